Context: an optimization exercise on an open-source flow, tuned for small area. The choices shown serve that exercise and are no tape-out recipe. Function was checked by simulation only, so behaviour that the tests miss may differ from the original. The runs stand in the order in which they began. Some may have run side by side, so a run need not build on the results above it, and the first need not be the original design. Some runs may be left out. An edit can pass the tests and still lose a function that they never use.

<file path="flow/design.v">
`timescale 1ns / 1ps
module Metastable_Remover(
    input signal_in,
    output signal_out,
    input clk
    );
    parameter BARLEN=4;  
    reg [BARLEN-1:0] barieer; 
    always @(posedge clk) begin
        barieer<={signal_in,barieer[BARLEN-1:1]};
    end
    assign signal_out=barieer[0];
endmodule
`timescale 1ns / 1ps
module Bounce_Remover(
    si,
    so,
    clk,
    rst
    );
    input  wire si;
    output reg so;
    input  wire clk;
    input  wire rst;
    parameter WAITBW=4;  
    reg si0;
    always @(posedge clk) si0<=rst ? 1'b0 : si;
    wire si_rise, si_fall;
    assign si_rise = (~si0)&si;
    assign si_fall  = si0&(~si);
    reg [WAITBW-1:0] waitcount;
    wire [WAITBW-1:0] all0;
    assign all0=0;
    always @(posedge clk) 
    if (rst) begin
        so<=0;
        waitcount<=0;
    end else if (waitcount>0) begin
        waitcount<=waitcount-1;
    end else if (si_rise) begin
        so<=1;
        waitcount<=~all0;
    end else if (si_fall) begin
        so<=0;
        waitcount<=~all0;
    end 
endmodule
`timescale 1ns / 1ps
module mixer(
        input wire ref_pulse,
        input wire pdm_pulse,
        output wire mixer_out
    );
    assign mixer_out = ref_pulse ^ pdm_pulse;
endmodule
`timescale 1ns / 1ps
module counter_new(
        input pulse,
        input CLK,
        input wire rst,
        input wire rst_count,
        output wire[15:0] result
    );
    reg[4:0] clk_count;
    reg[15:0] pulseCount;
    reg[15:0] countResult;
    reg[1:0] pulseRead;
    reg[4:0] rst_num;
    parameter TIMING = 5'd10;
    always@(posedge CLK) begin
        clk_count <= clk_count + 1'b1;
        if (rst) begin
            clk_count <= 0;
            pulseCount <= 0;
            countResult <= 0;
            pulseRead <= 0;
            rst_num <= 0;
        end
        else if (clk_count == TIMING) begin
            pulseRead[1] <= pulseRead[0];
            pulseRead[0] <= pulse;
            if (pulseRead == 2'b1) begin
                countResult <= pulseCount;
                pulseCount <= 0;
                rst_num <= 0;
            end
            else begin
                pulseCount <= pulseCount + 1'b1;
            end
            clk_count <= 0;
        end
        else begin
            if (rst_count == 1) begin
                if (rst_num == 0) begin
                end
                rst_num <= rst_num + 1'b1;
            end
        end
    end
    assign result = countResult;
endmodule
`timescale 1ns / 1ps
module Period_Measurer
  (si,Diff_fre_h,Diff_fre_l,init,locked,clk,rst);
   parameter COUNTBW  = 20;
   parameter BASEBW   = 12;
   input  wire si;
   output reg [COUNTBW-1:0] Diff_fre_h;
   output reg [COUNTBW-1:0] Diff_fre_l;
   input  wire init;
   output reg locked;
   input  wire clk;
   input  wire rst;
   reg [COUNTBW-1:0]  count_h,count_l;
   reg si0;
   always @(posedge clk) si0<=rst ? 1'b0 : si;
   wire si_rise, si_fall;
   assign si_rise = (~si0)&si;
   assign si_fall  = si0&(~si);
   always @(posedge clk)
     if (rst) begin
	count_h<=0;
	count_l<=0;
     end else
     begin
	if (si==1) begin
	   count_h<=count_h+1;
	end else if (si_fall) begin
	   period_h<=count_h;
	   count_h<=0;
	end
	if (si==0) begin
	   count_l<=count_l+1;
	end else if (si_rise) begin
	   period_l<=count_l;
	   count_l<=0;
	end
     end
   reg [BASEBW+COUNTBW-1:0]  base_h,base_l;
   reg [BASEBW-1:0] 	     basecount;  
	reg [COUNTBW-1:0] freq_count_stage1_h;
	reg [COUNTBW-1:0] freq_count_stage1_l;
	reg [COUNTBW-1:0] target_freq_stage1_h;
	reg [COUNTBW-1:0] target_freq_stage1_l;
	reg [COUNTBW-1:0] target_count_stage2_h;
	reg [COUNTBW-1:0] target_count_stage2_l;
	reg [COUNTBW-1:0] period_base_h,period_base_l;
	reg [COUNTBW-1:0] period_h,period_l;
   wire [BASEBW-1:0] 	     all0;
   assign all0=0;
   parameter DIFFFREQUENCY = 500;
   parameter STATE_BASE_INIT  = 0;
   parameter STATE_BASE_ACC   = 1;
   parameter STATE_BASE_AVG   = 2;
   parameter STATE_FREQ  = 3;
   parameter STATE_ADD_DIFF = 4;
   parameter STATE_COUNT = 5;
   parameter STATE_DONE = 6;
   reg [2:0] stt_base;
   reg count;
   always @(posedge clk)
     if (init | rst) begin
	count<=0;
	locked<=0;
	base_h<=0;
	base_l<=0;
	basecount<=~all0;
	stt_base<=STATE_BASE_INIT;
     end else begin
       case (stt_base)
	 STATE_BASE_INIT: begin  
	    if (si_rise)
	      stt_base<=STATE_BASE_ACC;
	 end
	 STATE_BASE_ACC: begin  
	    if (si_fall) begin
	       base_h<=base_h+count_h;
	    end
	    if (si_rise) begin
	       base_l<=base_l+count_l;
	       if (basecount>0) begin
		  basecount<=basecount-1;
	       end else begin
		  stt_base<=STATE_BASE_AVG;
	       end
	    end
	 end
	 STATE_BASE_AVG: begin  
	    period_base_h<=base_h[BASEBW+COUNTBW-1:BASEBW];
	    period_base_l<=base_l[BASEBW+COUNTBW-1:BASEBW];
	    stt_base<=STATE_FREQ;
	 end
	 STATE_FREQ: begin
		if (count == 0) begin
			freq_count_stage1_h <= 50000000 / period_base_h;
			freq_count_stage1_l <= 50000000 / period_base_l;
			count <= 1;
		end 
		else begin
			stt_base <= STATE_ADD_DIFF;
			count <= 0;
		end
	 end
	 STATE_ADD_DIFF: begin
		if (count == 0) begin
			target_freq_stage1_h <= freq_count_stage1_h + DIFFFREQUENCY*2;
			target_freq_stage1_l <= freq_count_stage1_l + DIFFFREQUENCY*2;
			count <= 1;
		end
		else begin
			stt_base <= STATE_COUNT;
			count <= 0;
		end
	 end
	 STATE_COUNT: begin
		if (count == 0) begin
			target_count_stage2_h <= 50000000 / target_freq_stage1_h;
			target_count_stage2_l <= 50000000 / target_freq_stage1_l;
			count <= 1;
		end
		else begin
			stt_base <= STATE_DONE;
			count <= 0;
		end
	 end
	 STATE_DONE: begin
		Diff_fre_h <= target_count_stage2_h;
		Diff_fre_l <= target_count_stage2_l;
		locked <= 1;
	 end
       endcase
    end
endmodule
`timescale 1ns / 1ps
module output_pulse(Diff_fre_h,Diff_fre_l,so,CLK,rst,locked);
    parameter COUNTBW = 20;
    input wire [COUNTBW-1:0] Diff_fre_h;
    input wire [COUNTBW-1:0] Diff_fre_l;
    input wire CLK;
    input wire rst;
    input wire locked;
    output wire so;
    reg so_reg;
    reg [1:0] sig_stt;
    reg [COUNTBW-1:0] counter;
    parameter HIGH_SIGNAL = 1;
    parameter LOW_SIGNAL = 2;
    parameter START = 3;
    always @(posedge CLK) begin
        if (locked & ~rst) begin
            if (sig_stt == 0) begin
                sig_stt <= START;
            end
            case (sig_stt)
            HIGH_SIGNAL: begin
                counter <= counter + 1;
                so_reg <= 1;
                if (counter == Diff_fre_h-1) begin
                    sig_stt <= LOW_SIGNAL;
                    counter <= 0;
                end
            end
            LOW_SIGNAL: begin
                counter <= counter +1;
                so_reg <= 0;
                if(counter==Diff_fre_l-1)begin
                    sig_stt <= HIGH_SIGNAL;
                    counter <= 0;
                end
            end
            START: begin
                sig_stt <= HIGH_SIGNAL;
            end
            endcase
        end
        else begin
            counter <= 0;
            sig_stt <= 0;
            so_reg <= 0;
        end
    end
    assign so = so_reg;
endmodule
`timescale 1ns / 1ps
module dfil_new(
    input wire indata,
    input CLK,
    input rst,
    output wire out
);
    reg [4999:0] filter;
    reg fil;
    reg [29:0] reg_sum;
    parameter STACK = 0;
    parameter WATING = 1;
    parameter GENERATE_PULSE = 2;
    parameter WATING_TIME = 16'd0;
    parameter WATING_SUM = 5'b11111;
    always@(posedge CLK)begin
        filter <= {filter[4998:0], indata & ~rst};
        if (rst) begin
            reg_sum <= 30'b0;
        end
        else if (filter[0] == 1 & filter[4999] == 0) begin
            reg_sum <= reg_sum + 1;    
        end
        else if (filter[0] == 0 & filter[4999] == 1) begin
            reg_sum <= reg_sum - 1;
        end
        else begin
            reg_sum <= reg_sum;
        end
    end
    always @(negedge CLK) begin
        if (rst) begin
            fil <= 1'b0;
        end
        else begin
        if(reg_sum > 30'd4500)begin
            fil <= 1'b1;
        end
        if(reg_sum < 30'd500)begin
            fil <= 1'b0;
        end
        end
    end
    assign out = fil;
endmodule
`timescale 1ns / 1ps
module UART(input[7:0] UARTDATA, input CLK, input rst, input START, output reg UARTTX);
    reg[7:0] uartTxBuff;
    reg[8:0] clkCount;
    reg[3:0] dataCount;
    reg sendStBit;
    parameter UARTTIMING = 9'd100;  
    always@(posedge CLK) begin
        if (rst) begin
            uartTxBuff <= 8'b0;
            clkCount <= 9'b0;
            dataCount <= 4'b0;
            sendStBit <= 0;
            UARTTX <= 1'b1;
        end
        else if (sendStBit) begin
            if (clkCount != UARTTIMING) begin
                clkCount <= clkCount + 9'b1;
            end
            else begin
                clkCount <= 9'b0;  
                dataCount <= dataCount + 4'b1;  
                UARTTX <= uartTxBuff[0];  
                uartTxBuff[7:0] <= {1'b1, uartTxBuff[7:1]};  
                if (dataCount == 4'b1001) begin
                    sendStBit <= 0;
                    clkCount <= 9'b0;
                    dataCount <= 4'b0;
                end
            end
        end
        else if (START) begin
            sendStBit <= 1;
            uartTxBuff[7:0] <= UARTDATA[7:0];
            UARTTX <= 0;
        end
    end
endmodule
`timescale 1ns / 1ps
module top(
        input CLK,
        input rst,
        input c1,
        input c2,
        input c3,
        input init,
        output Bounce_Remover_outc1,
        output Bounce_Remover_outc2,
        output Bounce_Remover_outc3,
        output mixer_out1,
        output mixer_out2,
        output mixer_out3,
        output so1,
        output so2,
        output so3,
        output dfil_new_out1,
        output dfil_new_out2,
        output dfil_new_out3,
        output UARTTX
    );
    wire binarization_out1;
    wire binarization_out2;
    wire binarization_out3;
    wire Metastable_Remover_outc1;
    wire Metastable_Remover_outc2;
    wire Metastable_Remover_outc3;
    wire Metastable_Remover_outrefc1;
    wire Metastable_Remover_outrefc2;
    wire Metastable_Remover_outrefc3;
    wire Bounce_Remover_outrefc1;
    wire Bounce_Remover_outrefc2;
    wire Bounce_Remover_outrefc3;
    wire[15:0] result1;
    wire[15:0] result2;
    wire[15:0] result3;
    wire rst_count1;
    wire rst_count2;
    wire rst_count3;
    wire division_CLK1;
    wire division_CLK2;
    wire division_CLK3;
    reg[7:0] UARTDATA;
    reg[16:0] sendtiming;
    reg[16:0] addtiming;
    reg[15:0] SENDDATA;
    reg[15:0] sensordata1;
    reg[15:0] sensordata2;
    reg[15:0] sensordata3;
    reg START;
    reg[1:0] shift;
    reg rst_countResult1;
    reg rst_countResult2;
    reg rst_countResult3;
    wire locked1;
    wire locked2;
    wire locked3;
    wire [19:0] Diff_fre_h1;
    wire [19:0] Diff_fre_l1;
    wire [19:0] Diff_fre_h2;
    wire [19:0] Diff_fre_l2;
    wire [19:0] Diff_fre_h3;
    wire [19:0] Diff_fre_l3;
    parameter PULSETIMING1 = 13'd1500;
    parameter PULSETIMING2 = 13'd2000;
    UART UART(
        .UARTDATA(UARTDATA),
        .CLK(CLK),
        .rst(rst),
        .START(START),
        .UARTTX(UARTTX)
    );
    Metastable_Remover Metastable_Remover_Sensor1(
        .signal_in(c1),
        .signal_out(Metastable_Remover_outc1),
        .clk(CLK)
    );
    Bounce_Remover Bounce_Remover_Sensor1(
        .si(Metastable_Remover_outc1),
        .so(Bounce_Remover_outc1),
        .clk(CLK),
        .rst(rst)
    );
    mixer mixer1(
        .ref_pulse(so1),
        .pdm_pulse(Bounce_Remover_outc1),
        .mixer_out(mixer_out1)
    );
    counter_new counter_new1(
        .pulse(dfil_new_out1),
        .CLK(CLK),
        .rst(rst),
        .rst_count(rst_count1),
        .result(result1)
    );
    Period_Measurer Period_Measurer1(
       .si(Bounce_Remover_outc1),
       .Diff_fre_h(Diff_fre_h1),
       .Diff_fre_l(Diff_fre_l1),
       .init(init),
       .locked(locked1),
       .clk(CLK),
       .rst(rst)
    );
    output_pulse output_pulse1(
        .Diff_fre_h(Diff_fre_h1),
        .Diff_fre_l(Diff_fre_l1),
        .so(so1),
        .CLK(CLK),
        .rst(rst),
        .locked(locked1)
    );
    dfil_new dfil_new1(
        .indata(mixer_out1),
        .CLK(CLK),
        .rst(rst),
        .out(dfil_new_out1)
    );
    Metastable_Remover Metastable_Remover_Sensor2(
        .signal_in(c2),
        .signal_out(Metastable_Remover_outc2),
        .clk(CLK)
    );
    Bounce_Remover Bounce_Remover_Sensor2(
        .si(Metastable_Remover_outc2),
        .so(Bounce_Remover_outc2),
        .clk(CLK),
        .rst(rst)
    );
    mixer mixer2(
        .ref_pulse(so2),
        .pdm_pulse(Bounce_Remover_outc2),
        .mixer_out(mixer_out2)
    );
    counter_new counter_new2(
        .pulse(dfil_new_out2),
        .CLK(CLK),
        .rst(rst),
        .rst_count(rst_count2),
        .result(result2)
    );
    Period_Measurer Period_Measurer2(
       .si(Bounce_Remover_outc2),
       .Diff_fre_h(Diff_fre_h2),
       .Diff_fre_l(Diff_fre_l2),
       .init(init),
       .locked(locked2),
       .clk(CLK),
       .rst(rst)
    );
    output_pulse output_pulse2(
        .Diff_fre_h(Diff_fre_h2),
        .Diff_fre_l(Diff_fre_l2),
        .so(so2),
        .CLK(CLK),
        .rst(rst),
        .locked(locked2)
    );
    dfil_new dfil_new2(
        .indata(mixer_out2),
        .CLK(CLK),
        .rst(rst),
        .out(dfil_new_out2)
    );
    Metastable_Remover Metastable_Remover_Sensor3(
        .signal_in(c3),
        .signal_out(Metastable_Remover_outc3),
        .clk(CLK)
    );
    Bounce_Remover Bounce_Remover_Sensor3(
        .si(Metastable_Remover_outc3),
        .so(Bounce_Remover_outc3),
        .clk(CLK),
        .rst(rst)
    );
    mixer mixer3(
        .ref_pulse(so3),
        .pdm_pulse(Bounce_Remover_outc3),
        .mixer_out(mixer_out3)
    );
    counter_new counter_new3(
        .pulse(dfil_new_out3),
        .CLK(CLK),
        .rst(rst),
        .rst_count(rst_count3),
        .result(result3)
    );
    Period_Measurer Period_Measurer3(
       .si(Bounce_Remover_outc3),
       .Diff_fre_h(Diff_fre_h3),
       .Diff_fre_l(Diff_fre_l3),
       .init(init),
       .locked(locked3),
       .clk(CLK),
       .rst(rst)
    );
    output_pulse output_pulse3(
        .Diff_fre_h(Diff_fre_h3),
        .Diff_fre_l(Diff_fre_l3),
        .so(so3),
        .CLK(CLK),
        .rst(rst),
        .locked(locked3)
    );
    dfil_new dfil_new3(
        .indata(mixer_out3),
        .CLK(CLK),
        .rst(rst),
        .out(dfil_new_out3)
    );
    always@(posedge CLK) begin
        if (rst) begin
            UARTDATA <= 0;
            sendtiming <= 0;
            addtiming <= 0;
            SENDDATA <= 0;
            sensordata1 <= 0;
            sensordata2 <= 0;
            sensordata3 <= 0;
            START <= 0;
            shift <= 0;
            rst_countResult1 <= 0;
            rst_countResult2 <= 0;
            rst_countResult3 <= 0;
        end
        else begin
        if (addtiming == 17'd49999) begin
            sensordata1 <= result1;
            sensordata2 <= result2;
            sensordata3 <= result3;
            rst_countResult1 <= 1;
            rst_countResult2 <= 1;
            rst_countResult3 <= 1;
        end
        else if (addtiming == 17'd50000)begin
            addtiming <= 0;
            rst_countResult1 <= 0;
            rst_countResult2 <= 0;
            rst_countResult3 <= 0;
        end
        if (sendtiming == 17'd12500) begin
            if (shift == 0) begin
                SENDDATA <= 16'hffff;
                shift <= 2'b01;
            end
            else if (shift == 2'b01) begin
                SENDDATA <= sensordata1;
                shift <= 2'b10;
            end
            else if (shift == 2'b10) begin
                SENDDATA <= sensordata2;
                shift <= 2'b11;
            end
            else if (shift == 2'b11) begin
                SENDDATA <= sensordata3;
                shift <= 0;
            end
            sendtiming <= 0;
            START <= 0;
        end
        else if (sendtiming == 17'd1) begin
            UARTDATA <= SENDDATA[7:0];
            sendtiming <= sendtiming + 1'b1;
            addtiming <= addtiming + 1'b1;
            START <= 1'b1;
        end
        else if (sendtiming == 17'd6251) begin
            UARTDATA <= SENDDATA[15:8];
            sendtiming <= sendtiming + 1'b1;
            addtiming <= addtiming + 1'b1;
            START <= 1'b1;
        end
        else begin
            sendtiming <= sendtiming + 1'b1;
            addtiming <= addtiming + 1'b1;
            START <= 0;
        end
        if (addtiming == 17'd50000) begin
            addtiming <= 0;
        end
        end
    end
    assign rst_count1 = rst_countResult1;
    assign rst_count2 = rst_countResult2;
    assign rst_count3 = rst_countResult3;
endmodule
</file>
<file path="flow/run.sh">
#!/bin/bash
# synth_recipe.tcl (not shown) runs the flow's synth.tcl, then flattens the netlist and writes it again
# the make line also repeats each setting of config.mk as NAME=value (left out here)
make -C /OpenROAD-flow-scripts/flow DESIGN_CONFIG=/design/flow/config.mk WORK_HOME=/design/flow/orfs CLKGATE_MAP_FILE= SYNTH_SCRIPT=/design/flow/synth_recipe.tcl finish
</file>
<file path="flow/config.mk">
export PLATFORM = sky130hd
export DESIGN_NAME = top
export DESIGN_NICKNAME = top
export VERILOG_FILES = /design/flow/design.v
export SDC_FILE = /design/flow/constraint.sdc
export NUM_CORES = 8
export LEC_CHECK = 0
export CAP_MARGIN = 20
export CORE_MARGIN = 2
export CORE_UTILIZATION = 50
export PLACE_DENSITY = 0.6
export SLEW_MARGIN = 20
</file>
<file path="flow/constraint.sdc">
create_clock -name core_clock -period 110.0 [get_ports {CLK}]
set_input_delay 22.0000 -clock core_clock [delete_from_list [all_inputs] [get_ports {CLK}]]
set_output_delay 22.0000 -clock core_clock [all_outputs]
set_load 0.01 [all_outputs]
</file>
==> impl_metrics.csv, run 1 <==
group,metric,value,unit
routing,drt_first_pass_iters,9,
placement,gp_congestion,0.901,
worst_setup_path,cp_slowest_cell,"a2111oi_1",
worst_setup_path,crit_type,"reg2reg",
layout,nets,72380,
die,die_y,1160,um
clocking,cts_tree,"done",
worst_setup_path,worstPathMaxFanout,39,
worst_setup_path,endpoint_kind,"flip-flop",
routing,wl_met1,759000,um
global_route,grt_pass1_vias,444919,
worst_setup_path,path_delay_family,"compound AO/OA/AOI/OAI gates",
layout,drive_above_1_share,8.24,%
layout,reg_top3,"dfil_new1.filter: 5000 flops, dfil_new2.filter: 5000 flops, dfil_new3.filter: 5000 flops",
clocking,insertion_delay,1.34,ns
sta,finalHoldViolations,0,
placement,dpl.hpwl,1070000,um
global_route,gr-usage-all-layers,21.7,%
routing,vias,470584,
sta,setup-tns-final,0,ns
routing,dr_wl_met2,644000,um
worst_setup_path,max_stage_delay,0.85,ns
sta,relSlewSlack,20.5,%
global_route,overflow,0,
clocking,cts_setup_buffers,0,
routing,top_layer_used,"met5",
sta,min_period,96.16,ns
die,rows,425,
global_route,grt_max_degree,71,
synthesis,ys_seq_elements,16407,
flow_run,max_cap_viol_count,0,
clocking,cts_hold_buf,0,
sta,setup_viol_count_final,0,
layout,fillers,117471,
die,dieArea,1.35,mm2
global_route,antenna_found_initial,40,
die,num_io_pins,19,
synthesis,ys_warn_count,8,
sta,slew_viol_final,0,
routing,post_drt_wl_per_cell,17.6,um
routing,drc,0,
clocking,cts.sinks,16407,
worst_setup_path,critPathArrivalTime,97.15,ns
clocking,path_clk_slew,0.06,ns
die,coreArea,1.34,mm2
worst_setup_path,cp.required,110.99,ns
synthesis,syn_inst,66275,
sta,worst_pin_slew,1.18,ns
worst_hold_path,hold_class,"reg2reg",
routing,via_per_inst,5.47,
synthesis,ys_types,171,
clocking,cts_made_buffers,1575,
sta,clock_skew,0.142,ns
global_route,grt_first_pass_wirelength,2420000,um
routing,ant_nets,0,
synthesis,synth-edff-count,600,
worst_setup_path,worstSetupStartpointType,"flip-flop",
worst_setup_path,crit_buf_inv,34,
placement,io_buffers,18,
layout,seqCellArea,0.334,mm2
die,start_util,50.0,%
layout,multi_input_area,0.321,mm2
clocking,clockRootBuffer,"clkbuf_16",
synthesis,yosysSeqAreaShare,50.0,%
synthesis,ys.flop_type,"dfxtp_1",
sta,fmax,0.0104,GHz
clocking,htreeDepth,7,
clocking,cts-resized-gates,0,
routing,met3WireLength,73300,um
sta,period_share,87.4,%
routing,initialDrtViolationCount,30183,
worst_setup_path,cp_common_cell,"o21a_1",
sta,rsz0062_at_grt,"no",
routing,wl,1520000,um
layout,area_growth,11.0,%
die,fp.dieW,1160,um
synthesis,syn_area,0.669,mm2
status,outcome,"finished clean",
clocking,clock_path_buffers,6,
synthesis,synth_async_sr_flop_share,0,%
synthesis,postSynthAreaPerCell,10.1,um2
-- cell families after synthesis --
kind of cell    share of synthesized area [%]
flops                                    50.0
other cells                          0.000561
mux                                      2.87
buf+inv                                  2.06
compound gates                           17.2
fa+ha+maj                                9.91
xor+xnor                                 5.08
simple gates                             12.9
-- cells in the mapped netlist (428+ instances only) --
master / count / area (um2)
dfxtp_1: 15807 / 316000
nand4_1: 532 / 3330
o21ai_0: 3162 / 15800
a21o_1: 1835 / 13800
edfxtp_1: 600 / 18000
nor2b_1: 602 / 3770
xor2_1: 1261 / 11000
nand3_1: 1144 / 5730
nand2b_1: 980 / 6130
mux2i_1: 428 / 4280
nand2_1: 4770 / 17900
a211oi_1: 446 / 3350
ha_1: 5282 / 66100
clkbuf_1: 927 / 3480
nor2_1: 5185 / 19500
or3_1: 486 / 3040
inv_1: 2059 / 7730
and3_1: 454 / 2840
o31ai_1: 896 / 6730
and2_1: 453 / 2830
or2_2: 431 / 2700
a21oi_1: 4698 / 23500
nor3_1: 1538 / 7700
o21bai_1: 540 / 4050
mux2_2: 1289 / 14500
a31oi_1: 532 / 3330
o21a_1: 1887 / 14200
xnor2_1: 2606 / 22800
-- worst paths after layout --
| check | depth (start not counted) | to | slack [ns] | from |
|---|---|---|---|---|
| hold / removal | 0 | dfil_new3.filter[3898] | 0.20 | dfil_new3.filter[3897] |
| setup / recovery | 389 | Period_Measurer1.target_count_stage2_l[0] | 13.84 | Period_Measurer1.target_freq_stage1_l[13] |
| hold reg to reg | 0 | dfil_new3.filter[3898] | 0.20 | dfil_new3.filter[3897] |
| setup reg to reg | 389 | Period_Measurer1.target_count_stage2_l[0] | 13.84 | Period_Measurer1.target_freq_stage1_l[13] |
-- placed cells by master, fill, tap and decap left out, types with 1261 or more instances in the layout --
master | synthesis | layout
xor2_1 | 1261 | 1261
a21oi_1 | 4698 | 4697
a21o_1 | 1835 | 1835
xnor2_1 | 2606 | 2606
o21ai_0 | 3162 | 3161
nand2_1 | 4770 | 4769
nor2_1 | 5185 | 5173
nor3_1 | 1538 | 1527
dfxtp_1 | 15807 | 15805
o21a_1 | 1887 | 1887
clkbuf_16 | 0 | 1610
ha_1 | 5282 | 5281
inv_1 | 2059 | 1970
mux2_2 | 1289 | 1289
-- through the flow --
step / instance area, um2 / utilization (%) / cells / setup slack (ns) / hold WS (ns)
finish: 743000 / 55.6 / 86024 / 13.84 / 0.203
global route: 743000 / 55.6 / 86006 / 5.08 / 0.181
CTS: 743000 / 55.6 / 85998 / 14.72 / 0.175
detailed placement: 691000 / 51.7 / 83222 / 15.07 / 0.312
global placement: 690000 / 51.6 / 83220 / 14.67 / 0.309
floorplan: 669000 / - / 66286 / 28.32 / 0.310
-- per-layer routing --
metal	up-vias	track usage, %
met5	-	0
met4	12	5.92
met1	219355	31.8
met3	2404	2.58
li1	239188	-
met2	9625	33.7
-- layout make-up --
cell class / count / area share [%]
clock inverter: 543 / 0.871
inverter: 2186 / 1.11
sequential: 16407 / 45.0
timing repair buffer: 587 / 0.606
tap: 17720 / 2.99
clock buffer: 2234 / 6.15
multi-input combinational: 46323 / 43.2
antenna: 24 / 0.00809
-- worst register-to-register path, delay by kind of cell (launching register included) --
family	cells	cell delay, ns
compound gates	225	51.30
fa+ha+maj	30	9.32
buf+inv	34	10.51
flops	1	0.48
mux	9	3.41
simple gates	91	20.84
Power of run 1 is not shown: the default activity estimate is doubtful for this run.
==> inputs of run 2 (changes only) <==
==> flow/design.v (replaced) <==
`timescale 1ns / 1ps
module Metastable_Remover(
    input signal_in,
    output signal_out,
    input clk
    );
    parameter BARLEN=4;  
    reg [BARLEN-1:0] barieer; 
    always @(posedge clk) begin
        barieer<={signal_in,barieer[BARLEN-1:1]};
    end
    assign signal_out=barieer[0];
endmodule
`timescale 1ns / 1ps
module Bounce_Remover(
    si,
    so,
    clk,
    rst
    );
    input  wire si;
    output reg so;
    input  wire clk;
    input  wire rst;
    parameter WAITBW=4;  
    reg si0;
    always @(posedge clk) si0<=rst ? 1'b0 : si;
    wire si_rise, si_fall;
    assign si_rise = (~si0)&si;
    assign si_fall  = si0&(~si);
    reg [WAITBW-1:0] waitcount;
    wire [WAITBW-1:0] all0;
    assign all0=0;
    always @(posedge clk) 
    if (rst) begin
        so<=0;
        waitcount<=0;
    end else if (waitcount>0) begin
        waitcount<=waitcount-1;
    end else if (si_rise) begin
        so<=1;
        waitcount<=~all0;
    end else if (si_fall) begin
        so<=0;
        waitcount<=~all0;
    end 
endmodule
`timescale 1ns / 1ps
module mixer(
        input wire ref_pulse,
        input wire pdm_pulse,
        output wire mixer_out
    );
    assign mixer_out = ref_pulse ^ pdm_pulse;
endmodule
module counter_new(
        input pulse,
        input CLK,
        input wire rst,
        input wire tick,
        output wire [15:0] result
    );
    reg [15:0] pulseCount;
    reg [15:0] countResult;
    reg [1:0] pulseRead;
    always @(posedge CLK)
        if (rst) begin
            pulseCount <= 16'd0;
            countResult <= 16'd0;
            pulseRead <= 2'd0;
        end else if (tick) begin
            pulseRead <= {pulseRead[0], pulse};
            if (pulseRead == 2'b01) begin
                countResult <= pulseCount;
                pulseCount <= 16'd0;
            end else
                pulseCount <= pulseCount + 1'b1;
        end
    assign result = countResult;
endmodule
module Period_Measurer(si, si0, Dh, Dl, init, locked, clk, rst);
   input  wire si;
   output reg  si0;
   output reg [15:0] Dh;
   output reg [15:0] Dl;
   input  wire init;
   output reg  locked;
   input  wire clk;
   input  wire rst;
   localparam [25:0] NUM = 26'd50000000;
   always @(posedge clk) si0 <= rst ? 1'b0 : si;
   wire si_rise = ~si0 & si;
   reg [31:0] base_h, base_l;
   reg [11:0] basecount;
   reg [1:0]  stt;           
   reg [2:0]  ph;            
   reg [4:0]  j;             
   reg [19:0] R;             
   reg [19:0] Q;             
   wire last = (stt == 2'd1) & si_rise & (basecount == 12'd0);
   wire [19:0] th  = Q + 20'd1000;
   wire [19:0] dv  = (ph == 3'd1) ? base_h[31:12] :
                     (ph == 3'd3) ? base_l[31:12] : th;
   wire [20:0] T   = {R, NUM[j]};
   wire [20:0] Tm  = T - {1'b0, dv};
   wire        qb  = ~Tm[20];
   wire [19:0] Rn  = qb ? Tm[19:0] : T[19:0];
   always @(posedge clk)
     if (init | rst) begin
        stt       <= 2'd0;
        locked    <= 1'b0;
        base_h    <= 32'd0;
        base_l    <= 32'd0;
        basecount <= 12'hfff;
        ph        <= 3'd0;
     end else begin
        case (stt)
          2'd0: if (si_rise) begin
                   stt    <= 2'd1;
                   base_h <= base_h + 1'b1;
                end
          2'd1: begin
                   if (si & ~last) base_h <= base_h + 1'b1;
                   if (~si)        base_l <= base_l + 1'b1;
                   if (si_rise) begin
                      if (basecount != 12'd0) basecount <= basecount - 1'b1;
                      else stt <= 2'd2;
                   end
                end
          default: ;
        endcase
        if (last) begin
           ph <= 3'd1;
           j  <= 5'd21;
           R  <= NUM[25:22];
           Dh <= 16'hffff;
           Dl <= 16'hffff;
        end else if (ph != 3'd0) begin
           R <= Rn;
           j <= j - 1'b1;
           if (ph == 3'd1 || ph == 3'd3) Q <= {Q[18:0], qb};
           if (ph == 3'd2) Dh <= {Dh[14:0], qb};
           if (ph == 3'd4) Dl <= {Dl[14:0], qb};
           if (ph == 3'd1 && j == 5'd14) locked <= 1'b1;
           if (j == 5'd0) begin
              ph <= (ph == 3'd4) ? 3'd0 : ph + 1'b1;
              if (ph == 3'd1 || ph == 3'd3) begin
                 j <= 5'd15;
                 R <= NUM[25:16];
              end else begin
                 j <= 5'd21;
                 R <= NUM[25:22];
              end
           end
        end
     end
endmodule
module output_pulse(Dh, Dl, so, CLK, rst, locked, rise, fall_done);
    input wire [15:0] Dh;
    input wire [15:0] Dl;
    input wire CLK;
    input wire rst;
    input wire locked;
    output wire so;
    output wire rise;
    output wire fall_done;
    reg so_reg;
    reg [1:0] st;
    reg [15:0] cnt;
    wire [15:0] cn = cnt + 1'b1;
    wire g = locked & ~rst;
    assign rise = g & (st == 2'd0);
    assign fall_done = (st == 2'd0) & (cnt == 16'd5000);
    always @(posedge CLK)
        if (g) begin
            case (st)
            2'd0: st <= 2'd3;
            2'd1: begin
                cnt <= cn;
                so_reg <= 1'b1;
                if (cn == Dh) begin st <= 2'd2; cnt <= 16'd0; end
            end
            2'd2: begin
                cnt <= cn;
                so_reg <= 1'b0;
                if (cn == Dl) begin st <= 2'd1; cnt <= 16'd0; end
            end
            2'd3: st <= 2'd1;
            endcase
        end else begin
            st <= 2'd0;
            so_reg <= 1'b0;
            if (rst | fall_done) cnt <= 16'd0;
            else if (st != 2'd0) cnt <= 16'd1;
            else if (cnt != 16'd0) cnt <= cn;
        end
    assign so = so_reg;
endmodule
module lag_pulse(Dh, Dl, so, CLK, rst, rise, fall_done);
    input wire [15:0] Dh;
    input wire [15:0] Dl;
    input wire CLK;
    input wire rst;
    input wire rise;
    input wire fall_done;
    output wire so;
    reg so_reg;
    reg [1:0] st;
    reg [15:0] cnt;
    wire [15:0] cn = cnt + 1'b1;
    always @(posedge CLK)
        if (rst | fall_done) begin
            st <= 2'd0;
            cnt <= 16'd0;
            so_reg <= 1'b0;
        end else begin
            case (st)
            2'd0: begin
                if (cnt == 16'd5000) begin st <= 2'd3; cnt <= 16'd0; end
                else if (cnt != 16'd0 || rise) cnt <= cn;
            end
            2'd1: begin
                cnt <= cn;
                so_reg <= 1'b1;
                if (cn == Dh) begin st <= 2'd2; cnt <= 16'd0; end
            end
            2'd2: begin
                cnt <= cn;
                so_reg <= 1'b0;
                if (cn == Dl) begin st <= 2'd1; cnt <= 16'd0; end
            end
            2'd3: st <= 2'd1;
            endcase
        end
    assign so = so_reg;
endmodule
module dfil_new #(parameter K = 20, parameter BW = 5, parameter L = 1245) (
    input wire indata,       
    input wire B,            
    input wire B0,           
    input wire so_d,         
    input wire [BW-1:0] W,   
    input wire bnd,          
    input wire rok,          
    input CLK,
    input rst,
    output wire out
);
    reg [BW-1:0] er;
    wire [BW-1:0] en = er + ((B ^ B0) ? W : {BW{1'b0}});
    always @(posedge CLK) er <= (rst | bnd) ? {BW{1'b0}} : en;
    reg [L-1:0] ring;
    always @(posedge CLK) begin
        ring <= {ring[L-2:0], ring[L-1]};
        if (rst | bnd) ring[BW-1:0] <= rst ? {BW{1'b0}} : en;
    end
    wire [BW-1:0] rd = {ring[BW-2:0], ring[L-1]};
    reg [BW-1:0] dr;
    reg [3:0] dcd;
    reg Bdr;
    wire free = (dcd == 4'd0);
    wire [BW:0] dm = {1'b0, dr} - {1'b0, W};
    wire e = free & ~dm[BW];
    wire Bd = Bdr ^ e;
    always @(posedge CLK)
        if (rst) begin
            dr <= {BW{1'b0}};
            dcd <= 4'd0;
            Bdr <= 1'b0;
        end else begin
            Bdr <= Bd;
            dcd <= e ? 4'd15 : (free ? 4'd0 : dcd - 1'b1);
            dr <= bnd ? rd : (e ? dm[BW-1:0] : dr);
        end
    wire x = indata & ~rst;
    reg xd1;
    always @(posedge CLK) xd1 <= x;
    wire xd = (so_d ^ Bd) & rok;
    reg [12:0] sum;
    always @(posedge CLK) sum <= rst ? 13'd0 : sum + {12'd0, xd1} - {12'd0, xd};
    reg fil;
    always @(negedge CLK)
        if (rst) fil <= 1'b0;
        else begin
            if (sum > 13'd4500) fil <= 1'b1;
            if (sum < 13'd500) fil <= 1'b0;
        end
    assign out = fil;
endmodule
module UART(input [15:0] DATA, input hi, input CLK, input rst, input START, output reg UARTTX);
    reg [6:0] clkCount;
    reg [3:0] dataCount;
    reg sendStBit;
    wire [7:0] byte_ = hi ? DATA[15:8] : DATA[7:0];
    always @(posedge CLK)
        if (rst) begin
            clkCount <= 7'd0;
            dataCount <= 4'd0;
            sendStBit <= 1'b0;
            UARTTX <= 1'b1;
        end else if (sendStBit) begin
            if (clkCount != 7'd100)
                clkCount <= clkCount + 1'b1;
            else begin
                clkCount <= 7'd0;
                dataCount <= dataCount + 1'b1;
                UARTTX <= dataCount[3] | byte_[dataCount[2:0]];
                if (dataCount == 4'd9) begin
                    sendStBit <= 1'b0;
                    dataCount <= 4'd0;
                end
            end
        end else if (START) begin
            sendStBit <= 1'b1;
            UARTTX <= 1'b0;
        end
endmodule
`timescale 1ns / 1ps
module top(
        input CLK,
        input rst,
        input c1,
        input c2,
        input c3,
        input init,
        output Bounce_Remover_outc1,
        output Bounce_Remover_outc2,
        output Bounce_Remover_outc3,
        output mixer_out1,
        output mixer_out2,
        output mixer_out3,
        output so1,
        output so2,
        output so3,
        output dfil_new_out1,
        output dfil_new_out2,
        output dfil_new_out3,
        output UARTTX
    );
    localparam K = 20;       
    localparam BW = 5;       
    localparam L = 1245;     
    reg [4:0] pos;
    always @(posedge CLK) pos <= (rst || pos == K - 1) ? 5'd0 : pos + 1'b1;
    wire bnd = (pos == K - 1);
    reg [BW-1:0] W;
    always @(*)
        case (pos)
            5'd0: W = 5'd26;
            5'd1: W = 5'd22;
            5'd2: W = 5'd19;
            default: W = 5'd20 - pos;
        endcase
    reg [12:0] rcnt;
    always @(posedge CLK) rcnt <= rst ? 13'd0 : (rcnt == 13'd5000 ? rcnt : rcnt + 1'b1);
    wire rok = (rcnt == 13'd5000);
    reg [3:0] clk_count;
    always @(posedge CLK) clk_count <= (rst || clk_count == 4'd10) ? 4'd0 : clk_count + 1'b1;
    wire tick = (clk_count == 4'd10);
    wire [15:0] result1, result2, result3;
    channel #(.K(K), .BW(BW), .L(L)) ch1 (.CLK(CLK), .rst(rst), .init(init), .c(c1),
        .W(W), .bnd(bnd), .rok(rok), .tick(tick),
        .B(Bounce_Remover_outc1), .mix(mixer_out1), .so(so1), .fil(dfil_new_out1), .result(result1));
    channel #(.K(K), .BW(BW), .L(L)) ch2 (.CLK(CLK), .rst(rst), .init(init), .c(c2),
        .W(W), .bnd(bnd), .rok(rok), .tick(tick),
        .B(Bounce_Remover_outc2), .mix(mixer_out2), .so(so2), .fil(dfil_new_out2), .result(result2));
    channel #(.K(K), .BW(BW), .L(L)) ch3 (.CLK(CLK), .rst(rst), .init(init), .c(c3),
        .W(W), .bnd(bnd), .rok(rok), .tick(tick),
        .B(Bounce_Remover_outc3), .mix(mixer_out3), .so(so3), .fil(dfil_new_out3), .result(result3));
    reg [13:0] sendtiming;
    reg [15:0] addtiming;
    reg [15:0] SENDDATA;
    reg [15:0] sensordata1, sensordata2, sensordata3;
    reg START;
    reg [1:0] shift;
    always @(posedge CLK)
        if (rst) begin
            sendtiming <= 14'd0;
            addtiming <= 16'd0;
            SENDDATA <= 16'd0;
            sensordata1 <= 16'd0;
            sensordata2 <= 16'd0;
            sensordata3 <= 16'd0;
            START <= 1'b0;
            shift <= 2'd0;
        end else begin
            if (addtiming == 16'd49999) begin
                sensordata1 <= result1;
                sensordata2 <= result2;
                sensordata3 <= result3;
            end
            if (sendtiming == 14'd12500) begin
                case (shift)
                    2'd0: SENDDATA <= 16'hffff;
                    2'd1: SENDDATA <= sensordata1;
                    2'd2: SENDDATA <= sensordata2;
                    2'd3: SENDDATA <= sensordata3;
                endcase
                shift <= shift + 1'b1;
                sendtiming <= 14'd0;
                START <= 1'b0;
            end else begin
                sendtiming <= sendtiming + 1'b1;
                addtiming <= addtiming + 1'b1;
                START <= (sendtiming == 14'd1) | (sendtiming == 14'd6251);
            end
            if (addtiming == 16'd50000) addtiming <= 16'd0;
        end
    UART UART(.DATA(SENDDATA), .hi(sendtiming[12]), .CLK(CLK), .rst(rst), .START(START), .UARTTX(UARTTX));
endmodule
module channel #(parameter K = 20, parameter BW = 5, parameter L = 1245) (
    input CLK, input rst, input init, input c,
    input [BW-1:0] W, input bnd, input rok, input tick,
    output B, output mix, output so, output fil, output [15:0] result
);
    wire sync, B0, locked, rise, fall_done, so_d;
    wire [15:0] Dh, Dl;
    Metastable_Remover mr(.signal_in(c), .signal_out(sync), .clk(CLK));
    Bounce_Remover br(.si(sync), .so(B), .clk(CLK), .rst(rst));
    Period_Measurer pm(.si(B), .si0(B0), .Dh(Dh), .Dl(Dl), .init(init), .locked(locked), .clk(CLK), .rst(rst));
    output_pulse op(.Dh(Dh), .Dl(Dl), .so(so), .CLK(CLK), .rst(rst), .locked(locked), .rise(rise), .fall_done(fall_done));
    lag_pulse lp(.Dh(Dh), .Dl(Dl), .so(so_d), .CLK(CLK), .rst(rst), .rise(rise), .fall_done(fall_done));
    mixer mx(.ref_pulse(so), .pdm_pulse(B), .mixer_out(mix));
    dfil_new #(.K(K), .BW(BW), .L(L)) df(.indata(mix), .B(B), .B0(B0), .so_d(so_d), .W(W), .bnd(bnd), .rok(rok),
        .CLK(CLK), .rst(rst), .out(fil));
    counter_new cn(.pulse(fil), .CLK(CLK), .rst(rst), .tick(tick), .result(result));
endmodule
==> impl_metrics.csv, run 2 <==
group,metric,value,unit
die,num_io_pins,19,
synthesis,synthTopCellsByArea,"dfxtp_1, edfxtp_1, ha_1",
die,coreArea,0.254,mm2
worst_setup_path,crit_buf_inv,1,
sta,worst_pin_slew,1.07,ns
synthesis,ys_types,98,
routing,drc,0,
global_route,gr-usage-all-layers,14.9,%
layout,area_growth,14.3,%
worst_setup_path,path_delay_family,"buffers and inverters",
routing,ant_nets,0,
worst_setup_path,crit_type,"reg2out",
worst_setup_path,endpoint_kind,"primary output",
sta,rsz0062_at_grt,"no",
synthesis,synth-edff-count,279,
synthesis,syn_inst,9631,
routing,initialDrtViolationCount,3494,
worst_setup_path,path_cells,"clkdlybuf4s50_1",
routing,vias,64507,
synthesis,ys_warn_count,9,
synthesis,ys_seq_elements,4683,
placement,gp_congestion,0.816,
clocking,clockRootBuffer,"clkbuf_16",
worst_setup_path,worstPathMaxFanout,3,
flow_run,max_cap_viol_count,0,
global_route,grt_max_degree,97,
layout,reg_top3,"ch1.df.ring: 1245 flops, ch2.df.ring: 1245 flops, ch3.df.ring: 1245 flops",
sta,layout_setup_ws,31.19,ns
worst_setup_path,cp.required,88.00,ns
synthesis,syn_area,0.127,mm2
worst_setup_path,max_stage_delay,0.57,ns
synthesis,yosysSeqAreaShare,75.8,%
layout,design_area,0.146,mm2
layout,nets,10165,
placement,dpl.hpwl,114000,um
sta,clock_skew,0.137,ns
synthesis,synth_top_area_share,69.2,%
worst_setup_path,worst-r2r-cell-count,11,
clocking,htreeDepth,5,
layout,final_common_cell,"dfxtp_1",
routing,via_per_inst,4.75,
worst_setup_path,worstReg2RegStart,"ch3.df.sum[3]",
layout,mostFrequentLayoutCells,"dfxtp_1, nor2_1, nand2_1",
status,outcome,"finished clean",
global_route,grt_first_pass_wirelength,325000,um
synthesis,postSynthAreaPerCell,13.2,um2
clocking,cts_hold_buf,0,
global_route,grt_pass1_vias,64560,
worst_setup_path,critPathArrivalTime,56.81,ns
worst_hold_path,hold_start,"ch1.df.ring[1064]",
die,start_util,50.2,%
die,die_y,509,um
synthesis,ys.flop_type,"dfxtp_1",
sta,finalHoldViolations,0,
die,rows,185,
clocking,cts.sinks,4683,
routing,wl,192000,um
worst_setup_path,worstSetupStartpointType,"flip-flop",
global_route,antenna_found_initial,2,
sta,slew_viol_final,0,
sta,relSlewSlack,28.3,%
layout,drive_above_1_share,7.86,%
clocking,cts_tree,"done",
worst_setup_path,reg2reg_to,"ch3.df.fil",
synthesis,synth_async_sr_flop_share,0,%
die,fp.dieW,509,um
routing,post_drt_wl_per_cell,14.2,um
sta,setup_viol_count_final,0,
sta,setup-tns-final,0,ns
synthesis,synth_common_cells,"dfxtp_1, nor2_1, nand2_1, a21oi_1, xor2_1",
synthesis,synth.most_common_cell,"dfxtp_1",
global_route,overflow,0,
synthesis,yosys.area.top_type,"dfxtp_1",
clocking,cts-resized-gates,0,
worst_setup_path,cp_slowest_cell,"clkdlybuf4s50_1",
clocking,clock_path_buffers,4,
worst_setup_path,ff2ff_setup_slack,53.42,ns
die,dieArea,0.259,mm2
clocking,cts_setup_buffers,0,
worst_hold_path,hold_class,"reg2reg",
worst_hold_path,min_path_cells,0,
placement,place_ws,31.88,ns
clocking,cts_made_buffers,438,
placement,io_buffers,18,
routing,drt_first_pass_iters,5,
placement,dpl_cell_area,0.131,mm2
clocking,insertion_delay,1.00,ns
clocking,path_clk_slew,0.06,ns
sta,holdWs,0.249,ns
worst_hold_path,hold_end,"ch1.df.ring[1065]",
-- run 2: cell count changes in the layout (fill, tap and decap cells not counted), moves of 1795 or more --
cell     change
a21o_1    -1795
a21oi_1   -4221
dfxtp_1  -11401
ha_1      -5000
nand2_1   -4181
nor2_1    -4448
o21a_1    -1859
o21ai_0   -2975
xnor2_1   -2317
-- run 2: cell type report --
cell class | count | area, um2
fill | 20491 | 108000
inverter | 241 | 905
timing repair buffer | 67 | 564
clock inverter | 159 | 1760
tap | 3366 | 4210
multi-input combinational | 4435 | 28900
antenna | 1 | 2.50
sequential | 4683 | 96500
clock buffer | 635 | 12700
-- run 2: cells by family after synthesis --
| logic type | after synthesis | synth area share (%) |
|---|---|---|
| buf+inv | 513 | 1.57 |
| xor+xnor | 652 | 5.01 |
| flops | 4683 | 75.8 |
| compound gates | 1081 | 5.22 |
| simple gates | 2321 | 8.75 |
| mux | 88 | 0.745 |
| fa+ha+maj | 293 | 2.92 |
-- run 2: how the worst max path moves through the flow --
stage,startpoint,endpoint,slack [ns],cells past startpoint
after floorplan,rst,ch1.df.fil,31.75,5
after CTS,ch1.df.fil,dfil_new_out1,31.06,1
after detailed placement,rst,ch2.df.fil,31.88,3
after global placement,rst,ch2.df.fil,31.92,3
final,ch1.df.fil,dfil_new_out1,31.19,1
after global routing,ch1.df.fil,dfil_new_out1,31.05,1
-- run 2: through the flow --
step | util (%) | instances
after floorplan | - | 9631
after global placement | 51.7 | 12793
after detailed placement | 51.7 | 12793
after CTS | 57.4 | 13586
after global routing | 57.4 | 13587
final | 57.4 | 13587
-- run 2: layer usage --
metal | vias to the layer above | GRT usage, % | share of wire (%)
met1 | 30498 | 21.6 | 51
li1 | 32634 | - | -
met3 | 374 | 3.07 | 4.3
met5 | - | 0 | 0
met2 | 1001 | 22.2 | 42
met4 | 0 | 5.06 | 2.6
Power of run 2 is not shown: the default activity estimate is doubtful for this run.
==> inputs of run 3 (changes only) <==
--- a/flow/design.v
+++ b/flow/design.v
@@ -55,2 +55,21 @@
 endmodule
+module rc_add #(parameter W = 8) (input [W-1:0] a, input [W-1:0] b, input ci, output [W-1:0] s, output co);
+    wire [W:0] c;
+    assign c[0] = ci;
+    genvar i;
+    generate for (i = 0; i < W; i = i + 1) begin : g
+        assign s[i] = a[i] ^ b[i] ^ c[i];
+        assign c[i+1] = (a[i] & b[i]) | (c[i] & (a[i] ^ b[i]));
+    end endgenerate
+    assign co = c[W];
+endmodule
+module rc_inc #(parameter W = 8) (input [W-1:0] a, input ci, output [W-1:0] s);
+    wire [W:0] c;
+    assign c[0] = ci;
+    genvar i;
+    generate for (i = 0; i < W; i = i + 1) begin : g
+        assign s[i] = a[i] ^ c[i];
+        assign c[i+1] = a[i] & c[i];
+    end endgenerate
+endmodule
 module counter_new(
@@ -65,2 +84,4 @@
     reg [1:0] pulseRead;
+    wire [15:0] pc_inc;
+    rc_inc #(16) u_inc(.a(pulseCount), .ci(1'b1), .s(pc_inc));
     always @(posedge CLK)
@@ -76,3 +97,3 @@
             end else
-                pulseCount <= pulseCount + 1'b1;
+                pulseCount <= pc_inc;
         end
@@ -93,36 +114,62 @@
    reg [31:0] base_h, base_l;
-   reg [11:0] basecount;
+   reg [11:0] bc;            
    reg [1:0]  stt;           
-   reg [2:0]  ph;            
-   reg [4:0]  j;             
+   reg [1:0]  ph;            
    reg [19:0] R;             
-   reg [19:0] Q;             
-   wire last = (stt == 2'd1) & si_rise & (basecount == 12'd0);
-   wire [19:0] th  = Q + 20'd1000;
-   wire [19:0] dv  = (ph == 3'd1) ? base_h[31:12] :
-                     (ph == 3'd3) ? base_l[31:12] : th;
-   wire [20:0] T   = {R, NUM[j]};
-   wire [20:0] Tm  = T - {1'b0, dv};
-   wire        qb  = ~Tm[20];
+   wire last = (stt == 2'd1) & si_rise & (bc == 12'd0);
+   wire cnt_h = ((stt == 2'd0) & si_rise) | ((stt == 2'd1) & si & ~last);
+   wire cnt_l = (stt == 2'd1) & ~si;
+   wire [31:0] bh_inc, bl_inc;
+   rc_inc #(32) u_bh(.a(base_h), .ci(cnt_h), .s(bh_inc));
+   rc_inc #(32) u_bl(.a(base_l), .ci(cnt_l), .s(bl_inc));
+   wire div = (stt == 2'd2);
+   wire [19:0] Q   = {base_l[7:0], base_h[11:0]};
+   wire [19:0] th;
+   rc_add #(20) u_th(.a(Q), .b(20'd1000), .ci(1'b0), .s(th), .co());
+   wire [19:0] dv  = ph[0] ? th : (ph[1] ? base_l[31:12] : base_h[31:12]);
+   wire [20:0] T   = {R, NUM[bc[4:0]]};
+   wire [20:0] Tm;
+   wire        qb;
+   rc_add #(21) u_sub(.a(T), .b(~{1'b0, dv}), .ci(1'b1), .s(Tm), .co(qb));
    wire [19:0] Rn  = qb ? Tm[19:0] : T[19:0];
+   wire qsh = div & ~ph[0];
+   wire jz = (bc[4:0] == 5'd0);
+   wire [11:0] bc_dec;
+   rc_add #(12) u_bc(.a(bc), .b(12'hfff), .ci(1'b0), .s(bc_dec), .co());
    always @(posedge clk)
      if (init | rst) begin
-        stt       <= 2'd0;
-        locked    <= 1'b0;
-        base_h    <= 32'd0;
-        base_l    <= 32'd0;
-        basecount <= 12'hfff;
-        ph        <= 3'd0;
+        stt    <= 2'd0;
+        locked <= 1'b0;
+        base_h <= 32'd0;
+        base_l <= 32'd0;
+        bc     <= 12'hfff;
      end else begin
+        base_h[31:12] <= bh_inc[31:12];
+        base_h[11:0]  <= qsh ? {base_h[10:0], qb} : bh_inc[11:0];
+        base_l[31:8]  <= bl_inc[31:8];
+        base_l[7:0]   <= qsh ? {base_l[6:0], base_h[11]} : bl_inc[7:0];
         case (stt)
-          2'd0: if (si_rise) begin
-                   stt    <= 2'd1;
-                   base_h <= base_h + 1'b1;
+          2'd0: if (si_rise) stt <= 2'd1;
+          2'd1: if (si_rise) begin
+                   if (bc != 12'd0) bc <= bc_dec;
+                   else begin
+                      stt <= 2'd2;
+                      ph  <= 2'd0;
+                      bc  <= 12'd21;
+                      R   <= NUM[25:22];
+                      Dh  <= 16'hffff;
+                      Dl  <= 16'hffff;
+                   end
                 end
-          2'd1: begin
-                   if (si & ~last) base_h <= base_h + 1'b1;
-                   if (~si)        base_l <= base_l + 1'b1;
-                   if (si_rise) begin
-                      if (basecount != 12'd0) basecount <= basecount - 1'b1;
-                      else stt <= 2'd2;
+          2'd2: begin
+                   bc <= bc_dec;
+                   R  <= Rn;
+                   if (ph == 2'd1) Dh <= {Dh[14:0], qb};
+                   if (ph == 2'd3) Dl <= {Dl[14:0], qb};
+                   if (ph == 2'd0 && bc[4:0] == 5'd14) locked <= 1'b1;
+                   if (jz) begin
+                      ph <= ph + 1'b1;
+                      if (ph == 2'd3) stt <= 2'd3;
+                      bc <= ph[0] ? 12'd21 : 12'd15;
+                      R  <= ph[0] ? {16'd0, NUM[25:22]} : {10'd0, NUM[25:16]};
                    end
@@ -131,26 +178,2 @@
         endcase
-        if (last) begin
-           ph <= 3'd1;
-           j  <= 5'd21;
-           R  <= NUM[25:22];
-           Dh <= 16'hffff;
-           Dl <= 16'hffff;
-        end else if (ph != 3'd0) begin
-           R <= Rn;
-           j <= j - 1'b1;
-           if (ph == 3'd1 || ph == 3'd3) Q <= {Q[18:0], qb};
-           if (ph == 3'd2) Dh <= {Dh[14:0], qb};
-           if (ph == 3'd4) Dl <= {Dl[14:0], qb};
-           if (ph == 3'd1 && j == 5'd14) locked <= 1'b1;
-           if (j == 5'd0) begin
-              ph <= (ph == 3'd4) ? 3'd0 : ph + 1'b1;
-              if (ph == 3'd1 || ph == 3'd3) begin
-                 j <= 5'd15;
-                 R <= NUM[25:16];
-              end else begin
-                 j <= 5'd21;
-                 R <= NUM[25:22];
-              end
-           end
-        end
      end
@@ -169,3 +192,4 @@
     reg [15:0] cnt;
-    wire [15:0] cn = cnt + 1'b1;
+    wire [15:0] cn;
+    rc_inc #(16) u_inc(.a(cnt), .ci(1'b1), .s(cn));
     wire g = locked & ~rst;
@@ -209,3 +233,4 @@
     reg [15:0] cnt;
-    wire [15:0] cn = cnt + 1'b1;
+    wire [15:0] cn;
+    rc_inc #(16) u_inc(.a(cnt), .ci(1'b1), .s(cn));
     always @(posedge CLK)
@@ -236,3 +261,3 @@
 endmodule
-module dfil_new #(parameter K = 20, parameter BW = 5, parameter L = 1245) (
+module dfil_new #(parameter K = 125, parameter BW = 25, parameter L = 975) (
     input wire indata,       
@@ -249,3 +274,4 @@
     reg [BW-1:0] er;
-    wire [BW-1:0] en = er + ((B ^ B0) ? W : {BW{1'b0}});
+    wire [BW-1:0] en;
+    rc_add #(BW) u_enc(.a(er), .b((B ^ B0) ? W : {BW{1'b0}}), .ci(1'b0), .s(en), .co());
     always @(posedge CLK) er <= (rst | bnd) ? {BW{1'b0}} : en;
@@ -261,4 +287,6 @@
     wire free = (dcd == 4'd0);
-    wire [BW:0] dm = {1'b0, dr} - {1'b0, W};
-    wire e = free & ~dm[BW];
+    wire [BW-1:0] dm;
+    wire ge;
+    rc_add #(BW) u_dec(.a(dr), .b(~W), .ci(1'b1), .s(dm), .co(ge));
+    wire e = free & ge;
     wire Bd = Bdr ^ e;
@@ -272,3 +300,3 @@
             dcd <= e ? 4'd15 : (free ? 4'd0 : dcd - 1'b1);
-            dr <= bnd ? rd : (e ? dm[BW-1:0] : dr);
+            dr <= bnd ? rd : (e ? dm : dr);
         end
@@ -279,3 +307,9 @@
     reg [12:0] sum;
-    always @(posedge CLK) sum <= rst ? 13'd0 : sum + {12'd0, xd1} - {12'd0, xd};
+    wire dn = xd & ~xd1;
+    wire [12:0] sum_n;
+    rc_add #(13) u_sum(.a(sum), .b({{12{dn}}, xd ^ xd1}), .ci(1'b0), .s(sum_n), .co());
+    always @(posedge CLK) sum <= rst ? 13'd0 : sum_n;
+    wire gt4500, ge500;
+    rc_add #(13) u_c1(.a(sum), .b(~13'd4501), .ci(1'b1), .s(), .co(gt4500));
+    rc_add #(13) u_c2(.a(sum), .b(~13'd500), .ci(1'b1), .s(), .co(ge500));
     reg fil;
@@ -284,4 +318,4 @@
         else begin
-            if (sum > 13'd4500) fil <= 1'b1;
-            if (sum < 13'd500) fil <= 1'b0;
+            if (gt4500) fil <= 1'b1;
+            if (~ge500) fil <= 1'b0;
         end
@@ -339,7 +373,7 @@
     );
-    localparam K = 20;       
-    localparam BW = 5;       
-    localparam L = 1245;     
-    reg [4:0] pos;
-    always @(posedge CLK) pos <= (rst || pos == K - 1) ? 5'd0 : pos + 1'b1;
+    localparam K = 125;      
+    localparam BW = 25;      
+    localparam L = 975;      
+    reg [6:0] pos;
+    always @(posedge CLK) pos <= (rst || pos == K - 1) ? 7'd0 : pos + 1'b1;
     wire bnd = (pos == K - 1);
@@ -348,9 +382,133 @@
         case (pos)
-            5'd0: W = 5'd26;
-            5'd1: W = 5'd22;
-            5'd2: W = 5'd19;
-            default: W = 5'd20 - pos;
+            7'd0: W = 25'd28706082;
+            7'd1: W = 25'd25178258;
+            7'd2: W = 25'd22083390;
+            7'd3: W = 25'd19368558;
+            7'd4: W = 25'd16987318;
+            7'd5: W = 25'd14898887;
+            7'd6: W = 25'd13067435;
+            7'd7: W = 25'd11461471;
+            7'd8: W = 25'd10053311;
+            7'd9: W = 25'd8818617;
+            7'd10: W = 25'd7735997;
+            7'd11: W = 25'd6786657;
+            7'd12: W = 25'd5954097;
+            7'd13: W = 25'd5223844;
+            7'd14: W = 25'd4583216;
+            7'd15: W = 25'd4021112;
+            7'd16: W = 25'd3527824;
+            7'd17: W = 25'd3094868;
+            7'd18: W = 25'd2714832;
+            7'd19: W = 25'd2381240;
+            7'd20: W = 25'd2088431;
+            7'd21: W = 25'd1831452;
+            7'd22: W = 25'd1605964;
+            7'd23: W = 25'd1408160;
+            7'd24: W = 25'd1234694;
+            7'd25: W = 25'd1082620;
+            7'd26: W = 25'd949340;
+            7'd27: W = 25'd832560;
+            7'd28: W = 25'd730253;
+            7'd29: W = 25'd640628;
+            7'd30: W = 25'd562104;
+            7'd31: W = 25'd493288;
+            7'd32: W = 25'd432956;
+            7'd33: W = 25'd380036;
+            7'd34: W = 25'd333592;
+            7'd35: W = 25'd292809;
+            7'd36: W = 25'd256979;
+            7'd37: W = 25'd225488;
+            7'd38: W = 25'd197804;
+            7'd39: W = 25'd173466;
+            7'd40: W = 25'd152074;
+            7'd41: W = 25'd133280;
+            7'd42: W = 25'd116780;
+            7'd43: W = 25'd102307;
+            7'd44: W = 25'd89625;
+            7'd45: W = 25'd78524;
+            7'd46: W = 25'd68816;
+            7'd47: W = 25'd60332;
+            7'd48: W = 25'd52920;
+            7'd49: W = 25'd46444;
+            7'd50: W = 25'd40783;
+            7'd51: W = 25'd35830;
+            7'd52: W = 25'd31491;
+            7'd53: W = 25'd27684;
+            7'd54: W = 25'd24338;
+            7'd55: W = 25'd21392;
+            7'd56: W = 25'd18794;
+            7'd57: W = 25'd16500;
+            7'd58: W = 25'd14473;
+            7'd59: W = 25'd12682;
+            7'd60: W = 25'd11101;
+            7'd61: W = 25'd9708;
+            7'd62: W = 25'd8484;
+            7'd63: W = 25'd7412;
+            7'd64: W = 25'd6476;
+            7'd65: W = 25'd5661;
+            7'd66: W = 25'd4953;
+            7'd67: W = 25'd4339;
+            7'd68: W = 25'd3807;
+            7'd69: W = 25'd3346;
+            7'd70: W = 25'd2946;
+            7'd71: W = 25'd2598;
+            7'd72: W = 25'd2294;
+            7'd73: W = 25'd2027;
+            7'd74: W = 25'd1791;
+            7'd75: W = 25'd1581;
+            7'd76: W = 25'd1393;
+            7'd77: W = 25'd1224;
+            7'd78: W = 25'd1072;
+            7'd79: W = 25'd936;
+            7'd80: W = 25'd815;
+            7'd81: W = 25'd708;
+            7'd82: W = 25'd614;
+            7'd83: W = 25'd532;
+            7'd84: W = 25'd461;
+            7'd85: W = 25'd400;
+            7'd86: W = 25'd348;
+            7'd87: W = 25'd304;
+            7'd88: W = 25'd267;
+            7'd89: W = 25'd236;
+            7'd90: W = 25'd210;
+            7'd91: W = 25'd188;
+            7'd92: W = 25'd169;
+            7'd93: W = 25'd152;
+            7'd94: W = 25'd136;
+            7'd95: W = 25'd121;
+            7'd96: W = 25'd107;
+            7'd97: W = 25'd94;
+            7'd98: W = 25'd82;
+            7'd99: W = 25'd71;
+            7'd100: W = 25'd61;
+            7'd101: W = 25'd52;
+            7'd102: W = 25'd44;
+            7'd103: W = 25'd37;
+            7'd104: W = 25'd31;
+            7'd105: W = 25'd26;
+            7'd106: W = 25'd22;
+            7'd107: W = 25'd19;
+            7'd108: W = 25'd17;
+            7'd109: W = 25'd16;
+            7'd110: W = 25'd15;
+            7'd111: W = 25'd14;
+            7'd112: W = 25'd13;
+            7'd113: W = 25'd12;
+            7'd114: W = 25'd11;
+            7'd115: W = 25'd10;
+            7'd116: W = 25'd9;
+            7'd117: W = 25'd8;
+            7'd118: W = 25'd7;
+            7'd119: W = 25'd6;
+            7'd120: W = 25'd5;
+            7'd121: W = 25'd4;
+            7'd122: W = 25'd3;
+            7'd123: W = 25'd2;
+            7'd124: W = 25'd1;
+            default: W = 25'd0;
         endcase
     reg [12:0] rcnt;
-    always @(posedge CLK) rcnt <= rst ? 13'd0 : (rcnt == 13'd5000 ? rcnt : rcnt + 1'b1);
+    wire [12:0] rcnt_n;
+    rc_inc #(13) u_rc(.a(rcnt), .ci(1'b1), .s(rcnt_n));
+    always @(posedge CLK) rcnt <= rst ? 13'd0 : (rcnt == 13'd5000 ? rcnt : rcnt_n);
     wire rok = (rcnt == 13'd5000);
@@ -375,2 +533,6 @@
     reg [1:0] shift;
+    wire [13:0] st_n;
+    wire [15:0] at_n;
+    rc_inc #(14) u_st(.a(sendtiming), .ci(1'b1), .s(st_n));
+    rc_inc #(16) u_at(.a(addtiming), .ci(1'b1), .s(at_n));
     always @(posedge CLK)
@@ -402,4 +564,4 @@
             end else begin
-                sendtiming <= sendtiming + 1'b1;
-                addtiming <= addtiming + 1'b1;
+                sendtiming <= st_n;
+                addtiming <= at_n;
                 START <= (sendtiming == 14'd1) | (sendtiming == 14'd6251);
@@ -410,3 +572,3 @@
 endmodule
-module channel #(parameter K = 20, parameter BW = 5, parameter L = 1245) (
+module channel #(parameter K = 125, parameter BW = 25, parameter L = 975) (
     input CLK, input rst, input init, input c,
--- a/flow/config.mk
+++ b/flow/config.mk
@@ -10,2 +10,5 @@
 export CORE_UTILIZATION = 50
+export CTS_BUF_LIST = sky130_fd_sc_hd__clkbuf_8
+export CTS_CLUSTER_DIAMETER = 60
+export CTS_CLUSTER_SIZE = 20
 export PLACE_DENSITY = 0.6
==> impl_metrics.csv, run 3 <==
group,metric,value,unit
status,outcome,"finished clean",
sta,clock_skew,0.116,ns
synthesis,syn_inst,8934,
clocking,cts-resized-gates,0,
clocking,cts_tree,"done",
synthesis,synth_async_sr_flop_share,0,%
routing,drc,0,
sta,rsz0062_at_grt,"no",
worst_setup_path,cp_slowest_cell,"clkdlybuf4s50_1",
worst_setup_path,worstPathMaxFanout,3,
clocking,cts_setup_buffers,0,
worst_setup_path,crit_buf_inv,1,
clocking,htreeDepth,5,
clocking,clockRootBuffer,"clkbuf_8",
layout,fillers,19394,
synthesis,yosysSeqAreaShare,70.0,%
placement,gp_congestion,0.881,
layout,area_growth,6.99,%
flow_run,max_cap_viol_count,0,
synthesis,synth_common_cells,"dfxtp_1, nand2_1, ha_1, a21oi_1, nor2_1",
die,num_io_pins,19,
synthesis,ys.flop_type,"dfxtp_1",
global_route,grt_max_degree,203,
synthesis,ys_warn_count,9,
placement,io_buffers,18,
routing,ant_nets,0,
global_route,grt_first_pass_wirelength,321000,um
worst_hold_path,hold_class,"reg2reg",
global_route,antenna_found_initial,5,
die,die_y,485,um
worst_setup_path,path_cells,"clkdlybuf4s50_1",
layout,final_common_cell,"dfxtp_1",
routing,post_drt_wl_per_cell,16.1,um
worst_setup_path,endpoint_kind,"primary output",
worst_setup_path,cp.required,88.00,ns
layout,nets,9768,
routing,initialDrtViolationCount,3216,
global_route,gr-usage-all-layers,16.6,%
die,coreArea,0.230,mm2
sta,setup-tns-final,0,ns
layout,reg_top3,"ch1.df.ring: 975 flops, ch2.df.ring: 975 flops, ch3.df.ring: 975 flops",
synthesis,synth.most_common_cell,"dfxtp_1",
synthesis,synth_top_area_share,64.6,%
worst_setup_path,max_stage_delay,0.55,ns
synthesis,syn_area,0.116,mm2
placement,dpl.hpwl,121000,um
synthesis,yosys.area.top_type,"dfxtp_1",
synthesis,synth-edff-count,210,
worst_setup_path,critPathArrivalTime,56.90,ns
synthesis,postSynthAreaPerCell,13.0,um2
layout,drive_above_1_share,5.74,%
die,fp.dieW,485,um
clocking,path_clk_slew,0.10,ns
worst_setup_path,path_delay_family,"buffers and inverters",
layout,mostFrequentLayoutCells,"dfxtp_1, nand2_1, ha_1",
die,dieArea,0.235,mm2
sta,worst_pin_slew,1.14,ns
die,start_util,50.3,%
sta,slew_viol_final,0,
routing,wl,194000,um
synthesis,ys_seq_elements,3942,
clocking,insertion_delay,1.05,ns
clocking,clock_path_buffers,4,
global_route,overflow,0,
synthesis,synthTopCellsByArea,"dfxtp_1, ha_1, edfxtp_1",
worst_setup_path,crit_type,"reg2out",
worst_setup_path,worstSetupStartpointType,"flip-flop",
worst_setup_path,ff2ff_setup_slack,53.62,ns
routing,via_per_inst,4.93,
routing,vias,59675,
global_route,grt_pass1_vias,60414,
sta,relSlewSlack,24.3,%
die,rows,176,
routing,drt_first_pass_iters,6,
clocking,cts.sinks,3942,
layout,utilization,53.8,%
sta,finalHoldViolations,0,
sta,setup_viol_count_final,0,
synthesis,ys_types,95,
clocking,cts_hold_buf,0,
clocking,cts_made_buffers,278,
==> run 3: through the flow <==
stage                     setup WS, ns  hold slack [ns]  cells  area (um2)
after floorplan                  31.52            0.310   8934      116000
after global placement           32.09            0.310  11718      119000
after detailed placement         32.10            0.312  11718      119000
after CTS                        31.00            0.246  12089      124000
after global routing             30.97            0.237  12093      124000
final                            31.10            0.254  12094      124000
==> run 3: final cells by class <==
| cell class | instances | area [um2] | share of cell area [%] |
|---|---|---|---|
| inverter | 353 | 1330 | 1.07 |
| antenna | 4 | 10.0 | 0.00809 |
| tap | 3026 | 3790 | 3.06 |
| clock inverter | 87 | 875 | 0.706 |
| timing repair buffer | 93 | 773 | 0.625 |
| clock buffer | 285 | 3920 | 3.17 |
| multi-input combinational | 4304 | 32100 | 25.9 |
| sequential | 3942 | 81000 | 65.4 |
==> run 3: worst paths after layout <==
kind	startpoint	end	cells after the start
worst max-delay path	ch2.df.fil	dfil_new_out2	1
worst min register to register	ch1.df.ring[968]	ch1.df.ring[969]	0
worst max register to register	ch3.df.sum[2]	ch3.df.fil	5
worst min-delay path	ch1.df.ring[968]	ch1.df.ring[969]	0
==> run 3: logic make-up after synthesis <==
kind of cell	count (synthesis)	share of synthesized area [%]
xor gates and xnor gates	251	1.93
buffers and inverters	688	2.36
DFF	3942	70.0
AOI/OAI and AO/OA	1261	7.00
and+or+nand+nor	1910	7.77
muxes	95	0.913
adders and majority gates	787	10.0
==> run 3: worst reg2reg max path, cell delays in order, from the launching register on <==
cell and delay (ns):
dfxtp_1 0.36, o2111a_1 0.26, o211ai_1 0.17, a21oi_1 0.08
o31ai_1 0.24, a21oi_1 0.09
==> run 3: metal layers <==
layer  GRT usage [%]  vias up  share of wire [%]
met4            5.45        2                2.9
met3            2.83      390                4.0
met2            25.7      948                 44
met1            23.7    28789                 49
li1                -    29546                  -
met5               0        -             0.0067
Power of run 3 is not shown: the default activity estimate is doubtful for this run.
==> inputs of run 4 (changes only) <==
--- a/flow/design.v
+++ b/flow/design.v
@@ -31,2 +31,4 @@
     reg [WAITBW-1:0] waitcount;
+    wire [WAITBW-1:0] wait_dec;
+    rc_add #(WAITBW) u_dec(.a(waitcount), .b({WAITBW{1'b1}}), .ci(1'b0), .s(wait_dec), .co());
     wire [WAITBW-1:0] all0;
@@ -37,4 +39,4 @@
         waitcount<=0;
-    end else if (waitcount>0) begin
-        waitcount<=waitcount-1;
+    end else if (|waitcount) begin
+        waitcount<=wait_dec;
     end else if (si_rise) begin
@@ -280,3 +282,3 @@
         ring <= {ring[L-2:0], ring[L-1]};
-        if (rst | bnd) ring[BW-1:0] <= rst ? {BW{1'b0}} : en;
+        if (rst | bnd) ring[BW-1:0] <= en;    
     end
@@ -287,2 +289,4 @@
     wire free = (dcd == 4'd0);
+    wire [3:0] dcd_dec;
+    rc_add #(4) u_dcd(.a(dcd), .b(4'hf), .ci(1'b0), .s(dcd_dec), .co());
     wire [BW-1:0] dm;
@@ -292,5 +296,4 @@
     wire Bd = Bdr ^ e;
-    always @(posedge CLK)
-        if (rst) begin
-            dr <= {BW{1'b0}};
+    always @(posedge CLK) begin
+        if (~rok) begin
             dcd <= 4'd0;
@@ -299,5 +302,6 @@
             Bdr <= Bd;
-            dcd <= e ? 4'd15 : (free ? 4'd0 : dcd - 1'b1);
-            dr <= bnd ? rd : (e ? dm : dr);
+            dcd <= e ? 4'd15 : (free ? 4'd0 : dcd_dec);
         end
+        dr <= bnd ? rd : (e ? dm : dr);
+    end
     wire x = indata & ~rst;
@@ -328,2 +332,6 @@
     wire [7:0] byte_ = hi ? DATA[15:8] : DATA[7:0];
+    wire [6:0] cc_n;
+    wire [3:0] dc_n;
+    rc_inc #(7) u_cc(.a(clkCount), .ci(1'b1), .s(cc_n));
+    rc_inc #(4) u_dc(.a(dataCount), .ci(1'b1), .s(dc_n));
     always @(posedge CLK)
@@ -336,6 +344,6 @@
             if (clkCount != 7'd100)
-                clkCount <= clkCount + 1'b1;
+                clkCount <= cc_n;
             else begin
                 clkCount <= 7'd0;
-                dataCount <= dataCount + 1'b1;
+                dataCount <= dc_n;
                 UARTTX <= dataCount[3] | byte_[dataCount[2:0]];
@@ -377,3 +385,5 @@
     reg [6:0] pos;
-    always @(posedge CLK) pos <= (rst || pos == K - 1) ? 7'd0 : pos + 1'b1;
+    wire [6:0] pos_n;
+    rc_inc #(7) u_pos(.a(pos), .ci(1'b1), .s(pos_n));
+    always @(posedge CLK) pos <= (rst || pos == K - 1) ? 7'd0 : pos_n;
     wire bnd = (pos == K - 1);
@@ -515,3 +525,5 @@
     reg [3:0] clk_count;
-    always @(posedge CLK) clk_count <= (rst || clk_count == 4'd10) ? 4'd0 : clk_count + 1'b1;
+    wire [3:0] cc_n;
+    rc_inc #(4) u_cc(.a(clk_count), .ci(1'b1), .s(cc_n));
+    always @(posedge CLK) clk_count <= (rst || clk_count == 4'd10) ? 4'd0 : cc_n;
     wire tick = (clk_count == 4'd10);
--- a/flow/config.mk
+++ b/flow/config.mk
@@ -11,4 +11,4 @@
 export CTS_BUF_LIST = sky130_fd_sc_hd__clkbuf_8
-export CTS_CLUSTER_DIAMETER = 60
-export CTS_CLUSTER_SIZE = 20
+export CTS_CLUSTER_DIAMETER = 80
+export CTS_CLUSTER_SIZE = 16
 export PLACE_DENSITY = 0.6
==> impl_metrics.csv, run 4 <==
group,metric,value,unit
layout,nets,9460,
clocking,clockRootBuffer,"clkbuf_8",
routing,initialDrtViolationCount,3075,
layout,final_common_cell,"dfxtp_1",
layout,design_area,0.122,mm2
worst_setup_path,max_stage_delay,0.56,ns
global_route,grt_first_pass_wirelength,302000,um
worst_setup_path,path_cells,"clkdlybuf4s50_1",
die,dieArea,0.233,mm2
routing,post_drt_wl_per_cell,15.3,um
synthesis,synth.most_common_cell,"dfxtp_1",
placement,dpl.hpwl,110000,um
worst_setup_path,ff2ff_setup_slack,53.62,ns
synthesis,ys_seq_elements,3942,
synthesis,ys_types,95,
routing,vias,56557,
clocking,cts_tree,"done",
sta,setup-tns-final,0,ns
sta,clock_skew,0.0958,ns
synthesis,yosysSeqAreaShare,71.4,%
sta,finalHoldViolations,0,
global_route,grt_max_degree,185,
clocking,path_clk_slew,0.09,ns
synthesis,synth_async_sr_flop_share,0,%
die,start_util,50.3,%
layout,drive_above_1_share,5.50,%
clocking,cts-resized-gates,0,
worst_setup_path,crit_type,"reg2out",
worst_setup_path,critPathArrivalTime,56.89,ns
die,rows,175,
placement,io_buffers,18,
sta,setup_viol_count_final,0,
global_route,grt_pass1_vias,58194,
synthesis,synth-edff-count,285,
synthesis,synth_common_cells,"dfxtp_1, nand2_1, ha_1, a21oi_1, nor2_1",
synthesis,synthTopCellsByArea,"dfxtp_1, edfxtp_1, ha_1",
die,num_io_pins,19,
sta,relSlewSlack,28.8,%
clocking,htreeDepth,5,
worst_setup_path,cp_slowest_cell,"clkdlybuf4s50_1",
placement,gp_congestion,0.839,
sta,worst_pin_slew,1.07,ns
layout,area_growth,6.95,%
global_route,antenna_found_initial,3,
worst_setup_path,crit_buf_inv,1,
clocking,insertion_delay,1.04,ns
clocking,clock_path_buffers,4,
sta,rsz0062_at_grt,"no",
routing,ant_nets,0,
status,outcome,"finished clean",
global_route,gr-usage-all-layers,15.7,%
die,die_y,483,um
synthesis,syn_area,0.115,mm2
flow_run,max_cap_viol_count,0,
routing,wl,179000,um
die,coreArea,0.227,mm2
worst_setup_path,worstSetupStartpointType,"flip-flop",
placement,place_ws,31.79,ns
global_route,overflow,0,
synthesis,ys_warn_count,9,
synthesis,postSynthAreaPerCell,13.4,um2
worst_hold_path,hold_class,"reg2reg",
routing,drt_first_pass_iters,13,
placement,dpl_cell_area,0.118,mm2
layout,mostFrequentLayoutCells,"dfxtp_1, nand2_1, ha_1",
sta,slew_viol_final,0,
sta,holdWs,0.279,ns
synthesis,syn_inst,8572,
die,fp.dieW,483,um
synthesis,synth_top_area_share,63.9,%
worst_setup_path,path_delay_family,"buffers and inverters",
routing,drc,0,
clocking,cts.sinks,3942,
routing,via_per_inst,4.82,
worst_setup_path,worstPathMaxFanout,3,
clocking,cts_setup_buffers,0,
synthesis,yosys.area.top_type,"dfxtp_1",
layout,reg_top3,"ch1.df.ring: 975 flops, ch2.df.ring: 975 flops, ch3.df.ring: 975 flops",
clocking,cts_made_buffers,300,
clocking,cts_hold_buf,0,
sta,layout_setup_ws,31.11,ns
synthesis,ys.flop_type,"dfxtp_1",
worst_setup_path,endpoint_kind,"primary output",
worst_setup_path,cp.required,88.00,ns
==> run 4: cell types whose count changed after synthesis, sizes merged, moves of 75 or more <==
cell and change:
o211ai -79, nor2b +83, edfxtp +75, nor2 -129, nand2b -77, and2 +77, dfxtp -75
==> run 4: kinds of logic after synthesis <==
logic type                 Yosys count  synth area share (%)
DFF                               3942                  71.4
and+or+nand+nor                   1901                  7.95
AOI/OAI and AO/OA                 1002                  5.57
adders and majority gates          800                  10.3
buffers and inverters              575                  1.92
xor gates and xnor gates           247                  1.91
muxes                              105                  1.01
==> run 4: worst register-to-register path, cell delays in order (launching register included) <==
cell      delay, ns
dfxtp_1        0.35
o2111a_1       0.26
o211ai_1       0.15
a21oi_1        0.08
o31ai_1        0.23
a21oi_1        0.10
==> run 4: layout make-up <==
cell class / instances / area, um2
antenna: 8 / 20.0
clock buffer: 306 / 4210
clock inverter: 71 / 387
fill: 18929 / 105000
inverter: 278 / 1040
multi-input combinational: 4055 / 30700
sequential: 3942 / 81800
tap: 3009 / 3760
timing repair buffer: 74 / 614
==> run 4: final timing paths <==
| path | to | start | depth (start not counted) |
|---|---|---|---|
| min | ch1.df.ring[912] | ch1.df.ring[911] | 0 |
| max | dfil_new_out3 | ch3.df.fil | 1 |
| max reg2reg | ch1.df.fil | ch1.df.sum[2] | 5 |
| min reg2reg | ch1.df.ring[912] | ch1.df.ring[911] | 0 |
==> run 4: metal layers <==
| metal | GRT usage (%) | wire length (um) | up-vias |
|---|---|---|---|
| li1 | - | - | 28257 |
| met1 | 22.2 | 88600 | 27153 |
| met2 | 24.5 | 79000 | 812 |
| met3 | 3.08 | 7430 | 335 |
| met4 | 4.58 | 4250 | 0 |
| met5 | 0 | 0 | - |
==> run 4: per-stage QoR <==
stage / cells / utilization, %
floorplan: 8572 / -
CTS: 11735 / 53.8
detailed placement: 11359 / 51.8
global placement: 11359 / 51.8
finish: 11743 / 53.8
global route: 11742 / 53.8
Power of run 4 is not shown: the default activity estimate is doubtful for this run.
==> inputs of run 5 (changes only) <==
--- a/flow/design.v
+++ b/flow/design.v
@@ -392,71 +392,71 @@
         case (pos)
-            7'd0: W = 25'd28706082;
-            7'd1: W = 25'd25178258;
-            7'd2: W = 25'd22083390;
-            7'd3: W = 25'd19368558;
-            7'd4: W = 25'd16987318;
-            7'd5: W = 25'd14898887;
-            7'd6: W = 25'd13067435;
-            7'd7: W = 25'd11461471;
-            7'd8: W = 25'd10053311;
-            7'd9: W = 25'd8818617;
-            7'd10: W = 25'd7735997;
-            7'd11: W = 25'd6786657;
-            7'd12: W = 25'd5954097;
-            7'd13: W = 25'd5223844;
-            7'd14: W = 25'd4583216;
-            7'd15: W = 25'd4021112;
-            7'd16: W = 25'd3527824;
-            7'd17: W = 25'd3094868;
-            7'd18: W = 25'd2714832;
-            7'd19: W = 25'd2381240;
-            7'd20: W = 25'd2088431;
-            7'd21: W = 25'd1831452;
-            7'd22: W = 25'd1605964;
-            7'd23: W = 25'd1408160;
-            7'd24: W = 25'd1234694;
-            7'd25: W = 25'd1082620;
-            7'd26: W = 25'd949340;
-            7'd27: W = 25'd832560;
-            7'd28: W = 25'd730253;
-            7'd29: W = 25'd640628;
-            7'd30: W = 25'd562104;
-            7'd31: W = 25'd493288;
-            7'd32: W = 25'd432956;
-            7'd33: W = 25'd380036;
-            7'd34: W = 25'd333592;
-            7'd35: W = 25'd292809;
-            7'd36: W = 25'd256979;
-            7'd37: W = 25'd225488;
-            7'd38: W = 25'd197804;
-            7'd39: W = 25'd173466;
-            7'd40: W = 25'd152074;
-            7'd41: W = 25'd133280;
-            7'd42: W = 25'd116780;
-            7'd43: W = 25'd102307;
-            7'd44: W = 25'd89625;
-            7'd45: W = 25'd78524;
-            7'd46: W = 25'd68816;
-            7'd47: W = 25'd60332;
-            7'd48: W = 25'd52920;
-            7'd49: W = 25'd46444;
-            7'd50: W = 25'd40783;
-            7'd51: W = 25'd35830;
-            7'd52: W = 25'd31491;
-            7'd53: W = 25'd27684;
-            7'd54: W = 25'd24338;
-            7'd55: W = 25'd21392;
-            7'd56: W = 25'd18794;
-            7'd57: W = 25'd16500;
-            7'd58: W = 25'd14473;
-            7'd59: W = 25'd12682;
-            7'd60: W = 25'd11101;
-            7'd61: W = 25'd9708;
-            7'd62: W = 25'd8484;
-            7'd63: W = 25'd7412;
-            7'd64: W = 25'd6476;
-            7'd65: W = 25'd5661;
-            7'd66: W = 25'd4953;
-            7'd67: W = 25'd4339;
-            7'd68: W = 25'd3807;
+            7'd0: W = 25'd28950528;
+            7'd1: W = 25'd25395200;
+            7'd2: W = 25'd22265856;
+            7'd3: W = 25'd19529728;
+            7'd4: W = 25'd17121280;
+            7'd5: W = 25'd15007744;
+            7'd6: W = 25'd13164544;
+            7'd7: W = 25'd11542528;
+            7'd8: W = 25'd10125312;
+            7'd9: W = 25'd8880128;
+            7'd10: W = 25'd7790592;
+            7'd11: W = 25'd6836224;
+            7'd12: W = 25'd5996544;
+            7'd13: W = 25'd5259264;
+            7'd14: W = 25'd4612096;
+            7'd15: W = 25'd4046848;
+            7'd16: W = 25'd3551232;
+            7'd17: W = 25'd3115008;
+            7'd18: W = 25'd2732032;
+            7'd19: W = 25'd2396160;
+            7'd20: W = 25'd2101248;
+            7'd21: W = 25'd1843200;
+            7'd22: W = 25'd1615872;
+            7'd23: W = 25'd1417216;
+            7'd24: W = 25'd1242112;
+            7'd25: W = 25'd1088512;
+            7'd26: W = 25'd953856;
+            7'd27: W = 25'd836608;
+            7'd28: W = 25'd733696;
+            7'd29: W = 25'd643584;
+            7'd30: W = 25'd564736;
+            7'd31: W = 25'd495616;
+            7'd32: W = 25'd434944;
+            7'd33: W = 25'd381696;
+            7'd34: W = 25'd335104;
+            7'd35: W = 25'd294144;
+            7'd36: W = 25'd258048;
+            7'd37: W = 25'd226432;
+            7'd38: W = 25'd198656;
+            7'd39: W = 25'd174208;
+            7'd40: W = 25'd152704;
+            7'd41: W = 25'd133760;
+            7'd42: W = 25'd117120;
+            7'd43: W = 25'd102592;
+            7'd44: W = 25'd89856;
+            7'd45: W = 25'd78720;
+            7'd46: W = 25'd68992;
+            7'd47: W = 25'd60480;
+            7'd48: W = 25'd53056;
+            7'd49: W = 25'd46560;
+            7'd50: W = 25'd40896;
+            7'd51: W = 25'd35936;
+            7'd52: W = 25'd31568;
+            7'd53: W = 25'd27760;
+            7'd54: W = 25'd24400;
+            7'd55: W = 25'd21440;
+            7'd56: W = 25'd18832;
+            7'd57: W = 25'd16528;
+            7'd58: W = 25'd14488;
+            7'd59: W = 25'd12696;
+            7'd60: W = 25'd11112;
+            7'd61: W = 25'd9712;
+            7'd62: W = 25'd8488;
+            7'd63: W = 25'd7416;
+            7'd64: W = 25'd6480;
+            7'd65: W = 25'd5664;
+            7'd66: W = 25'd4956;
+            7'd67: W = 25'd4340;
+            7'd68: W = 25'd3808;
             7'd69: W = 25'd3346;
==> impl_metrics.csv, run 5 <==
group,metric,value,unit
layout,reg_top3,"ch1.df.ring: 975 flops, ch2.df.ring: 975 flops, ch3.df.ring: 975 flops",
synthesis,postSynthAreaPerCell,13.5,um2
clocking,cts.sinks,3942,
status,outcome,"finished clean",
worst_setup_path,cp.required,88.00,ns
sta,relSlewSlack,30.2,%
layout,area_growth,7.04,%
placement,io_buffers,18,
placement,dpl.hpwl,105000,um
worst_hold_path,hold_start,"ch1.df.ring[353]",
flow_run,max_cap_viol_count,0,
synthesis,synth_top_area_share,64.4,%
routing,ant_nets,0,
synthesis,syn_inst,8429,
worst_setup_path,worstSetupStartpointType,"flip-flop",
worst_setup_path,crit_type,"reg2out",
layout,design_area,0.122,mm2
global_route,overflow,0,
synthesis,synth_async_sr_flop_share,0,%
worst_setup_path,crit_buf_inv,1,
worst_setup_path,reg2reg_to,"ch2.df.fil",
clocking,cts_made_buffers,299,
synthesis,synth-edff-count,285,
worst_hold_path,min_path_cells,0,
clocking,clockRootBuffer,"clkbuf_8",
clocking,cts_setup_buffers,0,
synthesis,synthTopCellsByArea,"dfxtp_1, edfxtp_1, ha_1",
worst_setup_path,worst-r2r-cell-count,5,
routing,drt_first_pass_iters,7,
worst_setup_path,max_stage_delay,0.57,ns
sta,rsz0062_at_grt,"no",
synthesis,ys_seq_elements,3942,
die,start_util,50.4,%
routing,drc,0,
routing,wl,172000,um
routing,via_per_inst,4.78,
worst_setup_path,worstPathMaxFanout,3,
placement,dpl_cell_area,0.117,mm2
routing,initialDrtViolationCount,2796,
sta,clock_skew,0.0696,ns
sta,worst_pin_slew,1.05,ns
worst_setup_path,ff2ff_setup_slack,53.62,ns
worst_setup_path,critPathArrivalTime,56.86,ns
global_route,antenna_found_initial,3,
synthesis,ys_warn_count,9,
placement,gp_congestion,0.859,
worst_setup_path,cp_slowest_cell,"clkdlybuf4s50_1",
synthesis,ys_types,90,
clocking,cts_hold_buf,0,
synthesis,synth_common_cells,"dfxtp_1, nand2_1, ha_1, a21oi_1, nor2_1",
sta,finalHoldViolations,0,
global_route,gr-usage-all-layers,15.2,%
synthesis,yosysSeqAreaShare,72.0,%
placement,place_ws,32.09,ns
worst_setup_path,path_cells,"clkdlybuf4s50_1",
layout,drive_above_1_share,5.47,%
sta,setup_viol_count_final,0,
layout,mostFrequentLayoutCells,"dfxtp_1, nand2_1, ha_1",
worst_hold_path,hold_class,"reg2reg",
layout,nets,9339,
sta,layout_setup_ws,31.14,ns
worst_setup_path,path_delay_family,"buffers and inverters",
routing,post_drt_wl_per_cell,14.8,um
clocking,clock_path_buffers,4,
worst_hold_path,hold_end,"ch1.df.ring[354]",
die,coreArea,0.225,mm2
global_route,grt_pass1_vias,56895,
global_route,grt_first_pass_wirelength,291000,um
synthesis,syn_area,0.114,mm2
worst_setup_path,worstReg2RegStart,"ch2.df.sum[2]",
die,fp.dieW,481,um
clocking,cts_tree,"done",
die,rows,174,
global_route,grt_max_degree,96,
die,die_y,481,um
worst_setup_path,endpoint_kind,"primary output",
sta,setup-tns-final,0,ns
clocking,htreeDepth,5,
sta,slew_viol_final,0,
synthesis,yosys.area.top_type,"dfxtp_1",
routing,vias,55429,
die,num_io_pins,19,
clocking,insertion_delay,1.04,ns
clocking,cts-resized-gates,0,
clocking,path_clk_slew,0.09,ns
die,dieArea,0.231,mm2
layout,final_common_cell,"dfxtp_1",
synthesis,synth.most_common_cell,"dfxtp_1",
synthesis,ys.flop_type,"dfxtp_1",
==> run 5: worst reg2reg max path: cells and delay by family, from the launching register on <==
kind           cells  cell delay, ns
AO/OA/AOI/OAI      5            0.82
flip-flops         1            0.35
==> run 5: area by class of cell <==
type	instances	area (um2)
antenna	2	5.00
clock buffer	312	4290
clock inverter	61	279
fill	18869	104000
inverter	285	1070
multi-input combinational	3930	29800
sequential	3942	81800
tap	2992	3740
timing repair buffer	75	612
==> run 5: kinds of logic (layout without fill, tap and decap cells) <==
family                   after synthesis  after routing  synth area share, %
flip-flops                          3942           3942                 72.0
AND/OR/NAND/NOR                     1839           1839                 7.73
AO/OA/AOI/OAI                        941            941                 5.21
adder cells (fa/ha/maj)              797            797                 10.3
buffers and inverters                557            733                 1.86
XOR/XNOR                             249            249                 1.92
multiplexers                         104            104                 1.01
other                                  0              2                    0
==> run 5: metal layers <==
metal	track usage (%)	vias to the layer above	routed length, um
li1	-	27790	-
met5	0	-	0
met4	4.89	0	4500
met2	23.6	740	75500
met3	2.76	329	6430
met1	21.5	26570	85200
==> run 5: worst max path at each step <==
| stage | start | to | slack [ns] | depth (start not counted) |
|---|---|---|---|---|
| 4_1_cts | ch1.df.fil | dfil_new_out1 | 31.01 | 1 |
| 3_3_place_gp | ch1.df.fil | dfil_new_out1 | 32.08 | 1 |
| 5_1_grt | ch1.df.fil | dfil_new_out1 | 30.98 | 1 |
| 3_5_place_dp | ch1.df.fil | dfil_new_out1 | 32.09 | 1 |
| 2_1_floorplan | rst | ch1.df.fil | 31.52 | 6 |
| 6_report | ch1.df.fil | dfil_new_out1 | 31.14 | 1 |
==> run 5: per-stage QoR <==
stage	instances	util, %	hold WS, ns
after global routing	11598	54.0	0.273
final	11599	54.0	0.285
after detailed placement	11224	51.9	0.312
after global placement	11224	51.9	0.310
after floorplan	8429	-	0.310
after CTS	11596	54.0	0.273
Power of run 5 is not shown: the default activity estimate is doubtful for this run.
==> inputs of run 6 (changes only) <==
==> flow/flow/run.sh (new file) <==
#!/bin/bash
# Layout flow: the standard flow (standard.sh, unchanged synthesis and
# steps) with one change to clock tree synthesis: small clkbuf_4 leaf buffers
# for clusters of at most 9 flip-flops, and no dummy loads. The full output
# of the flow goes to standard.log in the work folder.
set -euo pipefail
export CTS_ARGS="-sink_clustering_enable -repair_clock_nets -sink_clustering_size 9 -sink_clustering_max_diameter 60 -buf_list sky130_fd_sc_hd__clkbuf_4 -dont_use_dummy_load"
bash standard.sh > standard.log 2>&1
==> flow/standard.sh (new file) <==
#!/bin/bash
# synth_recipe.tcl (not shown) runs the flow's synth.tcl, then flattens the netlist and writes it again
# the make line also repeats each setting of config.mk as NAME=value (left out here)
make -C /OpenROAD-flow-scripts/flow DESIGN_CONFIG=/design/flow/config.mk WORK_HOME=/design/flow/orfs CLKGATE_MAP_FILE= SYNTH_SCRIPT=/design/flow/synth_recipe.tcl "${@:-finish}"
--- a/flow/config.mk
+++ b/flow/config.mk
@@ -10,5 +10,2 @@
 export CORE_UTILIZATION = 50
-export CTS_BUF_LIST = sky130_fd_sc_hd__clkbuf_8
-export CTS_CLUSTER_DIAMETER = 80
-export CTS_CLUSTER_SIZE = 16
 export PLACE_DENSITY = 0.6
removed: flow/run.sh
==> impl_metrics.csv, run 6 <==
group,metric,value,unit
layout,drive_above_1_share,7.30,%
clocking,htreeDepth,5,
placement,dpl.hpwl,105000,um
clocking,cts.sinks,3942,
sta,setup-tns-final,0,ns
die,coreArea,0.225,mm2
die,die_y,481,um
synthesis,synth-edff-count,285,
routing,post_drt_wl_per_cell,14.8,um
routing,drc,0,
layout,mostFrequentLayoutCells,"dfxtp_1, nand2_1, ha_1",
synthesis,synth.most_common_cell,"dfxtp_1",
worst_setup_path,critPathArrivalTime,57.10,ns
clocking,cts_tree,"done",
worst_setup_path,crit_buf_inv,1,
synthesis,synth_common_cells,"dfxtp_1, nand2_1, ha_1, a21oi_1, nor2_1",
global_route,grt_max_degree,96,
routing,wl,173000,um
routing,via_per_inst,4.82,
worst_setup_path,worstSetupStartpointType,"flip-flop",
die,rows,174,
synthesis,synth_async_sr_flop_share,0,%
clocking,cts-resized-gates,0,
worst_setup_path,cp_slowest_cell,"clkdlybuf4s50_1",
synthesis,ys.flop_type,"dfxtp_1",
synthesis,ys_seq_elements,3942,
die,start_util,50.4,%
worst_setup_path,cp.required,88.00,ns
clocking,path_clk_slew,0.10,ns
clocking,cts_hold_buf,0,
placement,io_buffers,18,
worst_setup_path,path_cells,"clkdlybuf4s50_1",
synthesis,yosysSeqAreaShare,72.0,%
layout,fillers,19049,
sta,worst_pin_slew,1.05,ns
placement,gp_congestion,0.859,
sta,relSlewSlack,30.2,%
layout,final_common_cell,"dfxtp_1",
synthesis,postSynthAreaPerCell,13.5,um2
global_route,grt_pass1_vias,58657,
worst_setup_path,ff2ff_setup_slack,53.46,ns
worst_setup_path,endpoint_kind,"primary output",
worst_setup_path,worstPathMaxFanout,3,
synthesis,synthTopCellsByArea,"dfxtp_1, edfxtp_1, ha_1",
synthesis,syn_inst,8429,
die,dieArea,0.231,mm2
layout,reg_top3,"ch1.df.ring: 975 flops, ch2.df.ring: 975 flops, ch3.df.ring: 975 flops",
worst_setup_path,crit_type,"reg2out",
worst_hold_path,hold_class,"reg2reg",
clocking,clock_path_buffers,4,
sta,slew_viol_final,0,
die,fp.dieW,481,um
sta,holdWs,0.231,ns
worst_setup_path,max_stage_delay,0.57,ns
global_route,gr-usage-all-layers,15.4,%
sta,rsz0062_at_grt,"no",
flow_run,max_cap_viol_count,0,
layout,area_growth,6.30,%
synthesis,ys_types,90,
global_route,antenna_found_initial,5,
worst_setup_path,path_delay_family,"buffers and inverters",
synthesis,synth_top_area_share,64.4,%
sta,clock_skew,0.226,ns
worst_setup_path,worst-r2r-cell-count,5,
status,outcome,"finished clean",
die,num_io_pins,19,
sta,finalHoldViolations,0,
clocking,cts_setup_buffers,0,
routing,drt_first_pass_iters,5,
clocking,cts_made_buffers,491,
synthesis,ys_warn_count,9,
clocking,clockRootBuffer,"clkbuf_4",
worst_hold_path,min_path_cells,0,
layout,nets,9531,
worst_setup_path,crit_cells,1,
routing,ant_nets,0,
synthesis,yosys.area.top_type,"dfxtp_1",
routing,initialDrtViolationCount,2614,
clocking,insertion_delay,1.42,ns
routing,vias,56552,
sta,setup_viol_count_final,0,
synthesis,syn_area,0.114,mm2
global_route,overflow,0,
global_route,grt_first_pass_wirelength,296000,um
run 6: cell counts after synthesis:
Identical to the previous run, type by type.
run 6: kinds of logic (layout without fill, tap and decap cells):
| kind of cell | Yosys count | in the layout | synth area share, % |
|---|---|---|---|
| AO/OA/AOI/OAI | 941 | 941 | 5.21 |
| XOR/XNOR | 249 | 249 | 1.92 |
| multiplexers | 104 | 104 | 1.01 |
| adder cells (fa/ha/maj) | 797 | 797 | 10.3 |
| other | 0 | 18 | 0 |
| buffers and inverters | 557 | 854 | 1.86 |
| AND/OR/NAND/NOR | 1839 | 1839 | 7.73 |
| flip-flops | 3942 | 3942 | 72.0 |
run 6: per-stage QoR:
| step | util [%] | cell area [um2] | setup slack, ns | cells |
|---|---|---|---|---|
| floorplan | - | 114000 | 31.52 | 8429 |
| global placement | 51.9 | 117000 | 32.08 | 11224 |
| detailed placement | 51.9 | 117000 | 32.09 | 11224 |
| CTS | 53.6 | 121000 | 30.67 | 11717 |
| global route | 53.6 | 121000 | 30.65 | 11731 |
| finish | 53.6 | 121000 | 30.90 | 11736 |
run 6: path summary, 6_finish.rpt:
kind / from / to
max: ch1.df.fil / dfil_new_out1
min: ch1.df.ring[455] / ch1.df.ring[456]
max reg2reg: ch2.df.sum[2] / ch2.df.fil
min reg2reg: ch1.df.ring[455] / ch1.df.ring[456]
run 6: cell type report:
type / instances / area [um2] / share of cell area (%)
well taps: 2992 / 3740 / 3.10
repair buffers: 75 / 612 / 0.507
diodes: 18 / 45.0 / 0.0373
flip-flops and latches: 3942 / 81800 / 67.7
clock buffers: 491 / 3690 / 3.05
inverters: 285 / 1070 / 0.886
multi-input cells: 3930 / 29800 / 24.7
clock inverters: 3 / 11.3 / 0.00932
run 6: layer usage:
layer,GRT usage (%),share of wire [%],wire length [um]
met5,0,0,0
met2,23.9,44,76500
met1,21.4,49,84500
met3,3.47,4.4,7670
met4,5.33,2.6,4590
Power of run 6 is not shown: the default activity estimate is doubtful for this run.
==> inputs of run 7 (changes only) <==
--- a/flow/design.v
+++ b/flow/design.v
@@ -519,7 +519,7 @@
         endcase
-    reg [12:0] rcnt;
-    wire [12:0] rcnt_n;
-    rc_inc #(13) u_rc(.a(rcnt), .ci(1'b1), .s(rcnt_n));
-    always @(posedge CLK) rcnt <= rst ? 13'd0 : (rcnt == 13'd5000 ? rcnt : rcnt_n);
-    wire rok = (rcnt == 13'd5000);
+    reg [5:0] blk;
+    wire [5:0] blk_n;
+    rc_inc #(6) u_blk(.a(blk), .ci(bnd & ~blk[5] | bnd & ~blk[3]), .s(blk_n));
+    always @(posedge CLK) blk <= rst ? 6'd0 : blk_n;
+    wire rok = blk[5] & blk[3];
     reg [3:0] clk_count;
==> flow/flow/run.sh (replaced) <==
#!/bin/bash
# Layout flow: the standard flow (standard.sh: the standard synthesis and
# ORFS steps) with two changes:
#  - clock tree synthesis uses small clkbuf_4 leaf buffers for clusters of at
#    most 9 flip-flops, and inserts no dummy loads;
#  - after global routing, ORFS's power recovery downsizes cells on paths
#    with slack (RECOVER_POWER).
# The full output of the flow goes to standard.log in the work folder.
set -euo pipefail
export CTS_ARGS="-sink_clustering_enable -repair_clock_nets -sink_clustering_size 9 -sink_clustering_max_diameter 60 -buf_list sky130_fd_sc_hd__clkbuf_4 -dont_use_dummy_load"
export RECOVER_POWER=100
bash standard.sh > standard.log 2>&1
==> impl_metrics.csv, run 7 <==
group,metric,value,unit
synthesis,synthTopCellsByArea,"dfxtp_1, edfxtp_1, ha_1",
worst_setup_path,critPathArrivalTime,26.54,ns
clocking,cts_hold_buf,0,
synthesis,yosysSeqAreaShare,72.1,%
layout,nets,9478,
clocking,cts_made_buffers,490,
layout,final_common_cell,"dfxtp_1",
clocking,cts_tree,"done",
sta,slew_viol_final,1256,
synthesis,syn_inst,8387,
worst_setup_path,path_cells,"clkbuf_1 > clkbuf_1 > a21oi_1",
routing,ant_nets,0,
die,rows,174,
routing,vias,56193,
synthesis,synth_common_cells,"dfxtp_1, nand2_1, ha_1, a21oi_1, nor2_1",
clocking,clockRootBuffer,"clkbuf_4",
placement,dpl.hpwl,106000,um
worst_setup_path,max_stage_delay,2.26,ns
clocking,clock_path_buffers,4,
sta,finalHoldViolations,0,
layout,fillers,19021,
global_route,grt_max_degree,108,
global_route,grt_pass1_vias,58632,
synthesis,ys_seq_elements,3935,
global_route,overflow,0,
sta,worst_pin_slew,4.74,ns
placement,io_buffers,18,
synthesis,ys.flop_type,"dfxtp_1",
placement,gp_congestion,0.844,
routing,wl,173000,um
sta,setup-tns-final,0,ns
worst_setup_path,crit_type,"in2reg",
die,start_util,50.4,%
layout,mostFrequentLayoutCells,"dfxtp_1, nand2_1, ha_1",
synthesis,postSynthAreaPerCell,13.5,um2
synthesis,yosys.area.top_type,"dfxtp_1",
global_route,gr-usage-all-layers,15.4,%
clocking,cts.sinks,3935,
worst_setup_path,cp_slowest_cell,"clkbuf_1",
routing,dr_wl_met2,76600,um
worst_setup_path,cp_common_cell,"clkbuf_1",
status,so.violations,"capacitance limit, slew limit",
clocking,insertion_delay,1.37,ns
layout,reg_top3,"ch1.df.ring: 975 flops, ch2.df.ring: 975 flops, ch3.df.ring: 975 flops",
routing,wl_met1,84400,um
die,num_io_pins,19,
sta,setup_viol_count_final,0,
synthesis,ys_warn_count,9,
worst_setup_path,worstPathMaxFanout,71,
global_route,grt_first_pass_wirelength,297000,um
synthesis,synth_top_area_share,64.5,%
clocking,htreeDepth,5,
die,coreArea,0.225,mm2
routing,initialDrtViolationCount,2679,
sta,clock_skew,0.202,ns
synthesis,syn_area,0.113,mm2
layout,post_layout_nonfiller_instances,11685,
clocking,cts-resized-gates,0,
flow_run,max_cap_viol_count,26,
worst_setup_path,cp.required,55.92,ns
clocking,path_clk_slew,0.09,ns
synthesis,synth-edff-count,285,
layout,drive_above_1_share,6.54,%
worst_setup_path,worstSetupStartpointType,"input pin",
routing,met3WireLength,6730,um
worst_setup_path,endpoint_kind,"flip-flop",
worst_hold_path,hold_class,"reg2reg",
routing,top_layer_used,"met4",
sta,rsz0062_at_grt,"no",
routing,via_per_inst,4.81,
clocking,cts_setup_buffers,0,
sta,relSlewSlack,-216,%
worst_setup_path,crit_buf_inv,2,
global_route,antenna_found_initial,5,
die,die_y,480,um
die,fp.dieW,480,um
placement,dp.cells,11180,
synthesis,ys_types,79,
layout,area_growth,6.09,%
routing,drc,0,
synthesis,synth_async_sr_flop_share,0,%
routing,drt_first_pass_iters,5,
worst_setup_path,path_delay_family,"buffers and inverters",
die,dieArea,0.230,mm2
routing,post_drt_wl_per_cell,14.8,um
status,outcome,"finished with violations",
synthesis,synth.most_common_cell,"dfxtp_1",
==> run 7: cell count changes after synthesis, sizes merged, moves of 7 or more <==
cell / before / now
nor2: 312 / 297
and2: 236 / 208
nand4: 33 / 40
ha: 566 / 559
xnor2: 121 / 140
a21oi: 436 / 443
nand3: 34 / 26
nor3: 49 / 42
dfxtp: 3657 / 3650
nor2b: 137 / 169
o21ai: 134 / 147
nand2: 797 / 773
xor2: 128 / 107
==> run 7: final cells by class <==
type	count	area, um2	area share [%]
inverter	283	1060	0.884
clock inverter	3	11.3	0.00937
tap	2992	3740	3.12
antenna	13	32.5	0.0271
multi-input combinational	3900	29600	24.6
sequential	3935	81600	67.9
clock buffer	490	3680	3.06
timing repair buffer	69	429	0.357
==> run 7: per-layer routing <==
layer	vias up	track usage [%]
met2	890	23.9
met1	26681	21.4
met5	-	0
met4	0	6.17
li1	28179	-
met3	443	2.90
==> run 7: logic make-up after synthesis <==
group / after synthesis / share of synthesized area [%]
buffers and inverters: 552 / 1.85
muxes: 107 / 1.03
and+or+nand+nor: 1788 / 7.54
DFF: 3935 / 72.1
xor gates and xnor gates: 247 / 1.92
adders and majority gates: 790 / 10.3
AOI/OAI and AO/OA: 968 / 5.32
==> run 7: final timing paths <==
path	startpoint	to	slack, ns	depth (start not counted)
worst max-delay path	rst	ch1.df.fil	29.38	3
worst min register to register	ch1.df.ring[897]	ch1.df.ring[898]	0.21	0
worst max register to register	ch1.df.sum[0]	ch1.df.fil	53.40	5
worst min-delay path	ch1.df.ring[897]	ch1.df.ring[898]	0.21	0
==> run 7: per-stage QoR <==
stage / hold WS [ns] / utilization, % / setup WS, ns / area, um2
CTS: 0.199 / 53.5 / 30.60 / 120000
global route: 0.209 / 53.4 / 29.07 / 120000
global placement: 0.310 / 51.8 / 31.62 / 117000
floorplan: 0.310 / - / 31.72 / 113000
detailed placement: 0.312 / 51.9 / 31.61 / 117000
finish: 0.211 / 53.4 / 29.38 / 120000
Power of run 7 is not shown: the default activity estimate is doubtful for this run.
==> inputs of run 8 (changes only) <==
--- a/flow/design.v
+++ b/flow/design.v
@@ -87,6 +87,7 @@
     wire [15:0] pc_inc;
-    rc_inc #(16) u_inc(.a(pulseCount), .ci(1'b1), .s(pc_inc));
-    always @(posedge CLK)
+    wire rise = tick & (pulseRead == 2'b01);
+    rc_inc #(16) u_inc(.a(pulseCount), .ci(tick), .s(pc_inc));
+    always @(posedge CLK) begin
+        pulseCount <= (rst | rise) ? 16'd0 : pc_inc;
         if (rst) begin
-            pulseCount <= 16'd0;
             countResult <= 16'd0;
@@ -95,8 +96,5 @@
             pulseRead <= {pulseRead[0], pulse};
-            if (pulseRead == 2'b01) begin
-                countResult <= pulseCount;
-                pulseCount <= 16'd0;
-            end else
-                pulseCount <= pc_inc;
+            if (rise) countResult <= pulseCount;
         end
+    end
     assign result = countResult;
@@ -138,4 +136,8 @@
    wire jz = (bc[4:0] == 5'd0);
+   wire bc_en = div | ((stt == 2'd1) & si_rise);
    wire [11:0] bc_dec;
-   rc_add #(12) u_bc(.a(bc), .b(12'hfff), .ci(1'b0), .s(bc_dec), .co());
+   rc_add #(12) u_bc(.a(bc), .b({12{bc_en}}), .ci(1'b0), .s(bc_dec), .co());
+   always @(posedge clk)
+     R <= last ? {16'd0, NUM[25:22]} :
+          jz   ? (ph[0] ? {16'd0, NUM[25:22]} : {10'd0, NUM[25:16]}) : Rn;
    always @(posedge clk)
@@ -152,18 +154,12 @@
         base_l[7:0]   <= qsh ? {base_l[6:0], base_h[11]} : bl_inc[7:0];
+        bc <= last ? 12'd21 : (div & jz) ? (ph[0] ? 12'd21 : 12'd15) : bc_dec;
         case (stt)
           2'd0: if (si_rise) stt <= 2'd1;
-          2'd1: if (si_rise) begin
-                   if (bc != 12'd0) bc <= bc_dec;
-                   else begin
-                      stt <= 2'd2;
-                      ph  <= 2'd0;
-                      bc  <= 12'd21;
-                      R   <= NUM[25:22];
-                      Dh  <= 16'hffff;
-                      Dl  <= 16'hffff;
-                   end
+          2'd1: if (last) begin
+                   stt <= 2'd2;
+                   ph  <= 2'd0;
+                   Dh  <= 16'hffff;
+                   Dl  <= 16'hffff;
                 end
           2'd2: begin
-                   bc <= bc_dec;
-                   R  <= Rn;
                    if (ph == 2'd1) Dh <= {Dh[14:0], qb};
@@ -174,4 +170,2 @@
                       if (ph == 2'd3) stt <= 2'd3;
-                      bc <= ph[0] ? 12'd21 : 12'd15;
-                      R  <= ph[0] ? {16'd0, NUM[25:22]} : {10'd0, NUM[25:16]};
                    end
@@ -192,4 +186,4 @@
     reg so_reg;
-    reg [1:0] st;
-    reg [15:0] cnt;
+    reg [1:0] st;            
+    reg [15:0] cnt;          
     wire [15:0] cn;
@@ -197,5 +191,7 @@
     wire g = locked & ~rst;
+    wire hit = (st == 2'd1) ? (cn == Dh) : (cn == Dl);
     assign rise = g & (st == 2'd0);
     assign fall_done = (st == 2'd0) & (cnt == 16'd5000);
-    always @(posedge CLK)
+    always @(posedge CLK) begin
+        so_reg <= g & (st == 2'd1);
         if (g) begin
@@ -203,21 +199,14 @@
             2'd0: st <= 2'd3;
-            2'd1: begin
-                cnt <= cn;
-                so_reg <= 1'b1;
-                if (cn == Dh) begin st <= 2'd2; cnt <= 16'd0; end
-            end
-            2'd2: begin
-                cnt <= cn;
-                so_reg <= 1'b0;
-                if (cn == Dl) begin st <= 2'd1; cnt <= 16'd0; end
-            end
+            2'd1: if (hit) st <= 2'd2;
+            2'd2: if (hit) st <= 2'd1;
             2'd3: st <= 2'd1;
             endcase
+            cnt <= (st[0] ^ st[1]) & ~hit ? cn : 16'd0;
         end else begin
             st <= 2'd0;
-            so_reg <= 1'b0;
-            if (rst | fall_done) cnt <= 16'd0;
-            else if (st != 2'd0) cnt <= 16'd1;
-            else if (cnt != 16'd0) cnt <= cn;
+            cnt <= (rst | fall_done) ? 16'd0 :
+                   (st != 2'd0) ? 16'd1 :
+                   (cnt != 16'd0) ? cn : 16'd0;
         end
+    end
     assign so = so_reg;
@@ -237,26 +226,21 @@
     rc_inc #(16) u_inc(.a(cnt), .ci(1'b1), .s(cn));
-    always @(posedge CLK)
-        if (rst | fall_done) begin
+    wire hit = (st == 2'd1) ? (cn == Dh) : (cn == Dl);
+    wire go = (cnt == 16'd5000);
+    wire run = ~(rst | fall_done);
+    always @(posedge CLK) begin
+        so_reg <= run & (st == 2'd1);
+        if (~run) begin
             st <= 2'd0;
             cnt <= 16'd0;
-            so_reg <= 1'b0;
         end else begin
             case (st)
-            2'd0: begin
-                if (cnt == 16'd5000) begin st <= 2'd3; cnt <= 16'd0; end
-                else if (cnt != 16'd0 || rise) cnt <= cn;
-            end
-            2'd1: begin
-                cnt <= cn;
-                so_reg <= 1'b1;
-                if (cn == Dh) begin st <= 2'd2; cnt <= 16'd0; end
-            end
-            2'd2: begin
-                cnt <= cn;
-                so_reg <= 1'b0;
-                if (cn == Dl) begin st <= 2'd1; cnt <= 16'd0; end
-            end
+            2'd0: if (go) st <= 2'd3;
+            2'd1: if (hit) st <= 2'd2;
+            2'd2: if (hit) st <= 2'd1;
             2'd3: st <= 2'd1;
             endcase
+            cnt <= (st == 2'd0) ? ((~go & (cnt != 16'd0 | rise)) ? cn : 16'd0) :
+                   ((st[0] ^ st[1]) & ~hit ? cn : 16'd0);
         end
+    end
     assign so = so_reg;
@@ -332,2 +316,3 @@
     wire [7:0] byte_ = hi ? DATA[15:8] : DATA[7:0];
+    wire bt;
     wire [6:0] cc_n;
@@ -335,7 +320,8 @@
     rc_inc #(7) u_cc(.a(clkCount), .ci(1'b1), .s(cc_n));
-    rc_inc #(4) u_dc(.a(dataCount), .ci(1'b1), .s(dc_n));
-    always @(posedge CLK)
+    rc_inc #(4) u_dc(.a(dataCount), .ci(bt), .s(dc_n));
+    assign bt = sendStBit & (clkCount == 7'd100);     
+    always @(posedge CLK) begin
+        clkCount <= (rst | ~sendStBit | bt) ? 7'd0 : cc_n;
+        dataCount <= (rst | (bt & (dataCount == 4'd9))) ? 4'd0 : dc_n;
         if (rst) begin
-            clkCount <= 7'd0;
-            dataCount <= 4'd0;
             sendStBit <= 1'b0;
@@ -343,12 +329,5 @@
         end else if (sendStBit) begin
-            if (clkCount != 7'd100)
-                clkCount <= cc_n;
-            else begin
-                clkCount <= 7'd0;
-                dataCount <= dc_n;
+            if (bt) begin
                 UARTTX <= dataCount[3] | byte_[dataCount[2:0]];
-                if (dataCount == 4'd9) begin
-                    sendStBit <= 1'b0;
-                    dataCount <= 4'd0;
-                end
+                if (dataCount == 4'd9) sendStBit <= 1'b0;
             end
@@ -358,2 +337,3 @@
         end
+    end
 endmodule
==> flow/flow/run.sh (replaced) <==
#!/bin/bash
# Layout flow: the standard flow (standard.sh: the standard synthesis and
# ORFS steps) with one change to clock tree synthesis: small clkbuf_4 leaf
# buffers for clusters of at most 9 flip-flops, and no dummy loads.
# The full output of the flow goes to standard.log in the work folder.
set -euo pipefail
export CTS_ARGS="-sink_clustering_enable -repair_clock_nets -sink_clustering_size 9 -sink_clustering_max_diameter 60 -buf_list sky130_fd_sc_hd__clkbuf_4 -dont_use_dummy_load"
bash standard.sh > standard.log 2>&1
==> impl_metrics.csv, run 8 <==
group,metric,value,unit
worst_setup_path,path_cells,"clkdlybuf4s50_1",
synthesis,yosys.area.top_type,"dfxtp_1",
worst_setup_path,crit_buf_inv,1,
synthesis,ys_types,79,
synthesis,synth-edff-count,177,
clocking,cts_tree,"done",
worst_setup_path,max_stage_delay,0.56,ns
die,coreArea,0.222,mm2
sta,setup_viol_count_final,0,
worst_setup_path,crit_type,"reg2out",
die,start_util,50.2,%
placement,io_buffers,18,
synthesis,ys_warn_count,9,
worst_setup_path,crit_cells,1,
clocking,path_clk_slew,0.10,ns
synthesis,ys_seq_elements,3935,
sta,clock_skew,0.188,ns
worst_setup_path,crit_start,"ch1.df.fil",
layout,nets,9338,
global_route,grt_max_degree,153,
global_route,overflow,0,
die,dieArea,0.227,mm2
synthesis,synth_top_area_share,67.4,%
clocking,htreeDepth,5,
routing,ant_nets,0,
synthesis,syn_area,0.112,mm2
worst_setup_path,crit_end,"dfil_new_out1",
flow_run,max_cap_viol_count,0,
worst_setup_path,cp_slowest_cell,"clkdlybuf4s50_1",
worst_setup_path,path_delay_family,"buffers and inverters",
synthesis,synth_async_sr_flop_share,0,%
global_route,grt_first_pass_wirelength,281000,um
worst_setup_path,worst-r2r-cell-count,5,
routing,drt_first_pass_iters,5,
die,rows,173,
routing,vias,54273,
status,outcome,"finished clean",
sta,relSlewSlack,28.1,%
clocking,insertion_delay,1.38,ns
layout,reg_top3,"ch1.df.ring: 975 flops, ch2.df.ring: 975 flops, ch3.df.ring: 975 flops",
layout,final_common_cell,"dfxtp_1",
layout,drive_above_1_share,7.30,%
layout,utilization,53.4,%
worst_setup_path,ff2ff_setup_slack,53.58,ns
synthesis,yosysSeqAreaShare,72.2,%
sta,slew_viol_final,0,
synthesis,syn_inst,8252,
synthesis,synth.most_common_cell,"dfxtp_1",
layout,mostFrequentLayoutCells,"dfxtp_1, nand2_1, ha_1",
die,die_y,476,um
worst_setup_path,worstReg2RegStart,"ch3.df.sum[2]",
sta,rsz0062_at_grt,"no",
die,num_io_pins,19,
sta,finalHoldViolations,0,
worst_setup_path,worstPathMaxFanout,3,
sta,setup-tns-final,0,ns
worst_hold_path,hold_class,"reg2reg",
clocking,clockRootBuffer,"clkbuf_4",
worst_setup_path,cp.required,88.00,ns
clocking,cts_hold_buf,0,
worst_setup_path,reg2reg_to,"ch3.df.fil",
worst_setup_path,critPathArrivalTime,57.12,ns
global_route,gr-usage-all-layers,14.7,%
clocking,clock_path_buffers,4,
clocking,cts_setup_buffers,0,
routing,drc,0,
routing,wl,164000,um
synthesis,synth_common_cells,"dfxtp_1, nand2_1, ha_1, a21oi_1, inv_1",
worst_setup_path,worstSetupStartpointType,"flip-flop",
die,fp.dieW,476,um
placement,dpl.hpwl,97800,um
worst_setup_path,endpoint_kind,"primary output",
synthesis,postSynthAreaPerCell,13.5,um2
routing,post_drt_wl_per_cell,14.2,um
synthesis,synthTopCellsByArea,"dfxtp_1, ha_1, edfxtp_1",
layout,fillers,18959,
clocking,cts.sinks,3935,
sta,worst_pin_slew,1.07,ns
synthesis,ys.flop_type,"dfxtp_1",
layout,area_growth,6.31,%
global_route,grt_pass1_vias,56250,
clocking,cts_made_buffers,491,
clocking,cts-resized-gates,0,
global_route,antenna_found_initial,2,
routing,via_per_inst,4.71,
placement,gp_congestion,0.838,
routing,initialDrtViolationCount,2367,
==> run 8: per-stage QoR <==
step | hold slack (ns) | instances | worst slack (ns) | instance area (um2)
final | 0.231 | 11527 | 30.88 | 119000
after global routing | 0.211 | 11525 | 30.70 | 119000
after CTS | 0.190 | 11516 | 30.71 | 119000
after detailed placement | 0.312 | 11023 | 31.56 | 115000
after global placement | 0.310 | 11023 | 31.58 | 115000
after floorplan | 0.310 | 8252 | 31.74 | 112000
==> run 8: worst min-delay path by stage <==
| stage | startpoint | to | cells past startpoint |
|---|---|---|---|
| 5_1_grt | ch2.df.ring[24] | ch2.df.ring[25] | 0 |
| 3_3_place_gp | ch2.df.ring[945] | ch2.df.ring[946] | 0 |
| 3_5_place_dp | ch1.df.ring[323] | ch1.df.ring[324] | 0 |
| 2_1_floorplan | ch1.df.ring[99] | ch1.df.ring[100] | 0 |
| 6_report | ch2.df.ring[24] | ch2.df.ring[25] | 0 |
| 4_1_cts | ch2.df.ring[24] | ch2.df.ring[25] | 0 |
==> run 8: cells by family after synthesis <==
| logic type | count (synthesis) | synth area share (%) |
|---|---|---|
| AO/OA/AOI/OAI | 761 | 4.08 |
| XOR/XNOR | 162 | 1.27 |
| adder cells (fa/ha/maj) | 786 | 10.6 |
| buffers and inverters | 545 | 1.89 |
| flip-flops | 3935 | 72.2 |
| multiplexers | 179 | 1.71 |
| AND/OR/NAND/NOR | 1884 | 8.27 |
==> run 8: final cells by class <==
type / instances / area (um2) / area share (%)
tap: 2975 / 3720 / 3.14
inverter: 274 / 1030 / 0.867
antenna: 8 / 20.0 / 0.0169
sequential: 3935 / 80500 / 67.9
clock inverter: 3 / 11.3 / 0.00950
timing repair buffer: 69 / 584 / 0.493
clock buffer: 491 / 3690 / 3.11
multi-input combinational: 3772 / 29000 / 24.4
==> run 8: routing by layer <==
metal,GRT usage [%],vias up,share of wire (%)
met3,2.91,393,3.9
met4,5.38,0,2.9
met2,22.2,739,43
li1,-,27384,-
met5,0,-,0
met1,20.9,25757,50
Power of run 8 is not shown: the default activity estimate is doubtful for this run.
==> inputs of run 9 (changes only) <==
==> flow/run.sh (new file) <==
#!/bin/bash
# synth_recipe.tcl (not shown) runs the flow's synth.tcl, then flattens the netlist and writes it again
# the make line also repeats each setting of config.mk as NAME=value (left out here)
make -C /OpenROAD-flow-scripts/flow DESIGN_CONFIG=/design/flow/config.mk WORK_HOME=/design/flow/orfs CLKGATE_MAP_FILE= SYNTH_SCRIPT=/design/flow/synth_recipe.tcl finish
--- a/flow/config.mk
+++ b/flow/config.mk
@@ -10,2 +10,5 @@
 export CORE_UTILIZATION = 50
+export CTS_BUF_LIST = sky130_fd_sc_hd__clkbuf_8
+export CTS_CLUSTER_DIAMETER = 80
+export CTS_CLUSTER_SIZE = 16
 export PLACE_DENSITY = 0.6
removed: flow/flow/run.sh
removed: flow/standard.sh
==> impl_metrics.csv, run 9 <==
group,metric,value,unit
synthesis,ys_types,79,
routing,initialDrtViolationCount,2608,
worst_hold_path,hold_class,"reg2reg",
worst_setup_path,worstSetupStartpointType,"flip-flop",
clocking,clock_path_buffers,4,
clocking,cts_hold_buf,0,
global_route,grt_max_degree,153,
routing,drt_first_pass_iters,5,
clocking,path_clk_slew,0.10,ns
layout,reg_top3,"ch1.df.ring: 975 flops, ch2.df.ring: 975 flops, ch3.df.ring: 975 flops",
synthesis,synthTopCellsByArea,"dfxtp_1, ha_1, edfxtp_1",
synthesis,synth_async_sr_flop_share,0,%
global_route,antenna_found_initial,2,
die,num_io_pins,19,
worst_setup_path,max_stage_delay,0.56,ns
routing,wl,162000,um
placement,io_buffers,18,
clocking,insertion_delay,1.00,ns
layout,drive_above_1_share,5.38,%
clocking,cts_tree,"done",
layout,fillers,18755,
die,die_y,476,um
worst_setup_path,crit_start,"ch1.df.fil",
synthesis,yosysSeqAreaShare,72.2,%
routing,post_drt_wl_per_cell,14.2,um
worst_setup_path,path_delay_family,"buffers and inverters",
layout,multi_input_area,0.0290,mm2
synthesis,syn_inst,8252,
worst_setup_path,worst-r2r-cell-count,5,
synthesis,syn_area,0.112,mm2
synthesis,yosys.area.top_type,"dfxtp_1",
synthesis,ys_warn_count,9,
routing,vias,53314,
synthesis,postSynthAreaPerCell,13.5,um2
die,start_util,50.2,%
worst_setup_path,crit_buf_inv,1,
global_route,gr-usage-all-layers,14.4,%
worst_setup_path,worstReg2RegStart,"ch1.df.sum[2]",
sta,setup-tns-final,0,ns
sta,relSlewSlack,27.8,%
layout,area_growth,6.97,%
sta,clock_skew,0.107,ns
worst_setup_path,crit_type,"reg2out",
clocking,htreeDepth,5,
sta,holdWs,0.259,ns
worst_setup_path,worstPathMaxFanout,3,
layout,seqCellArea,0.0805,mm2
die,fp.dieW,476,um
clocking,cts.sinks,3935,
sta,rsz0062_at_grt,"no",
global_route,grt_first_pass_wirelength,276000,um
sta,slew_viol_final,0,
worst_setup_path,path_cells,"clkdlybuf4s50_1",
synthesis,synth-edff-count,177,
global_route,grt_pass1_vias,54507,
worst_setup_path,crit_cells,1,
worst_setup_path,reg2reg_to,"ch1.df.fil",
synthesis,synth_common_cells,"dfxtp_1, nand2_1, ha_1, a21oi_1, inv_1",
die,rows,173,
flow_run,max_cap_viol_count,0,
die,dieArea,0.227,mm2
sta,finalHoldViolations,0,
routing,dr_wl_met2,69600,um
die,coreArea,0.222,mm2
clocking,cts_setup_buffers,0,
worst_hold_path,hold_start,"ch3.df.ring[965]",
synthesis,synth.most_common_cell,"dfxtp_1",
synthesis,synth_top_area_share,67.4,%
routing,via_per_inst,4.68,
placement,dpl.hpwl,97800,um
layout,mostFrequentLayoutCells,"dfxtp_1, nand2_1, ha_1",
global_route,overflow,0,
sta,setup_viol_count_final,0,
routing,top_layer_used,"met4",
worst_setup_path,cp.required,88.00,ns
clocking,cts-resized-gates,0,
worst_setup_path,critPathArrivalTime,56.84,ns
routing,met3WireLength,5560,um
routing,ant_nets,0,
worst_setup_path,crit_end,"dfil_new_out1",
worst_setup_path,endpoint_kind,"primary output",
layout,nets,9146,
synthesis,ys_seq_elements,3935,
routing,wl_met1,82500,um
clocking,clockRootBuffer,"clkbuf_8",
layout,final_common_cell,"dfxtp_1",
status,outcome,"finished clean",
routing,drc,0,
worst_setup_path,cp_slowest_cell,"clkdlybuf4s50_1",
worst_setup_path,ff2ff_setup_slack,53.60,ns
synthesis,ys.flop_type,"dfxtp_1",
placement,gp_congestion,0.838,
sta,worst_pin_slew,1.08,ns
clocking,cts_made_buffers,298,
run 9: cell counts after synthesis:
Identical to the previous run, type by type.
run 9: kinds of logic (layout without fill, tap and decap cells):
logic type                 after synthesis  in the layout  synth area share [%]
xor gates and xnor gates               162            162                  1.27
muxes                                  179            179                  1.71
adders and majority gates              786            786                  10.6
other                                    0              6                     0
DFF                                   3935           3935                  72.2
buffers and inverters                  545            697                  1.89
and+or+nand+nor                       1884           1884                  8.27
AOI/OAI and AO/OA                      761            761                  4.08
run 9: stage by stage:
stage	std cells	worst slack [ns]	util, %	area, um2
after floorplan	8252	31.74	-	112000
after global placement	11023	31.58	51.7	115000
after detailed placement	11023	31.56	51.7	115000
after CTS	11375	31.05	53.7	119000
after global routing	11383	31.05	53.7	119000
final	11385	31.16	53.7	119000
run 9: area by class of cell:
class,instances,share of cell area (%)
Sequential cell,3935,67.5
Multi-Input combinational cell,3772,24.3
Clock buffer,303,3.49
Tap cell,2975,3.12
Inverter,274,0.862
Timing Repair Buffer,70,0.499
Clock inverter,50,0.221
Antenna cell,6,0.0126
run 9: worst min-delay path by stage:
stage / endpoint / slack [ns] / depth (start not counted)
after CTS: ch3.df.ring[966] / 0.24 / 0
after detailed placement: ch1.df.ring[324] / 0.31 / 0
final: ch3.df.ring[966] / 0.26 / 0
after floorplan: ch1.df.ring[100] / 0.31 / 0
after global routing: ch3.df.ring[966] / 0.26 / 0
after global placement: ch2.df.ring[946] / 0.31 / 0
run 9: metal layers:
metal  global-route usage [%]  vias to the layer above
li1                         -                    26866
met3                     2.44                      345
met4                     4.74                        0
met5                        0                        -
met2                     22.0                      642
met1                     20.9                    25461
Power of run 9 is not shown: the default activity estimate is doubtful for this run.
==> inputs of run 10 (changes only) <==
--- a/flow/design.v
+++ b/flow/design.v
@@ -101,3 +101,3 @@
 endmodule
-module Period_Measurer(si, si0, Dh, Dl, init, locked, clk, rst);
+module Period_Measurer(si, si0, Dh, Dl, Dh_ok, Dl_ok, init, locked, clk, rst);
    input  wire si;
@@ -106,2 +106,4 @@
    output reg [15:0] Dl;
+   output reg  Dh_ok;       
+   output reg  Dl_ok;
    input  wire init;
@@ -160,4 +162,4 @@
                    ph  <= 2'd0;
-                   Dh  <= 16'hffff;
-                   Dl  <= 16'hffff;
+                   Dh_ok <= 1'b0;
+                   Dl_ok <= 1'b0;
                 end
@@ -169,3 +171,7 @@
                       ph <= ph + 1'b1;
-                      if (ph == 2'd3) stt <= 2'd3;
+                      if (ph == 2'd1) Dh_ok <= 1'b1;
+                      if (ph == 2'd3) begin
+                         Dl_ok <= 1'b1;
+                         stt <= 2'd3;
+                      end
                    end
@@ -176,5 +182,7 @@
 endmodule
-module output_pulse(Dh, Dl, so, CLK, rst, locked, rise, fall_done);
+module output_pulse(Dh, Dl, Dh_ok, Dl_ok, so, CLK, rst, locked, rise, fall_done);
     input wire [15:0] Dh;
     input wire [15:0] Dl;
+    input wire Dh_ok;        
+    input wire Dl_ok;
     input wire CLK;
@@ -191,3 +199,3 @@
     wire g = locked & ~rst;
-    wire hit = (st == 2'd1) ? (cn == Dh) : (cn == Dl);
+    wire hit = (st == 2'd1) ? (Dh_ok & (cn == Dh)) : (Dl_ok & (cn == Dl));
     assign rise = g & (st == 2'd0);
@@ -213,5 +221,7 @@
 endmodule
-module lag_pulse(Dh, Dl, so, CLK, rst, rise, fall_done);
+module lag_pulse(Dh, Dl, Dh_ok, Dl_ok, so, CLK, rst, rise, fall_done);
     input wire [15:0] Dh;
     input wire [15:0] Dl;
+    input wire Dh_ok;        
+    input wire Dl_ok;
     input wire CLK;
@@ -226,3 +236,3 @@
     rc_inc #(16) u_inc(.a(cnt), .ci(1'b1), .s(cn));
-    wire hit = (st == 2'd1) ? (cn == Dh) : (cn == Dl);
+    wire hit = (st == 2'd1) ? (Dh_ok & (cn == Dh)) : (Dl_ok & (cn == Dl));
     wire go = (cnt == 16'd5000);
@@ -270,20 +280,9 @@
     reg [BW-1:0] dr;
-    reg [3:0] dcd;
     reg Bdr;
-    wire free = (dcd == 4'd0);
-    wire [3:0] dcd_dec;
-    rc_add #(4) u_dcd(.a(dcd), .b(4'hf), .ci(1'b0), .s(dcd_dec), .co());
     wire [BW-1:0] dm;
-    wire ge;
-    rc_add #(BW) u_dec(.a(dr), .b(~W), .ci(1'b1), .s(dm), .co(ge));
-    wire e = free & ge;
+    wire e;
+    rc_add #(BW) u_dec(.a(dr), .b(~W), .ci(1'b1), .s(dm), .co(e));
     wire Bd = Bdr ^ e;
     always @(posedge CLK) begin
-        if (~rok) begin
-            dcd <= 4'd0;
-            Bdr <= 1'b0;
-        end else begin
-            Bdr <= Bd;
-            dcd <= e ? 4'd15 : (free ? 4'd0 : dcd_dec);
-        end
+        Bdr <= rok & Bd;
         dr <= bnd ? rd : (e ? dm : dr);
@@ -528,3 +527,3 @@
     rc_inc #(14) u_st(.a(sendtiming), .ci(1'b1), .s(st_n));
-    rc_inc #(16) u_at(.a(addtiming), .ci(1'b1), .s(at_n));
+    rc_inc #(16) u_at(.a(addtiming), .ci(sendtiming != 14'd12500), .s(at_n));
     always @(posedge CLK)
@@ -545,2 +544,3 @@
             end
+            addtiming <= (addtiming == 16'd50000) ? 16'd0 : at_n;
             if (sendtiming == 14'd12500) begin
@@ -557,6 +557,4 @@
                 sendtiming <= st_n;
-                addtiming <= at_n;
                 START <= (sendtiming == 14'd1) | (sendtiming == 14'd6251);
             end
-            if (addtiming == 16'd50000) addtiming <= 16'd0;
         end
@@ -571,7 +569,8 @@
     wire [15:0] Dh, Dl;
+    wire Dh_ok, Dl_ok;
     Metastable_Remover mr(.signal_in(c), .signal_out(sync), .clk(CLK));
     Bounce_Remover br(.si(sync), .so(B), .clk(CLK), .rst(rst));
-    Period_Measurer pm(.si(B), .si0(B0), .Dh(Dh), .Dl(Dl), .init(init), .locked(locked), .clk(CLK), .rst(rst));
-    output_pulse op(.Dh(Dh), .Dl(Dl), .so(so), .CLK(CLK), .rst(rst), .locked(locked), .rise(rise), .fall_done(fall_done));
-    lag_pulse lp(.Dh(Dh), .Dl(Dl), .so(so_d), .CLK(CLK), .rst(rst), .rise(rise), .fall_done(fall_done));
+    Period_Measurer pm(.si(B), .si0(B0), .Dh(Dh), .Dl(Dl), .Dh_ok(Dh_ok), .Dl_ok(Dl_ok), .init(init), .locked(locked), .clk(CLK), .rst(rst));
+    output_pulse op(.Dh(Dh), .Dl(Dl), .Dh_ok(Dh_ok), .Dl_ok(Dl_ok), .so(so), .CLK(CLK), .rst(rst), .locked(locked), .rise(rise), .fall_done(fall_done));
+    lag_pulse lp(.Dh(Dh), .Dl(Dl), .Dh_ok(Dh_ok), .Dl_ok(Dl_ok), .so(so_d), .CLK(CLK), .rst(rst), .rise(rise), .fall_done(fall_done));
     mixer mx(.ref_pulse(so), .pdm_pulse(B), .mixer_out(mix));
==> flow/flow/run.sh (new file) <==
#!/bin/bash
# Layout flow: the standard flow (standard.sh: the standard synthesis and
# ORFS steps) with one change to clock tree synthesis: small clkbuf_4 leaf
# buffers for clusters of at most 9 flip-flops, and no dummy loads.
# The full output of the flow goes to standard.log in the work folder.
set -euo pipefail
export CTS_ARGS="-sink_clustering_enable -repair_clock_nets -sink_clustering_size 9 -sink_clustering_max_diameter 60 -buf_list sky130_fd_sc_hd__clkbuf_4 -dont_use_dummy_load"
bash standard.sh > standard.log 2>&1
==> flow/standard.sh (new file) <==
#!/bin/bash
# synth_recipe.tcl (not shown) runs the flow's synth.tcl, then flattens the netlist and writes it again
# the make line also repeats each setting of config.mk as NAME=value (left out here)
make -C /OpenROAD-flow-scripts/flow DESIGN_CONFIG=/design/flow/config.mk WORK_HOME=/design/flow/orfs CLKGATE_MAP_FILE= SYNTH_SCRIPT=/design/flow/synth_recipe.tcl "${@:-finish}"
--- a/flow/config.mk
+++ b/flow/config.mk
@@ -10,5 +10,2 @@
 export CORE_UTILIZATION = 50
-export CTS_BUF_LIST = sky130_fd_sc_hd__clkbuf_8
-export CTS_CLUSTER_DIAMETER = 80
-export CTS_CLUSTER_SIZE = 16
 export PLACE_DENSITY = 0.6
removed: flow/run.sh
==> impl_metrics.csv, run 10 <==
group,metric,value,unit
global_route,antenna_found_initial,3,
placement,place_ws,32.06,ns
routing,via_per_inst,4.74,
routing,post_drt_wl_per_cell,14.7,um
die,die_y,474,um
synthesis,yosys.area.top_type,"dfxtp_1",
die,coreArea,0.220,mm2
routing,ant_nets,0,
worst_setup_path,crit_type,"reg2out",
clocking,htreeDepth,5,
sta,rsz0062_at_grt,"no",
clocking,cts.sinks,3929,
synthesis,postSynthAreaPerCell,13.6,um2
worst_setup_path,crit_start,"ch3.df.fil",
worst_setup_path,endpoint_kind,"primary output",
synthesis,synthTopCellsByArea,"dfxtp_1, ha_1, edfxtp_1",
synthesis,synth_common_cells,"dfxtp_1, nand2_1, ha_1, a21oi_1, and2_1",
clocking,path_clk_slew,0.10,ns
clocking,cts_made_buffers,491,
clocking,cts-resized-gates,0,
worst_setup_path,crit_buf_inv,1,
worst_setup_path,worst-r2r-cell-count,5,
global_route,overflow,0,
worst_setup_path,worstPathMaxFanout,3,
synthesis,ys_warn_count,9,
layout,nets,9232,
sta,setup_viol_count_final,0,
sta,relSlewSlack,23.8,%
sta,worst_pin_slew,1.14,ns
layout,reg_top3,"ch1.df.ring: 975 flops, ch2.df.ring: 975 flops, ch3.df.ring: 975 flops",
synthesis,synth_async_sr_flop_share,0,%
die,rows,172,
worst_setup_path,worstSetupStartpointType,"flip-flop",
worst_setup_path,cp.required,88.00,ns
worst_setup_path,path_cells,"clkdlybuf4s50_1",
worst_setup_path,crit_cells,1,
synthesis,ys.flop_type,"dfxtp_1",
clocking,cts_tree,"done",
synthesis,ys_types,84,
die,num_io_pins,19,
clocking,clock_path_buffers,4,
placement,io_buffers,18,
worst_setup_path,critPathArrivalTime,57.10,ns
die,start_util,50.3,%
synthesis,syn_inst,8127,
worst_setup_path,max_stage_delay,0.59,ns
global_route,grt_max_degree,111,
sta,layout_setup_ws,30.90,ns
worst_setup_path,ff2ff_setup_slack,53.56,ns
sta,finalHoldViolations,0,
worst_setup_path,worstReg2RegStart,"ch1.df.sum[0]",
placement,gp_congestion,0.818,
routing,wl,167000,um
worst_setup_path,reg2reg_to,"ch1.df.fil",
global_route,grt_first_pass_wirelength,285000,um
synthesis,syn_area,0.111,mm2
routing,drt_first_pass_iters,5,
routing,drc,0,
status,outcome,"finished clean",
clocking,cts_hold_buf,0,
global_route,grt_pass1_vias,55914,
worst_setup_path,path_delay_family,"buffers and inverters",
placement,dpl.hpwl,102000,um
layout,area_growth,6.44,%
sta,slew_viol_final,0,
die,fp.dieW,474,um
clocking,cts_setup_buffers,0,
sta,setup-tns-final,0,ns
worst_setup_path,crit_end,"dfil_new_out3",
synthesis,synth.most_common_cell,"dfxtp_1",
synthesis,yosysSeqAreaShare,72.7,%
synthesis,synth-edff-count,183,
layout,drive_above_1_share,7.20,%
sta,clock_skew,0.158,ns
synthesis,synth_top_area_share,67.8,%
layout,mostFrequentLayoutCells,"dfxtp_1, nand2_1, ha_1",
flow_run,max_cap_viol_count,0,
worst_setup_path,cp_slowest_cell,"clkdlybuf4s50_1",
routing,initialDrtViolationCount,2330,
die,dieArea,0.225,mm2
clocking,clockRootBuffer,"clkbuf_4",
layout,final_common_cell,"dfxtp_1",
global_route,gr-usage-all-layers,15.3,%
worst_hold_path,hold_class,"reg2reg",
synthesis,ys_seq_elements,3929,
clocking,insertion_delay,1.35,ns
routing,vias,54027,
run 10: worst min-delay path by stage:
stage	start	endpoint	slack, ns	cells past startpoint
3_5_place_dp	ch1.df.ring[163]	ch1.df.ring[164]	0.31	0
4_1_cts	ch3.df.ring[843]	ch3.df.ring[844]	0.21	0
2_1_floorplan	ch1.df.ring[99]	ch1.df.ring[100]	0.31	0
3_3_place_gp	ch1.df.ring[417]	ch1.df.ring[418]	0.31	0
5_1_grt	ch2.df.ring[665]	ch2.df.ring[666]	0.20	0
6_report	ch2.df.ring[665]	ch2.df.ring[666]	0.24	0
run 10: worst reg2reg max path, cell delays in order, from the launching register on:
cell     delay [ns]
dfxtp_1        0.33
o21a_1         0.18
o21ai_0        0.18
a21oi_1        0.12
o31ai_1        0.23
a21oi_1        0.09
run 10: cell type report:
type                       count  area, um2
inverter                     257        965
multi-input combinational   3699      28300
antenna                        6       15.0
clock buffer                 491       3690
fill                       18663     102000
tap                         2958       3700
timing repair buffer          66        561
sequential                  3929      80500
clock inverter                 3       11.3
run 10: per-stage QoR:
| stage | hold WS [ns] | std cells | instance area [um2] | util, % |
|---|---|---|---|---|
| after global routing | 0.204 | 11408 | 118000 | 53.5 |
| after floorplan | 0.310 | 8127 | 111000 | - |
| after detailed placement | 0.312 | 10907 | 114000 | 51.8 |
| after CTS | 0.207 | 11400 | 118000 | 53.5 |
| after global placement | 0.310 | 10907 | 114000 | 51.8 |
| final | 0.242 | 11409 | 118000 | 53.5 |
run 10: cells by family (layout without fill, tap and decap cells):
logic type / count (synthesis) / after routing / synth area share (%)
flops: 3929 / 3929 / 72.7
simple gates: 1843 / 1843 / 8.10
fa+ha+maj: 779 / 779 / 10.6
compound gates: 738 / 738 / 4.00
buf+inv: 499 / 817 / 1.70
xor+xnor: 254 / 254 / 2.01
mux: 85 / 85 / 0.867
other cells: 0 / 6 / 0
run 10: metal layers:
metal | vias to the layer above | part of all wire, % | GRT usage [%]
li1 | 27048 | - | -
met1 | 25739 | 49 | 21.6
met2 | 843 | 44 | 23.3
met3 | 397 | 3.9 | 3.00
met4 | 0 | 3.1 | 6.18
met5 | - | 0 | 0
Power of run 10 is not shown: the default activity estimate is doubtful for this run.
==> inputs of run 11 (changes only) <==
==> flow/run.sh (new file) <==
#!/bin/bash
# synth_recipe.tcl (not shown) runs the flow's synth.tcl, then flattens the netlist and writes it again
# the make line also repeats each setting of config.mk as NAME=value (left out here)
make -C /OpenROAD-flow-scripts/flow DESIGN_CONFIG=/design/flow/config.mk WORK_HOME=/design/flow/orfs CLKGATE_MAP_FILE= SYNTH_SCRIPT=/design/flow/synth_recipe.tcl finish
--- a/flow/config.mk
+++ b/flow/config.mk
@@ -10,2 +10,5 @@
 export CORE_UTILIZATION = 50
+export CTS_BUF_LIST = sky130_fd_sc_hd__clkbuf_8
+export CTS_CLUSTER_DIAMETER = 80
+export CTS_CLUSTER_SIZE = 16
 export PLACE_DENSITY = 0.6
removed: flow/flow/run.sh
removed: flow/standard.sh
==> impl_metrics.csv, run 11 <==
group,metric,value,unit
clocking,insertion_delay,1.01,ns
worst_setup_path,worstPathMaxFanout,3,
worst_setup_path,crit_cells,1,
synthesis,synth_top_area_share,67.8,%
sta,clock_skew,0.0910,ns
die,die_y,474,um
synthesis,yosys.area.top_type,"dfxtp_1",
worst_setup_path,path_cells,"clkdlybuf4s50_1",
clocking,path_clk_slew,0.09,ns
sta,finalHoldViolations,0,
clocking,cts_setup_buffers,0,
die,coreArea,0.220,mm2
synthesis,synthMuxAreaShare,0.867,%
synthesis,syn_inst,8127,
die,fp.dieW,474,um
worst_setup_path,path_delay_family,"buffers and inverters",
worst_setup_path,crit_type,"reg2out",
worst_setup_path,cp.required,88.00,ns
routing,initialDrtViolationCount,2507,
synthesis,ys_warn_count,9,
synthesis,synth_async_sr_flop_share,0,%
worst_hold_path,min_path_cells,0,
clocking,clockRootBuffer,"clkbuf_8",
synthesis,synthAdderAreaFrac,10.6,%
routing,post_drt_wl_per_cell,14.7,um
clocking,cts_tree,"done",
synthesis,ys_seq_elements,3929,
synthesis,yosysSeqAreaShare,72.7,%
synthesis,synth_common_cells,"dfxtp_1, nand2_1, ha_1, a21oi_1, and2_1",
global_route,gr-usage-all-layers,15.1,%
worst_setup_path,worst-r2r-cell-count,5,
global_route,grt_max_degree,111,
layout,area_growth,7.26,%
synthesis,syn_area,0.111,mm2
worst_setup_path,max_stage_delay,0.58,ns
clocking,cts.sinks,3929,
status,outcome,"finished clean",
clocking,cts-resized-gates,0,
placement,gp_congestion,0.818,
routing,ant_nets,0,
clocking,cts_hold_buf,0,
routing,drc,0,
global_route,antenna_found_initial,3,
worst_hold_path,hold_class,"reg2reg",
synthesis,synth_top_family_by_area,"adder cells",
layout,nets,9040,
layout,final_common_cell,"dfxtp_1",
die,rows,172,
routing,drt_first_pass_iters,5,
worst_setup_path,crit_buf_inv,1,
synthesis,synth_compound_area_share,4.00,%
sta,setup_viol_count_final,0,
sta,setup-tns-final,0,ns
synthesis,postSynthAreaPerCell,13.6,um2
layout,mostFrequentLayoutCells,"dfxtp_1, nand2_1, ha_1",
worst_setup_path,worstSetupStartpointType,"flip-flop",
die,num_io_pins,19,
synthesis,ys_types,84,
global_route,grt_pass1_vias,54213,
die,dieArea,0.225,mm2
sta,worst_pin_slew,1.15,ns
worst_setup_path,cp_slowest_cell,"clkdlybuf4s50_1",
synthesis,synthTopCellsByArea,"dfxtp_1, ha_1, edfxtp_1",
global_route,grt_first_pass_wirelength,281000,um
sta,relSlewSlack,22.8,%
global_route,overflow,0,
clocking,htreeDepth,5,
routing,via_per_inst,4.71,
synthesis,synth.most_common_cell,"dfxtp_1",
clocking,clock_path_buffers,4,
flow_run,max_cap_viol_count,0,
die,start_util,50.3,%
worst_setup_path,critPathArrivalTime,56.84,ns
placement,dpl.hpwl,102000,um
synthesis,yosys.area_share.simple,8.10,%
clocking,cts_made_buffers,299,
routing,vias,53059,
layout,reg_top3,"ch1.df.ring: 975 flops, ch2.df.ring: 975 flops, ch3.df.ring: 975 flops",
synthesis,ys.flop_type,"dfxtp_1",
worst_setup_path,endpoint_kind,"primary output",
layout,drive_above_1_share,5.30,%
routing,wl,166000,um
synthesis,synth_xor_area_share,2.01,%
sta,rsz0062_at_grt,"no",
synthesis,synth-edff-count,183,
sta,slew_viol_final,0,
placement,io_buffers,18,
run 11: path summary, 6_finish.rpt:
| path | start | endpoint | slack [ns] |
|---|---|---|---|
| max | ch3.df.fil | dfil_new_out3 | 31.16 |
| min | ch2.df.ring[823] | ch2.df.ring[824] | 0.26 |
| min reg2reg | ch2.df.ring[823] | ch2.df.ring[824] | 0.26 |
| max reg2reg | ch2.df.sum[2] | ch2.df.fil | 53.62 |
run 11: cell type report:
type                    instances  area [um2]
clock inverters                59         400
multi-input cells            3699       28300
clock buffers                 306        4210
fillers                     18377      101000
flip-flops and latches       3929       80500
diodes                          3        7.51
repair buffers                 66         561
well taps                    2958        3700
inverters                     257         965
run 11: routing by layer:
| metal | up-vias | GRT usage, % | routed length, um |
|---|---|---|---|
| met5 | - | 0 | 0 |
| met4 | 0 | 5.15 | 5080 |
| met3 | 345 | 2.57 | 5830 |
| met2 | 707 | 23.1 | 71900 |
| met1 | 25459 | 21.7 | 82900 |
| li1 | 26548 | - | - |
run 11: logic make-up (layout without fill, tap and decap cells):
group           count (synthesis)  count (layout)
mux                            85              85
fa+ha+maj                     779             779
xor+xnor                      254             254
simple gates                 1843            1843
flops                        3929            3929
buf+inv                       499             688
compound gates                738             738
other cells                     0               3
run 11: per-stage QoR:
step                util, %  cell area (um2)  cells  setup WS [ns]  hold slack, ns
floorplan                 -           111000   8127          31.84           0.310
global placement       51.8           114000  10907          32.05           0.310
detailed placement     51.8           114000  10907          32.06           0.312
CTS                    53.9           119000  11271          31.02           0.258
global route           54.0           119000  11276          31.03           0.269
finish                 54.0           119000  11277          31.16           0.265
Power of run 11 is not shown: the default activity estimate is doubtful for this run.
==> inputs of run 12 (changes only) <==
--- a/flow/design.v
+++ b/flow/design.v
@@ -101,7 +101,7 @@
 endmodule
-module Period_Measurer(si, si0, Dh, Dl, Dh_ok, Dl_ok, init, locked, clk, rst);
+module Period_Measurer(si, si0, Dh, Dl, Dh_ok, Dl_ok, init, locked, gen_idle, lag_end, clk, rst);
    input  wire si;
    output reg  si0;
-   output reg [15:0] Dh;
-   output reg [15:0] Dl;
+   output wire [15:0] Dh;
+   output wire [15:0] Dl;
    output reg  Dh_ok;       
@@ -110,2 +110,4 @@
    output reg  locked;
+   input  wire gen_idle;    
+   input  wire lag_end;     
    input  wire clk;
@@ -144,2 +146,11 @@
           jz   ? (ph[0] ? {16'd0, NUM[25:22]} : {10'd0, NUM[25:16]}) : Rn;
+   assign Dh = base_h[31:16];
+   assign Dl = base_l[31:16];
+   wire clr_hi = rst | lag_end | (init & gen_idle);
+   wire dsh_h = div & (ph == 2'd1);
+   wire dsh_l = div & (ph == 2'd3);
+   always @(posedge clk) begin
+     base_h[31:16] <= clr_hi ? 16'd0 : dsh_h ? {base_h[30:16], qb} : bh_inc[31:16];
+     base_l[31:16] <= clr_hi ? 16'd0 : dsh_l ? {base_l[30:16], qb} : bl_inc[31:16];
+   end
    always @(posedge clk)
@@ -148,9 +159,9 @@
         locked <= 1'b0;
-        base_h <= 32'd0;
-        base_l <= 32'd0;
+        base_h[15:0] <= 16'd0;
+        base_l[15:0] <= 16'd0;
         bc     <= 12'hfff;
      end else begin
-        base_h[31:12] <= bh_inc[31:12];
+        base_h[15:12] <= bh_inc[15:12];
         base_h[11:0]  <= qsh ? {base_h[10:0], qb} : bh_inc[11:0];
-        base_l[31:8]  <= bl_inc[31:8];
+        base_l[15:8]  <= bl_inc[15:8];
         base_l[7:0]   <= qsh ? {base_l[6:0], base_h[11]} : bl_inc[7:0];
@@ -166,4 +177,2 @@
           2'd2: begin
-                   if (ph == 2'd1) Dh <= {Dh[14:0], qb};
-                   if (ph == 2'd3) Dl <= {Dl[14:0], qb};
                    if (ph == 2'd0 && bc[4:0] == 5'd14) locked <= 1'b1;
@@ -182,3 +191,3 @@
 endmodule
-module output_pulse(Dh, Dl, Dh_ok, Dl_ok, so, CLK, rst, locked, rise, fall_done);
+module output_pulse(Dh, Dl, Dh_ok, Dl_ok, so, CLK, rst, locked, rise, fall_done, idle);
     input wire [15:0] Dh;
@@ -193,2 +202,3 @@
     output wire fall_done;
+    output wire idle;
     reg so_reg;
@@ -202,2 +212,3 @@
     assign fall_done = (st == 2'd0) & (cnt == 16'd5000);
+    assign idle = (st == 2'd0) & (cnt == 16'd0);
     always @(posedge CLK) begin
@@ -567,3 +578,3 @@
 );
-    wire sync, B0, locked, rise, fall_done, so_d;
+    wire sync, B0, locked, rise, fall_done, gen_idle, so_d;
     wire [15:0] Dh, Dl;
@@ -572,4 +583,4 @@
     Bounce_Remover br(.si(sync), .so(B), .clk(CLK), .rst(rst));
-    Period_Measurer pm(.si(B), .si0(B0), .Dh(Dh), .Dl(Dl), .Dh_ok(Dh_ok), .Dl_ok(Dl_ok), .init(init), .locked(locked), .clk(CLK), .rst(rst));
-    output_pulse op(.Dh(Dh), .Dl(Dl), .Dh_ok(Dh_ok), .Dl_ok(Dl_ok), .so(so), .CLK(CLK), .rst(rst), .locked(locked), .rise(rise), .fall_done(fall_done));
+    Period_Measurer pm(.si(B), .si0(B0), .Dh(Dh), .Dl(Dl), .Dh_ok(Dh_ok), .Dl_ok(Dl_ok), .init(init), .locked(locked), .gen_idle(gen_idle), .lag_end(fall_done), .clk(CLK), .rst(rst));
+    output_pulse op(.Dh(Dh), .Dl(Dl), .Dh_ok(Dh_ok), .Dl_ok(Dl_ok), .so(so), .CLK(CLK), .rst(rst), .locked(locked), .rise(rise), .fall_done(fall_done), .idle(gen_idle));
     lag_pulse lp(.Dh(Dh), .Dl(Dl), .Dh_ok(Dh_ok), .Dl_ok(Dl_ok), .so(so_d), .CLK(CLK), .rst(rst), .rise(rise), .fall_done(fall_done));
==> flow/flow/run.sh (new file) <==
#!/bin/bash
# Layout flow: the standard flow (standard.sh: the standard synthesis and
# ORFS steps) with one change to clock tree synthesis: small clkbuf_4 leaf
# buffers for clusters of at most 9 flip-flops, and no dummy loads.
# The full output of the flow goes to standard.log in the work folder.
set -euo pipefail
export CTS_ARGS="-sink_clustering_enable -repair_clock_nets -sink_clustering_size 9 -sink_clustering_max_diameter 60 -buf_list sky130_fd_sc_hd__clkbuf_4 -dont_use_dummy_load"
bash standard.sh > standard.log 2>&1
==> flow/standard.sh (new file) <==
#!/bin/bash
# synth_recipe.tcl (not shown) runs the flow's synth.tcl, then flattens the netlist and writes it again
# the make line also repeats each setting of config.mk as NAME=value (left out here)
make -C /OpenROAD-flow-scripts/flow DESIGN_CONFIG=/design/flow/config.mk WORK_HOME=/design/flow/orfs CLKGATE_MAP_FILE= SYNTH_SCRIPT=/design/flow/synth_recipe.tcl "${@:-finish}"
--- a/flow/config.mk
+++ b/flow/config.mk
@@ -10,5 +10,2 @@
 export CORE_UTILIZATION = 50
-export CTS_BUF_LIST = sky130_fd_sc_hd__clkbuf_8
-export CTS_CLUSTER_DIAMETER = 80
-export CTS_CLUSTER_SIZE = 16
 export PLACE_DENSITY = 0.6
removed: flow/run.sh
==> impl_metrics.csv, run 12 <==
group,metric,value,unit
synthesis,ys_types,92,
clocking,insertion_delay,1.38,ns
global_route,grt_pass1_vias,56270,
synthesis,ys_seq_elements,3833,
worst_setup_path,ff2ff_setup_slack,53.56,ns
synthesis,synthMuxAreaShare,0.869,%
placement,gp_congestion,0.868,
synthesis,synth_xor_area_share,2.03,%
worst_hold_path,hold_start,"ch2.df.ring[287]",
routing,ant_nets,0,
synthesis,yosys.area.top_type,"dfxtp_1",
clocking,path_clk_slew,0.09,ns
global_route,gr-usage-met2,23.0,%
routing,wl,169000,um
status,outcome,"finished clean",
routing,drc,0,
layout,multi_input_area,0.0293,mm2
die,coreArea,0.217,mm2
synthesis,synth-edff-count,87,
layout,reg_top3,"ch1.df.ring: 975 flops, ch2.df.ring: 975 flops, ch3.df.ring: 975 flops",
worst_setup_path,critPathArrivalTime,57.15,ns
clocking,htreeDepth,5,
worst_setup_path,worstReg2RegStart,"ch2.df.sum[2]",
synthesis,syn_inst,8263,
synthesis,synth_common_cells,"dfxtp_1, nand2_1, ha_1, a21oi_1",
clocking,cts-resized-gates,0,
worst_setup_path,worstSetupStartpointType,"flip-flop",
routing,vias,54691,
layout,mostFrequentLayoutCells,"dfxtp_1, nand2_1, ha_1",
die,start_util,50.2,%
synthesis,ys.flop_type,"dfxtp_1",
global_route,overflow,0,
clocking,cts_tree,"done",
worst_hold_path,hold_class,"reg2reg",
layout,drive_above_1_share,7.34,%
worst_setup_path,cp_slowest_cell,"clkdlybuf4s50_1",
synthesis,synth_top_family_by_area,"adder cells",
clocking,cts_made_buffers,479,
global_route,grt.busiest_layer,"met2",
layout,nets,9330,
layout,fillers,18375,
die,dieArea,0.221,mm2
worst_setup_path,reg2reg_to,"ch2.df.fil",
layout,final_common_cell,"dfxtp_1",
global_route,gr-usage-all-layers,15.6,%
synthesis,synth_async_sr_flop_share,0,%
worst_setup_path,path_delay_family,"buffers and inverters",
layout,area_growth,6.26,%
worst_hold_path,min_path_cells,0,
synthesis,synth_compound_area_share,4.56,%
worst_setup_path,worstPathMaxFanout,3,
sta,setup-tns-final,0,ns
sta,worst_pin_slew,1.06,ns
synthesis,synthTopCellsByArea,"dfxtp_1, ha_1, fa_1",
routing,initialDrtViolationCount,2766,
synthesis,syn_area,0.109,mm2
worst_setup_path,path_cells,"clkdlybuf4s50_1",
worst_setup_path,cp.required,88.00,ns
synthesis,yosys.area_share.simple,8.63,%
clocking,cts_hold_buf,0,
worst_hold_path,hold_end,"ch2.df.ring[288]",
die,fp.dieW,470,um
synthesis,synth_top_area_share,69.0,%
routing,post_drt_wl_per_cell,14.8,um
global_route,grt_first_pass_wirelength,287000,um
synthesis,synthAdderAreaFrac,10.8,%
die,rows,171,
routing,via_per_inst,4.79,
sta,slew_viol_final,0,
worst_setup_path,crit_type,"reg2out",
synthesis,postSynthAreaPerCell,13.2,um2
die,die_y,470,um
sta,finalHoldViolations,0,
placement,io_buffers,18,
placement,dpl.hpwl,104000,um
sta,clock_skew,0.125,ns
worst_setup_path,endpoint_kind,"primary output",
flow_run,max_cap_viol_count,0,
global_route,met1_usage,22.5,%
routing,drt_first_pass_iters,6,
worst_setup_path,worst-r2r-cell-count,5,
sta,setup_viol_count_final,0,
synthesis,yosysSeqAreaShare,71.4,%
synthesis,synth.most_common_cell,"dfxtp_1",
clocking,clockRootBuffer,"clkbuf_4",
layout,seqCellArea,0.0776,mm2
synthesis,ys_warn_count,9,
global_route,grt_util_met3,3.42,%
sta,rsz0062_at_grt,"no",
worst_setup_path,max_stage_delay,0.57,ns
clocking,cts_setup_buffers,0,
die,num_io_pins,19,
global_route,grt_max_degree,98,
global_route,antenna_found_initial,3,
clocking,clock_path_buffers,4,
clocking,cts.sinks,3833,
sta,relSlewSlack,29.2,%
worst_setup_path,crit_cells,1,
worst_setup_path,crit_buf_inv,1,
==> run 12: kinds of logic after synthesis <==
kind of cell / after synthesis
buffers and inverters: 517
adders and majority gates: 778
AOI/OAI and AO/OA: 833
DFF: 3833
and+or+nand+nor: 1965
xor gates and xnor gates: 252
muxes: 85
==> run 12: routing by layer <==
layer | vias to the layer above | routed length [um] | part of all wire, %
met1 | 25939 | 84800 | 50
li1 | 27386 | - | -
met5 | - | 13 | 0.0077
met3 | 361 | 8380 | 5.0
met2 | 1003 | 71300 | 42
met4 | 2 | 4470 | 2.6
==> run 12: final cells by class <==
| type | instances | area share [%] |
|---|---|---|
| Clock inverter | 3 | 0.00974 |
| Inverter | 251 | 0.815 |
| Antenna cell | 8 | 0.0173 |
| Timing Repair Buffer | 65 | 0.487 |
| Clock buffer | 479 | 3.11 |
| Tap cell | 2854 | 3.09 |
| Sequential cell | 3833 | 67.2 |
| Multi-Input combinational cell | 3913 | 25.3 |
==> run 12: through the flow <==
stage                     hold WS (ns)  worst slack [ns]  util [%]  std cells  cell area (um2)
final                            0.249             30.85      53.3      11406           116000
after global placement           0.310             32.04      51.6      10912           112000
after CTS                        0.234             30.63      53.3      11394           115000
after global routing             0.248             30.65      53.3      11404           116000
after detailed placement         0.312             32.03      51.6      10913           112000
after floorplan                  0.310             31.55         -       8263           109000
==> run 12: worst max-delay path by stage <==
| stage | start | to | slack [ns] |
|---|---|---|---|
| after floorplan | rst | ch1.df.fil | 31.55 |
| after global placement | ch2.df.fil | dfil_new_out2 | 32.04 |
| after detailed placement | ch2.df.fil | dfil_new_out2 | 32.03 |
| after CTS | ch2.df.fil | dfil_new_out2 | 30.63 |
| after global routing | ch2.df.fil | dfil_new_out2 | 30.65 |
| final | ch2.df.fil | dfil_new_out2 | 30.85 |
Power of run 12 is not shown: the default activity estimate is doubtful for this run.
==> inputs of run 13 (changes only) <==
==> flow/run.sh (new file) <==
#!/bin/bash
# synth_recipe.tcl (not shown) runs the flow's synth.tcl, then flattens the netlist and writes it again
# the make line also repeats each setting of config.mk as NAME=value (left out here)
make -C /OpenROAD-flow-scripts/flow DESIGN_CONFIG=/design/flow/config.mk WORK_HOME=/design/flow/orfs CLKGATE_MAP_FILE= SYNTH_SCRIPT=/design/flow/synth_recipe.tcl finish
--- a/flow/config.mk
+++ b/flow/config.mk
@@ -10,2 +10,5 @@
 export CORE_UTILIZATION = 50
+export CTS_BUF_LIST = sky130_fd_sc_hd__clkbuf_8
+export CTS_CLUSTER_DIAMETER = 80
+export CTS_CLUSTER_SIZE = 16
 export PLACE_DENSITY = 0.6
removed: flow/flow/run.sh
removed: flow/standard.sh
==> impl_metrics.csv, run 13 <==
group,metric,value,unit
worst_setup_path,max_stage_delay,0.56,ns
die,coreArea,0.217,mm2
worst_setup_path,crit_type,"reg2out",
synthesis,ys.flop_type,"dfxtp_1",
global_route,grt_max_degree,98,
sta,setup-tns-final,0,ns
layout,area_growth,6.93,%
synthesis,syn_area,0.109,mm2
status,outcome,"finished clean",
sta,finalHoldViolations,0,
layout,mostFrequentLayoutCells,"dfxtp_1, nand2_1, ha_1",
global_route,overflow,0,
routing,via_per_inst,4.76,
die,num_io_pins,19,
synthesis,ys_warn_count,9,
routing,drt_first_pass_iters,6,
clocking,clockRootBuffer,"clkbuf_8",
layout,drive_above_1_share,5.47,%
synthesis,synth_top_area_share,69.0,%
worst_setup_path,critPathArrivalTime,56.89,ns
global_route,grt.busiest_layer,"met2",
worst_setup_path,endpoint_kind,"primary output",
routing,wl,167000,um
clocking,cts-resized-gates,0,
sta,worst_pin_slew,1.08,ns
placement,dpl.hpwl,104000,um
routing,post_drt_wl_per_cell,14.9,um
worst_hold_path,hold_class,"reg2reg",
placement,gp_congestion,0.868,
die,die_y,470,um
worst_setup_path,worstSetupStartpointType,"flip-flop",
synthesis,synth-edff-count,87,
sta,relSlewSlack,27.5,%
clocking,cts_hold_buf,0,
clocking,cts_made_buffers,292,
synthesis,ys_types,92,
sta,rsz0062_at_grt,"no",
synthesis,postSynthAreaPerCell,13.2,um2
synthesis,synthTopCellsByArea,"dfxtp_1, ha_1, fa_1",
global_route,met1_usage,22.6,%
synthesis,yosys.area.top_type,"dfxtp_1",
worst_setup_path,cp_slowest_cell,"clkdlybuf4s50_1",
layout,nets,9143,
global_route,grt_first_pass_wirelength,282000,um
worst_setup_path,path_cells,"clkdlybuf4s50_1",
worst_setup_path,cp.required,88.00,ns
clocking,cts_tree,"done",
routing,vias,53599,
synthesis,synth_common_cells,"dfxtp_1, nand2_1, ha_1, a21oi_1",
synthesis,yosysSeqAreaShare,71.4,%
routing,initialDrtViolationCount,2696,
clocking,clock_path_buffers,4,
layout,reg_top3,"ch1.df.ring: 975 flops, ch2.df.ring: 975 flops, ch3.df.ring: 975 flops",
global_route,gr-usage-met2,22.8,%
routing,ant_nets,0,
clocking,cts.sinks,3833,
synthesis,synth_async_sr_flop_share,0,%
synthesis,syn_inst,8263,
synthesis,ys_seq_elements,3833,
sta,slew_viol_final,0,
die,dieArea,0.221,mm2
die,start_util,50.2,%
global_route,antenna_found_initial,1,
clocking,cts_setup_buffers,0,
clocking,insertion_delay,1.03,ns
sta,clock_skew,0.0720,ns
placement,io_buffers,18,
routing,drc,0,
layout,final_common_cell,"dfxtp_1",
worst_setup_path,crit_buf_inv,1,
global_route,grt_util_met3,2.93,%
synthesis,synth.most_common_cell,"dfxtp_1",
sta,setup_viol_count_final,0,
flow_run,max_cap_viol_count,0,
worst_setup_path,path_delay_family,"buffers and inverters",
global_route,grt_pass1_vias,54600,
clocking,path_clk_slew,0.09,ns
die,rows,171,
die,fp.dieW,470,um
worst_setup_path,worstPathMaxFanout,3,
clocking,htreeDepth,5,
global_route,gr-usage-all-layers,15.3,%
==> run 13: cell counts after synthesis <==
Identical to the previous run, type by type.
==> run 13: metrics by stage <==
stage | std cells | hold slack (ns) | utilization [%] | setup slack [ns] | instance area (um2)
2_1_floorplan | 8263 | 0.310 | - | 31.55 | 109000
4_1_cts | 11257 | 0.266 | 53.6 | 30.97 | 116000
5_1_grt | 11263 | 0.270 | 53.7 | 30.99 | 116000
3_3_place_gp | 10912 | 0.310 | 51.6 | 32.04 | 112000
6_report | 11263 | 0.276 | 53.7 | 31.11 | 116000
3_5_place_dp | 10913 | 0.312 | 51.6 | 32.03 | 112000
==> run 13: metal layers <==
layer / up-vias / part of all wire [%] / wire length [um]
met2: 842 / 42 / 70300
li1: 26892 / - / -
met3: 327 / 4.5 / 7490
met5: - / 0 / 0
met1: 25538 / 51 / 85200
met4: 0 / 2.6 / 4380
==> run 13: layout make-up <==
type	instances	area, um2
Antenna cell	2	5.00
Multi-Input combinational cell	3913	29300
Inverter	251	942
Timing Repair Buffer	65	567
Clock inverter	49	265
Fill cell	18201	100000
Sequential cell	3833	77600
Tap cell	2854	3570
Clock buffer	296	4070
==> run 13: worst paths after layout <==
check | cells after the start | endpoint | slack [ns] | startpoint
worst max-delay path | 1 | dfil_new_out2 | 31.11 | ch2.df.fil
worst min-delay path | 0 | ch3.df.ring[959] | 0.28 | ch3.df.ring[958]
worst max register to register | 5 | ch2.df.fil | 53.61 | ch2.df.sum[2]
worst min register to register | 0 | ch3.df.ring[959] | 0.28 | ch3.df.ring[958]
==> run 13: logic make-up after synthesis <==
kind of cell	count (synthesis)	synth area share [%]
DFF	3833	71.4
adders and majority gates	778	10.8
and+or+nand+nor	1965	8.63
muxes	85	0.869
buffers and inverters	517	1.80
AOI/OAI and AO/OA	833	4.56
xor gates and xnor gates	252	2.03
Power of run 13 is not shown: the default activity estimate is doubtful for this run.
